Source: an optimization exercise on an open RTL-to-GDS flow (aim: small area). Production flows keep margins and buffers that such runs may drop.
RTL that was checked went through simulation tests only; none was proved equivalent to the original.
The runs stand in the order in which they began. Some may have run side by side, so a run need not build on the results above it, and the first need not be the original design.
Not every run is shown, and edits may drop behaviour that the tests do not exercise.
The RTL of runs 2 to 6, 9 and 14 was laid out without a check of its function.
The clock port is modelled as an ideal driver; clocking choices that lean on that would not hold on a real chip.

`flow/config.mk`:
```
export PLATFORM = sky130hd
export DESIGN_NAME = breakout
export DESIGN_NICKNAME = breakout
export VERILOG_FILES = /design/flow/design.v
export SDC_FILE = /design/flow/constraint.sdc
export NUM_CORES = 4
export LEC_CHECK = 0
export CAP_MARGIN = 20
export CORE_MARGIN = 2
export CORE_UTILIZATION = 40
export SLEW_MARGIN = 20
```
`flow/constraint.sdc`:
```
create_clock -name core_clock -period 40.0 [get_ports {clk}]
set_input_delay 8.0000 -clock core_clock [delete_from_list [all_inputs] [get_ports {clk}]]
set_output_delay 8.0000 -clock core_clock [all_outputs]
set_load 0.01 [all_outputs]
```
`flow/design.v`:
```
module signal_generator(input clk25,
       input rst,
       output hsyncOut,
       output vsyncOut,
       output [9:0] xposOut,
       output [9:0] yposOut);
reg
[9:0] xpos;
reg
[9:0] ypos;
wire
endline = (xpos == 799);
always
@(posedge clk25) begin
 if (rst || endline)
   xpos <= 0;
 else
   xpos <= xpos + 1;
end
always
@(posedge clk25) begin
 if (rst)
  ypos <= 0;
 else if (endline) begin
  if (ypos == 520)
   ypos <= 0;
  else
   ypos <= ypos + 1; 
 end
end
reg
hsync, vsync;
always
@(posedge clk25) begin
 if (rst) begin
 hsync <= 1'b1;
 vsync <= 1'b1;
 end else begin
 hsync <= ~(xpos > 664 && xpos
<= 759);   
 vsync <= ~(ypos == 490 || ypos ==
491);    
 end
end
assign
hsyncOut = hsync;
assign
vsyncOut = vsync;
assign
xposOut = xpos;
assign
yposOut = ypos;
endmodule
module game(input clk25,
    input rst,
    input [9:0] xpos,
    input [9:0] ypos,
    input rota,
    input rotb,
    input de,
    output red,
    output green,
    output blue);
reg [8:0] paddlePosition;
reg [27:0] counter;
always @(posedge clk25)
begin
 if (rst) begin
  counter <= 0;
  paddlePosition <= 160;
 end
 else begin
  counter <= counter + 1;
  if (counter == 250_000)
    begin
      counter <= 0;
if(rota || rotb)
begin
 if(rota) begin
  if(paddlePosition < 520)         
   paddlePosition <= paddlePosition + 3 ; 
 end
 else if(rotb) begin
  if(paddlePosition >= 0)         
   paddlePosition <= paddlePosition - 3;  
 end
end
end
 end
end
reg [9:0] ballX;
reg [8:0] ballY;
reg ballXpos, ballYpos;
reg Xbounce, Ybounce;
wire endOfFrame = (xpos == 0 && ypos == 480);
integer b; 
always @(posedge clk25) begin
 if (rst) begin
  ballX <= 0;
  ballY <= 0;
 end
 else if (endOfFrame) begin  
  if (ballX == 0 && ballY == 0) begin   
  ballX <= 25;
  ballY <= 280;  
  end
  else begin
   if (ballXpos ^ Xbounce) 
    ballX <= ballX + b;  
   else 
    ballX <= ballX - b;  
   if (ballYpos ^ Ybounce) 
    ballY <= ballY + b;   
   else
    ballY <= ballY - b;   
  end
 end 
end
reg [5:0] missTimer; 
reg brick_alive1;
reg brick_alive2;
reg brick_alive3;
reg brick_alive4;
reg brick_alive5;
reg brick_alive6;
reg brick_alive7;
reg brick_alive8;
reg brick_alive9; 
reg brick_alive10;
reg brick_alive11;
reg brick_alive12;
reg brick_alive13;
reg brick_alive14;
reg brick_alive15;
reg brick_alive16;
reg brick_alive17;
reg brick_alive18;
reg brick_alive19;
reg brick_alive20;
reg brick_alive21;
reg brick_alive22;
reg brick_alive23;
reg brick_alive24;
reg brick_alive25;
reg brick_alive26;
reg brick_alive27;
reg brick_alive28;
reg brick_alive29;
reg brick_alive30;
reg brick_alive31;
reg brick_alive32;
reg brick_alive33;
reg brick_alive34;
reg brick_alive35;
reg brick_alive36;
reg brick_alive37;
reg brick_alive38;  
reg brick_alive39;
reg brick_alive40;
reg brick_alive41;
reg brick_alive42;
reg brick_alive43;
reg brick_alive44;
reg brick_alive45; 
reg brick_alive46;
reg brick_alive47;
reg brick_alive48;
reg brick_alive49;
reg brick_alive50;
reg brick_alive51;
reg brick_alive52;
reg brick_alive53;
reg brick_alive54;
reg brick_alive55;
reg brick_alive56;
reg brick_alive57;
reg brick_alive58;
reg brick_alive59;
reg brick_alive60;
reg brick_alive61;
reg brick_alive62;
reg brick_alive63;
reg brick_alive64;
reg brick_alive65;
reg brick_alive66;
reg brick_alive67;
reg brick_alive68;
reg brick_alive69;
reg brick_alive70;
reg brick_alive71;
reg brick_alive72;
reg brick_alive73;
reg brick_alive74;
reg brick_alive75;
reg brick_alive76;
reg brick_alive77;
reg brick_alive78;
reg brick_alive79;
reg brick_alive80;
reg brick_alive81;
reg brick_alive82;
reg brick_alive83;
reg brick_alive84;
reg brick_alive85;
reg brick_alive86;
reg brick_alive87;
reg brick_alive88;
reg brick_alive89;
reg brick_alive90;
reg brick_alive91;
reg brick_alive92;
reg brick_alive93;
reg brick_alive94;
reg brick_alive95;
reg brick_alive96;
wire area = (xpos < 640 && ypos < 480);
wire top = (area && ypos <= 10);
wire bottom = (area && ypos >= 476);
wire left = (area && xpos <= 3);
wire right = (area && xpos >= 637);
wire border = (area && (left || right || top ));
wire brick1 = ((area && xpos >= 13 && xpos <=55 && ypos<=50 && ypos>=30)&& brick_alive1);
wire brick2 = ((area && xpos >= 65 && xpos <=107 && ypos<=50 && ypos>=30)&& brick_alive2);
wire brick3 = ((area && xpos >= 117 && xpos <=159 && ypos<=50 && ypos>=30)&& brick_alive3);
wire brick4 = ((area && xpos >= 169 && xpos <=211 && ypos<=50 && ypos>=30)&& brick_alive4);
wire brick5 = ((area && xpos >= 221 && xpos <=263 && ypos<=50 && ypos>=30)&& brick_alive5);
wire brick6 = ((area && xpos >= 273 && xpos <=315 && ypos<=50 && ypos>=30)&& brick_alive6);
wire brick7 = ((area && xpos >= 325 && xpos <=367 && ypos<=50 && ypos>=30)&& brick_alive7);
wire brick8 = ((area && xpos >= 377 && xpos <=419 && ypos<=50 && ypos>=30)&& brick_alive8);
wire brick9 = ((area && xpos >= 429 && xpos <=471 && ypos<=50 && ypos>=30)&& brick_alive9);
wire brick10 = ((area && xpos >= 481 && xpos <=523 && ypos<=50 && ypos>=30)&& brick_alive10);
wire brick11 = ((area && xpos >= 533 && xpos <=575 && ypos<=50 && ypos>=30)&& brick_alive11);
wire brick12 = ((area && xpos >= 585 && xpos <=627 && ypos<=50 && ypos>=30)&& brick_alive12);
wire brick13 = ((area && xpos >= 13 && xpos <=55 && ypos<=80 && ypos>=60)&& brick_alive13);
wire brick14 = ((area && xpos >= 65 && xpos <=107 && ypos<=80 && ypos>=60)&& brick_alive14);
wire brick15 = ((area && xpos >= 117 && xpos <=159 && ypos<=80 && ypos>=60)&& brick_alive15);
wire brick16 = ((area && xpos >= 169 && xpos <=211 && ypos<=80 && ypos>=60)&& brick_alive16);
wire brick17 = ((area && xpos >= 221 && xpos <=263 && ypos<=80 && ypos>=60)&& brick_alive17);
wire brick18 = ((area && xpos >= 273 && xpos <=315 && ypos<=80 && ypos>=60)&& brick_alive18);
wire brick19 = ((area && xpos >= 325 && xpos <=367 && ypos<=80 && ypos>=60)&& brick_alive19);
wire brick20 = ((area && xpos >= 377 && xpos <=419 && ypos<=80 && ypos>=60)&& brick_alive20);
wire brick21 = ((area && xpos >= 429 && xpos <=471 && ypos<=80 && ypos>=60)&& brick_alive21);
wire brick22 = ((area && xpos >= 481 && xpos <=523 && ypos<=80 && ypos>=60)&& brick_alive22);
wire brick23 = ((area && xpos >= 533 && xpos <=575 && ypos<=80 && ypos>=60)&& brick_alive23);
wire brick24 = ((area && xpos >= 585 && xpos <=627 && ypos<=80 && ypos>=60)&& brick_alive24);
wire brick25 = ((area && xpos >= 13 && xpos <=55 && ypos<=110 && ypos>=90)&& brick_alive25);
wire brick26 = ((area && xpos >= 65 && xpos <=107 && ypos<=110 && ypos>=90)&& brick_alive26);
wire brick27 = ((area && xpos >= 117 && xpos <=159 && ypos<=110 && ypos>=90)&& brick_alive27);
wire brick28 = ((area && xpos >= 169 && xpos <=211 && ypos<=110 && ypos>=90)&& brick_alive28);
wire brick29 = ((area && xpos >= 221 && xpos <=263 && ypos<=110 && ypos>=90)&& brick_alive29);
wire brick30 = ((area && xpos >= 273 && xpos <=315 && ypos<=110 && ypos>=90)&& brick_alive30);
wire brick31 = ((area && xpos >= 325 && xpos <=367 && ypos<=110 && ypos>=90)&& brick_alive31);
wire brick32 = ((area && xpos >= 377 && xpos <=419 && ypos<=110 && ypos>=90)&& brick_alive32);
wire brick33 = ((area && xpos >= 429 && xpos <=471 && ypos<=110 && ypos>=90)&& brick_alive33);
wire brick34 = ((area && xpos >= 481 && xpos <=523 && ypos<=110 && ypos>=90)&& brick_alive34);
wire brick35 = ((area && xpos >= 533 && xpos <=575 && ypos<=110 && ypos>=90)&& brick_alive35);
wire brick36 = ((area && xpos >= 585 && xpos <=627 && ypos<=110 && ypos>=90)&& brick_alive36);
wire brick37 = ((area && xpos >= 13 && xpos <=55 && ypos<=140 && ypos>=120)&& brick_alive37);
wire brick38 = ((area && xpos >= 65 && xpos <=107 && ypos<=140 && ypos>=120)&& brick_alive38);
wire brick39 = ((area && xpos >= 117 && xpos <=159 && ypos<=140 && ypos>=120)&& brick_alive39);
wire brick40 = ((area && xpos >= 169 && xpos <=211 && ypos<=140 && ypos>=120)&& brick_alive40);
wire brick41 = ((area && xpos >= 221 && xpos <=263 && ypos<=140 && ypos>=120)&& brick_alive41);
wire brick42 = ((area && xpos >= 273 && xpos <=315 && ypos<=140 && ypos>=120)&& brick_alive42);
wire brick43 = ((area && xpos >= 325 && xpos <=367 && ypos<=140 && ypos>=120)&& brick_alive43);
wire brick44 = ((area && xpos >= 377 && xpos <=419 && ypos<=140 && ypos>=120)&& brick_alive44);
wire brick45 = ((area && xpos >= 429 && xpos <=471 && ypos<=140 && ypos>=120)&& brick_alive45);
wire brick46 = ((area && xpos >= 481 && xpos <=523 && ypos<=140 && ypos>=120)&& brick_alive46);
wire brick47 = ((area && xpos >= 533 && xpos <=575 && ypos<=140 && ypos>=120)&& brick_alive47);
wire brick48 = ((area && xpos >= 585 && xpos <=627 && ypos<=140 && ypos>=120)&& brick_alive48);
wire brick49 = ((area && xpos >= 13 && xpos <=55 && ypos<=170 && ypos>=150)&& brick_alive49);
wire brick50 = ((area && xpos >= 65 && xpos <=107 && ypos<=170 && ypos>=150)&& brick_alive50);
wire brick51 = ((area && xpos >= 117 && xpos <=159 && ypos<=170 && ypos>=150)&& brick_alive51);
wire brick52 = ((area && xpos >= 169 && xpos <=211 && ypos<=170 && ypos>=150)&& brick_alive52);
wire brick53 = ((area && xpos >= 221 && xpos <=263 && ypos<=170 && ypos>=150)&& brick_alive53);
wire brick54 = ((area && xpos >= 273 && xpos <=315 && ypos<=170 && ypos>=150)&& brick_alive54);
wire brick55 = ((area && xpos >= 325 && xpos <=367 && ypos<=170 && ypos>=150)&& brick_alive55);
wire brick56 = ((area && xpos >= 377 && xpos <=419 && ypos<=170 && ypos>=150)&& brick_alive56);
wire brick57 = ((area && xpos >= 429 && xpos <=471 && ypos<=170 && ypos>=150)&& brick_alive57);
wire brick58 = ((area && xpos >= 481 && xpos <=523 && ypos<=170 && ypos>=150)&& brick_alive58);
wire brick59 = ((area && xpos >= 533 && xpos <=575 && ypos<=170 && ypos>=150)&& brick_alive59);
wire brick60 = ((area && xpos >= 585 && xpos <=627 && ypos<=170 && ypos>=150)&& brick_alive60);
wire brick61 = ((area && xpos >= 13 && xpos <=55 && ypos<=200 && ypos>=180)&& brick_alive61);
wire brick62 = ((area && xpos >= 65 && xpos <=107 && ypos<=200 && ypos>=180)&& brick_alive62);
wire brick63 = ((area && xpos >= 117 && xpos <=159 && ypos<=200 && ypos>=180)&& brick_alive63);
wire brick64 = ((area && xpos >= 169 && xpos <=211 && ypos<=200 && ypos>=180)&& brick_alive64);
wire brick65 = ((area && xpos >= 221 && xpos <=263 && ypos<=200 && ypos>=180)&& brick_alive65);
wire brick66 = ((area && xpos >= 273 && xpos <=315 && ypos<=200 && ypos>=180)&& brick_alive66);
wire brick67 = ((area && xpos >= 325 && xpos <=367 && ypos<=200 && ypos>=180)&& brick_alive67);
wire brick68 = ((area && xpos >= 377 && xpos <=419 && ypos<=200 && ypos>=180)&& brick_alive68);
wire brick69 = ((area && xpos >= 429 && xpos <=471 && ypos<=200 && ypos>=180)&& brick_alive69);
wire brick70 = ((area && xpos >= 481 && xpos <=523 && ypos<=200 && ypos>=180)&& brick_alive70);
wire brick71 = ((area && xpos >= 533 && xpos <=575 && ypos<=200 && ypos>=180)&& brick_alive71);
wire brick72 = ((area && xpos >= 585 && xpos <=627 && ypos<=200 && ypos>=180)&& brick_alive72);
wire brick73 = ((area && xpos >= 13 && xpos <=55 && ypos<=230 && ypos>=210)&& brick_alive73);
wire brick74 = ((area && xpos >= 65 && xpos <=107 && ypos<=230 && ypos>=210)&& brick_alive74);
wire brick75 = ((area && xpos >= 117 && xpos <=159 && ypos<=230 && ypos>=210)&& brick_alive75);
wire brick76 = ((area && xpos >= 169 && xpos <=211 && ypos<=230 && ypos>=210)&& brick_alive76);
wire brick77 = ((area && xpos >= 221 && xpos <=263 && ypos<=230 && ypos>=210)&& brick_alive77);
wire brick78 = ((area && xpos >= 273 && xpos <=315 && ypos<=230 && ypos>=210)&& brick_alive78);
wire brick79 = ((area && xpos >= 325 && xpos <=367 && ypos<=230 && ypos>=210)&& brick_alive79);
wire brick80 = ((area && xpos >= 377 && xpos <=419 && ypos<=230 && ypos>=210)&& brick_alive80);
wire brick81 = ((area && xpos >= 429 && xpos <=471 && ypos<=230 && ypos>=210)&& brick_alive81);
wire brick82 = ((area && xpos >= 481 && xpos <=523 && ypos<=230 && ypos>=210)&& brick_alive82);
wire brick83 = ((area && xpos >= 533 && xpos <=575 && ypos<=230 && ypos>=210)&& brick_alive83);
wire brick84 = ((area && xpos >= 585 && xpos <=627 && ypos<=230 && ypos>=210)&& brick_alive84);
wire brick85 = ((area && xpos >= 13 && xpos <=55 && ypos<=260 && ypos>=240)&& brick_alive85);
wire brick86 = ((area && xpos >= 65 && xpos <=107 && ypos<=260 && ypos>=240)&& brick_alive86);
wire brick87 = ((area && xpos >= 117 && xpos <=159 && ypos<=260 && ypos>=240)&& brick_alive87);
wire brick88 = ((area && xpos >= 169 && xpos <=211 && ypos<=260 && ypos>=240)&& brick_alive88);
wire brick89 = ((area && xpos >= 221 && xpos <=263 && ypos<=260 && ypos>=240)&& brick_alive89);
wire brick90 = ((area && xpos >= 273 && xpos <=315 && ypos<=260 && ypos>=240)&& brick_alive90);
wire brick91 = ((area && xpos >= 325 && xpos <=367 && ypos<=260 && ypos>=240)&& brick_alive91);
wire brick92 = ((area && xpos >= 377 && xpos <=419 && ypos<=260 && ypos>=240)&& brick_alive92);
wire brick93 = ((area && xpos >= 429 && xpos <=471 && ypos<=260 && ypos>=240)&& brick_alive93);
wire brick94 = ((area && xpos >= 481 && xpos <=523 && ypos<=260 && ypos>=240)&& brick_alive94);
wire brick95 = ((area && xpos >= 533 && xpos <=575 && ypos<=260 && ypos>=240)&& brick_alive95);
wire brick96 = ((area && xpos >= 585 && xpos <=627 && ypos<=260 && ypos>=240)&& brick_alive96);
integer a;
wire paddle = (xpos >= paddlePosition+4 && xpos <= paddlePosition+80+a && ypos >= 440 && ypos <= 447); 
wire ball = (xpos >= ballX && xpos <= ballX+5 && ypos >= ballY && ypos <= ballY+5); 
wire background = (area && !(border || paddle || ball));
wire missed = area && missTimer != 0;
assign red   = { missed || border || paddle || ball || brick1 || brick2 || brick3 || brick4 || brick5 || brick6 || brick7 || brick8 
                                                 || brick9 || brick10 || brick11 || brick12 || brick13 || brick14 || brick15 || brick16 
                 || brick17 || brick18 || brick19 || brick20 || brick21 || brick22 || brick23 || brick24 
                 || brick73 || brick74 || brick75 || brick76 || brick77 || brick78 || brick79 || brick80 
                 || brick81 || brick82 || brick83 || brick84 || brick85 || brick86 || brick87 || brick88 
                 || brick89 || brick90 || brick91 || brick92 || brick93 || brick94 || brick95 || brick96};
assign green = {  missed ||  border || paddle ||ball || brick25 || brick26 || brick27 || brick28 || brick29 || brick32
                 || brick33 || brick34 || brick35 || brick36 || brick37 || brick38 || brick39 || brick40 
                 || brick41 || brick42 || brick43 || brick44 || brick45 || brick46 || brick47 || brick48 
                 || brick49 || brick50 || brick51 || brick52 || brick53 || brick54 || brick55 || brick56 
                 || brick57 || brick58 || brick59 || brick60 || brick61 || brick62 || brick63 || brick64 
                 || brick65 || brick66 || brick67 || brick68 || brick69 || brick70 || brick71 || brick72 
                 || brick73 || brick74 || brick75 || brick76 || brick77 || brick78 || brick79 || brick80 
                 || brick81 || brick82 || brick83 || brick84 || brick85 || brick86 || brick87 || brick88 
                 || brick89 || brick90 || brick91 || brick92 || brick93 || brick94 || brick95 || brick96 };
assign blue  = {  missed ||  border || paddle || ball || brick25 || brick26 || brick27 || brick28 || brick29 || brick30 || brick31 || brick32 
                 || brick33 || brick34 || brick35 || brick36 || brick37 || brick38 || brick39 || brick40 
               || brick41 || brick42 || brick43 || brick44 || brick45 || brick46 || brick47 || brick48};
always @(posedge clk25) begin
 if (rst) begin
  Xbounce <= 0;
  Ybounce <= 0;
  ballXpos <= 1;
  ballYpos <= 1;
  missTimer <= 0;
a=4;
b=3;
brick_alive1=1;
brick_alive2=1;
brick_alive3=1;
brick_alive4=1;
brick_alive5=1;
brick_alive6=1;
brick_alive7=1;
brick_alive8=1;
brick_alive9=1;
brick_alive10=1;
brick_alive11=1;
brick_alive12=1;
brick_alive13=1;
brick_alive14=1;
brick_alive15=1;
brick_alive16=1;
brick_alive17=1;
brick_alive18=1;
brick_alive19=1;
brick_alive20=1;
brick_alive21=1;
brick_alive22=1;
brick_alive23=1;
brick_alive24=1;
brick_alive25=1;
brick_alive26=1;
brick_alive27=1;
brick_alive28=1;
brick_alive29=1;
brick_alive30=1;
brick_alive31=1;
brick_alive32=1;
brick_alive33=1;
brick_alive34=1;
brick_alive35=1;
brick_alive36=1;
brick_alive37=1;
brick_alive38=1;
brick_alive39=1;
brick_alive40=1;
brick_alive41=1;
brick_alive42=1;
brick_alive43=1;
brick_alive44=1;
brick_alive45=1;
brick_alive46=1;
brick_alive47=1;
brick_alive48=1;
brick_alive49=1;
brick_alive50=1;
brick_alive51=1;
brick_alive52=1;
brick_alive53=1;
brick_alive54=1;
brick_alive55=1;
brick_alive56=1;
brick_alive57=1;
brick_alive58=1;
brick_alive59=1;
brick_alive60=1;
brick_alive61=1;
brick_alive62=1;
brick_alive63=1;
brick_alive64=1;
brick_alive65=1;
brick_alive66=1;
brick_alive67=1;
brick_alive68=1;
brick_alive69=1;
brick_alive70=1;
brick_alive71=1;
brick_alive72=1;
brick_alive73=1;
brick_alive74=1;
brick_alive75=1;
brick_alive76=1;
brick_alive77=1;
brick_alive78=1;
brick_alive79=1;
brick_alive80=1;
brick_alive81=1;
brick_alive82=1;
brick_alive83=1;
brick_alive84=1;
brick_alive85=1;
brick_alive86=1;
brick_alive87=1;
brick_alive88=1;
brick_alive89=1;
brick_alive90=1;
brick_alive91=1;
brick_alive92=1;
brick_alive93=1;
brick_alive94=1;
brick_alive95=1;
brick_alive96=1;
 end
 else if (!endOfFrame) begin
  if (ball && (left || right))
   Xbounce <= 1;
  if (ball && (top || bottom || (paddle && ballYpos)))
   Ybounce <= 1;
  if (ball && bottom)
   missTimer <= 60; 
   if (de==1'b1) begin
a=4;
b=3;
brick_alive1=1;
brick_alive2=1;
brick_alive3=1;
brick_alive4=1;
brick_alive5=1;
brick_alive6=1;
brick_alive7=1;
brick_alive8=1;
brick_alive9=1; 
brick_alive10=1;
brick_alive11=1;
brick_alive12=1;
brick_alive13=1;
brick_alive14=1;
brick_alive15=1;
brick_alive16=1;
brick_alive17=1;
brick_alive18=1;
brick_alive19=1;
brick_alive20=1;
brick_alive21=1;
brick_alive22=1;
brick_alive23=1;
brick_alive24=1;
brick_alive25=1;
brick_alive26=1;
brick_alive27=1;
brick_alive28=1;
brick_alive29=1;
brick_alive30=1;
brick_alive31=1;
brick_alive32=1;
brick_alive33=1;
brick_alive34=1;
brick_alive35=1;
brick_alive36=1;
brick_alive37=1;
brick_alive38=1;  
brick_alive39=1;
brick_alive40=1;
brick_alive41=1;
brick_alive42=1;
brick_alive43=1;
brick_alive44=1;
brick_alive45=1; 
brick_alive46=1;
brick_alive47=1;
brick_alive48=1;
brick_alive49=1;
brick_alive50=1;
brick_alive51=1;
brick_alive52=1;
brick_alive53=1;
brick_alive54=1;
brick_alive55=1;
brick_alive56=1;
brick_alive57=1;
brick_alive58=1;
brick_alive59=1;
brick_alive60=1;
brick_alive61=1;
brick_alive62=1;
brick_alive63=1;
brick_alive64=1;
brick_alive65=1;
brick_alive66=1;
brick_alive67=1;
brick_alive68=1;
brick_alive69=1;
brick_alive70=1;
brick_alive71=1;
brick_alive72=1;
brick_alive73=1;
brick_alive74=1;
brick_alive75=1;
brick_alive76=1;
brick_alive77=1;
brick_alive78=1;
brick_alive79=1;
brick_alive80=1;
brick_alive81=1;
brick_alive82=1;
brick_alive83=1;
brick_alive84=1;
brick_alive85=1;
brick_alive86=1;
brick_alive87=1;
brick_alive88=1;
brick_alive89=1;
brick_alive90=1;
brick_alive91=1;
brick_alive92=1;
brick_alive93=1;
brick_alive94=1;
brick_alive95=1;
brick_alive96=1;
   end
     if (ball && (area && xpos >= 13 && xpos <=55 && ypos<=50 && ypos>=30)) 
     brick_alive1 = 0;
     if (ball && (area && xpos >= 65 && xpos <=107 && ypos<=50 && ypos>=30)) 
     brick_alive2=0;
     if (ball&& (area && xpos >= 117 && xpos <=159 && ypos<=50 && ypos>=30))
     brick_alive3=0;
     if ( ball && (area && xpos >= 169 && xpos <=211 && ypos<=50 && ypos>=30)) 
    brick_alive4=0;
     if ( ball && (area && xpos >= 221 && xpos <=263 && ypos<=50 && ypos>=30)) 
    brick_alive5=0;
     if ( ball&& (area && xpos >= 273 && xpos <=315 && ypos<=50 && ypos>=30)) 
    brick_alive6=0;
     if (ball&& (area && xpos >= 325 && xpos <=367 && ypos<=50 && ypos>=30)) begin
    brick_alive7=0;
    end
     if ( ball&& (area && xpos >= 377 && xpos <=419 && ypos<=50 && ypos>=30)) begin
    brick_alive8=0;
    end
     if ( ball&& (area && xpos >= 429 && xpos <=471 && ypos<=50 && ypos>=30)) begin
    brick_alive9=0;
    end
     if ( ball && (area && xpos >= 481 && xpos <=523 && ypos<=50 && ypos>=30)) begin
    brick_alive10=0;
    end
     if ( ball && (area && xpos >= 533 && xpos <=575 && ypos<=50 && ypos>=30)) begin
    brick_alive11=0;
    end
     if ( ball && (area && xpos >= 585 && xpos <=627 && ypos<=50 && ypos>=30)) begin
    brick_alive12=0;
    end
     if (ball && (area && xpos >= 13 && xpos <=55 && ypos<=80 && ypos>=60))begin
     brick_alive13 = 0;
    end
     if (ball && (area && xpos >= 65 && xpos <=107 && ypos<=80 && ypos>=60)) begin
     brick_alive14=0;
    end
     if (ball&& (area && xpos >= 117 && xpos <=159 && ypos<=80 && ypos>=60))begin
     brick_alive15=0;
    end
     if ( ball && (area && xpos >= 169 && xpos <=211 && ypos<=80 && ypos>=60)) begin
    brick_alive16=0;
    end
     if ( ball && (area && xpos >= 221 && xpos <=263 && ypos<=80 && ypos>=60)) begin
    brick_alive17=0;
    end
     if ( ball&& (area && xpos >= 273 && xpos <=315 && ypos<=80 && ypos>=60)) begin
    brick_alive18=0;
    end
     if (ball&& (area && xpos >= 325 && xpos <=367 && ypos<=80 && ypos>=60)) begin
    brick_alive19=0;
    end
     if ( ball&& (area && xpos >= 377 && xpos <=419 && ypos<=80 && ypos>=60)) begin
    brick_alive20=0;
    end
     if ( ball&& (area && xpos >= 429 && xpos <=471 && ypos<=80 && ypos>=60)) begin
    brick_alive21=0;
    end
     if ( ball && (area && xpos >= 481 && xpos <=523 && ypos<=80 && ypos>=60)) begin
    brick_alive22=0;
    end
     if ( ball && (area && xpos >= 533 && xpos <=575 && ypos<=80 && ypos>=60)) begin
    brick_alive23=0;
    end
     if ( ball && (area && xpos >= 585 && xpos <=627 && ypos<=80 && ypos>=60)) begin
    brick_alive24=0;
    end
     if (ball && (area && xpos >= 13 && xpos <=55 && ypos<=110 && ypos>=90)) begin
     brick_alive25 = 0;
    end
     if (ball && (area && xpos >= 65 && xpos <=107 && ypos<=110 && ypos>=90)) begin
     brick_alive26=0;
    end
     if (ball&& (area && xpos >= 117 && xpos <=159 && ypos<=110 && ypos>=90))begin
     brick_alive27=0;
    end
     if ( ball && (area && xpos >= 169 && xpos <=211 && ypos<=110 && ypos>=90)) begin
    brick_alive28=0;
    end
     if ( ball && (area && xpos >= 221 && xpos <=263 && ypos<=110 && ypos>=90)) begin
    brick_alive29=0;
    end
     if ( ball&& (area && xpos >= 273 && xpos <=315 && ypos<=110 && ypos>=90)) begin
    brick_alive30=0;
    a=40;
    end
     if (ball&& (area && xpos >= 325 && xpos <=367 && ypos<=110 && ypos>=90)) begin
    brick_alive31=0;
    b=5;
    end
     if ( ball&& (area && xpos >= 377 && xpos <=419 && ypos<=110 && ypos>=90)) begin
    brick_alive32=0;
    end
     if ( ball&& (area && xpos >= 429 && xpos <=471 && ypos<=110 && ypos>=90)) begin
    brick_alive33=0;
    end
     if ( ball && (area && xpos >= 481 && xpos <=523 && ypos<=110 && ypos>=90)) begin
    brick_alive34=0;
    end
     if ( ball && (area && xpos >= 533 && xpos <=575 && ypos<=110 && ypos>=90)) begin
    brick_alive35=0;
    end
     if ( ball && (area && xpos >= 585 && xpos <=627 && ypos<=110 && ypos>=90)) begin
    brick_alive36=0;
    end
     if (ball && (area && xpos >= 13 && xpos <=55 && ypos<=140 && ypos>=120))begin
     brick_alive37 = 0;
    end
     if (ball && (area && xpos >= 65 && xpos <=107 && ypos<=140 && ypos>=120)) begin
     brick_alive38=0;
    end
     if (ball&& (area && xpos >= 117 && xpos <=159 && ypos<=140 && ypos>=120))begin
     brick_alive39=0;
    end
     if ( ball && (area && xpos >= 169 && xpos <=211 && ypos<=140 && ypos>=120)) begin
    brick_alive40=0;
    end
     if ( ball && (area && xpos >= 221 && xpos <=263 && ypos<=140 && ypos>=120)) begin
    brick_alive41=0;
    end
     if ( ball&& (area && xpos >= 273 && xpos <=315 && ypos<=140 && ypos>=120)) begin
    brick_alive42=0;
    end
     if (ball&& (area && xpos >= 325 && xpos <=367 && ypos<=140 && ypos>=120)) begin
    brick_alive43=0;
    end
     if ( ball&& (area && xpos >= 377 && xpos <=419 && ypos<=140 && ypos>=120)) begin
    brick_alive44=0;
    end
     if ( ball&& (area && xpos >= 429 && xpos <=471 && ypos<=140 && ypos>=120)) begin
    brick_alive45=0;
    end
     if ( ball && (area && xpos >= 481 && xpos <=523 && ypos<=140 && ypos>=120)) begin
    brick_alive46=0;
    end
     if ( ball && (area && xpos >= 533 && xpos <=575 && ypos<=140 && ypos>=120)) begin
    brick_alive47=0;
    end
     if ( ball && (area && xpos >= 585 && xpos <=627 && ypos<=140 && ypos>=120)) begin
    brick_alive48=0;
    end
     if (ball && (area && xpos >= 13 && xpos <=55 && ypos<=170 && ypos>=150)) begin
     brick_alive49 = 0;
    end
     if (ball && (area && xpos >= 65 && xpos <=107 && ypos<=170 && ypos>=150)) begin
     brick_alive50=0;
    end
     if (ball&& (area && xpos >= 117 && xpos <=159 && ypos<=170 && ypos>=150))begin
     brick_alive51=0;
    end
     if ( ball && (area && xpos >= 169 && xpos <=211 && ypos<=170 && ypos>=150)) begin
    brick_alive52=0;
    end
     if ( ball && (area && xpos >= 221 && xpos <=263 && ypos<=170 && ypos>=150)) begin
    brick_alive53=0;
    end
     if ( ball&& (area && xpos >= 273 && xpos <=315 && ypos<=170 && ypos>=150)) begin
    brick_alive54=0;
    end
     if (ball&& (area && xpos >= 325 && xpos <=367 && ypos<=170 && ypos>=150)) begin
    brick_alive55=0;
    end
     if ( ball&& (area && xpos >= 377 && xpos <=419 && ypos<=170 && ypos>=150)) begin
    brick_alive56=0;
    end
     if ( ball&& (area && xpos >= 429 && xpos <=471 && ypos<=170 && ypos>=150)) begin
    brick_alive57=0;
    end
     if ( ball && (area && xpos >= 481 && xpos <=523 && ypos<=170 && ypos>=150)) begin
    brick_alive58=0;
    end
     if ( ball && (area && xpos >= 533 && xpos <=575 && ypos<=170 && ypos>=150)) begin
    brick_alive59=0;
    end
     if ( ball && (area && xpos >= 585 && xpos <=627 && ypos<=170 && ypos>=150)) begin
    brick_alive60=0;
    end
     if (ball && (area && xpos >= 13 && xpos <=55 && ypos<=200 && ypos>=180)) begin
     brick_alive61 = 0;
    end
     if (ball && (area && xpos >= 65 && xpos <=107 && ypos<=200 && ypos>=180)) begin
     brick_alive62=0;
    end
     if (ball&& (area && xpos >= 117 && xpos <=159 && ypos<=200 && ypos>=180))begin
     brick_alive63=0;
    end
     if ( ball && (area && xpos >= 169 && xpos <=211 && ypos<=200 && ypos>=180)) begin
    brick_alive64=0;
    end
     if ( ball && (area && xpos >= 221 && xpos <=263 && ypos<=200 && ypos>=180)) begin
    brick_alive65=0;
    end
     if ( ball&& (area && xpos >= 273 && xpos <=315 && ypos<=200 && ypos>=180)) begin
    brick_alive66=0;
    end
     if (ball&& (area && xpos >= 325 && xpos <=367 && ypos<=200 && ypos>=180)) begin
    brick_alive67=0;
    end
     if ( ball&& (area && xpos >= 377 && xpos <=419 && ypos<=200 && ypos>=180)) begin
    brick_alive68=0;
    end
     if ( ball&& (area && xpos >= 429 && xpos <=471 && ypos<=200 && ypos>=180)) begin
    brick_alive69=0;   
    end
     if ( ball && (area && xpos >= 481 && xpos <=523 && ypos<=200 && ypos>=180)) begin
    brick_alive70=0;
    end
     if ( ball && (area && xpos >= 533 && xpos <=575 && ypos<=200 && ypos>=180)) begin
    brick_alive71=0;
    end
     if ( ball && (area && xpos >= 585 && xpos <=627 && ypos<=200 && ypos>=180)) begin
    brick_alive72=0;
    end
     if (ball && (area && xpos >= 13 && xpos <=55 && ypos<=230 && ypos>=210)) begin
     brick_alive73 =0;
    end
     if (ball && (area && xpos >= 65 && xpos <=107 && ypos<=230 && ypos>=210)) begin
     brick_alive74=0;
    end
     if (ball&& (area && xpos >= 117 && xpos <=159 && ypos<=230 && ypos>=210))begin
     brick_alive75=0;
    end
     if ( ball && (area && xpos >= 169 && xpos <=211 && ypos<=230 && ypos>=210)) begin
    brick_alive76=0;
    end
     if ( ball && (area && xpos >= 221 && xpos <=263 && ypos<=230 && ypos>=210)) begin
    brick_alive77=0;
    end
     if ( ball&& (area && xpos >= 273 && xpos <=315 && ypos<=230 && ypos>=210)) begin
    brick_alive78=0;
    end
     if (ball&& (area && xpos >= 325 && xpos <=367 && ypos<=230 && ypos>=210)) begin
    brick_alive79=0;
    end
     if ( ball&& (area && xpos >= 377 && xpos <=419 && ypos<=230 && ypos>=210)) begin
    brick_alive80=0;
    end
     if ( ball&& (area && xpos >= 429 && xpos <=471 && ypos<=230 && ypos>=210)) begin
    brick_alive81=0;
    end
     if ( ball && (area && xpos >= 481 && xpos <=523 && ypos<=230 && ypos>=210)) begin
    brick_alive82=0;
    end
     if ( ball && (area && xpos >= 533 && xpos <=575 && ypos<=230 && ypos>=210)) begin
    brick_alive83=0;
    end
     if ( ball && (area && xpos >= 585 && xpos <=627 && ypos<=230 && ypos>=210)) begin
    brick_alive84=0;
    end
     if (ball && (area && xpos >= 13 && xpos <=55 && ypos<=260 && ypos>=240)) begin
     brick_alive85 = 0;
    end
     if (ball && (area && xpos >= 65 && xpos <=107 && ypos<=260 && ypos>=240)) begin
     brick_alive86=0;
    end
     if (ball&& (area && xpos >= 117 && xpos <=159 && ypos<=260 && ypos>=240))begin
     brick_alive87=0;
    end
     if ( ball && (area && xpos >= 169 && xpos <=211 && ypos<=260 && ypos>=240)) begin
    brick_alive88=0;
    end
     if ( ball && (area && xpos >= 221 && xpos <=263 && ypos<=260 && ypos>=240)) begin
    brick_alive89=0;
    end
     if ( ball&& (area && xpos >= 273 && xpos <=315 && ypos<=260 && ypos>=240)) begin
    brick_alive90=0;
    end
     if (ball&& (area && xpos >= 325 && xpos <=367 && ypos<=260 && ypos>=240)) begin
    brick_alive91=0;
    end
     if ( ball&& (area && xpos >= 377 && xpos <=419 && ypos<=260 && ypos>=240)) begin
    brick_alive92=0;
    end
     if ( ball&& (area && xpos >= 429 && xpos <=471 && ypos<=260 && ypos>=240)) begin
    brick_alive93=0;
    end
     if ( ball && (area && xpos >= 481 && xpos <=523 && ypos<=260 && ypos>=240)) begin
    brick_alive94=0;
    end
     if ( ball && (area && xpos >= 533 && xpos <=575 && ypos<=260 && ypos>=240)) begin
    brick_alive95=0;
    end
     if ( ball && (area && xpos >= 585 && xpos <=627 && ypos<=260 && ypos>=240)) begin
    brick_alive96=0;
    end    
 end
  else begin
  if (ballX == 0 && ballY == 0) begin 
   ballXpos <= 1;
   ballYpos <= 1;
   Xbounce <= 0;
   Ybounce <= 0;
  end 
  else begin
   if (Xbounce)
    ballXpos <= ~ballXpos;
   if (Ybounce)
    ballYpos <= ~ballYpos;   
   Xbounce <= 0;  
   Ybounce <= 0;  
   if (missTimer != 0)
    missTimer <= missTimer - 1;
  end
 end
end  
endmodule
module breakout(
    input  clk,
    input  rst,
    input  rota,
    input  rotb,
    input  de,
    output red,
    output green,
    output blue,
    output hsync,
    output vsync
    );
wire [9:0] xpos;
wire [9:0] ypos;
signal_generator signal_generator_inst(clk, rst, hsync, vsync, xpos, ypos);
game game_inst(clk, rst, xpos, ypos, ~rota, ~rotb, ~de, red, green, blue);
endmodule
```
`flow/run.sh`:
```
#!/bin/bash
# synth_recipe.tcl (not shown) runs the flow's synth.tcl, then flattens the netlist and writes it again
# the make line also repeats each setting of config.mk as NAME=value (left out here)
make -C /OpenROAD-flow-scripts/flow DESIGN_CONFIG=/design/flow/config.mk WORK_HOME=/design/flow/orfs CLKGATE_MAP_FILE= SYNTH_SCRIPT=/design/flow/synth_recipe.tcl finish
```
==> results.yml, run 1 <==
status:
  outcome: "timing/DRC/antenna clean"
cts:
  root_buffer: "clkbuf_16"
  cts_tree: "done"
  cts.path.max_buffers: 2
  cts_buffers: 17
  htree_num_levels: 4
  post_cts_resized: 0
  clkSinkCount: 186
  clk_latency_ns: 0.45
  ctsHoldBuffers: 0
  cts.clk_slew.worst_paths_ns: 0.08
  post_cts_buffers: 0
global_route:
  grt_max_degree: 95
  grtUsageTotal_pct: 20.5
  grt_pass1_vias: 9115
  antenna_found_initial: 0
  grt_pass1_wl_um: 47700
  gr-total-overflow: 0
worst_setup_path:
  rr_worst_depth: 16
  cp_cell_sequence: "ha_1, ha_1, a21oi_1, nor2b_1, o21ai_0, o21ai_0, a21oi_1, xor2_1, ha_1, nand4_1, a21oi_1, a21oi_1, o211a_1, nor4_1, nor4b_1, o21ai_0, clkdlybuf4s50_1"
  rrSetupSlack_ns: 36.45
  worstPathRequired_ns: 32.00
  end_kind: "output port"
  crit_arrival_ns: 5.18
  worstSetupStartpointType: "flop"
  crit_top_cell: "a21oi_1"
  rr_startpoint: "game_inst.paddlePosition[4]"
  critPathTopFamily: "compound AO/OA/AOI/OAI gates"
  crit_type: "reg -> out"
  slowest_stage: "nor4b_1"
  slowest_delay_ns: 0.60
  worst-path-buf-inv: 1
  path_depth: 17
  crit_fanout: 10
  r2r-end: "game_inst.Ybounce"
placed_design:
  place.gp.congestion: 0.865
  pre_cts_ws_ns: 27.33
  port_buffers: 9
  dp_hpwl_um: 20400
hold_path:
  hp-start: "game_inst.counter[0]"
  whs_endpoint: "game_inst.counter[0]"
  hold_class: "reg -> reg"
  hold_depth: 1
layout:
  syn_to_final_growth_pct: 9.80
  fin_nets: 1412
  num_antenna_cells: 0
  drive_gt1_share_pct: 5.39
timing:
  clock_skew_ns: 0.0215
  fin_ws_ns: 26.82
  slew_violations: 0
  slew-limit-headroom_pct: 29.1
  layout_min_cycle_time_ns: 13.18
  fin_crit_sh_pct: 32.9
  worst_pin_slew_ns: 1.06
  setup_tns_ns: 0
  rsz0062_at_grt: "no"
  max_freq_ghz: 0.0759
  hold_viol: 0
  setup_violations: 0
yosys:
  synth.most_common_cell: "dfxtp_1"
  yosys.area.top_type_share_pct: 33.7
  yosysTopAreaCell: "dfxtp_1"
  synthCells: 1324
  synth-seq-cells: 186
  synth_top_cells_by_count: "186 x dfxtp_1, 154 x nor2_1, 112 x a21oi_1"
  netlist_area_um2: 11100
  synthTopCellsByArea: "dfxtp_1 34%, ha_1 11%, nor2_1 5.2%, a21oi_1 5.1%, o22a_1 3.7%"
  synth_flop_cell: "dfxtp_1"
  ys_warn_count: 2
  synth_area_per_cell_um2: 8.35
  yosysUniqueCellTypes: 77
  synth_fp_nets: 1432
  synth_seq_area_share_pct: 33.7
  synth-edff-count: 0
  synth-async-reset-ratio_pct: 0
route:
  antenna_left: 0
  via_per_inst: 5.84
  drt_iter0_drc: 776
  vias: 9682
  totalWireLength_um: 29200
  drc: 0
  wl_per_cell_um: 17.6
  drt_pass1_iterations: 6
floorplan:
  chipHeight_um: 170
  coreArea_um2: 27000
  dieArea_um2: 29000
  start_util_pct: 40.9
  die_w_um: 170
  rows: 60
  ios: 10
job:
  maxCapViolations: 0
[metrics by stage]
step	hold WS (ns)	instance area, um2	cells	utilization, %
after CTS	0.473	12100	1658	44.9
after floorplan	0.426	11100	1324	-
final	0.467	12100	1658	44.9
after global placement	0.445	11500	1626	42.5
after detailed placement	0.454	11500	1626	42.5
after global routing	0.491	12100	1658	44.9
[cells in the final DEF, fill, tap and decap left out, drive strengths merged, types with 14 or more instances in the layout]
master / netlist / layout
and3: 20 / 20
nor2b: 14 / 14
nand4: 23 / 23
o22a: 47 / 47
a22oi: 14 / 14
ha: 99 / 99
xnor2: 47 / 47
or3: 15 / 15
a222oi: 15 / 15
nor2: 155 / 155
a31oi: 21 / 21
inv: 57 / 69
nor3: 26 / 26
clkbuf: 51 / 17
dfxtp: 186 / 186
a21oi: 112 / 112
o21ai: 63 / 63
nand3: 35 / 35
buf: 11 / 14
nand2: 105 / 105
xor2: 46 / 46
[per-layer routing]
metal / GRT usage (%) / part of all wire [%] / vias to the layer above / routed length (um)
met5: 0 / 0 / - / 0
met4: 7.13 / 2.4 / 0 / 704
met3: 2.53 / 4.3 / 51 / 1260
met2: 33.4 / 45 / 237 / 13300
met1: 28.1 / 48 / 4606 / 14000
li1: - / - / 4788 / -
[kinds of logic after synthesis]
logic type | count (synthesis) | synth area share [%]
compound gates | 356 | 21.5
simple gates | 461 | 20.9
xor+xnor | 93 | 7.36
mux | 6 | 0.543
flops | 186 | 33.7
buf+inv | 119 | 4.11
fa+ha+maj | 103 | 11.9
[how the worst max path moves through the flow]
stage / to / from
after floorplan: blue / game_inst.paddlePosition[2]
after global placement: blue / game_inst.paddlePosition[4]
after detailed placement: blue / game_inst.paddlePosition[4]
after CTS: blue / game_inst.paddlePosition[4]
after global routing: blue / game_inst.paddlePosition[4]
final: blue / game_inst.paddlePosition[4]
[worst register-to-register path, delay by kind of cell (launching register included)]
kind	cells	cell delay (ns)
xor gates and xnor gates	1	0.09
and+or+nand+nor	3	0.25
AOI/OAI and AO/OA	9	1.63
adders and majority gates	3	0.94
DFF	1	0.54
[flip-flops by register name (all words and copies together), names as in the netlist, 2 cells and up]
signal and cells:
game_inst.missTimer 6, game_inst.a 2, game_inst.paddlePosition 9, signal_generator_inst.ypos 10, game_inst.counter 28, signal_generator_inst.xpos 10
game_inst.ballX 10, game_inst.ballY 9, game_inst.b 2
[layout make-up]
class / instances / area (um2)
Clock inverter: 15 / 229
Inverter: 57 / 214
Clock buffer: 17 / 425
Fill cell: 2674 / 14900
Tap cell: 341 / 427
Timing Repair Buffer: 23 / 195
Multi-Input combinational cell: 1019 / 6930
Sequential cell: 186 / 3720
Power of run 1 is not shown: the default activity estimate is doubtful for this run.
==> run 2, diff against run 1 <==
==> flow/design.v (replaced) <==
module signal_generator(input clk25,
       input rst,
       output hsyncOut,
       output vsyncOut,
       output [9:0] xposOut,
       output [9:0] yposOut);
reg [9:0] xpos;
reg [9:0] ypos;
wire endline = (xpos == 799);
always @(posedge clk25) begin
 if (rst || endline)
   xpos <= 0;
 else
   xpos <= xpos + 1;
end
always @(posedge clk25) begin
 if (rst)
  ypos <= 0;
 else if (endline) begin
  if (ypos == 520)
   ypos <= 0;
  else
   ypos <= ypos + 1;
 end
end
assign hsyncOut = ~(xpos >= 666 && xpos <= 760);
wire x0 = (xpos == 0);
assign vsyncOut = ~(x0 ? (ypos == 491 || ypos == 492) : (ypos == 490 || ypos == 491));
assign xposOut = xpos;
assign yposOut = ypos;
endmodule
module game(input clk25,
    input rst,
    input [9:0] xpos,
    input [9:0] ypos,
    input rota,
    input rotb,
    input de,
    output red,
    output green,
    output blue);
reg [17:0] tmr;
wire tmr_wrap = (tmr == 18'h0de83);
wire tmr_fb = ~(tmr[17] ^ tmr[10]);
always @(posedge clk25) begin
 if (rst || tmr_wrap)
  tmr <= 18'd0;
 else
  tmr <= {tmr[16:0], tmr_fb};
end
reg [8:0] paddlePosition;
always @(posedge clk25) begin
 if (rst)
  paddlePosition <= 160;
 else if (tmr_wrap) begin
  if (rota)
   paddlePosition <= paddlePosition + 3;
  else if (rotb)
   paddlePosition <= paddlePosition - 3;
 end
end
reg [95:0] dead;
wire wide = dead[29];    
wire fast = dead[30];    
wire endOfFrame = (xpos == 0 && ypos == 480);
wire [7:0] row;
wire [11:0] col;
genvar gi;
generate
 for (gi = 0; gi < 8; gi = gi + 1) begin : g_row
  assign row[gi] = (ypos >= 30 + 30*gi) && (ypos <= 50 + 30*gi);
 end
 for (gi = 0; gi < 12; gi = gi + 1) begin : g_col
  assign col[gi] = (xpos >= 13 + 52*gi) && (xpos <= 55 + 52*gi);
 end
endgenerate
reg [9:0] ballX;
reg [8:0] ballY;
reg ballXpos, ballYpos;
reg Xbounce, Ybounce;
reg [5:0] missTimer;
wire [10:0] dbx = {1'b0, xpos} - {1'b0, ballX};
wire [10:0] dby = {1'b0, ypos} - {2'b0, ballY};
wire ball = (dbx <= 5) && (dby <= 5);
wire [10:0] dpx = {1'b0, xpos} - {2'b0, paddlePosition};
wire paddle = (dpx >= 4) && (dpx <= (wide ? 120 : 84)) && (ypos >= 440) && (ypos <= 447);
wire area = (xpos < 640 && ypos < 480);
wire top = (area && ypos <= 10);
wire bottom = (area && ypos >= 476);
wire left = (area && xpos <= 3);
wire right = (area && xpos >= 637);
wire border = left || right || top;
wire missed = area && (missTimer != 0);
wire atOrigin = (ballX == 0 && ballY == 0);
wire [3:0] step = fast ? 4'd5 : 4'd3;
always @(posedge clk25) begin
 if (rst) begin
  ballX <= 0;
  ballY <= 0;
 end
 else if (endOfFrame) begin
  if (atOrigin) begin
   ballX <= 25;
   ballY <= 280;
  end
  else begin
   if (ballXpos ^ Xbounce)
    ballX <= ballX + step;
   else
    ballX <= ballX - step;
   if (ballYpos ^ Ybounce)
    ballY <= ballY + step;
   else
    ballY <= ballY - step;
  end
 end
end
always @(posedge clk25) begin
 if (rst) begin
  Xbounce <= 0;
  Ybounce <= 0;
  ballXpos <= 1;
  ballYpos <= 1;
  missTimer <= 0;
 end
 else if (!endOfFrame) begin
  if (ball && (left || right))
   Xbounce <= 1;
  if (ball && (top || bottom || (paddle && ballYpos)))
   Ybounce <= 1;
  if (ball && bottom)
   missTimer <= 60;
 end
 else begin
  if (atOrigin) begin
   ballXpos <= 1;
   ballYpos <= 1;
   Xbounce <= 0;
   Ybounce <= 0;
  end
  else begin
   if (Xbounce)
    ballXpos <= ~ballXpos;
   if (Ybounce)
    ballYpos <= ~ballYpos;
   Xbounce <= 0;
   Ybounce <= 0;
   if (missTimer != 0)
    missTimer <= missTimer - 1;
  end
 end
end
wire set_all = rst | (~endOfFrame & de);
wire [7:0] hitrow = row & {8{ball & ~endOfFrame & ~rst}};
wire [95:0] hit;
wire [95:0] lit;
generate
 for (gi = 0; gi < 96; gi = gi + 1) begin : g_brick
  assign hit[gi] = hitrow[gi / 12] & col[gi % 12];
  assign lit[gi] = row[gi / 12] & col[gi % 12] & ~dead[gi];
 end
endgenerate
always @(posedge clk25)
 dead <= hit | (dead & {96{~set_all}});
wire common = missed || border || paddle || ball;
wire bR = |lit[23:0] | |lit[95:72];
wire bG = |lit[28:24] | |lit[95:31];
wire bB = |lit[47:24];
assign red   = common | bR;
assign green = common | bG;
assign blue  = common | bB;
endmodule
module breakout(
    input  clk,
    input  rst,
    input  rota,
    input  rotb,
    input  de,
    output red,
    output green,
    output blue,
    output hsync,
    output vsync
    );
wire [9:0] xpos;
wire [9:0] ypos;
signal_generator signal_generator_inst(clk, rst, hsync, vsync, xpos, ypos);
game game_inst(clk, rst, xpos, ypos, ~rota, ~rotb, ~de, red, green, blue);
endmodule
==> run 2 against run 1 <==
  * Die area shrank 10%
  * First-iteration DRC count grew 24%
  * Synthesized cell count fell by 7.1%
  * Clock-buffer cell count rose by 1
  * Global-route usage rose by 0.22 points
  * Core utilization shrank 0.27 points
  * Sequential share of layout area up 1.1 points
  * Sequential cell count is 14 lower
  * Register-to-register slack got worse by 0.50 ns
  * Area after synthesis shrank 11%
  * Cell area down 11%
  * Critical endpoint unchanged
==> results.yml, run 2 <==
yosys:
  netlist_area_um2: 9870
  yosysTopAreaCell: "dfxtp_1"
  synthMuxAreaShare_pct: 0.925
  synth_seq_area_share_pct: 34.9
  synth_top_cells_by_count: "172 x dfxtp_1, 160 x nand2_1, 126 x o21ai_0"
  synth-edff-count: 0
  synthTopCellsByArea: "dfxtp_1 35%, ha_1 7.7%, o21ai_0 6.4%, nand2_1 6.1%, nor2_1 3.8%"
  synth_xor_area_share_pct: 5.23
  synth-async-reset-ratio_pct: 0
  synth-adder-area-share_pct: 8.95
  synth_fp_nets: 1302
  synth-seq-cells: 172
  synth-compound-area-share_pct: 21.5
  yosys.area_share.simple_pct: 23.9
  synth.most_common_cell: "dfxtp_1"
  yosysUniqueCellTypes: 79
  synth_flop_cell: "dfxtp_1"
  ys_warn_count: 2
  synth_area_per_cell_um2: 8.03
  synth_top_family_by_area: "simple AND/OR/NAND/NOR gates"
  synthCells: 1230
  yosys.area.top_type_share_pct: 34.9
global_route:
  antenna_found_initial: 0
  grtUsageTotal_pct: 20.7
  gr-total-overflow: 0
  grt_pass1_wl_um: 43400
  grt_max_degree: 62
  grt_pass1_vias: 8281
floorplan:
  coreArea_um2: 24200
  rows: 57
  start_util_pct: 40.7
  die_w_um: 161
  ios: 10
  dieArea_um2: 26000
  chipHeight_um: 161
worst_setup_path:
  crit_fanout: 19
  worstSetupStartpointType: "flop"
  crit_type: "reg -> out"
  worstPathRequired_ns: 32.00
  end_kind: "output port"
  crit_arrival_ns: 4.98
route:
  vias: 8727
  drc: 0
  wl_per_cell_um: 16.8
  via_per_inst: 5.62
  drt_pass1_iterations: 5
  drt_iter0_drc: 966
  totalWireLength_um: 26100
  antenna_left: 0
placed_design:
  port_buffers: 9
  place.gp.congestion: 0.899
  dp_hpwl_um: 18400
layout:
  layout_commonest_cell: "dfxtp_1"
  fin_nets: 1288
  num_antenna_cells: 0
  largest_reg_flops: 96
  top_register: "game_inst.dead"
  largestRegisters: "game_inst.dead: 96 flops, game_inst.tmr: 18 flops"
  drive_gt1_share_pct: 6.83
  syn_to_final_growth_pct: 9.69
  layout_common_cells: "172 x dfxtp_1, 160 x nand2_1, 125 x o21ai_0"
timing:
  setup_violations: 0
  max_freq_ghz: 0.0771
  slew_violations: 0
  layout_min_cycle_time_ns: 12.98
  setup_tns_ns: 0
  hold_viol: 0
  fin_crit_sh_pct: 32.4
  slew-limit-headroom_pct: 20.0
  worst_pin_slew_ns: 1.17
  clock_skew_ns: 0.0180
  rsz0062_at_grt: "no"
job:
  maxCapViolations: 0
cts:
  cts.path.max_buffers: 2
  post_cts_resized: 0
  root_buffer: "clkbuf_16"
  clk_latency_ns: 0.44
  htree_num_levels: 4
  cts.clk_slew.worst_paths_ns: 0.07
  ctsHoldBuffers: 0
  cts_buffers: 17
  post_cts_buffers: 0
  clkSinkCount: 172
  cts_tree: "done"
hold_path:
  hold_class: "reg -> reg"
status:
  outcome: "timing/DRC/antenna clean"
## run 2: final cells by class
cell class	count	area, um2
Fill cell	2457	13400
Multi-Input combinational cell	942	5980
Sequential cell	172	3440
Clock buffer	18	439
Tap cell	324	405
Inverter	60	225
Timing Repair Buffer	23	195
Clock inverter	14	145
## run 2: layer usage
layer	track usage [%]	routed length, um	vias to the layer above
met3	3.54	1000	38
li1	-	-	4369
met1	28.7	12700	4117
met2	33.2	11800	203
met5	0	0	-
met4	6.29	516	0
## run 2: cell families after synthesis
family,after synthesis
AND/OR/NAND/NOR,476
buffers and inverters,116
flip-flops,172
AO/OA/AOI/OAI,331
XOR/XNOR,59
adder cells (fa/ha/maj),67
multiplexers,9
## run 2: stage by stage
stage	util (%)	instances	hold WS, ns	instance area [um2]	setup WS (ns)
floorplan	-	1230	0.420	9870	28.99
global placement	42.3	1521	0.433	10200	27.66
detailed placement	42.3	1521	0.436	10200	27.61
CTS	44.7	1553	0.457	10800	27.15
global route	44.7	1553	0.474	10800	26.87
finish	44.7	1553	0.453	10800	27.02
## run 2: final timing paths
path | startpoint | endpoint | slack [ns] | cells after the start
hold / removal | game_inst.tmr[7] | game_inst.tmr[8] | 0.45 | 1
setup reg to reg | signal_generator_inst.xpos[0] | game_inst.dead[9] | 35.95 | 11
hold reg to reg | game_inst.tmr[7] | game_inst.tmr[8] | 0.45 | 1
setup / recovery | signal_generator_inst.xpos[3] | blue | 27.02 | 13
## run 2: worst max-delay path, stage by stage, from the launching register on
cell and delay, ns:
dfxtp_1 0.73, ha_1 0.42, a21o_1 0.21, nand2_1 0.08
nand3b_1 0.10, xor2_1 0.17, ha_1 0.31, and3_1 0.16
nand4_1 0.10, a21o_1 0.18, a2111oi_0 0.98, nor3_1 0.32
nand3_1 0.24, clkdlybuf4s50_1 0.57
Power of run 2 is not shown: the default activity estimate is doubtful for this run.
==> run 3, diff against run 2 <==
--- a/flow/config.mk
+++ b/flow/config.mk
@@ -7,5 +7,6 @@
 export LEC_CHECK = 0
 export CAP_MARGIN = 20
 export CORE_MARGIN = 2
-export CORE_UTILIZATION = 40
+export CORE_UTILIZATION = 60
+export CTS_BUF_LIST = sky130_fd_sc_hd__clkbuf_8
 export SLEW_MARGIN = 20
==> run 3 against run 2 <==
  * Clock-buffer cell count shrank 1
  * Sequential cell count is the same
  * Critical path depth stayed put
  * Core utilization is 21 points higher
  * Area after synthesis did not move
==> results.yml, run 3 <==
floorplan:
  dieArea_um2: 17500
  chipHeight_um: 132
  ios: 10
  coreArea_um2: 16000
  start_util_pct: 61.7
  die_w_um: 132
  rows: 46
global_route:
  top_usage_layer: "met2"
  antenna_found_initial: 0
  use_met2_pct: 47.9
  use_met1_pct: 39.5
  gr-total-overflow: 0
  grtUsageTotal_pct: 29.6
  grt_pass1_vias: 8129
  grt_pass1_wl_um: 41900
  met3_usage_pct: 4.73
  grt_max_degree: 97
route:
  totalWireLength_um: 25700
  drc: 0
  antenna_left: 0
  drt_iter0_drc: 671
  vias: 8737
  wl_per_cell_um: 17.8
  drt_pass1_iterations: 7
  via_per_inst: 6.04
timing:
  setup_violations: 0
  hold_viol: 0
  setup_tns_ns: 0
  clock_skew_ns: 0.0188
  slew-limit-headroom_pct: 22.6
  max_freq_ghz: 0.0776
  slew_violations: 0
  rsz0062_at_grt: "no"
  layout_min_cycle_time_ns: 12.89
  fin_crit_sh_pct: 32.2
  worst_pin_slew_ns: 1.13
layout:
  layout_commonest_cell: "dfxtp_1"
  layout_common_cells: "172 x dfxtp_1, 160 x nand2_1, 125 x o21ai_0"
  fillCellCount: 1449
  drive_gt1_share_pct: 6.91
  syn_to_final_growth_pct: 6.74
  regArea_um2: 3440
  fin_nets: 1289
  num_antenna_cells: 0
  multiInputGateArea_um2: 5980
  top_register: "game_inst.dead"
  largest_reg_flops: 96
  finalNonFillerCells: 1446
  largestRegisters: "game_inst.dead: 96 flops, game_inst.tmr: 18 flops"
yosys:
  synth_flop_cell: "dfxtp_1"
  synthTopCellsByArea: "dfxtp_1 35%, ha_1 7.7%, o21ai_0 6.4%, nand2_1 6.1%, nor2_1 3.8%"
  netlist_area_um2: 9870
  synth-edff-count: 0
  yosysTopAreaCell: "dfxtp_1"
  synth-seq-cells: 172
  synth_area_per_cell_um2: 8.03
  synth_seq_area_share_pct: 34.9
  synth-async-reset-ratio_pct: 0
  yosysUniqueCellTypes: 79
  synth.most_common_cell: "dfxtp_1"
  ys_warn_count: 2
  synth_fp_nets: 1302
  synth_top_cells_by_count: "172 x dfxtp_1, 160 x nand2_1, 126 x o21ai_0"
  yosys.area.top_type_share_pct: 34.9
  synthCells: 1230
worst_setup_path:
  cp_cell_sequence: "ha_1, a21o_1, nand2_1, nand3b_1, xor2_1, ha_1, and3_1, nand4_1, a21o_1, a2111oi_0, nor3_1, nand4_1, clkdlybuf4s50_1"
  worstSetupStartpointType: "flop"
  worst-path-buf-inv: 1
  critPathTopFamily: "compound AO/OA/AOI/OAI gates"
  slowest_stage: "a2111oi_0"
  crit_fanout: 19
  worstPathRequired_ns: 32.00
  end_kind: "output port"
  crit_type: "reg -> out"
  crit_arrival_ns: 4.89
  slowest_delay_ns: 0.94
cts:
  htree_num_levels: 4
  cts_tree: "done"
  cts_buffers: 17
  clkSinkCount: 172
  ctsHoldBuffers: 0
  root_buffer: "clkbuf_8"
  cts.clk_slew.worst_paths_ns: 0.10
  post_cts_resized: 0
  clk_latency_ns: 0.48
  cts.path.max_buffers: 2
  post_cts_buffers: 0
placed_design:
  place.gp.congestion: 0.948
  dp_hpwl_um: 18200
  numPlacedInstances: 1414
  port_buffers: 9
status:
  outcome: "timing/DRC/antenna clean"
hold_path:
  hold_class: "reg -> reg"
job:
  maxCapViolations: 0
[run 3: area by class of cell]
class | instances | area share [%]
multi-input cells | 942 | 56.7
flip-flops and latches | 172 | 32.7
well taps | 216 | 2.56
clock buffers | 17 | 2.22
inverters | 60 | 2.14
repair buffers | 24 | 1.92
clock inverters | 15 | 1.77
[run 3: routing by layer]
| metal | share of wire (%) | vias to the layer above | wire [um] |
|---|---|---|---|
| met5 | 0 | - | 0 |
| met2 | 46 | 249 | 11900 |
| met3 | 5.9 | 57 | 1510 |
| met4 | 3.2 | 0 | 831 |
| met1 | 45 | 4067 | 11500 |
| li1 | - | 4364 | - |
[run 3: worst paths after layout]
check | cells after the start | endpoint | from | slack, ns
max | 13 | green | signal_generator_inst.xpos[3] | 27.11
min reg2reg | 1 | game_inst.tmr[8] | game_inst.tmr[7] | 0.45
min | 1 | game_inst.tmr[8] | game_inst.tmr[7] | 0.45
max reg2reg | 9 | game_inst.dead[3] | signal_generator_inst.ypos[4] | 35.84
[run 3: logic make-up after synthesis]
kind of cell               synth area share, %
muxes                                    0.925
xor gates and xnor gates                  5.23
and+or+nand+nor                           23.9
adders and majority gates                 8.95
DFF                                       34.9
AOI/OAI and AO/OA                         21.5
buffers and inverters                     4.66
[run 3: through the flow]
stage / cell area (um2) / setup slack (ns) / hold WS [ns] / utilization (%)
detailed placement: 10100 / 27.70 / 0.429 / 63.2
floorplan: 9870 / 28.99 / 0.420 / -
CTS: 10500 / 27.17 / 0.450 / 65.9
global route: 10500 / 26.97 / 0.462 / 65.9
global placement: 10100 / 27.87 / 0.428 / 63.2
finish: 10500 / 27.11 / 0.450 / 65.9
Power of run 3 is not shown: the default activity estimate is doubtful for this run.
==> run 4, diff against run 3 <==
--- a/flow/config.mk
+++ b/flow/config.mk
@@ -7,6 +7,6 @@
 export LEC_CHECK = 0
 export CAP_MARGIN = 20
 export CORE_MARGIN = 2
-export CORE_UTILIZATION = 60
+export CORE_UTILIZATION = 80
 export CTS_BUF_LIST = sky130_fd_sc_hd__clkbuf_8
 export SLEW_MARGIN = 20
==> run 4 against run 3 <==
  * Highest routed layer unchanged
  * Synthesized cell count is the same
  * Register-to-register slack improved by 0.15 ns
  * Still clean on timing, DRC and antenna
  * Global-route usage is 11 points higher
  * First-iteration DRC count is 52% higher
==> results.yml, run 4 <==
cts:
  post_cts_buffers: 0
  cts.path.max_buffers: 2
  cts_tree: "done"
  ctsHoldBuffers: 0
  htree_num_levels: 4
  clk_latency_ns: 0.48
  clkSinkCount: 172
  cts.clk_slew.worst_paths_ns: 0.09
  cts_buffers: 17
  root_buffer: "clkbuf_8"
  post_cts_resized: 0
layout:
  fin_nets: 1287
  design_area_um2: 10400
  largestRegisters: "game_inst.dead: 96 flops, game_inst.tmr: 18 flops"
  top_register: "game_inst.dead"
  finalNonFillerCells: 1376
  syn_to_final_growth_pct: 5.17
  largest_reg_flops: 96
  drive_gt1_share_pct: 6.68
  layout_common_cells: "172 x dfxtp_1, 160 x nand2_1, 125 x o21ai_0"
  layout_commonest_cell: "dfxtp_1"
  fillCellCount: 669
yosys:
  yosys.area.top_type_share_pct: 34.9
  synth_fp_nets: 1302
  yosysUniqueCellTypes: 79
  ys_warn_count: 2
  synth_flop_cell: "dfxtp_1"
  netlist_area_um2: 9870
  synth-async-reset-ratio_pct: 0
  synth.most_common_cell: "dfxtp_1"
  synth-seq-cells: 172
  synth_seq_area_share_pct: 34.9
  synth_top_cells_by_count: "172 x dfxtp_1, 160 x nand2_1, 126 x o21ai_0"
  synth_area_per_cell_um2: 8.03
  yosysTopAreaCell: "dfxtp_1"
  synth-edff-count: 0
  synthCells: 1230
  synthTopCellsByArea: "dfxtp_1 35%, ha_1 7.7%, o21ai_0 6.4%, nand2_1 6.1%, nor2_1 3.8%"
status:
  outcome: "timing/DRC/antenna clean"
worst_setup_path:
  crit_fanout: 19
  worstPathRequired_ns: 32.00
  cp_cell_sequence: "ha_1, a21o_1, nand2_1, nand3b_1, xor2_1, ha_1, and3_1, nand4_1, a21o_1, a2111oi_0, nor3_1, nand4_1, clkdlybuf4s50_1"
  slowest_delay_ns: 0.90
  crit_type: "reg -> out"
  end_kind: "output port"
  worstSetupStartpointType: "flop"
  crit_arrival_ns: 4.92
  rrSetupSlack_ns: 35.99
  slowest_stage: "a2111oi_0"
timing:
  slew-limit-headroom_pct: 23.6
  layout_min_cycle_time_ns: 12.92
  clock_skew_ns: 0.0135
  fin_crit_sh_pct: 32.3
  slew_violations: 0
  rsz0062_at_grt: "no"
  hold_viol: 0
  worst_pin_slew_ns: 1.14
  fin_ws_ns: 27.08
  setup_tns_ns: 0
  setup_violations: 0
  max_freq_ghz: 0.0774
placed_design:
  numPlacedInstances: 1343
  port_buffers: 9
  place.gp.congestion: 0.963
  placed_area_um2: 10000
  dp_hpwl_um: 18600
  pre_cts_ws_ns: 27.77
global_route:
  grtUsageTotal_pct: 40.3
  gr-total-overflow: 0
  grt_pass1_vias: 8773
  grt_max_degree: 97
  antenna_found_initial: 0
  grt_pass1_wl_um: 42200
hold_path:
  hold_class: "reg -> reg"
floorplan:
  coreArea_um2: 12000
  start_util_pct: 82.2
  dieArea_um2: 13200
  die_w_um: 115
  ios: 10
  rows: 40
  chipHeight_um: 115
route:
  via_per_inst: 6.76
  drt_pass1_iterations: 5
  antenna_left: 0
  wl_per_cell_um: 19.2
  drt_iter0_drc: 1021
  vias: 9300
  totalWireLength_um: 26400
  drc: 0
job:
  maxCapViolations: 0
-- run 4: cell counts after synthesis --
Identical to the previous run, type by type.
-- run 4: kinds of logic after synthesis --
group / synth area share, %
simple gates: 23.9
compound gates: 21.5
flops: 34.9
buf+inv: 4.66
fa+ha+maj: 8.95
xor+xnor: 5.23
mux: 0.925
-- run 4: path summary, 6_finish.rpt --
check,start,endpoint,cells past startpoint
min reg2reg,game_inst.dead[5],game_inst.dead[5],2
max reg2reg,signal_generator_inst.ypos[4],game_inst.dead[3],9
min,game_inst.dead[5],game_inst.dead[5],2
max,signal_generator_inst.xpos[3],green,13
-- run 4: critical path, delay by kind of cell (launching register included) --
| family | cells | cell delay [ns] |
|---|---|---|
| AO/OA/AOI/OAI | 3 | 1.28 |
| AND/OR/NAND/NOR | 6 | 0.89 |
| flip-flops | 1 | 0.77 |
| adder cells (fa/ha/maj) | 2 | 0.75 |
| buffers and inverters | 1 | 0.57 |
| XOR/XNOR | 1 | 0.17 |
-- run 4: layout make-up --
type | instances | area, um2 | area share [%]
multi-input combinational | 942 | 5980 | 57.6
timing repair buffer | 22 | 188 | 1.81
tap | 147 | 184 | 1.77
sequential | 172 | 3440 | 33.2
clock buffer | 19 | 262 | 2.52
inverter | 60 | 225 | 2.17
antenna | 1 | 2.50 | 0.0241
clock inverter | 13 | 103 | 0.988
-- run 4: metrics by stage --
| stage | util (%) | hold slack, ns |
|---|---|---|
| finish | 86.5 | 0.462 |
| global route | 86.4 | 0.477 |
| CTS | 86.4 | 0.462 |
| detailed placement | 83.4 | 0.437 |
| global placement | 83.4 | 0.430 |
| floorplan | - | 0.420 |
-- run 4: layer usage --
layer  up-vias  share of wire [%]  GRT usage [%]
li1       4357                  -              -
met5         -                  0              0
met3       127                8.6           8.38
met4         0                5.4           23.6
met1      4306                 39           48.7
met2       510                 47           66.5
Power of run 4 is not shown: the default activity estimate is doubtful for this run.
==> run 5, diff against run 4 <==
--- a/flow/config.mk
+++ b/flow/config.mk
@@ -7,6 +7,6 @@
 export LEC_CHECK = 0
 export CAP_MARGIN = 20
 export CORE_MARGIN = 2
-export CORE_UTILIZATION = 80
-export CTS_BUF_LIST = sky130_fd_sc_hd__clkbuf_8
+export CORE_UTILIZATION = 60
+export CTS_BUF_LIST = sky130_fd_sc_hd__clkbuf_4 sky130_fd_sc_hd__clkbuf_8
 export SLEW_MARGIN = 20
==> run 5 against run 4 <==
  * Cell area grew 1.5%
  * Synthesized cell count stayed put
  * Register-to-register slack lost 0.15 ns
  * Sequential share of layout area down 0.49 points
  * Clock-buffer cell count fell by 2
  * Critical path depth did not move
  * Cell count is 5.1% higher
  * Wire length down 2.6%
  * Core utilization is 21 points lower
  * Area after synthesis did not move
==> results.yml, run 5 <==
yosys:
  synth_seq_area_share_pct: 34.9
  yosysUniqueCellTypes: 79
  ys_warn_count: 2
  synth_fp_nets: 1302
  synth-edff-count: 0
  synth_flop_cell: "dfxtp_1"
  synth_area_per_cell_um2: 8.03
  synthCells: 1230
  yosysTopAreaCell: "dfxtp_1"
  synth-async-reset-ratio_pct: 0
  synth.most_common_cell: "dfxtp_1"
  synthTopCellsByArea: "dfxtp_1 35%, ha_1 7.7%, o21ai_0 6.4%, nand2_1 6.1%, nor2_1 3.8%"
  synth_top_cells_by_count: "172 x dfxtp_1, 160 x nand2_1, 126 x o21ai_0"
  netlist_area_um2: 9870
  synth-seq-cells: 172
  yosys.area.top_type_share_pct: 34.9
timing:
  hold_viol: 0
  setup_tns_ns: 0
  slew-limit-headroom_pct: 22.6
  fin_crit_sh_pct: 32.2
  setup_violations: 0
  max_freq_ghz: 0.0776
  layout_min_cycle_time_ns: 12.89
  slew_violations: 0
  clock_skew_ns: 0.0188
  rsz0062_at_grt: "no"
  worst_pin_slew_ns: 1.13
cts:
  clk_latency_ns: 0.48
  cts.clk_slew.worst_paths_ns: 0.10
  htree_num_levels: 4
  cts_buffers: 17
  cts.path.max_buffers: 2
  post_cts_resized: 0
  clkSinkCount: 172
  post_cts_buffers: 0
  cts_tree: "done"
  ctsHoldBuffers: 0
  root_buffer: "clkbuf_8"
layout:
  layout_common_cells: "172 x dfxtp_1, 160 x nand2_1, 125 x o21ai_0"
  num_antenna_cells: 0
  top_register: "game_inst.dead"
  largestRegisters: "game_inst.dead: 96 flops, game_inst.tmr: 18 flops"
  fillCellCount: 1449
  fin_nets: 1289
  syn_to_final_growth_pct: 6.74
  layout_commonest_cell: "dfxtp_1"
  drive_gt1_share_pct: 6.91
  largest_reg_flops: 96
floorplan:
  start_util_pct: 61.7
  chipHeight_um: 132
  coreArea_um2: 16000
  dieArea_um2: 17500
  rows: 46
  ios: 10
  die_w_um: 132
hold_path:
  hp-start: "game_inst.tmr[7]"
  hold_class: "reg -> reg"
  hold_depth: 1
worst_setup_path:
  endpoint: "green"
  crit_fanout: 19
  rr_worst_depth: 9
  rrSetupSlack_ns: 35.84
  end_kind: "output port"
  worstSetupStartpointType: "flop"
  worstPathRequired_ns: 32.00
  rr_startpoint: "signal_generator_inst.ypos[4]"
  r2r-end: "game_inst.dead[3]"
  cp-startpoint: "signal_generator_inst.xpos[3]"
  crit_arrival_ns: 4.89
  crit_type: "reg -> out"
placed_design:
  dp_hpwl_um: 18200
  place.gp.congestion: 0.948
  port_buffers: 9
global_route:
  grt_max_degree: 97
  antenna_found_initial: 0
  grtUsageTotal_pct: 29.6
  gr-total-overflow: 0
  grt_pass1_vias: 8129
  grt_pass1_wl_um: 41900
route:
  vias: 8737
  drt_iter0_drc: 671
  drc: 0
  drt_pass1_iterations: 7
  via_per_inst: 6.04
  wl_per_cell_um: 17.8
  antenna_left: 0
  totalWireLength_um: 25700
status:
  outcome: "timing/DRC/antenna clean"
job:
  maxCapViolations: 0
## run 5: area by class of cell
type | instances | area [um2] | area share, %
tap | 216 | 270 | 2.56
multi-input combinational | 942 | 5980 | 56.7
sequential | 172 | 3440 | 32.7
inverter | 60 | 225 | 2.14
clock buffer | 17 | 234 | 2.22
timing repair buffer | 24 | 203 | 1.92
clock inverter | 15 | 186 | 1.77
## run 5: critical path: stages, from the launching register on
cell	delay [ns]
dfxtp_1	0.75
ha_1	0.43
a21o_1	0.20
nand2_1	0.09
nand3b_1	0.09
xor2_1	0.17
ha_1	0.31
and3_1	0.15
nand4_1	0.09
a21o_1	0.18
a2111oi_0	0.94
nor3_1	0.26
nand4_1	0.19
clkdlybuf4s50_1	0.56
## run 5: stage by stage
| step | hold slack, ns | setup WS, ns | instances | util [%] | area [um2] |
|---|---|---|---|---|---|
| detailed placement | 0.429 | 27.70 | 1414 | 63.2 | 10100 |
| global placement | 0.428 | 27.87 | 1414 | 63.2 | 10100 |
| finish | 0.450 | 27.11 | 1446 | 65.9 | 10500 |
| global route | 0.462 | 26.97 | 1446 | 65.9 | 10500 |
| floorplan | 0.420 | 28.99 | 1230 | - | 9870 |
| CTS | 0.450 | 27.17 | 1446 | 65.9 | 10500 |
## run 5: how the worst min path moves through the flow
| stage | endpoint | slack [ns] |
|---|---|---|
| finish | game_inst.tmr[8] | 0.45 |
| global route | game_inst.tmr[8] | 0.46 |
| CTS | game_inst.tmr[8] | 0.45 |
| detailed placement | game_inst.tmr[8] | 0.43 |
| global placement | game_inst.tmr[8] | 0.43 |
| floorplan | game_inst.dead[51] | 0.42 |
## run 5: cells by family after synthesis
kind of cell,after synthesis,share of synthesized area [%]
AO/OA/AOI/OAI,331,21.5
AND/OR/NAND/NOR,476,23.9
XOR/XNOR,59,5.23
flip-flops,172,34.9
adder cells (fa/ha/maj),67,8.95
multiplexers,9,0.925
buffers and inverters,116,4.66
## run 5: per-layer routing
layer  global-route usage, %  part of all wire (%)
met5                       0                     0
met4                    12.1                   3.2
met3                    4.73                   5.9
met2                    47.9                    46
met1                    39.5                    45
Power of run 5 is not shown: the default activity estimate is doubtful for this run.
==> run 6, diff against run 5 <==
--- a/flow/config.mk
+++ b/flow/config.mk
@@ -7,6 +7,8 @@
 export LEC_CHECK = 0
 export CAP_MARGIN = 20
 export CORE_MARGIN = 2
-export CORE_UTILIZATION = 60
-export CTS_BUF_LIST = sky130_fd_sc_hd__clkbuf_4 sky130_fd_sc_hd__clkbuf_8
+export CORE_UTILIZATION = 80
+export CTS_BUF_LIST = sky130_fd_sc_hd__clkbuf_8
+export GPL_ROUTABILITY_DRIVEN = 0
+export GPL_TIMING_DRIVEN = 0
 export SLEW_MARGIN = 20
==> run 6 against run 5 <==
  * Wire length up 14%
  * Critical path depth shrank 1
  * Highest routed layer unchanged
  * Still clean on timing, DRC and antenna
  * Synthesized cell count is the same
  * Largest cell class unchanged
==> results.yml, run 6 <==
route:
  drt_pass1_iterations: 7
  drc: 0
  wl_per_cell_um: 20.5
  drt_iter0_drc: 1609
  vias: 9953
  totalWireLength_um: 29200
  via_per_inst: 7.01
  antenna_left: 0
floorplan:
  ios: 10
  chipHeight_um: 115
  rows: 40
  start_util_pct: 82.2
  dieArea_um2: 13200
  die_w_um: 115
  coreArea_um2: 12000
layout:
  syn_to_final_growth_pct: 7.91
  layout_common_cells: "172 x dfxtp_1, 160 x nand2_1, 126 x o21ai_0"
  largestRegisters: "game_inst.dead: 96 flops, game_inst.tmr: 18 flops"
  layout_commonest_cell: "dfxtp_1"
  largest_reg_flops: 96
  fin_nets: 1332
  drive_gt1_share_pct: 6.53
  top_register: "game_inst.dead"
  fillCellCount: 635
  num_antenna_cells: 0
worst_setup_path:
  worstSetupStartpointType: "flop"
  rr_worst_depth: 11
  slowest_delay_ns: 0.89
  crit_arrival_ns: 4.99
  cp-startpoint: "signal_generator_inst.xpos[0]"
  rrSetupSlack_ns: 35.66
  slowest_stage: "a2111oi_1"
  rr_startpoint: "signal_generator_inst.ypos[1]"
  cp_cell_sequence: "inv_1, ha_1, fa_1, nor2b_1, o211ai_1, a21oi_1, mux2i_1, or4_1, a2111oi_1, nor3_1, nand4bb_1, clkdlybuf4s50_1"
  crit_type: "reg -> out"
  r2r-end: "game_inst.missTimer[0]"
  crit_fanout: 5
  end_kind: "output port"
  worstPathRequired_ns: 32.00
global_route:
  antenna_found_initial: 0
  grt_pass1_wl_um: 46700
  gr-total-overflow: 0
  grtUsageTotal_pct: 44.8
  grt_max_degree: 17
  grt_pass1_vias: 9389
cts:
  cts_buffers: 17
  post_cts_buffers: 0
  post_cts_resized: 0
  root_buffer: "clkbuf_8"
  cts_tree: "done"
  ctsHoldBuffers: 0
  clk_latency_ns: 0.49
  cts.path.max_buffers: 2
  clkSinkCount: 172
  htree_num_levels: 4
  cts.clk_slew.worst_paths_ns: 0.09
status:
  outcome: "timing/DRC/antenna clean"
yosys:
  netlist_area_um2: 9870
  synth.most_common_cell: "dfxtp_1"
  synthTopCellsByArea: "dfxtp_1 35%, ha_1 7.7%, o21ai_0 6.4%, nand2_1 6.1%, nor2_1 3.8%"
  synth_seq_area_share_pct: 34.9
  synthCells: 1230
  synth_area_per_cell_um2: 8.03
  yosysUniqueCellTypes: 79
  synth_top_cells_by_count: "172 x dfxtp_1, 160 x nand2_1, 126 x o21ai_0"
  synth-async-reset-ratio_pct: 0
  ys_warn_count: 2
  synth_fp_nets: 1302
  yosys.area.top_type_share_pct: 34.9
  yosysTopAreaCell: "dfxtp_1"
  synth-edff-count: 0
  synth_flop_cell: "dfxtp_1"
  synth-seq-cells: 172
placed_design:
  pre_cts_ws_ns: 27.55
  port_buffers: 9
  dp_hpwl_um: 20000
timing:
  fin_ws_ns: 27.01
  worst_pin_slew_ns: 1.02
  hold_viol: 0
  fin_hold_ws_ns: 0.466
  rsz0062_at_grt: "no"
  layout_min_cycle_time_ns: 12.99
  clock_skew_ns: 0.0162
  fin_crit_sh_pct: 32.5
  slew_violations: 0
  max_freq_ghz: 0.0770
  slew-limit-headroom_pct: 32.0
  setup_tns_ns: 0
  setup_violations: 0
hold_path:
  hp-start: "game_inst.dead[12]"
  hold_depth: 2
  whs_endpoint: "game_inst.dead[12]"
  hold_class: "reg -> reg"
job:
  maxCapViolations: 0
run 6: how the worst max path moves through the flow:
stage / end / cells after the start
floorplan: red / 11
global route: red / 12
detailed placement: red / 12
CTS: red / 12
global placement: red / 12
finish: red / 12
run 6: cell type report:
class,instances,area (um2),share of cell area (%)
multi-input cells,942,5980,56.1
clock inverters,13,238,2.23
repair buffers,11,103,0.963
inverters,60,225,2.11
flip-flops and latches,172,3440,32.3
plain buffers,56,235,2.21
well taps,147,184,1.73
clock buffers,18,248,2.33
run 6: cell families (layout without fill, tap and decap cells):
logic type                 Yosys count  in the layout  synth area share, %
AOI/OAI and AO/OA                  331            331                 21.5
xor gates and xnor gates            59             59                 5.23
adders and majority gates           67             67                 8.95
buffers and inverters              116            158                 4.66
DFF                                172            172                 34.9
muxes                                9              9                0.925
and+or+nand+nor                    476            476                 23.9
run 6: per-layer routing:
metal / track usage (%) / wire [um]
met1: 57.5 / 11100
met2: 69.3 / 12600
met3: 13.4 / 3960
met4: 21.1 / 1520
met5: 0 / 0
run 6: worst max-delay path, delay by kind of cell, from the launching register on:
family	cells	cell delay [ns]
AO/OA/AOI/OAI	3	1.26
AND/OR/NAND/NOR	4	1.34
flip-flops	1	0.41
adder cells (fa/ha/maj)	2	0.64
buffers and inverters	2	0.70
multiplexers	1	0.16
run 6: stage by stage:
stage / std cells / util (%) / area (um2)
2_1_floorplan: 1230 / - / 9870
4_1_cts: 1419 / 88.7 / 10700
5_1_grt: 1419 / 88.7 / 10700
3_3_place_gp: 1386 / 84.5 / 10100
6_report: 1419 / 88.7 / 10700
3_5_place_dp: 1388 / 84.7 / 10200
Power of run 6 is not shown: the default activity estimate is doubtful for this run.
==> run 7, diff against run 6 <==
--- a/flow/design.v
+++ b/flow/design.v
@@ -39,6 +39,17 @@
     output red,
     output green,
     output blue);
+function automatic [10:0] radd10(input [9:0] a, input [9:0] b, input cin);
+  integer i; reg c; reg [9:0] s;
+  begin
+    c = cin;
+    for (i = 0; i < 10; i = i + 1) begin
+      s[i] = a[i] ^ b[i] ^ c;
+      c = (a[i] & b[i]) | ((a[i] ^ b[i]) & c);
+    end
+    radd10 = {c, s};
+  end
+endfunction
 reg [17:0] tmr;
 wire tmr_wrap = (tmr == 18'h0de83);
 wire tmr_fb = ~(tmr[17] ^ tmr[10]);
@@ -48,16 +59,14 @@
  else
   tmr <= {tmr[16:0], tmr_fb};
 end
-reg [8:0] paddlePosition;
+reg [8:0] nP;
+wire [9:0] kP = rota ? 10'h3fd : 10'h003;           
+wire [10:0] nPadd = radd10({1'b0, nP}, kP, 1'b0);
 always @(posedge clk25) begin
  if (rst)
-  paddlePosition <= 160;
- else if (tmr_wrap) begin
-  if (rota)
-   paddlePosition <= paddlePosition + 3;
-  else if (rotb)
-   paddlePosition <= paddlePosition - 3;
- end
+  nP <= ~9'd160;
+ else if (tmr_wrap && (rota || rotb))
+  nP <= nPadd[8:0];
 end
 reg [95:0] dead;
 wire wide = dead[29];    
@@ -74,16 +83,21 @@
   assign col[gi] = (xpos >= 13 + 52*gi) && (xpos <= 55 + 52*gi);
  end
 endgenerate
-reg [9:0] ballX;
-reg [8:0] ballY;
+reg [9:0] nbx;
+reg [8:0] nby;
 reg ballXpos, ballYpos;
 reg Xbounce, Ybounce;
 reg [5:0] missTimer;
-wire [10:0] dbx = {1'b0, xpos} - {1'b0, ballX};
-wire [10:0] dby = {1'b0, ypos} - {2'b0, ballY};
-wire ball = (dbx <= 5) && (dby <= 5);
-wire [10:0] dpx = {1'b0, xpos} - {2'b0, paddlePosition};
-wire paddle = (dpx >= 4) && (dpx <= (wide ? 120 : 84)) && (ypos >= 440) && (ypos <= 447);
+wire [9:0] ballX = ~nbx;
+wire [8:0] ballY = ~nby;
+wire [8:0] paddlePosition = ~nP;
+wire [10:0] sbx = radd10(xpos, nbx, 1'b1);
+wire [10:0] sby = radd10(ypos, {1'b1, nby}, 1'b1);
+wire ball = sbx[10] && (sbx[9:3] == 0) && !(sbx[2] && sbx[1]) &&
+            sby[10] && (sby[9:3] == 0) && !(sby[2] && sby[1]);
+wire [10:0] spx = radd10(xpos, {1'b1, nP}, 1'b1);
+wire [9:0] dpx = spx[9:0];
+wire paddle = spx[10] && (dpx >= 4) && (dpx <= (wide ? 120 : 84)) && (ypos[9:3] == 55);
 wire area = (xpos < 640 && ypos < 480);
 wire top = (area && ypos <= 10);
 wire bottom = (area && ypos >= 476);
@@ -91,27 +105,26 @@
 wire right = (area && xpos >= 637);
 wire border = left || right || top;
 wire missed = area && (missTimer != 0);
-wire atOrigin = (ballX == 0 && ballY == 0);
-wire [3:0] step = fast ? 4'd5 : 4'd3;
+wire atOrigin = (&nbx) && (&nby);
+wire dirX = ballXpos ^ Xbounce;
+wire dirY = ballYpos ^ Ybounce;
+wire sx = dirX ^ fast;
+wire sy = dirY ^ fast;
+wire [10:0] nbxn = radd10(nbx, {{7{dirX}}, sx, ~sx, 1'b1}, 1'b0);
+wire [10:0] nbyn = radd10({1'b0, nby}, {1'b0, {6{dirY}}, sy, ~sy, 1'b1}, 1'b0);
 always @(posedge clk25) begin
  if (rst) begin
-  ballX <= 0;
-  ballY <= 0;
+  nbx <= 10'h3ff;
+  nby <= 9'h1ff;
  end
  else if (endOfFrame) begin
   if (atOrigin) begin
-   ballX <= 25;
-   ballY <= 280;
+   nbx <= ~10'd25;
+   nby <= ~9'd280;
   end
   else begin
-   if (ballXpos ^ Xbounce)
-    ballX <= ballX + step;
-   else
-    ballX <= ballX - step;
-   if (ballYpos ^ Ybounce)
-    ballY <= ballY + step;
-   else
-    ballY <= ballY - step;
+   nbx <= nbxn[9:0];
+   nby <= nbyn[8:0];
   end
  end
 end
@@ -139,10 +152,8 @@
    Ybounce <= 0;
   end
   else begin
-   if (Xbounce)
-    ballXpos <= ~ballXpos;
-   if (Ybounce)
-    ballYpos <= ~ballYpos;
+   ballXpos <= dirX;
+   ballYpos <= dirY;
    Xbounce <= 0;
    Ybounce <= 0;
    if (missTimer != 0)
--- a/flow/config.mk
+++ b/flow/config.mk
@@ -9,6 +9,4 @@
 export CORE_MARGIN = 2
 export CORE_UTILIZATION = 80
 export CTS_BUF_LIST = sky130_fd_sc_hd__clkbuf_8
-export GPL_ROUTABILITY_DRIVEN = 0
-export GPL_TIMING_DRIVEN = 0
 export SLEW_MARGIN = 20
==> run 7 against run 6 <==
  * Maximum frequency is 9.2% lower
  * First-iteration DRC count is 28% lower
  * Still clean
  * Highest routed layer unchanged
  * Die area is 10% lower
  * Hold slack worse by 0.0039 ns
  * Clock skew is 0.00076 ns lower
  * Worst setup slack worse by 1.3 ns
  * Non-clock buffer count is 52 lower
==> results.yml, run 7 <==
status:
  outcome: "timing/DRC/antenna clean"
worst_setup_path:
  crit_type: "reg -> out"
  worstSetupStartpointType: "flop"
  slowest_stage: "or4_1"
  worstPathRequired_ns: 32.00
  crit_top_cell: "fa_1"
  crit_fanout: 5
  cp_cell_sequence: "inv_1, fa_1, inv_1, fa_1, fa_1, fa_1, fa_1, fa_1, fa_1, fa_1, inv_1, fa_1, nor4b_1, nand3_1, nor2_1, nand3b_1, nand3b_1, or4_1, clkdlybuf4s50_1"
  crit_arrival_ns: 6.31
  slowest_delay_ns: 0.55
  end_kind: "output port"
hold_path:
  hold_class: "reg -> reg"
global_route:
  grt_pass1_vias: 7396
  grt_pass1_wl_um: 37900
  grt_max_degree: 97
  gr-total-overflow: 0
  antenna_found_initial: 0
  grtUsageTotal_pct: 41.9
route:
  met2_length_um: 10900
  wl_per_cell_um: 21.9
  drc: 0
  drt_iter0_drc: 1158
  vias: 7594
  wl_met3_um: 2760
  totalWireLength_um: 23500
  drt_pass1_iterations: 8
  drt-met1-wl_um: 8990
  antenna_left: 0
  dr.max_layer_used: "met4"
  via_per_inst: 7.09
layout:
  regArea_um2: 3440
  largestRegisters: "game_inst.dead: 96 flops, game_inst.tmr: 18 flops"
  num_antenna_cells: 0
  syn_to_final_growth_pct: 5.42
  layout_commonest_cell: "dfxtp_1"
  largest_reg_flops: 96
  fillCellCount: 575
  fin_nets: 983
  drive_gt1_share_pct: 5.37
  design_area_um2: 9290
  layout_common_cells: "172 x dfxtp_1, 98 x nor2_1, 96 x a22o_1"
  multiInputGateArea_um2: 4860
  top_register: "game_inst.dead"
yosys:
  synth_top_family_by_area: "compound AO/OA/AOI/OAI gates"
  netlist_area_um2: 8820
  synthMuxAreaShare_pct: 0
  synth-edff-count: 0
  synth_fp_nets: 1017
  yosysUniqueCellTypes: 62
  synth-compound-area-share_pct: 21.8
  synth_top_cells_by_count: "172 x dfxtp_1, 99 x nor2_1, 96 x a22o_1"
  synth_area_per_cell_um2: 9.26
  synth.most_common_cell: "dfxtp_1"
  yosys.area.top_type_share_pct: 39.1
  synth_xor_area_share_pct: 2.68
  synth-async-reset-ratio_pct: 0
  synth-adder-area-share_pct: 12.5
  yosysTopAreaCell: "dfxtp_1"
  synth_flop_cell: "dfxtp_1"
  synthTopCellsByArea: "dfxtp_1 39%, fa_1 11%, a22o_1 9.5%, nor2_1 4.2%, inv_1 2.8%"
  synthCells: 952
  yosys.area_share.simple_pct: 18.0
  ys_warn_count: 2
  synth_seq_area_share_pct: 39.1
  synth-seq-cells: 172
cts:
  clk_latency_ns: 0.49
  ctsHoldBuffers: 0
  root_buffer: "clkbuf_8"
  cts.clk_slew.worst_paths_ns: 0.10
  cts.path.max_buffers: 2
  htree_num_levels: 4
  post_cts_resized: 0
  cts_buffers: 17
  post_cts_buffers: 0
  cts_tree: "done"
  clkSinkCount: 172
floorplan:
  coreArea_um2: 10800
  die_w_um: 109
  rows: 38
  chipHeight_um: 109
  dieArea_um2: 11900
  ios: 10
  start_util_pct: 81.7
timing:
  max_freq_ghz: 0.0699
  clock_skew_ns: 0.0155
  worst_pin_slew_ns: 1.13
  hold_viol: 0
  setup_violations: 0
  slew_violations: 0
  setup_tns_ns: 0
  fin_crit_sh_pct: 35.8
  rsz0062_at_grt: "no"
  layout_min_cycle_time_ns: 14.31
  slew-limit-headroom_pct: 24.3
placed_design:
  placed_area_um2: 8860
  place.gp.congestion: 0.957
  dp_hpwl_um: 16200
  port_buffers: 9
job:
  maxCapViolations: 0
==> run 7: cell types whose count changed after synthesis, sizes merged, moves of 14 or more <==
cell,delta
fa,+41
xnor2,-15
nand2,-133
clkbuf,+14
nand3,-16
xor2,-17
o21ai,-116
ha,-48
a22o,+96
==> run 7: final timing paths <==
check | startpoint | slack (ns) | end | cells past startpoint
worst max-delay path | signal_generator_inst.xpos[1] | 25.69 | green | 19
worst min-delay path | game_inst.tmr[4] | 0.46 | game_inst.tmr[5] | 1
worst max register to register | signal_generator_inst.xpos[1] | 34.03 | game_inst.dead[32] | 18
worst min register to register | game_inst.tmr[4] | 0.46 | game_inst.tmr[5] | 1
==> run 7: metrics by stage <==
| step | cells | setup slack, ns | hold WS [ns] | util, % |
|---|---|---|---|---|
| after global placement | 1039 | 26.40 | 0.430 | 82.1 |
| after global routing | 1071 | 25.47 | 0.489 | 86.1 |
| after CTS | 1071 | 25.73 | 0.467 | 86.1 |
| after floorplan | 952 | 27.07 | 0.421 | - |
| after detailed placement | 1039 | 26.26 | 0.444 | 82.1 |
| final | 1071 | 25.69 | 0.462 | 86.1 |
==> run 7: worst max-delay path: cells and delay by family (launching register included) <==
family,cells,cell delay (ns)
adder cells (fa/ha/maj),9,3.36
AND/OR/NAND/NOR,6,1.31
buffers and inverters,4,0.79
flip-flops,1,0.38
==> run 7: cell type report <==
class	count	share of cell area, %
Clock buffer	18	2.67
Clock inverter	14	1.98
Inverter	66	2.67
Multi-Input combinational cell	646	52.3
Sequential cell	172	37.0
Tap cell	140	1.88
Timing Repair Buffer	15	1.45
==> run 7: layer usage <==
layer	global-route usage (%)	vias up
li1	-	3351
met1	53.3	3600
met2	64.3	544
met3	14.3	99
met4	19.8	0
met5	0	-
==> run 7: cell families (layout without fill, tap and decap cells) <==
family | Yosys count | in the layout
compound gates | 255 | 255
xor+xnor | 27 | 27
simple gates | 304 | 304
flops | 172 | 172
buf+inv | 134 | 113
fa+ha+maj | 60 | 60
Power of run 7 is not shown: the default activity estimate is doubtful for this run.
==> run 8, diff against run 7 <==
--- a/flow/design.v
+++ b/flow/design.v
@@ -60,12 +60,13 @@
   tmr <= {tmr[16:0], tmr_fb};
 end
 reg [8:0] nP;
-wire [9:0] kP = rota ? 10'h3fd : 10'h003;           
+wire pmove = tmr_wrap && (rota || rotb);
+wire [9:0] kP = {1'b0, {7{pmove & rota}}, pmove & ~rota, pmove};   
 wire [10:0] nPadd = radd10({1'b0, nP}, kP, 1'b0);
 always @(posedge clk25) begin
  if (rst)
   nP <= ~9'd160;
- else if (tmr_wrap && (rota || rotb))
+ else
   nP <= nPadd[8:0];
 end
 reg [95:0] dead;
@@ -91,10 +92,21 @@
 wire [9:0] ballX = ~nbx;
 wire [8:0] ballY = ~nby;
 wire [8:0] paddlePosition = ~nP;
-wire [10:0] sbx = radd10(xpos, nbx, 1'b1);
-wire [10:0] sby = radd10(ypos, {1'b1, nby}, 1'b1);
-wire ball = sbx[10] && (sbx[9:3] == 0) && !(sbx[2] && sbx[1]) &&
-            sby[10] && (sby[9:3] == 0) && !(sby[2] && sby[1]);
+wire atOrigin = (&nbx) && (&nby);
+wire dirX = ballXpos ^ Xbounce;
+wire dirY = ballYpos ^ Ybounce;
+wire sx = dirX ^ fast;
+wire sy = dirY ^ fast;
+wire [9:0] kx = {{7{dirX}}, sx, ~sx, 1'b1};
+wire [9:0] ky = {1'b0, {6{dirY}}, sy, ~sy, 1'b1};
+wire [9:0] ax = xpos | ({10{endOfFrame}} & kx);
+wire [9:0] ay = (ypos & ~({10{endOfFrame}} & 10'b0111100000)) | ({10{endOfFrame}} & ky);
+wire [10:0] sbx = radd10(ax, nbx, ~endOfFrame);
+wire [10:0] sby = radd10(ay, {1'b1, nby}, ~endOfFrame);
+wire ball_run = sbx[10] && (sbx[9:3] == 0) && !(sbx[2] && sbx[1]) &&
+                sby[10] && (sby[9:3] == 0) && !(sby[2] && sby[1]);
+wire ball_eof = (&nbx) && (ballY >= 475) && (ballY <= 480);
+wire ball = endOfFrame ? ball_eof : ball_run;
 wire [10:0] spx = radd10(xpos, {1'b1, nP}, 1'b1);
 wire [9:0] dpx = spx[9:0];
 wire paddle = spx[10] && (dpx >= 4) && (dpx <= (wide ? 120 : 84)) && (ypos[9:3] == 55);
@@ -105,13 +117,6 @@
 wire right = (area && xpos >= 637);
 wire border = left || right || top;
 wire missed = area && (missTimer != 0);
-wire atOrigin = (&nbx) && (&nby);
-wire dirX = ballXpos ^ Xbounce;
-wire dirY = ballYpos ^ Ybounce;
-wire sx = dirX ^ fast;
-wire sy = dirY ^ fast;
-wire [10:0] nbxn = radd10(nbx, {{7{dirX}}, sx, ~sx, 1'b1}, 1'b0);
-wire [10:0] nbyn = radd10({1'b0, nby}, {1'b0, {6{dirY}}, sy, ~sy, 1'b1}, 1'b0);
 always @(posedge clk25) begin
  if (rst) begin
   nbx <= 10'h3ff;
@@ -123,8 +128,8 @@
    nby <= ~9'd280;
   end
   else begin
-   nbx <= nbxn[9:0];
-   nby <= nbyn[8:0];
+   nbx <= sbx[9:0];
+   nby <= sby[8:0];
   end
  end
 end
@@ -164,19 +169,24 @@
 wire set_all = rst | (~endOfFrame & de);
 wire [7:0] hitrow = row & {8{ball & ~endOfFrame & ~rst}};
 wire [95:0] hit;
-wire [95:0] lit;
 generate
  for (gi = 0; gi < 96; gi = gi + 1) begin : g_brick
   assign hit[gi] = hitrow[gi / 12] & col[gi % 12];
-  assign lit[gi] = row[gi / 12] & col[gi % 12] & ~dead[gi];
  end
 endgenerate
 always @(posedge clk25)
  dead <= hit | (dead & {96{~set_all}});
 wire common = missed || border || paddle || ball;
-wire bR = |lit[23:0] | |lit[95:72];
-wire bG = |lit[28:24] | |lit[95:31];
-wire bB = |lit[47:24];
+wire [7:0] S;
+generate
+ for (gi = 0; gi < 8; gi = gi + 1) begin : g_rowsel
+  assign S[gi] = |(col & ~dead[12*gi +: 12]);
+ end
+endgenerate
+wire S2g = |(col[4:0] & ~dead[28:24]) | |(col[11:7] & ~dead[35:31]);
+wire bR = (row[0] & S[0]) | (row[1] & S[1]) | (row[6] & S[6]) | (row[7] & S[7]);
+wire bG = (row[2] & S2g) | (row[3] & S[3]) | (row[4] & S[4]) | (row[5] & S[5]) | (row[6] & S[6]) | (row[7] & S[7]);
+wire bB = (row[2] & S[2]) | (row[3] & S[3]);
 assign red   = common | bR;
 assign green = common | bG;
 assign blue  = common | bB;
==> run 8 against run 7 <==
  * Cell area shrank 3.1%
  * Clock-buffer cell count is 1 higher
  * Die area is 3.1% lower
  * Register-to-register slack worse by 2.8 ns
  * First-iteration DRC count grew 19%
  * Via count is 2.9% higher
  * Largest cell class unchanged
==> results.yml, run 8 <==
cts:
  clk_latency_ns: 0.48
  ctsHoldBuffers: 0
  cts_buffers: 17
  post_cts_buffers: 0
  clkSinkCount: 172
  post_cts_resized: 0
  cts.path.max_buffers: 2
  root_buffer: "clkbuf_8"
  cts.clk_slew.worst_paths_ns: 0.09
  cts_tree: "done"
  htree_num_levels: 4
global_route:
  grt_pass1_vias: 7342
  gr-total-overflow: 0
  antenna_found_initial: 0
  grtUsageTotal_pct: 43.5
  grt_pass1_wl_um: 38400
  grt_max_degree: 97
floorplan:
  ios: 10
  rows: 37
  start_util_pct: 82.6
  coreArea_um2: 10300
  dieArea_um2: 11500
  chipHeight_um: 107
  die_w_um: 107
layout:
  largest_reg_flops: 96
  num_antenna_cells: 0
  layout_common_cells: "172 x dfxtp_1, 97 x nor2_1, 97 x a22o_1"
  drive_gt1_share_pct: 6.97
  largestRegisters: "game_inst.dead: 96 flops, game_inst.tmr: 18 flops"
  top_register: "game_inst.dead"
  layout_commonest_cell: "dfxtp_1"
  syn_to_final_growth_pct: 5.59
  fillCellCount: 534
  fin_nets: 957
placed_design:
  pre_cts_ws_ns: 23.90
  port_buffers: 9
  place.gp.congestion: 0.988
  dp_hpwl_um: 16400
worst_setup_path:
  worstPathRequired_ns: 32.00
  worstSetupStartpointType: "flop"
  rr_startpoint: "signal_generator_inst.xpos[7]"
  rrSetupSlack_ns: 31.23
  crit_type: "reg -> out"
  critPathTopFamily: "adder cells"
  crit_fanout: 18
  r2r-end: "game_inst.dead[77]"
  worst-path-buf-inv: 5
  crit_top_cell: "fa_1"
  slowest_delay_ns: 0.67
  end_kind: "output port"
  crit_arrival_ns: 8.82
  rr_worst_depth: 25
  slowest_stage: "or4_4"
timing:
  rsz0062_at_grt: "no"
  max_freq_ghz: 0.0595
  layout_min_cycle_time_ns: 16.82
  worst_pin_slew_ns: 1.01
  clock_skew_ns: 0.0142
  setup_violations: 0
  setup_tns_ns: 0
  slew_violations: 0
  fin_crit_sh_pct: 42.0
  hold_viol: 0
  fin_ws_ns: 23.18
  slew-limit-headroom_pct: 32.2
  fin_hold_ws_ns: 0.477
yosys:
  synth-seq-cells: 172
  synth_area_per_cell_um2: 9.24
  synth_flop_cell: "dfxtp_1"
  yosysUniqueCellTypes: 72
  synthTopCellsByArea: "dfxtp_1 40%, a22o_1 10%, fa_1 7.7%, nor2_1 4.3%, inv_1 2.5%"
  synth-adder-area-share_pct: 9.80
  netlist_area_um2: 8530
  synth_top_family_by_area: "compound AO/OA/AOI/OAI gates"
  synth_xor_area_share_pct: 2.57
  synthMuxAreaShare_pct: 0
  synth_seq_area_share_pct: 40.4
  synth-edff-count: 0
  yosysTopAreaCell: "dfxtp_1"
  synth_top_cells_by_count: "172 x dfxtp_1, 98 x nor2_1, 97 x a22o_1"
  ys_warn_count: 2
  synthCells: 923
  synth-compound-area-share_pct: 22.5
  synth.most_common_cell: "dfxtp_1"
  yosys.area.top_type_share_pct: 40.4
  yosys.area_share.simple_pct: 19.5
  synth-async-reset-ratio_pct: 0
  synth_fp_nets: 975
route:
  antenna_left: 0
  drc: 0
  vias: 7811
  via_per_inst: 7.41
  drt_iter0_drc: 1377
  totalWireLength_um: 24300
  wl_per_cell_um: 23.0
  drt_pass1_iterations: 7
hold_path:
  hp-start: "game_inst.tmr[14]"
  hold_depth: 1
  hold_class: "reg -> reg"
  whs_endpoint: "game_inst.tmr[15]"
job:
  maxCapViolations: 0
status:
  outcome: "timing/DRC/antenna clean"
[run 8: cell count changes in the layout (fill, tap and decap cells not counted), sizes merged, moves of 5 or more]
cell / delta
fa: -14
inv: -11
or3: -9
nand2: +8
o21ai: +8
a211o: -7
nand3: -7
or2: +7
a21oi: -6
o22a: +5
[run 8: worst max-delay path by stage]
stage | startpoint | to | slack (ns) | cells past startpoint
after floorplan | signal_generator_inst.xpos[5] | red | 25.55 | 27
after global placement | signal_generator_inst.xpos[7] | red | 24.18 | 27
after detailed placement | signal_generator_inst.xpos[7] | red | 23.90 | 27
after CTS | signal_generator_inst.xpos[7] | red | 23.36 | 27
after global routing | signal_generator_inst.xpos[7] | red | 22.84 | 27
final | signal_generator_inst.xpos[7] | red | 23.18 | 27
[run 8: per-stage QoR]
stage	instance area [um2]	std cells	util (%)
2_1_floorplan	8530	923	-
3_3_place_gp	8620	1022	83.5
3_5_place_dp	8620	1022	83.5
4_1_cts	8990	1054	87.1
5_1_grt	9010	1054	87.2
6_report	9010	1054	87.2
[run 8: metal layers]
metal | up-vias | wire length [um] | global-route usage [%]
li1 | 3317 | - | -
met1 | 3621 | 9180 | 58.4
met2 | 717 | 10800 | 66.9
met3 | 156 | 3050 | 9.38
met4 | 0 | 1260 | 21.5
met5 | - | 0 | 0
[run 8: layout make-up]
class	count	area, um2	area share [%]
clock buffers	19	262	2.90
clock inverters	13	106	1.18
inverters	58	218	2.42
multi-input cells	640	4660	51.8
flip-flops and latches	172	3440	38.2
well taps	136	170	1.89
repair buffers	16	143	1.58
[run 8: cells by family after synthesis]
family | count (synthesis)
compound gates | 262
buf+inv | 111
xor+xnor | 25
fa+ha+maj | 47
flops | 172
simple gates | 306
[run 8: worst reg2reg max path, cell delays in order, from the launching register on]
cell and delay, ns:
dfxtp_1 0.51, or4_4 0.67, nor4_4 0.33, nand4_2 0.52, clkinv_1 0.38, nor2_1 0.10
fa_1 0.37, inv_1 0.08, fa_1 0.15, inv_1 0.05, fa_1 0.40, fa_1 0.42
fa_1 0.40, fa_1 0.39, fa_1 0.39, fa_1 0.41, fa_1 0.39, inv_1 0.09
fa_1 0.43, and4b_1 0.27, o221ai_1 0.11, nor4_1 0.22, nand2_1 0.16, or2_1 0.39
nor2_1 0.82, a22o_1 0.27
Power of run 8 is not shown: the default activity estimate is doubtful for this run.
==> run 9, diff against run 8 <==
--- a/flow/design.v
+++ b/flow/design.v
@@ -59,15 +59,15 @@
  else
   tmr <= {tmr[16:0], tmr_fb};
 end
-reg [8:0] nP;
+reg [8:0] paddlePosition;
 wire pmove = tmr_wrap && (rota || rotb);
-wire [9:0] kP = {1'b0, {7{pmove & rota}}, pmove & ~rota, pmove};   
-wire [10:0] nPadd = radd10({1'b0, nP}, kP, 1'b0);
+wire [9:0] kP = {1'b0, {7{pmove & ~rota}}, pmove & rota, pmove};   
+wire [10:0] Padd = radd10({1'b0, paddlePosition}, kP, 1'b0);
 always @(posedge clk25) begin
  if (rst)
-  nP <= ~9'd160;
+  paddlePosition <= 9'd160;
  else
-  nP <= nPadd[8:0];
+  paddlePosition <= Padd[8:0];
 end
 reg [95:0] dead;
 wire wide = dead[29];    
@@ -84,32 +84,30 @@
   assign col[gi] = (xpos >= 13 + 52*gi) && (xpos <= 55 + 52*gi);
  end
 endgenerate
-reg [9:0] nbx;
-reg [8:0] nby;
+reg [9:0] ballX;
+reg [8:0] ballY;
 reg ballXpos, ballYpos;
 reg Xbounce, Ybounce;
 reg [5:0] missTimer;
-wire [9:0] ballX = ~nbx;
-wire [8:0] ballY = ~nby;
-wire [8:0] paddlePosition = ~nP;
-wire atOrigin = (&nbx) && (&nby);
+wire [9:0] nx = ~xpos;
+wire [9:0] ny = ~ypos;
+wire atOrigin = (ballX == 0) && (ballY == 0);
 wire dirX = ballXpos ^ Xbounce;
 wire dirY = ballYpos ^ Ybounce;
 wire sx = dirX ^ fast;
 wire sy = dirY ^ fast;
-wire [9:0] kx = {{7{dirX}}, sx, ~sx, 1'b1};
-wire [9:0] ky = {1'b0, {6{dirY}}, sy, ~sy, 1'b1};
-wire [9:0] ax = xpos | ({10{endOfFrame}} & kx);
-wire [9:0] ay = (ypos & ~({10{endOfFrame}} & 10'b0111100000)) | ({10{endOfFrame}} & ky);
-wire [10:0] sbx = radd10(ax, nbx, ~endOfFrame);
-wire [10:0] sby = radd10(ay, {1'b1, nby}, ~endOfFrame);
-wire ball_run = sbx[10] && (sbx[9:3] == 0) && !(sbx[2] && sbx[1]) &&
-                sby[10] && (sby[9:3] == 0) && !(sby[2] && sby[1]);
-wire ball_eof = (&nbx) && (ballY >= 475) && (ballY <= 480);
+wire [9:0] kx = {{7{~dirX}}, ~sx, sx, 1'b1};
+wire [9:0] ky = {1'b0, {6{~dirY}}, ~sy, sy, 1'b1};
+wire [9:0] ax = nx & ~({10{endOfFrame}} & ~kx);
+wire [9:0] ay = (ny & ~({10{endOfFrame}} & ~ky & 10'b1000011111)) | ({10{endOfFrame}} & ky & 10'b0111100000);
+wire [10:0] ebx = radd10(ax, ballX, 1'b0);             
+wire [10:0] eby = radd10(ay, {1'b0, ballY}, 1'b0);     
+wire ball_run = !ebx[10] && (&ebx[9:3]) && (ebx[2] || ebx[1]) &&
+                !eby[10] && (&eby[9:3]) && (eby[2] || eby[1]);
+wire ball_eof = (ballX == 0) && (ballY >= 475) && (ballY <= 480);
 wire ball = endOfFrame ? ball_eof : ball_run;
-wire [10:0] spx = radd10(xpos, {1'b1, nP}, 1'b1);
-wire [9:0] dpx = spx[9:0];
-wire paddle = spx[10] && (dpx >= 4) && (dpx <= (wide ? 120 : 84)) && (ypos[9:3] == 55);
+wire [10:0] epx = radd10(nx, {1'b0, paddlePosition}, 1'b0);
+wire paddle = !epx[10] && (epx[9:0] <= 1019) && (epx[9:0] >= (wide ? 903 : 939)) && (ypos[9:3] == 55);
 wire area = (xpos < 640 && ypos < 480);
 wire top = (area && ypos <= 10);
 wire bottom = (area && ypos >= 476);
@@ -119,17 +117,17 @@
 wire missed = area && (missTimer != 0);
 always @(posedge clk25) begin
  if (rst) begin
-  nbx <= 10'h3ff;
-  nby <= 9'h1ff;
+  ballX <= 0;
+  ballY <= 0;
  end
  else if (endOfFrame) begin
   if (atOrigin) begin
-   nbx <= ~10'd25;
-   nby <= ~9'd280;
+   ballX <= 25;
+   ballY <= 280;
   end
   else begin
-   nbx <= sbx[9:0];
-   nby <= sby[8:0];
+   ballX <= ebx[9:0];
+   ballY <= eby[8:0];
   end
  end
 end
==> run 9 against run 8 <==
  * Still clean on timing, DRC and antenna
  * Clock-buffer cell count unchanged
  * Maximum frequency grew 0.70%
  * Global-route usage shrank 2.1 points
  * Core utilization fell by 0.99 points
  * Sequential share of layout area grew 0.62 points
  * Die area is 1.5% lower
  * Worst setup slack better by 0.12 ns
  * First-iteration DRC count fell by 22%
  * Cell count is 4.1% higher
  * Hold slack got worse by 0.016 ns
  * Non-clock buffer count is the same
  * Largest cell class unchanged
==> results.yml, run 9 <==
yosys:
  synth_top_cells_by_count: "172 x dfxtp_1, 120 x nand2_1, 107 x o21ai_0"
  synth_seq_area_share_pct: 41.0
  synthTopCellsByArea: "dfxtp_1 41%, fa_1 7.6%, o21ai_0 6.4%, nand2_1 5.4%, nor2_1 3.2%"
  synth_flop_cell: "dfxtp_1"
  synth.most_common_cell: "dfxtp_1"
  synth-async-reset-ratio_pct: 0
  synthCells: 979
  synth_area_per_cell_um2: 8.58
  ys_warn_count: 2
  yosys.area.top_type_share_pct: 41.0
  synth-edff-count: 0
  synth_fp_nets: 1033
  netlist_area_um2: 8400
  yosysTopAreaCell: "dfxtp_1"
  yosysUniqueCellTypes: 65
  synth-seq-cells: 172
floorplan:
  coreArea_um2: 10300
  chipHeight_um: 106
  ios: 10
  dieArea_um2: 11300
  die_w_um: 106
  start_util_pct: 81.7
  rows: 37
hold_path:
  hold_depth: 2
  hold_class: "reg -> reg"
global_route:
  gr-total-overflow: 0
  grtUsageTotal_pct: 41.4
  grt_max_degree: 97
  grt_pass1_vias: 7368
  antenna_found_initial: 0
  grt_pass1_wl_um: 36300
cts:
  ctsHoldBuffers: 0
  post_cts_resized: 0
  clkSinkCount: 172
  cts.path.max_buffers: 2
  cts.clk_slew.worst_paths_ns: 0.09
  root_buffer: "clkbuf_8"
  clk_latency_ns: 0.48
  cts_tree: "done"
  htree_num_levels: 4
  post_cts_buffers: 0
  cts_buffers: 17
placed_design:
  place.gp.congestion: 1.04
  dp_hpwl_um: 15300
  port_buffers: 9
worst_setup_path:
  end_kind: "output port"
  worstSetupStartpointType: "flop"
  crit_fanout: 16
  crit_arrival_ns: 8.70
  worstPathRequired_ns: 32.00
  rr_worst_depth: 23
  crit_type: "reg -> out"
layout:
  num_antenna_cells: 0
  fin_nets: 1002
  syn_to_final_growth_pct: 5.56
  largestRegisters: "game_inst.dead: 96 flops, game_inst.tmr: 18 flops"
  drive_gt1_share_pct: 5.72
  fillCellCount: 537
  largest_reg_flops: 96
  layout_common_cells: "172 x dfxtp_1, 120 x nand2_1, 107 x o21ai_0"
  layout_commonest_cell: "dfxtp_1"
  top_register: "game_inst.dead"
job:
  maxCapViolations: 0
route:
  drt_iter0_drc: 1073
  drt_pass1_iterations: 19
  via_per_inst: 6.82
  vias: 7482
  totalWireLength_um: 22600
  wl_per_cell_um: 20.6
  drc: 0
  antenna_left: 0
timing:
  clock_skew_ns: 0.0117
  worst_pin_slew_ns: 1.02
  hold_viol: 0
  slew_violations: 0
  slew-limit-headroom_pct: 30.1
  setup_tns_ns: 0
  setup_violations: 0
  fin_crit_sh_pct: 41.7
  rsz0062_at_grt: "no"
  max_freq_ghz: 0.0599
  layout_min_cycle_time_ns: 16.70
status:
  outcome: "timing/DRC/antenna clean"
[run 9: area by class of cell]
type	count	area, um2	area share (%)
clock buffers	19	262	2.95
clock inverters	13	143	1.61
inverters	51	191	2.16
multi-input cells	690	4510	50.9
flip-flops and latches	172	3440	38.8
well taps	136	170	1.92
repair buffers	16	143	1.61
[run 9: worst max-delay path: stages, from the launching register on]
cell,delay (ns)
dfxtp_1,0.39
inv_1,0.14
ha_1,0.17
or4b_2,0.62
nor4_4,0.31
and4_1,0.63
a21oi_1,0.17
fa_1,0.42
inv_1,0.09
fa_1,0.20
fa_1,0.19
fa_1,0.17
inv_1,0.05
fa_1,0.37
fa_1,0.43
fa_1,0.43
fa_1,0.40
ha_1,0.28
nand2_1,0.07
nor3_1,0.06
and4_1,0.24
a2111oi_0,0.93
o2111ai_1,0.35
or4b_1,0.61
clkdlybuf4s50_1,0.50
[run 9: path summary, 6_finish.rpt]
| check | startpoint | to | slack, ns |
|---|---|---|---|
| hold / removal | game_inst.dead[31] | game_inst.dead[31] | 0.46 |
| setup reg to reg | signal_generator_inst.xpos[1] | game_inst.dead[91] | 32.43 |
| hold reg to reg | game_inst.dead[31] | game_inst.dead[31] | 0.46 |
| setup / recovery | signal_generator_inst.xpos[1] | green | 23.30 |
[run 9: cells by family (layout without fill, tap and decap cells)]
| family | count (synthesis) | after routing | share of synthesized area [%] |
|---|---|---|---|
| and+or+nand+nor | 359 | 359 | 21.3 |
| AOI/OAI and AO/OA | 255 | 255 | 19.3 |
| DFF | 172 | 172 | 41.0 |
| buffers and inverters | 117 | 99 | 5.35 |
| adders and majority gates | 49 | 49 | 10.2 |
| xor gates and xnor gates | 24 | 24 | 2.50 |
| muxes | 3 | 3 | 0.387 |
[run 9: layer usage]
layer  part of all wire, %  GRT usage, %
met1                    38          48.9
met4                   5.3          25.0
met2                    48          69.0
met5                     0             0
met3                   8.5          9.38
[run 9: per-stage QoR]
| stage | hold slack (ns) | worst slack (ns) | util [%] | cells | area (um2) |
|---|---|---|---|---|---|
| 2_1_floorplan | 0.420 | 25.36 | - | 979 | 8400 |
| 3_3_place_gp | 0.428 | 24.41 | 82.3 | 1065 | 8460 |
| 3_5_place_dp | 0.443 | 24.11 | 82.3 | 1065 | 8460 |
| 4_1_cts | 0.464 | 23.55 | 86.2 | 1097 | 8860 |
| 5_1_grt | 0.484 | 23.16 | 86.2 | 1097 | 8860 |
| 6_report | 0.462 | 23.30 | 86.2 | 1097 | 8860 |
Power of run 9 is not shown: the default activity estimate is doubtful for this run.
==> run 10, diff against run 9 <==
--- a/flow/design.v
+++ b/flow/design.v
@@ -6,7 +6,7 @@
        output [9:0] yposOut);
 reg [9:0] xpos;
 reg [9:0] ypos;
-wire endline = (xpos == 799);
+wire endline = xpos[9] & xpos[8] & (&xpos[4:0]);
 always @(posedge clk25) begin
  if (rst || endline)
    xpos <= 0;
@@ -17,7 +17,7 @@
  if (rst)
   ypos <= 0;
  else if (endline) begin
-  if (ypos == 520)
+  if (ypos[9] & ypos[3])    
    ypos <= 0;
   else
    ypos <= ypos + 1;
@@ -89,6 +89,7 @@
 reg ballXpos, ballYpos;
 reg Xbounce, Ybounce;
 reg [5:0] missTimer;
+wire [5:0] missStep = {missTimer[4:0], ~(missTimer[5] ^ missTimer[4])};
 wire [9:0] nx = ~xpos;
 wire [9:0] ny = ~ypos;
 wire atOrigin = (ballX == 0) && (ballY == 0);
@@ -145,7 +146,7 @@
   if (ball && (top || bottom || (paddle && ballYpos)))
    Ybounce <= 1;
   if (ball && bottom)
-   missTimer <= 60;
+   missTimer <= 6'd7;
  end
  else begin
   if (atOrigin) begin
@@ -160,7 +161,7 @@
    Xbounce <= 0;
    Ybounce <= 0;
    if (missTimer != 0)
-    missTimer <= missTimer - 1;
+    missTimer <= missStep;
   end
  end
 end
==> run 10 against run 9 <==
  * Register-to-register slack got worse by 0.41 ns
  * Sequential cell count unchanged
  * Clock skew increased by 0.0014 ns
  * Hold slack got worse by 0.00094 ns
  * Highest routed layer unchanged
==> results.yml, run 10 <==
status:
  outcome: "timing/DRC/antenna clean"
route:
  drc: 0
  wl_per_cell_um: 23.8
  drt_iter0_drc: 1107
  drt_pass1_iterations: 6
  antenna_left: 0
  via_per_inst: 7.32
  vias: 7539
  totalWireLength_um: 24500
cts:
  post_cts_buffers: 0
  cts.clk_slew.worst_paths_ns: 0.09
  root_buffer: "clkbuf_8"
  cts_buffers: 17
  ctsHoldBuffers: 0
  cts.path.max_buffers: 2
  htree_num_levels: 4
  clk_latency_ns: 0.48
  post_cts_resized: 0
  clkSinkCount: 172
  cts_tree: "done"
timing:
  slew_violations: 0
  max_freq_ghz: 0.0620
  worst_pin_slew_ns: 1.20
  hold_viol: 0
  fin_hold_ws_ns: 0.461
  setup_tns_ns: 0
  slew-limit-headroom_pct: 18.1
  rsz0062_at_grt: "no"
  fin_crit_sh_pct: 40.3
  clock_skew_ns: 0.0131
  setup_violations: 0
  layout_min_cycle_time_ns: 16.13
floorplan:
  dieArea_um2: 11100
  die_w_um: 106
  start_util_pct: 81.0
  ios: 10
  coreArea_um2: 10200
  rows: 37
  chipHeight_um: 106
yosys:
  yosysTopAreaCell: "dfxtp_1"
  synth_top_cells_by_count: "172 x dfxtp_1, 85 x nand2_1, 75 x nor2_1"
  netlist_area_um2: 8250
  synth_flop_cell: "dfxtp_1"
  synthCells: 908
  yosys.area.top_type_share_pct: 41.7
  synth.most_common_cell: "dfxtp_1"
  synth-async-reset-ratio_pct: 0
  synth_fp_nets: 962
  synth_seq_area_share_pct: 41.7
  ys_warn_count: 2
  synthTopCellsByArea: "dfxtp_1 42%, fa_1 7.8%, a22o_1 7.0%, o21ai_0 4.1%, nand2_1 3.9%"
  synth-seq-cells: 172
  synth-edff-count: 0
  yosysUniqueCellTypes: 63
  synth_area_per_cell_um2: 9.09
worst_setup_path:
  critPathTopFamily: "adder cells"
  worstSetupStartpointType: "flop"
  end_kind: "output port"
  crit_arrival_ns: 8.13
  worst-path-buf-inv: 2
  crit_type: "reg -> out"
  cp_cell_sequence: "nor4_1, and3_1, and4_1, a21oi_1, fa_1, inv_1, fa_1, fa_1, fa_1, fa_1, fa_1, fa_1, fa_1, fa_1, nor2_1, nand4_1, nor3_1, a2111oi_1, o211a_1, o211ai_1, clkdlybuf4s50_1"
  crit_top_cell: "fa_1"
  crit_fanout: 15
  slowest_stage: "a2111oi_1"
  slowest_delay_ns: 0.90
  worstPathRequired_ns: 32.00
layout:
  finalNonFillerCells: 1030
  num_antenna_cells: 0
  drive_gt1_share_pct: 5.48
  syn_to_final_growth_pct: 6.23
  largest_reg_flops: 96
  top_register: "game_inst.dead"
  layout_commonest_cell: "dfxtp_1"
  layout_common_cells: "172 x dfxtp_1, 85 x nand2_1, 73 x nor2_1"
  largestRegisters: "game_inst.dead: 96 flops, game_inst.tmr: 18 flops"
  fin_nets: 935
placed_design:
  numPlacedInstances: 998
  place.gp.congestion: 1.04
  port_buffers: 9
  dp_hpwl_um: 16200
global_route:
  grt_max_degree: 97
  grtUsageTotal_pct: 45.5
  antenna_found_initial: 0
  gr-total-overflow: 0
  grt_pass1_vias: 7431
  grt_pass1_wl_um: 38900
job:
  maxCapViolations: 0
hold_path:
  hold_class: "reg -> reg"
run 10: cell count changes in the layout (fill, tap and decap cells not counted), moves of 4 or more:
cell / delta
buf_4: -4
nor3_1: -4
o22a_1: -4
and2_1: +4
or2_2: -4
a21oi_1: -11
nand2b_1: -5
o21ai_0: -40
xor2_1: -4
nand2_1: -35
inv_1: -13
nand4_1: -8
a22o_1: +36
run 10: layout make-up:
type                    count  area, um2
inverters                  39        146
clock inverters            12        184
fillers                   529       1420
well taps                 136        170
clock buffers              20        275
multi-input cells         639       4440
flip-flops and latches    172       3440
repair buffers             12        113
run 10: kinds of logic (layout without fill, tap and decap cells):
kind of cell | Yosys count | in the layout | share of synthesized area [%]
compound gates | 254 | 254 | 21.5
xor+xnor | 22 | 22 | 2.33
fa+ha+maj | 49 | 49 | 10.3
buf+inv | 97 | 83 | 4.67
flops | 172 | 172 | 41.7
mux | 1 | 1 | 0.121
simple gates | 313 | 313 | 19.3
run 10: routing by layer:
| metal | wire length, um | track usage, % | share of wire [%] | up-vias |
|---|---|---|---|---|
| met5 | 0 | 0 | 0 | - |
| li1 | - | - | - | 3227 |
| met1 | 8830 | 55.1 | 36 | 3468 |
| met4 | 1910 | 32.0 | 7.8 | 0 |
| met2 | 11200 | 71.3 | 46 | 660 |
| met3 | 2560 | 11.2 | 10 | 184 |
run 10: path summary, 6_finish.rpt:
path	from	depth (start not counted)	end	slack, ns
worst max-delay path	signal_generator_inst.xpos[5]	21	red	23.87
worst min-delay path	game_inst.tmr[7]	1	game_inst.tmr[8]	0.46
worst max register to register	signal_generator_inst.xpos[5]	20	game_inst.dead[21]	32.02
worst min register to register	game_inst.tmr[7]	1	game_inst.tmr[8]	0.46
run 10: stage by stage:
step                      setup slack, ns  area (um2)  utilization, %
after floorplan                     26.07        8250               -
after global placement              24.85        8300            81.5
after detailed placement            24.53        8300            81.5
final                               23.87        8770            86.1
after global routing                23.58        8770            86.1
after CTS                           23.84        8760            86.0
Power of run 10 is not shown: the default activity estimate is doubtful for this run.
==> run 11, diff against run 10 <==
==> flow/flow/run.sh (new file) <==
#!/bin/bash
# Standard ORFS layout (standard.sh), with two changes:
#  - port buffers use the smallest buffer cell (every port still gets one)
#  - clock tree: clkbuf_8 root, clkbuf_4 leaves, no dummy loads
set -o pipefail
export BUFFER_PORTS_ARGS="-buffer_cell sky130_fd_sc_hd__buf_1"
export CTS_ARGS="-sink_clustering_enable -repair_clock_nets -buf_list sky130_fd_sc_hd__clkbuf_4 -root_buf sky130_fd_sc_hd__clkbuf_8 -dont_use_dummy_load"
bash standard.sh > standard_flow.log 2>&1
==> flow/standard.sh (new file) <==
#!/bin/bash
# synth_recipe.tcl (not shown) runs the flow's synth.tcl, then flattens the netlist and writes it again
# the make line also repeats each setting of config.mk as NAME=value (left out here)
make -C /OpenROAD-flow-scripts/flow DESIGN_CONFIG=/design/flow/config.mk WORK_HOME=/design/flow/orfs CLKGATE_MAP_FILE= SYNTH_SCRIPT=/design/flow/synth_recipe.tcl "${@:-finish}"
--- a/flow/config.mk
+++ b/flow/config.mk
@@ -7,6 +7,6 @@
 export LEC_CHECK = 0
 export CAP_MARGIN = 20
 export CORE_MARGIN = 2
-export CORE_UTILIZATION = 80
+export CORE_UTILIZATION = 88
 export CTS_BUF_LIST = sky130_fd_sc_hd__clkbuf_8
 export SLEW_MARGIN = 20
removed: flow/run.sh
==> run 11 against run 10 <==
  * Area after synthesis unchanged
  * Synthesized cell count unchanged
  * The run now fails in 3_1_place_gp_skip_io
==> results.yml, run 11 <==
status:
  outcome: "did not finish"
  stop_stage: "3_1_place_gp_skip_io"
  tool.error: "[ERROR GPL-0301] Utilization 101.666 % exceeds 100%."
yosys:
  yosys.area.top_type_share_pct: 41.7
  yosysUniqueCellTypes: 63
  synth_flop_cell: "dfxtp_1"
  synthCells: 908
  synth-async-reset-ratio_pct: 0
  synth-edff-count: 0
  synth_seq_area_share_pct: 41.7
  netlist_area_um2: 8250
  synth-seq-cells: 172
  ys_warn_count: 2
  synth_top_cells_by_count: "172 x dfxtp_1, 85 x nand2_1, 75 x nor2_1"
  synth.most_common_cell: "dfxtp_1"
  synth_fp_nets: 962
  yosysTopAreaCell: "dfxtp_1"
  synthTopCellsByArea: "dfxtp_1 42%, fa_1 7.8%, a22o_1 7.0%, o21ai_0 4.1%, nand2_1 3.9%"
  synth_area_per_cell_um2: 9.09
floorplan:
  start_util_pct: 90.2
  die_w_um: 101
  chipHeight_um: 101
  rows: 35
run 11: cell counts after synthesis:
No cell type changed its count.
run 11: kinds of logic after synthesis:
| group | after synthesis | synth area share (%) |
|---|---|---|
| AND/OR/NAND/NOR | 313 | 19.3 |
| AO/OA/AOI/OAI | 254 | 21.5 |
| flip-flops | 172 | 41.7 |
| buffers and inverters | 97 | 4.67 |
| adder cells (fa/ha/maj) | 49 | 10.3 |
| XOR/XNOR | 22 | 2.33 |
| multiplexers | 1 | 0.121 |
==> run 12, diff against run 11 <==
==> flow/flow/run.sh (replaced) <==
#!/bin/bash
# Standard ORFS layout (standard.sh), with two changes:
#  - port buffers use the smallest buffer cell (every port still gets one)
#  - clock tree: clkbuf_8 buffers, no dummy loads
set -o pipefail
export BUFFER_PORTS_ARGS="-buffer_cell sky130_fd_sc_hd__buf_1"
export CTS_ARGS="-sink_clustering_enable -repair_clock_nets -buf_list sky130_fd_sc_hd__clkbuf_8 -dont_use_dummy_load"
bash standard.sh > standard_flow.log 2>&1
--- a/flow/config.mk
+++ b/flow/config.mk
@@ -7,6 +7,6 @@
 export LEC_CHECK = 0
 export CAP_MARGIN = 20
 export CORE_MARGIN = 2
-export CORE_UTILIZATION = 88
+export CORE_UTILIZATION = 80
 export CTS_BUF_LIST = sky130_fd_sc_hd__clkbuf_8
 export SLEW_MARGIN = 20
==> run 12 against run 11 <==
  * Now clean on timing, DRC and antenna
  * Area after synthesis unchanged
  * Synthesized cell count unchanged
==> results.yml, run 12 <==
timing:
  rsz0062_at_grt: "no"
  slew-limit-headroom_pct: 23.7
  fin_crit_sh_pct: 39.1
  layout_min_cycle_time_ns: 15.62
  setup_tns_ns: 0
  slew_violations: 0
  setup_violations: 0
  max_freq_ghz: 0.0640
  hold_viol: 0
  worst_pin_slew_ns: 1.14
  clock_skew_ns: 0.0199
layout:
  fillCellCount: 589
  largestRegisters: "game_inst.dead: 96 flops, game_inst.tmr: 18 flops"
  layout_common_cells: "172 x dfxtp_1, 85 x nand2_1, 74 x nor2_1"
  largest_reg_flops: 96
  num_antenna_cells: 0
  finalNonFillerCells: 1015
  fin_nets: 935
  drive_gt1_share_pct: 3.75
  layout_commonest_cell: "dfxtp_1"
  top_register: "game_inst.dead"
  syn_to_final_growth_pct: 2.79
global_route:
  gr-total-overflow: 0
  grt_pass1_vias: 7053
  grt_max_degree: 97
  grt_pass1_wl_um: 36200
  antenna_found_initial: 0
  grtUsageTotal_pct: 42.0
yosys:
  synth_fp_nets: 962
  yosysUniqueCellTypes: 63
  netlist_area_um2: 8250
  synth_area_per_cell_um2: 9.09
  synth-async-reset-ratio_pct: 0
  synthTopCellsByArea: "dfxtp_1 42%, fa_1 7.8%, a22o_1 7.0%, o21ai_0 4.1%, nand2_1 3.9%"
  yosysTopAreaCell: "dfxtp_1"
  synth.most_common_cell: "dfxtp_1"
  yosys.area.top_type_share_pct: 41.7
  synth_top_cells_by_count: "172 x dfxtp_1, 85 x nand2_1, 75 x nor2_1"
  synthCells: 908
  synth_flop_cell: "dfxtp_1"
  synth_seq_area_share_pct: 41.7
  synth-edff-count: 0
  synth-seq-cells: 172
  ys_warn_count: 2
cts:
  cts.path.max_buffers: 2
  ctsHoldBuffers: 0
  post_cts_resized: 0
  cts_tree: "done"
  htree_num_levels: 4
  root_buffer: "clkbuf_8"
  cts.clk_slew.worst_paths_ns: 0.08
  cts_buffers: 17
  clkSinkCount: 172
  post_cts_buffers: 0
  clk_latency_ns: 0.48
floorplan:
  coreArea_um2: 10200
  chipHeight_um: 106
  ios: 10
  die_w_um: 106
  rows: 37
  start_util_pct: 81.0
  dieArea_um2: 11100
worst_setup_path:
  critPathTopFamily: "adder cells"
  crit_fanout: 21
  crit_type: "reg -> out"
  crit_arrival_ns: 7.62
  cp_cell_sequence: "nor4_1, and3_1, nand4_1, o21ai_0, fa_1, fa_1, fa_1, fa_1, fa_1, fa_1, fa_1, fa_1, nor2_1, nand4_1, nor3_1, a2111oi_1, o211a_1, o211ai_1, buf_1"
  worst-path-buf-inv: 1
  worstSetupStartpointType: "flop"
  worstPathRequired_ns: 32.00
  slowest_delay_ns: 0.94
  slowest_stage: "a2111oi_1"
  crit_top_cell: "fa_1"
  end_kind: "output port"
placed_design:
  port_buffers: 9
  numPlacedInstances: 997
  place.gp.congestion: 0.996
  dp_hpwl_um: 16000
route:
  drc: 0
  vias: 7251
  totalWireLength_um: 22700
  drt_pass1_iterations: 6
  wl_per_cell_um: 22.3
  antenna_left: 0
  via_per_inst: 7.14
  drt_iter0_drc: 934
status:
  outcome: "timing/DRC/antenna clean"
hold_path:
  hold_class: "reg -> reg"
job:
  maxCapViolations: 0
[run 12: metrics by stage]
step / area (um2) / util, % / hold slack [ns] / setup WS, ns
after CTS: 8470 / 83.2 / 0.458 / 24.38
after global routing: 8480 / 83.3 / 0.476 / 24.14
final: 8480 / 83.3 / 0.461 / 24.38
after detailed placement: 8240 / 80.9 / 0.444 / 24.94
after floorplan: 8250 / - / 0.420 / 26.07
after global placement: 8240 / 80.9 / 0.433 / 25.19
[run 12: worst paths after layout]
kind / from / end / slack [ns] / depth (start not counted)
hold reg to reg: game_inst.missTimer[5] / game_inst.missTimer[5] / 0.46 / 2
hold / removal: game_inst.missTimer[5] / game_inst.missTimer[5] / 0.46 / 2
setup / recovery: signal_generator_inst.xpos[2] / red / 24.38 / 19
setup reg to reg: signal_generator_inst.ypos[5] / game_inst.dead[54] / 32.35 / 21
[run 12: logic make-up after synthesis]
group / share of synthesized area [%]
flops: 41.7
buf+inv: 4.67
fa+ha+maj: 10.3
xor+xnor: 2.33
mux: 0.121
simple gates: 19.3
compound gates: 21.5
[run 12: area by class of cell]
cell class	instances	area [um2]	area share, %
Multi-Input combinational cell	639	4430	52.3
Sequential cell	172	3440	40.6
Clock buffer	17	234	2.76
Tap cell	136	170	2.01
Inverter	39	146	1.73
Timing Repair Buffer	12	56.3	0.664
[run 12: worst register-to-register path, cell delays in order (launching register included)]
cell and delay, ns:
dfxtp_1 0.67, nand2b_1 0.19, nor4b_1 0.48, and4_1 0.65, a21oi_1 0.19, fa_1 0.43, inv_1 0.08, fa_1 0.19
fa_1 0.20, fa_1 0.17, inv_1 0.05, fa_1 0.37, fa_1 0.39, fa_1 0.40, fa_1 0.38, ha_1 0.19
nor4b_1 0.41, nand4_1 0.18, nor3_1 0.63, nand2_1 0.30, nor2_1 0.81, a22o_1 0.26
[run 12: layer usage]
layer  up-vias  routed length (um)  global-route usage [%]  share of wire (%)
met3       115                2150                    10.2                9.5
met2       508               10500                    65.9                 46
met1      3435                8730                    52.9                 39
li1       3193                   -                       -                  -
met4         0                1260                    24.7                5.6
met5         -                   0                       0                  0
Power of run 12 is not shown: the default activity estimate is doubtful for this run.
==> run 13, diff against run 12 <==
==> flow/flow/run.sh (replaced) <==
#!/bin/bash
# Standard ORFS layout (standard.sh), with two changes:
#  - port buffers use the smallest buffer cell (every port still gets one)
#  - clock tree: clkbuf_8 buffers, no dummy loads
set -o pipefail
export BUFFER_PORTS_ARGS="-buffer_cell sky130_fd_sc_hd__buf_1"
export CTS_ARGS="-sink_clustering_enable -repair_clock_nets -buf_list sky130_fd_sc_hd__clkbuf_8 -dont_use_dummy_load -sink_clustering_size 24 -sink_clustering_max_diameter 150 -balance_levels"
bash standard.sh > standard_flow.log 2>&1
==> run 13 against run 12 <==
  * Still clean on timing, DRC and antenna
  * Register-to-register slack about the same
  * Wire length stayed put
  * First-iteration DRC count is the same
  * Hold slack stayed put
  * Worst setup slack is the same
  * Sequential share of layout area stayed put
  * Critical path type unchanged
==> results.yml, run 13 <==
yosys:
  synth.most_common_cell: "dfxtp_1"
  yosysUniqueCellTypes: 63
  ys_warn_count: 2
  synthTopCellsByArea: "dfxtp_1 42%, fa_1 7.8%, a22o_1 7.0%, o21ai_0 4.1%, nand2_1 3.9%"
  synth_top_cells_by_count: "172 x dfxtp_1, 85 x nand2_1, 75 x nor2_1"
  synth_fp_nets: 962
  synth_flop_cell: "dfxtp_1"
  synth-async-reset-ratio_pct: 0
  synth_area_per_cell_um2: 9.09
  yosysTopAreaCell: "dfxtp_1"
  netlist_area_um2: 8250
  yosys.area.top_type_share_pct: 41.7
  synthCells: 908
  synth_seq_area_share_pct: 41.7
  synth-edff-count: 0
  synth-seq-cells: 172
layout:
  layout_common_cells: "172 x dfxtp_1, 85 x nand2_1, 74 x nor2_1"
  top_register: "game_inst.dead"
  fin_util_pct: 83.3
  layout_commonest_cell: "dfxtp_1"
  num_antenna_cells: 0
  largest_reg_flops: 96
  fin_nets: 935
  largestRegisters: "game_inst.dead: 96 flops, game_inst.tmr: 18 flops"
  drive_gt1_share_pct: 3.75
  design_area_um2: 8480
  syn_to_final_growth_pct: 2.79
route:
  antenna_left: 0
  wl_per_cell_um: 22.3
  drc: 0
  totalWireLength_um: 22700
  drt_iter0_drc: 934
  drt_pass1_iterations: 6
  via_per_inst: 7.14
  vias: 7251
global_route:
  grt_max_degree: 97
  grt_pass1_vias: 7053
  antenna_found_initial: 0
  gr-total-overflow: 0
  use_met2_pct: 65.9
  grt_pass1_wl_um: 36200
  use_met1_pct: 52.9
  met3_usage_pct: 10.2
  top_usage_layer: "met2"
  grtUsageTotal_pct: 42.0
hold_path:
  hold_depth: 2
  hold_class: "reg -> reg"
worst_setup_path:
  crit_type: "reg -> out"
  slowest_stage: "a2111oi_1"
  slowest_delay_ns: 0.94
  endpoint: "red"
  end_kind: "output port"
  crit_fanout: 21
  crit_arrival_ns: 7.62
  r2r-end: "game_inst.dead[54]"
  cp-startpoint: "signal_generator_inst.xpos[2]"
  rr_startpoint: "signal_generator_inst.ypos[5]"
  rr_worst_depth: 21
  cp_cell_sequence: "nor4_1, and3_1, nand4_1, o21ai_0, fa_1, fa_1, fa_1, fa_1, fa_1, fa_1, fa_1, fa_1, nor2_1, nand4_1, nor3_1, a2111oi_1, o211a_1, o211ai_1, buf_1"
  worstPathRequired_ns: 32.00
  crit_top_cell: "fa_1"
  worstSetupStartpointType: "flop"
  rrSetupSlack_ns: 32.35
placed_design:
  placed_area_um2: 8240
  place.gp.congestion: 0.996
  dp_hpwl_um: 16000
  port_buffers: 9
job:
  maxCapViolations: 0
cts:
  cts_tree: "done"
  htree_num_levels: 4
  ctsHoldBuffers: 0
  clk_latency_ns: 0.48
  cts.path.max_buffers: 2
  root_buffer: "clkbuf_8"
  post_cts_buffers: 0
  cts.clk_slew.worst_paths_ns: 0.08
  post_cts_resized: 0
  clkSinkCount: 172
  cts_buffers: 17
timing:
  fin_hold_ws_ns: 0.461
  setup_tns_ns: 0
  worst_pin_slew_ns: 1.14
  fin_crit_sh_pct: 39.1
  layout_min_cycle_time_ns: 15.62
  clock_skew_ns: 0.0199
  setup_violations: 0
  slew_violations: 0
  slew-limit-headroom_pct: 23.7
  max_freq_ghz: 0.0640
  rsz0062_at_grt: "no"
  hold_viol: 0
floorplan:
  dieArea_um2: 11100
  ios: 10
  rows: 37
  start_util_pct: 81.0
  chipHeight_um: 106
  coreArea_um2: 10200
  die_w_um: 106
status:
  outcome: "timing/DRC/antenna clean"
[run 13: cell counts after synthesis]
No cell type changed its count.
[run 13: worst min path at each step]
stage	start	slack, ns	end
global placement	game_inst.tmr[6]	0.43	game_inst.tmr[7]
detailed placement	game_inst.dead[9]	0.44	game_inst.dead[9]
finish	game_inst.missTimer[5]	0.46	game_inst.missTimer[5]
global route	game_inst.missTimer[5]	0.48	game_inst.missTimer[5]
CTS	game_inst.missTimer[5]	0.46	game_inst.missTimer[5]
floorplan	game_inst.tmr[13]	0.42	game_inst.tmr[14]
[run 13: cell families (layout without fill, tap and decap cells)]
| logic type | count (synthesis) | in the layout | synth area share, % |
|---|---|---|---|
| AND/OR/NAND/NOR | 313 | 313 | 19.3 |
| AO/OA/AOI/OAI | 254 | 254 | 21.5 |
| flip-flops | 172 | 172 | 41.7 |
| buffers and inverters | 97 | 68 | 4.67 |
| adder cells (fa/ha/maj) | 49 | 49 | 10.3 |
| XOR/XNOR | 22 | 22 | 2.33 |
| multiplexers | 1 | 1 | 0.121 |
[run 13: metrics by stage]
stage,worst slack (ns),std cells
floorplan,26.07,908
global placement,25.19,997
detailed placement,24.94,997
CTS,24.38,1014
global route,24.14,1015
finish,24.38,1015
[run 13: layout make-up]
type / count / area (um2)
flip-flops and latches: 172 / 3440
repair buffers: 12 / 56.3
fillers: 589 / 1700
well taps: 136 / 170
multi-input cells: 639 / 4430
inverters: 39 / 146
clock buffers: 17 / 234
[run 13: layer usage]
| layer | part of all wire, % | up-vias | wire [um] |
|---|---|---|---|
| met4 | 5.6 | 0 | 1260 |
| met1 | 39 | 3435 | 8730 |
| met3 | 9.5 | 115 | 2150 |
| li1 | - | 3193 | - |
| met2 | 46 | 508 | 10500 |
| met5 | 0 | - | 0 |
[run 13: worst max-delay path, delay by kind of cell (launching register included)]
kind	cells	cell delay (ns)
buffers and inverters	1	0.15
adders and majority gates	8	3.40
AOI/OAI and AO/OA	4	1.60
DFF	1	0.63
and+or+nand+nor	6	1.35
Power of run 13 is not shown: the default activity estimate is doubtful for this run.
==> run 14, diff against run 13 <==
--- a/flow/design.v
+++ b/flow/design.v
@@ -50,14 +50,16 @@
     radd10 = {c, s};
   end
 endfunction
-reg [17:0] tmr;
+localparam [17:0] TMASK = 18'h2aaaa;
+reg [17:0] ts;
+wire [17:0] tmr = ts ^ TMASK;
 wire tmr_wrap = (tmr == 18'h0de83);
 wire tmr_fb = ~(tmr[17] ^ tmr[10]);
 always @(posedge clk25) begin
  if (rst || tmr_wrap)
-  tmr <= 18'd0;
+  ts <= TMASK;
  else
-  tmr <= {tmr[16:0], tmr_fb};
+  ts <= {tmr[16:0], tmr_fb} ^ TMASK;
 end
 reg [8:0] paddlePosition;
 wire pmove = tmr_wrap && (rota || rotb);
==> flow/flow/run.sh (replaced) <==
#!/bin/bash
# Standard ORFS layout (standard.sh), with two changes:
#  - port buffers use the smallest buffer cell (every port still gets one)
#  - clock tree: clkbuf_8 buffers, no dummy loads
set -o pipefail
export BUFFER_PORTS_ARGS="-buffer_cell sky130_fd_sc_hd__buf_1"
export CTS_ARGS="-sink_clustering_enable -repair_clock_nets -buf_list sky130_fd_sc_hd__clkbuf_8 -dont_use_dummy_load"
bash standard.sh > standard_flow.log 2>&1
==> run 14 against run 13 <==
  * Global-route usage shrank 1.0 points
  * Sequential share of layout area decreased by 0.29 points
  * Via count rose by 0.50%
  * Largest cell class unchanged
==> results.yml, run 14 <==
status:
  outcome: "timing/DRC/antenna clean"
yosys:
  synth_flop_cell: "dfxtp_1"
  ys_warn_count: 2
  synth-seq-cells: 172
  synthCells: 915
  yosys.area.top_type_share_pct: 41.7
  synth_area_per_cell_um2: 9.03
  synth.most_common_cell: "dfxtp_1"
  netlist_area_um2: 8260
  synth-async-reset-ratio_pct: 0
  synthTopCellsByArea: "dfxtp_1 42%, a22o_1 8.3%, fa_1 7.8%, nand2_1 3.9%, nor2_1 3.5%"
  yosysUniqueCellTypes: 68
  synth_fp_nets: 969
  synth_top_cells_by_count: "172 x dfxtp_1, 86 x nand2_1, 78 x a22o_1"
  synth-edff-count: 0
  yosysTopAreaCell: "dfxtp_1"
  synth_seq_area_share_pct: 41.7
layout:
  syn_to_final_growth_pct: 3.39
  regArea_um2: 3440
  fillCellCount: 574
  finalNonFillerCells: 1028
  layout_commonest_cell: "dfxtp_1"
  largest_reg_flops: 96
  fin_nets: 948
  drive_gt1_share_pct: 4.60
  top_register: "game_inst.dead"
  layout_common_cells: "172 x dfxtp_1, 86 x nand2_1, 78 x a22o_1"
  multiInputGateArea_um2: 4460
  fin_util_pct: 83.9
  num_antenna_cells: 0
  largestRegisters: "game_inst.dead: 96 flops, game_inst.ts: 18 flops"
cts:
  clkSinkCount: 172
  ctsHoldBuffers: 0
  clk_latency_ns: 0.47
  post_cts_resized: 0
  cts_tree: "done"
  cts_buffers: 17
  post_cts_buffers: 0
  htree_num_levels: 4
  cts.path.max_buffers: 2
  cts.clk_slew.worst_paths_ns: 0.07
  root_buffer: "clkbuf_8"
global_route:
  grt_pass1_wl_um: 35400
  grtUsageTotal_pct: 41.0
  gr-total-overflow: 0
  grt_pass1_vias: 6981
  grt_max_degree: 97
  antenna_found_initial: 0
placed_design:
  dp_hpwl_um: 16200
  place.gp.congestion: 0.963
  numPlacedInstances: 1011
  port_buffers: 9
route:
  wl_per_cell_um: 22.1
  drt_iter0_drc: 988
  totalWireLength_um: 22700
  vias: 7287
  drt_pass1_iterations: 6
  via_per_inst: 7.09
  drc: 0
  antenna_left: 0
floorplan:
  ios: 10
  coreArea_um2: 10200
  start_util_pct: 81.1
  rows: 37
  dieArea_um2: 11200
  chipHeight_um: 106
  die_w_um: 106
timing:
  worst_pin_slew_ns: 1.10
  layout_min_cycle_time_ns: 15.97
  hold_viol: 0
  rsz0062_at_grt: "no"
  fin_hold_ws_ns: 0.401
  slew_violations: 0
  setup_violations: 0
  slew-limit-headroom_pct: 27.0
  setup_tns_ns: 0
  fin_crit_sh_pct: 39.9
  max_freq_ghz: 0.0626
  clock_skew_ns: 0.0288
job:
  maxCapViolations: 0
worst_setup_path:
  worstPathRequired_ns: 32.00
  end_kind: "output port"
  crit_type: "reg -> out"
  worstSetupStartpointType: "flop"
  crit_arrival_ns: 7.97
  crit_fanout: 17
hold_path:
  hold_class: "reg -> reg"
[run 14: changes by cell type after synthesis, sizes merged, moves of 7 or more]
cell   before  now
a21oi      20   32
a22o       66   78
and2       22    5
nand3      17   24
nand4       5   12
nor3       21   28
nor4       16    9
o21ai      68   53
[run 14: path summary, 6_finish.rpt]
| path | depth (start not counted) | to | slack [ns] | startpoint |
|---|---|---|---|---|
| worst min-delay path | 1 | game_inst.ts[3] | 0.40 | game_inst.ts[2] |
| worst max register to register | 21 | game_inst.dead[22] | 32.18 | signal_generator_inst.xpos[2] |
| worst max-delay path | 22 | green | 24.03 | signal_generator_inst.xpos[2] |
| worst min register to register | 1 | game_inst.ts[3] | 0.40 | game_inst.ts[2] |
[run 14: layout make-up]
type | instances | area share [%]
multi-input combinational | 646 | 52.2
sequential | 172 | 40.3
clock buffer | 17 | 2.74
tap | 136 | 1.99
inverter | 42 | 1.85
timing repair buffer | 15 | 0.937
[run 14: critical path: stages, from the launching register on]
cell and delay [ns]:
dfxtp_1 0.63, inv_1 0.25, nand4_1 0.29, nor3_2 0.09
buf_4 0.21, a21oi_1 0.21, fa_1 0.20, inv_1 0.06
fa_1 0.37, fa_1 0.38, fa_1 0.39, fa_1 0.40
fa_1 0.39, fa_1 0.39, fa_1 0.41, fa_1 0.51
or4_1 0.12, nor4_1 0.06, nor2b_1 0.22, nor4b_1 0.80
o211ai_1 0.29, or4_1 0.66, buf_1 0.17
[run 14: per-layer routing]
metal / global-route usage [%] / vias up / part of all wire, %
met2: 68.4 / 465 / 48
met4: 20.9 / 0 / 4.7
met3: 9.28 / 108 / 9.0
li1: - / 3246 / -
met1: 49.9 / 3468 / 38
met5: 0 / - / 0
[run 14: logic make-up after synthesis]
group                    after synthesis  synth area share (%)
AO/OA/AOI/OAI                        253                  21.7
flip-flops                           172                  41.7
adder cells (fa/ha/maj)               49                  10.3
XOR/XNOR                              18                  1.91
AND/OR/NAND/NOR                      326                  19.9
buffers and inverters                 97                  4.47
[run 14: stage by stage]
stage | setup slack, ns | instance area, um2
global placement | 25.19 | 8310
floorplan | 25.73 | 8260
detailed placement | 24.90 | 8310
global route | 23.96 | 8540
finish | 24.03 | 8540
CTS | 24.31 | 8540
Power of run 14 is not shown: the default activity estimate is doubtful for this run.
==> run 15, diff against run 14 <==
--- a/flow/design.v
+++ b/flow/design.v
@@ -50,16 +50,14 @@
     radd10 = {c, s};
   end
 endfunction
-localparam [17:0] TMASK = 18'h2aaaa;
-reg [17:0] ts;
-wire [17:0] tmr = ts ^ TMASK;
+reg [17:0] tmr;
 wire tmr_wrap = (tmr == 18'h0de83);
 wire tmr_fb = ~(tmr[17] ^ tmr[10]);
 always @(posedge clk25) begin
  if (rst || tmr_wrap)
-  ts <= TMASK;
+  tmr <= 18'd0;
  else
-  ts <= {tmr[16:0], tmr_fb} ^ TMASK;
+  tmr <= {tmr[16:0], tmr_fb};
 end
 reg [8:0] paddlePosition;
 wire pmove = tmr_wrap && (rota || rotb);
==> flow/flow/run.sh (replaced) <==
#!/bin/bash
# Standard ORFS layout (standard.sh), with these changes:
#  - port buffers use the smallest buffer cell (every port still gets one)
#  - clock tree: clkbuf_8 buffers, no dummy loads
#  - after CTS, leaf clock buffers whose sinks keep a small slew with a
#    clkbuf_4 are downsized to clkbuf_4 (flow/downsize_clk.tcl)
set -eo pipefail
export BUFFER_PORTS_ARGS="-buffer_cell sky130_fd_sc_hd__buf_1"
export CTS_ARGS="-sink_clustering_enable -repair_clock_nets -buf_list sky130_fd_sc_hd__clkbuf_8 -dont_use_dummy_load"
bash standard.sh cts > standard_cts.log 2>&1
openroad -no_init -exit flow/downsize_clk.tcl > downsize_clk.log 2>&1
bash standard.sh > standard_flow.log 2>&1
==> flow/flow/downsize_clk.tcl (new file) <==
# Downsize leaf clock buffers (clkbuf_8 -> clkbuf_4) where the estimated
# slew at every sink stays below a conservative limit.
set res orfs/results/sky130hd/breakout/base
read_db $res/4_cts.odb
read_liberty $::env(FLOW_HOME)/platforms/sky130hd/lib/sky130_fd_sc_hd__tt_025C_1v80.lib
read_sdc $res/4_cts.sdc
source $::env(FLOW_HOME)/platforms/sky130hd/setRC.tcl
set limit 0.100
proc sink_slew { inst } {
  set out [get_pins -of_objects $inst -filter "direction == output"]
  set net [get_nets -of_objects $out]
  set mx 0
  foreach l [get_pins -of_objects $net -filter "direction == input"] {
    set s [get_property $l slew_max]
    if { $s > $mx } { set mx $s }
  }
  return $mx
}
proc drives_only_flops { inst } {
  set out [get_pins -of_objects $inst -filter "direction == output"]
  set net [get_nets -of_objects $out]
  foreach l [get_pins -of_objects $net -filter "direction == input"] {
    set c [get_cells -of_objects $l]
    if { ![string match "*df*" [get_property $c ref_name]] } { return 0 }
  }
  return 1
}
estimate_parasitics -placement
foreach inst [get_cells -filter "ref_name == sky130_fd_sc_hd__clkbuf_8"] {
  if { ![drives_only_flops $inst] } { continue }
  set before [sink_slew $inst]
  replace_cell $inst sky130_fd_sc_hd__clkbuf_4
  estimate_parasitics -placement
  set after [sink_slew $inst]
  if { $after > $limit } {
    replace_cell $inst sky130_fd_sc_hd__clkbuf_8
    estimate_parasitics -placement
    puts "keep [get_full_name $inst]: slew $before -> $after"
  } else {
    puts "downsize [get_full_name $inst]: slew $before -> $after"
  }
}
write_db $res/4_cts.odb
==> run 15 against run 14 <==
  * Still clean on timing, DRC and antenna
  * Via count fell by 1.3%
  * Wire length fell by 0.20%
  * Area after synthesis fell by 0.14%
  * Sequential share of layout area rose by 0.44 points
  * Maximum frequency rose by 2.2%
  * Non-clock buffer count fell by 3
  * Worst setup slack improved by 0.34 ns
  * Register-to-register slack improved by 0.14 ns
  * First-iteration DRC count rose by 0.81%
  * Clock skew rose by 0.0018 ns
  * Critical path type unchanged
  * Critical endpoint is now red
  * Highest routed layer unchanged
==> results.yml, run 15 <==
yosys:
  synthTopCellsByArea: "dfxtp_1 42%, fa_1 7.8%, a22o_1 7.0%, o21ai_0 4.1%, nand2_1 3.9%"
  synth-seq-cells: 172
  yosysUniqueCellTypes: 63
  synth-async-reset-ratio_pct: 0
  synth-edff-count: 0
  ys_warn_count: 2
  synth.most_common_cell: "dfxtp_1"
  synth_flop_cell: "dfxtp_1"
  synth_area_per_cell_um2: 9.09
  synthCells: 908
  yosysTopAreaCell: "dfxtp_1"
  synth_seq_area_share_pct: 41.7
  synth_top_cells_by_count: "172 x dfxtp_1, 85 x nand2_1, 75 x nor2_1"
  yosys.area.top_type_share_pct: 41.7
  synth_fp_nets: 962
  netlist_area_um2: 8250
cts:
  cts.clk_slew.worst_paths_ns: 0.10
  clk_latency_ns: 0.49
  post_cts_buffers: 0
  cts_tree: "done"
  post_cts_resized: 0
  clkSinkCount: 172
  cts_buffers: 17
  ctsHoldBuffers: 0
  cts.path.max_buffers: 2
  htree_num_levels: 4
  root_buffer: "clkbuf_8"
route:
  wl_per_cell_um: 22.3
  antenna_left: 0
  drt_pass1_iterations: 8
  drc: 0
  drt_iter0_drc: 996
  totalWireLength_um: 22700
  via_per_inst: 7.08
  drt-met1-wl_um: 8850
  met2_length_um: 10500
  wl_met3_um: 2020
  vias: 7190
  dr.max_layer_used: "met4"
job:
  maxCapViolations: 0
layout:
  num_antenna_cells: 0
  drive_gt1_share_pct: 3.75
  syn_to_final_growth_pct: 2.41
  largest_reg_flops: 96
  largestRegisters: "game_inst.dead: 96 flops, game_inst.tmr: 18 flops"
  top_register: "game_inst.dead"
  fin_nets: 935
  layout_commonest_cell: "dfxtp_1"
  fillCellCount: 594
  layout_common_cells: "172 x dfxtp_1, 85 x nand2_1, 74 x nor2_1"
global_route:
  antenna_found_initial: 0
  grt_max_degree: 97
  grtUsageTotal_pct: 42.1
  gr-total-overflow: 0
  grt_pass1_vias: 7056
  grt_pass1_wl_um: 36200
hold_path:
  hold_class: "reg -> reg"
worst_setup_path:
  worstPathRequired_ns: 32.00
  end_kind: "output port"
  crit_fanout: 21
  worstSetupStartpointType: "flop"
  crit_arrival_ns: 7.63
  crit_type: "reg -> out"
placed_design:
  port_buffers: 9
  dp_hpwl_um: 16000
  place.gp.congestion: 0.996
timing:
  layout_min_cycle_time_ns: 15.63
  hold_viol: 0
  setup_tns_ns: 0
  setup_violations: 0
  slew-limit-headroom_pct: 26.2
  clock_skew_ns: 0.0306
  rsz0062_at_grt: "no"
  fin_crit_sh_pct: 39.1
  worst_pin_slew_ns: 1.10
  max_freq_ghz: 0.0640
  slew_violations: 0
floorplan:
  start_util_pct: 81.0
  die_w_um: 106
  chipHeight_um: 106
  ios: 10
  coreArea_um2: 10200
  dieArea_um2: 11100
  rows: 37
status:
  outcome: "timing/DRC/antenna clean"
run 15: final timing paths:
kind,start,to,slack (ns),cells after the start
max,signal_generator_inst.xpos[2],red,24.37,19
min,game_inst.tmr[9],game_inst.tmr[10],0.45,1
max reg2reg,signal_generator_inst.ypos[5],game_inst.dead[54],32.32,21
min reg2reg,game_inst.tmr[9],game_inst.tmr[10],0.45,1
run 15: area by class of cell:
type | count | area, um2 | area share, %
Clock buffer | 17 | 203 | 2.40
Timing Repair Buffer | 12 | 56.3 | 0.666
Inverter | 39 | 146 | 1.73
Tap cell | 136 | 170 | 2.01
Multi-Input combinational cell | 639 | 4430 | 52.4
Sequential cell | 172 | 3440 | 40.7
run 15: critical path, stage by stage (launching register included):
cell and delay (ns):
dfxtp_1 0.64, nor4_1 0.19, and3_1 0.27, nand4_1 0.59, o21ai_0 0.26, fa_1 0.45
fa_1 0.43, fa_1 0.41, fa_1 0.40, fa_1 0.39, fa_1 0.38, fa_1 0.39
fa_1 0.55, nor2_1 0.06, nand4_1 0.10, nor3_1 0.13, a2111oi_1 0.93, o211a_1 0.30
o211ai_1 0.11, buf_1 0.16
run 15: metrics by stage:
| step | area [um2] | cells | worst slack [ns] | utilization [%] | hold WS, ns |
|---|---|---|---|---|---|
| floorplan | 8250 | 908 | 26.07 | - | 0.420 |
| global placement | 8240 | 997 | 25.19 | 80.9 | 0.433 |
| finish | 8450 | 1015 | 24.37 | 83.0 | 0.454 |
| CTS | 8470 | 1014 | 24.38 | 83.2 | 0.458 |
| global route | 8450 | 1015 | 24.09 | 83.0 | 0.476 |
| detailed placement | 8240 | 997 | 24.94 | 80.9 | 0.444 |
run 15: logic make-up after synthesis:
kind of cell | Yosys count | synth area share, %
AOI/OAI and AO/OA | 254 | 21.5
xor gates and xnor gates | 22 | 2.33
adders and majority gates | 49 | 10.3
buffers and inverters | 97 | 4.67
DFF | 172 | 41.7
muxes | 1 | 0.121
and+or+nand+nor | 313 | 19.3
run 15: per-layer routing:
metal / track usage (%) / vias to the layer above
li1: - / 3199
met1: 53.0 / 3425
met2: 65.8 / 460
met3: 10.3 / 106
met4: 25.0 / 0
met5: 0 / -
Power of run 15 is not shown: the default activity estimate is doubtful for this run.
==> run 16, diff against run 15 <==
--- a/flow/flow/downsize_clk.tcl
+++ b/flow/flow/downsize_clk.tcl
@@ -5,7 +5,7 @@
 read_liberty $::env(FLOW_HOME)/platforms/sky130hd/lib/sky130_fd_sc_hd__tt_025C_1v80.lib
 read_sdc $res/4_cts.sdc
 source $::env(FLOW_HOME)/platforms/sky130hd/setRC.tcl
-set limit 0.100
+set limit 0.112
 proc sink_slew { inst } {
   set out [get_pins -of_objects $inst -filter "direction == output"]
   set net [get_nets -of_objects $out]
==> run 16 against run 15 <==
  * Area after synthesis unchanged
  * Maximum frequency up 0.14%
  * Sequential share of layout area increased by 0.13 points
  * Non-clock buffer count fell by 1
  * Hold slack improved by 0.0092 ns
  * Worst setup slack improved by 0.021 ns
  * Critical path depth unchanged
  * Cell area fell by 0.31%
  * Global-route usage about the same
  * Synthesized cell count unchanged
  * Largest cell class unchanged
  * Highest routed layer unchanged
==> results.yml, run 16 <==
yosys:
  synth_flop_cell: "dfxtp_1"
  ys_warn_count: 2
  synth_fp_nets: 962
  synthTopCellsByArea: "dfxtp_1 42%, fa_1 7.8%, a22o_1 7.0%, o21ai_0 4.1%, nand2_1 3.9%"
  synthCells: 908
  yosysUniqueCellTypes: 63
  synth_top_cells_by_count: "172 x dfxtp_1, 85 x nand2_1, 75 x nor2_1"
  synth-async-reset-ratio_pct: 0
  yosysTopAreaCell: "dfxtp_1"
  synth_seq_area_share_pct: 41.7
  synth-edff-count: 0
  synth_area_per_cell_um2: 9.09
  yosys.area.top_type_share_pct: 41.7
  netlist_area_um2: 8250
  synth-seq-cells: 172
  synth.most_common_cell: "dfxtp_1"
cts:
  ctsHoldBuffers: 0
  root_buffer: "clkbuf_8"
  post_cts_buffers: 0
  cts.clk_slew.worst_paths_ns: 0.10
  cts.path.max_buffers: 2
  cts_buffers: 17
  clkSinkCount: 172
  post_cts_resized: 0
  htree_num_levels: 4
  cts_tree: "done"
  clk_latency_ns: 0.48
global_route:
  grt_pass1_wl_um: 36200
  antenna_found_initial: 0
  grt_max_degree: 97
  grtUsageTotal_pct: 42.0
  grt_pass1_vias: 7048
  gr-total-overflow: 0
timing:
  worst_pin_slew_ns: 1.18
  setup_tns_ns: 0
  setup_violations: 0
  fin_crit_sh_pct: 39.0
  clock_skew_ns: 0.0378
  slew_violations: 0
  rsz0062_at_grt: "no"
  layout_min_cycle_time_ns: 15.61
  hold_viol: 0
  slew-limit-headroom_pct: 21.4
  max_freq_ghz: 0.0641
  fin_hold_ws_ns: 0.463
layout:
  fin_nets: 934
  largest_reg_flops: 96
  top_register: "game_inst.dead"
  syn_to_final_growth_pct: 2.09
  fillCellCount: 600
  drive_gt1_share_pct: 3.64
  num_antenna_cells: 0
  layout_common_cells: "172 x dfxtp_1, 85 x nand2_1, 74 x nor2_1"
  largestRegisters: "game_inst.dead: 96 flops, game_inst.tmr: 18 flops"
  fin_util_pct: 82.7
  layout_commonest_cell: "dfxtp_1"
route:
  vias: 7286
  via_per_inst: 7.19
  met2_length_um: 10400
  wl_met3_um: 2100
  antenna_left: 0
  drt_pass1_iterations: 6
  drt-met1-wl_um: 8750
  dr.max_layer_used: "met4"
  wl_per_cell_um: 22.4
  totalWireLength_um: 22700
  drt_iter0_drc: 989
  drc: 0
worst_setup_path:
  crit_arrival_ns: 7.61
  cp_cell_sequence: "nor4_1, and3_1, nand4_1, o21ai_0, fa_1, fa_1, fa_1, fa_1, fa_1, fa_1, fa_1, fa_1, nor2_1, nand4_1, nor3_1, a2111oi_1, o211a_1, o211ai_1, buf_1"
  crit_top_cell: "fa_1"
  slowest_stage: "a2111oi_1"
  worstSetupStartpointType: "flop"
  end_kind: "output port"
  crit_fanout: 21
  slowest_delay_ns: 0.92
  worstPathRequired_ns: 32.00
  crit_type: "reg -> out"
floorplan:
  start_util_pct: 81.0
  ios: 10
  coreArea_um2: 10200
  dieArea_um2: 11100
  rows: 37
  die_w_um: 106
  chipHeight_um: 106
status:
  outcome: "timing/DRC/antenna clean"
hold_path:
  hold_class: "reg -> reg"
job:
  maxCapViolations: 0
placed_design:
  dp_hpwl_um: 16000
  port_buffers: 9
  place.gp.congestion: 0.996
==> run 16: final cells by class <==
class                   instances  area, um2  share of cell area [%]
multi-input cells             639       4430                    52.6
well taps                     136        170                    2.02
repair buffers                 11       48.8                   0.579
inverters                      39        146                    1.74
flip-flops and latches        172       3440                    40.9
clock buffers                  17        184                    2.18
==> run 16: per-stage QoR <==
step | cells | worst slack [ns] | cell area, um2
final | 1014 | 24.39 | 8430
after global routing | 1014 | 24.10 | 8430
after floorplan | 908 | 26.07 | 8250
after detailed placement | 997 | 24.94 | 8240
after global placement | 997 | 25.19 | 8240
after CTS | 1014 | 24.38 | 8470
==> run 16: critical path: cells and delay by family, from the launching register on <==
kind / cells / cell delay (ns)
AOI/OAI and AO/OA: 4 / 1.57
adders and majority gates: 8 / 3.41
DFF: 1 / 0.64
and+or+nand+nor: 6 / 1.33
buffers and inverters: 1 / 0.16
==> run 16: final timing paths <==
check	start	end	slack (ns)	cells after the start
worst max-delay path	signal_generator_inst.xpos[2]	red	24.39	19
worst min-delay path	game_inst.dead[10]	game_inst.dead[10]	0.46	2
worst max register to register	signal_generator_inst.ypos[5]	game_inst.dead[54]	32.27	21
worst min register to register	game_inst.dead[10]	game_inst.dead[10]	0.46	2
==> run 16: kinds of logic (layout without fill, tap and decap cells) <==
| group | after synthesis | in the layout | synth area share, % |
|---|---|---|---|
| compound gates | 254 | 254 | 21.5 |
| xor+xnor | 22 | 22 | 2.33 |
| fa+ha+maj | 49 | 49 | 10.3 |
| buf+inv | 97 | 67 | 4.67 |
| flops | 172 | 172 | 41.7 |
| mux | 1 | 1 | 0.121 |
| simple gates | 313 | 313 | 19.3 |
==> run 16: layer usage <==
metal	vias to the layer above	global-route usage (%)
met5	-	0
met4	0	24.5
met3	129	9.89
met2	487	66.0
met1	3472	53.2
li1	3198	-
Power of run 16 is not shown: the default activity estimate is doubtful for this run.

-- static timing again, ports no longer ideal --
The flow's constraints put no driver on any port. The routed layouts listed below were extracted and timed again, unchanged, in two steps.
Step 1 sets driving cells, clkbuf_16 on the clock port and buf_2 on the other inputs (assumed; they add their load-dependent delay and slew).
Step 2 also shifts input and output timing later by t, the mid clock arrival at the registers, as if the neighbouring blocks saw the same clock.
Three values: ideal ports, drivers, drivers and shift; two values: the first two.
run | shift t [ns] | setup slack, ns | latest minus earliest clock arrival (ns) | slew at the worst register clock pin (ns)
run 1 | 0.480 | 26.823 / 26.777 / 27.258 | 0.021 / 0.021 | 0.10 / 0.10
run 2 | 0.483 | 27.025 / 26.977 / 27.460 | 0.018 / 0.018 | 0.08 / 0.08
run 3 | 0.514 | 27.114 / 27.073 / 27.588 | 0.019 / 0.019 | 0.11 / 0.11
run 4 | 0.514 | 27.081 / 27.043 / 27.557 | 0.015 / 0.015 | 0.10 / 0.10
run 5 | 0.514 | 27.114 / 27.073 / 27.588 | 0.019 / 0.019 | 0.11 / 0.11
run 6 | 0.518 | 27.006 / 26.966 / 27.484 | 0.017 / 0.017 | 0.10 / 0.10
run 7 | 0.517 | 25.686 / 25.648 / 26.165 | 0.015 / 0.016 | 0.10 / 0.10
run 8 | 0.511 | 23.183 / 23.145 / 23.656 | 0.015 / 0.014 | 0.10 / 0.10
run 9 | 0.515 | 23.300 / 23.264 / 23.779 | 0.012 / 0.012 | 0.09 / 0.09
run 10 | 0.514 | 23.866 / 23.829 / 24.343 | 0.013 / 0.013 | 0.09 / 0.09
run 12 | 0.508 | 24.379 / 24.340 / 24.848 | 0.020 / 0.020 | 0.09 / 0.09
run 13 | 0.508 | 24.379 / 24.340 / 24.848 | 0.020 / 0.020 | 0.09 / 0.09
run 14 | 0.496 | 24.035 / 23.997 / 24.494 | 0.029 / 0.029 | 0.09 / 0.09
run 15 | 0.508 | 24.373 / 24.335 / 24.843 | 0.032 / 0.031 | 0.10 / 0.10
run 16 | 0.502 | 24.394 / 24.356 / 24.859 | 0.038 / 0.039 | 0.12 / 0.12
After both steps every run listed still meets setup and hold.
